Context: an optimization exercise on an open-source flow, tuned for small area. The choices shown serve that exercise and are no tape-out recipe. Where RTL was checked, it was by simulation tests only, not by an equivalence proof against the original. Order is by start time. A run may have started before the one above it ended, and the first run may already hold edits. Not every run is shown, and edits may drop behaviour that the tests do not exercise. The RTL of runs 3 to 7, 11, 18 and 23 was laid out without a check of its function. The clock port is modelled as an ideal driver; clocking choices that lean on that would not hold on a real chip.

### flow/run.sh
#!/bin/bash
# synth_recipe.tcl (not shown) runs the flow's synth.tcl, then flattens the netlist and writes it again
# the make line also repeats each setting of config.mk as NAME=value (left out here)
make -C /OpenROAD-flow-scripts/flow DESIGN_CONFIG=/design/flow/config.mk WORK_HOME=/design/flow/orfs CLKGATE_MAP_FILE= SYNTH_SCRIPT=/design/flow/synth_recipe.tcl finish
### flow/design.v
module regfile(
		input [4:0] wr_num, input [31:0] wr_data, input wr_en,
		input [4:0] rd0_num, output [31:0] rd0_data,
		input [4:0] rd1_num, output [31:0] rd1_data,
		input clk, reset);
	parameter [31:0] sp_init = 0;
	parameter [31:0] ra_init = 0;
    wire [32*32-1:0] data;
    assign data[31:0] = 32'h00000000;
    genvar i;
    generate
        for (i = 1; i < 32; i = i + 1) begin : g_reg
            reg [31:0] q;
            if (i == 29 || i == 31) begin : g_rst
                always @(posedge clk or posedge reset)
                if(reset)
                    q <= (i == 29) ? sp_init : ra_init;
                else if(wr_en && wr_num == i)
                    q <= wr_data;
            end
            else begin : g_norst
                always @(posedge clk)
                if(wr_en && wr_num == i)
                    q <= wr_data;
            end
            assign data[i*32 +: 32] = q;
        end
    endgenerate
   	assign rd0_data = data[rd0_num*32 +: 32];
   	assign rd1_data = data[rd1_num*32 +: 32];
endmodule
module mips(
	input clk, reset,
    output [31:0] instr_addr,
    input [31:0] instr_in,
    output [31:0] data_addr,
    input [31:0] data_in,
    output logic [31:0] data_out,
    output logic [1:0] data_access_size,
    output data_rd_wr);
	parameter [31:0] pc_init = 0;
	parameter [31:0] sp_init = 0;
	parameter [31:0] ra_init = 0;
	localparam [1:0] sz_byte = 2'd0, sz_word = 2'd1, sz_4word = 2'd2, sz_8word = 2'd3;
	logic [31:0] pc, pc_4, pc_8;
	assign instr_addr = pc;
	logic [31:0] ir;
	logic [5:0] opcode, func;
	logic [4:0] rs, rt, rd, shift_amt;
	logic [15:0] imm;
	logic [25:0] target;
	assign opcode = ir[31:26];
	assign rs = ir[25:21];
	assign rt = ir[20:16];
	assign rd = ir[15:11];
	assign shift_amt = ir[10:6];
	assign func = ir[5:0];
	assign imm = ir[15:0];
	assign target = ir[25:0];
    logic [4:0] reg_rd_num0, reg_rd_num1;
    wire [31:0] reg_rd_data0, reg_rd_data1, rs_data, rt_data;
	assign reg_rd_num0 = ir[25:21];
	assign reg_rd_num1 = ir[20:16];
	assign rs_data = reg_rd_data0;
	assign rt_data = reg_rd_data1;
	logic set;
	logic [31:0] a, b, sign_ext_imm, alu_out, add, sub, shift, upper_imm, ext_data_in, zero;
	logic [63:0] mult;
	logic alu_src_a, alu_src_b;
	logic [1:0] alu_op;
	assign sign_ext_imm = {{16{ir[15]}},ir[15:0]};
	assign upper_imm = imm << 16;
	assign ext_data_in = {24'b0, data_in[7:0]};
	logic st_en;
	assign data_out = rt_data;
	assign data_rd_wr = ~st_en;
	logic mem_wr;
	logic [2:0] mem_to_reg;
 	assign data_addr = alu_out;
	assign st_en = (mem_wr && (state == me)) ? 1 : 0;
    logic [4:0] reg_wr_num;
    logic [31:0] reg_wr_data;
    logic reg_wr_en, reg_wr;
    logic [1:0] reg_dst;
    assign reg_wr = (reg_wr_en && (state==me || state==wb)) ? 1 : 0;
    logic [1:0] pc_src;
    logic [31:0] jump_target, branch_target, next_pc;	
    assign jump_target = {pc_4[31:28], target, 2'b00};
    assign branch_target = pc_4 + {{14{ir[15]}}, imm, 2'b0};
	localparam [2:0] init = 3'd0, fetch = 3'd1, id = 3'd2, ex = 3'd3, me = 3'd4, wb = 3'd5;
	logic [2:0] state;
    regfile #(.sp_init(sp_init), .ra_init(ra_init)) regs(
		.wr_num(reg_wr_num), .wr_data(reg_wr_data), .wr_en(reg_wr),
        .rd0_num(reg_rd_num0), .rd0_data(reg_rd_data0),
		.rd1_num(reg_rd_num1), .rd1_data(reg_rd_data1),
        .clk(clk), .reset(reset));
	assign reg_wr_data = (mem_to_reg==0) ? alu_out : (mem_to_reg==1) ? data_in : (mem_to_reg==2) ? set : (mem_to_reg==3) ? pc_8 : (mem_to_reg==4) ? upper_imm : ext_data_in;
	assign a = (alu_src_a) ? shift_amt : rs_data;
	assign b = (alu_src_b) ? rt_data : sign_ext_imm;
	assign reg_wr_num = (reg_dst==0) ? rt : (reg_dst==1) ? rd : 31;
	assign next_pc = (pc_src==0) ? pc_4 : (pc_src==1) ? jump_target : (pc_src==2) ? rs_data : branch_target;
	assign add = a + b;
	assign sub = a - b;
	assign mult = a * b;
	assign shift = b << a;
	always @(posedge clk or posedge reset) begin
		if(reset) begin
			reg_wr_en <= 0;
			pc <= pc_init;
			state <= init;
			alu_out <= 0;
			data_access_size <= sz_word;
		end
		else
			case(state)
				init: state <= fetch;
				fetch: begin
					reg_wr_en <= 0;
					data_access_size <= sz_word;
					state <= id;
				end
				id: begin
					case(opcode)
						6'b000000: begin  
							case(func)
								6'b000000: reg_wr_en <= 1;  
								6'b100001: reg_wr_en <= 1;  
								6'b100011: reg_wr_en <= 1;  
							endcase
						end
						6'b011100: begin  
							case(func)
								6'b000010: reg_wr_en <= 1;  
							endcase
						end
						6'b001001: reg_wr_en <= 1;  
						6'b001111: reg_wr_en <= 1;  
						6'b101000: data_access_size <= sz_byte;  
						6'b100011: reg_wr_en <= 1;  
						6'b100100: begin  
							reg_wr_en <= 1;
							data_access_size <= sz_byte;
						end
						6'b000011: reg_wr_en <= 1;  
						6'b001010: reg_wr_en <= 1;  
					endcase
					state <= ex;
				end
				ex: begin
					alu_out <= (alu_op==0) ? sub : (alu_op==1) ? add : (alu_op==2) ? mult : shift;
					state <= me;
				end
				me: begin
					pc <= next_pc;
					state <= wb;
				end
				wb: state <= fetch;
				default: begin
					reg_wr_en <= 0;
					state <= fetch;
				end
			endcase
	end
	always @(posedge clk) begin
		if(!reset)
			case(state)
				init: begin
				end
				fetch: begin
					ir <= instr_in;
					pc_4 <= pc + 4;
					pc_8 <= pc + 8;
					pc_src <= 0;
					mem_wr <= 0;
				end
				id: begin
					case(opcode)
						6'b000000: begin  
							case(func)
								6'b000000: begin  
									reg_dst <= 1;  
									mem_to_reg <= 0;  
									alu_src_a <= 1;  
									alu_src_b <= 1;  
									alu_op <= 3;  
								end
								6'b100001: begin  
									alu_op <= 1;
									mem_to_reg <= 0;  
									alu_src_a <= 0;  
									alu_src_b <= 1;  
									reg_dst <= 1;  
								end
								6'b100011: begin  
									alu_op <= 0;
									mem_to_reg <= 0;  
									alu_src_a <= 0;  
									alu_src_b <= 1;  
									reg_dst <= 1;  
								end
								6'b001000: begin  
									pc_src <= 2;  
								end
							endcase
						end
						6'b011100: begin  
							case(func)
								6'b000010: begin  
									alu_src_a <= 0;  
									alu_src_b <= 1;  
									alu_op <= 2;  
									reg_dst <= 1;  
									mem_to_reg <= 0;  
								end
							endcase
						end
						6'b001001: begin  
							alu_op <= 1;
							mem_to_reg <= 0;  
							alu_src_a <= 0;  
							alu_src_b <= 0;  
							reg_dst <= 0;  
						end
						6'b001111: begin  
							mem_to_reg <= 4;  
							reg_dst <= 0;  
						end
						6'b101011: begin  
							alu_src_a <= 0;  
							alu_src_b <= 0;  
							alu_op <= 1;  
							mem_wr <= 1;  
						end
						6'b101000: begin  
							alu_src_a <= 0;  
							alu_src_b <= 0;  
							alu_op <= 1;  
							mem_wr <= 1;  
						end
						6'b100011: begin  
							alu_op <= 1;  
							mem_to_reg <= 1;  
							alu_src_a <= 0;  
							alu_src_b <= 0;  
							mem_wr <= 0;  
							reg_dst <= 0;  
						end
						6'b100100: begin  
							alu_op <= 1;  
							alu_src_a <= 0;  
							alu_src_b <= 0;  
							mem_wr <= 0;  
							reg_dst <= 0;  
							mem_to_reg <= 5;  
						end
						6'b000010: begin  
							pc_src <= 1;  
						end
						6'b000011: begin  
							pc_src <= 1;  
							reg_dst <= 2;  
							mem_to_reg <= 3;  
						end
						6'b001010: begin  
							mem_to_reg <= 2;  
							set <= (rs_data < sign_ext_imm) ? 1 : 0;
							reg_dst <= 0;  
						end
						6'b000100: begin  
							pc_src <= (rs_data == rt_data) ? 3 : 0;  
						end
						6'b000101: begin  
							pc_src <= (rs_data != rt_data) ? 3 : 0;  
						end
					endcase
				end
				ex: begin
				end
				me: begin
				end
				wb: begin
				end
				default: begin
				end
			endcase
	end
endmodule
### flow/constraint.sdc
create_clock -name core_clock -period 15.0 [get_ports {clk}]
set_input_delay 3.0000 -clock core_clock [delete_from_list [all_inputs] [get_ports {clk}]]
set_output_delay 3.0000 -clock core_clock [all_outputs]
set_load 0.01 [all_outputs]
### flow/config.mk
export PLATFORM = sky130hd
export DESIGN_NAME = mips
export DESIGN_NICKNAME = mips
export VERILOG_FILES = /design/flow/design.v
export SDC_FILE = /design/flow/constraint.sdc
export NUM_CORES = 4
export LEC_CHECK = 0
export CAP_MARGIN = 20
export CORE_MARGIN = 2
export CORE_UTILIZATION = 40
export PLACE_DENSITY = 0.6
export SLEW_MARGIN = 20
==> summary.txt, run 1 <==
Detailed routing
  • WL/cell: 35.43 um
  • Initial DRC count: roughly 9,500
  • Vias: roughly 60,000
  • Pre-Repair DR Iteration Count: 8
  • Routed WL: 329.9 mm
  • Vias per cell: between 6 and 7
  • Drt drc: 0
  • Post-DRT Antenna Nets: 0

Logic synthesis
  • Syn Inst Count: 6,467
  • Mean area per synthesized cell: 12.35 sq um
  • Synth Register Bits: 1,168
  • FFs w/ async S/R, synth: between 10% and 20%
  • Post-synthesis sequential area ratio: between 40% and 50%
  • Syn. warnings: 2
  • Top FF cell, synth: edfxtp_1
  • Post-synthesis cell area: between 0.07 and 0.08 sq mm
  • EDFF count, synth: 1,035
  • Netlist cell types: around 120

Clock tree
  • Worst skew pair latency: between 800 and 900 ps
  • # hold bufs at CTS: 0
  • CTS Buffer Depth: 3
  • Root Buffer: clkbuf_16
  • # Post-CTS Setup Buffers: 0
  • TritonCTS clock tree: yes
  • CTS Buf Count: around 120
  • Clk sinks: roughly 1,200
  • Clock transition at path regs: roughly 70 ps
  • H-tree level count: 3
  • Post_cts resized: 0

Worst setup path
  • Crit start category: flop
  • Crit path max fanout: between 80 and 90
  • CP max stage cell: nand2_1
  • R2R Path End: alu_out[30]
  • CP Capture Type: flop
  • Cells on worst reg2reg path: 34
  • Flop2flop setup slack: about 3100 ps
  • CP peak stage delay: slightly above 900 ps
  • Reg2reg start: ir[21]
  • Setup CP Type: flop to flop
  • Critical path data required time: ~16,000 ps
  • Crit path DAT: around 13,000 ps
  • Cell mode on critical path: fa_1

Floorplan
  • Die H: around 450 um
  • Placement Rows: ~160
  • Die area: 0.2033 sq mm
  • Io pins: roughly 170
  • Die width: ~450 um
  • CORE AREA: ~0.2 sq mm
  • Initial Util: between 40% and 50%

Worst hold path
  • Hold Path Stages: 2
  • Worst Min Path Start: data_access_size[0]
  • Worst hold path type: flop to flop
  • Worst Hold End: data_access_size[0]

Global route
  • First-pass GRT wire length: ~460 mm
  • Total track usage: a little under a third
  • Largest net degree at the start of global routing: 130
  • Initial antenna violation count: 22
  • Grt ovf: 0
  • Vias in the first global route: slightly below 60,000

Placement
  • Routability Congestion: between 0.9 and 1
  • DP Wirelength: between 200 and 250 mm
  • Number of port buffers: 163

STA
  • Actual slew at the worst max-slew pin: around 1400 ps
  • F_max: 84.06 MHz
  • Period Utilization, post-route: approximately four fifths
  • Slew Viols, Final: 0
  • Clk_skew: 74.94 ps
  • Rel. slew slack: under 10%
  • Final Critical Period: 11,900 ps
  • Setup_tns: 0 ps
  • Final setup fails: 0
  • RSZ-0062 raised after global routing: false
  • Fin. Hold Viols: 0

Outcome
  • Run status: complete, no violations

Final layout
  • Max reg flops: between 900 and 1,000
  • Layout cells sized above 1: between 15 and 20%
  • Reg with most FFs: regs.g.q
  • Fin nets: between 7,000 and 8,000
  • Layout overhead on the synthesized area: 11.23%

Run
  • Max-cap violations: 0
metal layers:
| metal | global-route usage [%] | vias to the layer above | routed length [um] |
|---|---|---|---|
| met5 | 0 | - | 126 |
| met4 | 17.15 | 18 | 21630 |
| met3 | 9.274 | 909 | 42590 |
| met2 | 47.22 | 4460 | 142600 |
| met1 | 42.39 | 30866 | 123000 |
| li1 | - | 23918 | - |
cells in the final DEF (no fill, tap or decap), types with 66 or more instances in the layout:
cell	n
ha_1	247
nor2_1	536
clkdlybuf4s50_1	163
dfrtp_1	132
a21oi_1	240
fa_1	411
edfxtp_1	1035
mux2_2	159
xnor2_1	144
nor3_1	124
o21ai_0	167
nand3_1	66
mux2i_1	219
mux4_2	367
buf_4	197
a22oi_1	102
inv_1	584
nand2_1	485
clkbuf_16	119
final cells by class:
class / count / area [sq um]
clock buffers: 150 / 3204
inverters: 609 / 2291
multi-input cells: 4283 / 41350
diodes: 2 / 5.005
fillers: 18144 / 110200
clock inverters: 74 / 973.4
repair buffers: 370 / 3302
well taps: 2656 / 3323
flip-flops and latches: 1168 / 34410
kinds of logic (layout without fill, tap and decap cells):
family,after synthesis,count (layout),synth area share [%]
mux,781,781,16.47
other cells,1,3,0.004694
buf+inv,1016,1203,5.895
flops,1168,1168,43.07
fa+ha+maj,658,658,14.17
xor+xnor,212,212,2.445
compound gates,1062,1062,9.111
simple gates,1569,1569,8.832
stage by stage:
stage,hold WS (ps),setup WS [ps],instance area [sq um],std cells,util (%)
floorplan,470.7,5730,79890,6467,-
global placement,473.7,3594,84640,9085,42.52
detailed placement,469.0,3509,84650,9085,42.53
CTS,479.2,3464,88830,9309,44.63
global route,513.9,2845,88850,9310,44.64
finish,482.6,3104,88860,9312,44.64
cell usage after synthesis, types with 53 or more instances:
cell type | instances | area [sq um]
buf_2 | 62 | 310.3
fa_1 | 411 | 8228
xor2_1 | 61 | 534.3
a21oi_1 | 243 | 1216
nor2b_1 | 53 | 331.6
dfrtp_1 | 132 | 3303
mux4_2 | 367 | 8265
ha_1 | 247 | 3090
clkbuf_1 | 198 | 743.2
a22oi_1 | 102 | 765.7
o21ai_0 | 168 | 840.8
mux2i_1 | 220 | 2202
edfxtp_1 | 1035 | 31080
nand3_1 | 66 | 330.3
mux2_2 | 159 | 1790
nand2_1 | 485 | 1821
xnor2_1 | 144 | 1261
nor3_1 | 124 | 620.6
inv_1 | 586 | 2200
nor2_1 | 594 | 2230
worst max path at each step:
stage,from,end
floorplan,ir[23],alu_out[30]
global placement,ir[22],alu_out[31]
detailed placement,ir[22],alu_out[31]
CTS,ir[22],alu_out[31]
global route,ir[21],alu_out[30]
finish,ir[21],alu_out[30]
worst max-delay path, delay by kind of cell (launching register included):
family	cells	cell delay [ps]
multiplexers	1	630
XOR/XNOR	1	230
buffers and inverters	9	2520
adder cells (fa/ha/maj)	10	4530
AND/OR/NAND/NOR	4	1380
flip-flops	1	400
AO/OA/AOI/OAI	9	1920
Power of run 1 is not shown: the default activity estimate is doubtful for this run.
==> run 2: changes to the inputs <==
==> flow/design.v (replaced) <==
module regfile(
		input clk, reset,
		input wr_en, input [4:0] wr_num, input [7:0] wr_data,
		input [4:0] rd0_num, output [7:0] rd0_data,
		input [4:0] rd1_num, output [7:0] rd1_data);
	parameter [31:0] sp_init = 0;
	parameter [31:0] ra_init = 0;
	wire [8*32-1:0] head;
	assign head[7:0] = 8'h00;
	genvar i;
	generate
		for (i = 1; i < 32; i = i + 1) begin : g_reg
			reg [31:0] q;
			wire [7:0] nxt = (wr_en && wr_num == i) ? wr_data : q[7:0];
			if (i == 29 || i == 31) begin : g_rst
				always @(posedge clk or posedge reset)
					if (reset)
						q <= (i == 29) ? sp_init : ra_init;
					else
						q <= {nxt, q[31:8]};
			end
			else begin : g_norst
				always @(posedge clk)
					q <= {nxt, q[31:8]};
			end
			assign head[i*8 +: 8] = q[7:0];
		end
	endgenerate
	assign rd0_data = head[rd0_num*8 +: 8];
	assign rd1_data = head[rd1_num*8 +: 8];
endmodule
module mips(
	input clk, reset,
	output [31:0] instr_addr,
	input [31:0] instr_in,
	output [31:0] data_addr,
	input [31:0] data_in,
	output logic [31:0] data_out,
	output logic [1:0] data_access_size,
	output data_rd_wr);
	parameter [31:0] pc_init = 0;
	parameter [31:0] sp_init = 0;
	parameter [31:0] ra_init = 0;
	logic [1:0] ph, rnd;
	logic [31:0] pc;
	assign instr_addr = pc;
	wire [5:0] op = instr_in[31:26];
	wire [5:0] fn = instr_in[5:0];
	wire [4:0] rs = instr_in[25:21];
	wire [4:0] rt = instr_in[20:16];
	wire [4:0] rd = instr_in[15:11];
	wire [4:0] sh = instr_in[10:6];
	wire [15:0] imm = instr_in[15:0];
	wire special = (op == 6'h00);
	wire i_sll   = special && fn == 6'h00;
	wire i_addu  = special && fn == 6'h21;
	wire i_subu  = special && fn == 6'h23;
	wire i_jr    = special && fn == 6'h08;
	wire i_mul   = (op == 6'h1c) && fn == 6'h02;
	wire i_addiu = (op == 6'h09);
	wire i_lui   = (op == 6'h0f);
	wire i_slti  = (op == 6'h0a);
	wire i_lw    = (op == 6'h23);
	wire i_lbu   = (op == 6'h24);
	wire i_sw    = (op == 6'h2b);
	wire i_sb    = (op == 6'h28);
	wire i_j     = (op == 6'h02);
	wire i_jal   = (op == 6'h03);
	wire i_beq   = (op == 6'h04);
	wire i_bne   = (op == 6'h05);
	wire i_load  = i_lw | i_lbu;
	wire i_store = i_sw | i_sb;
	wire i_mulsh = i_mul | i_sll;
	wire i_jump  = i_j | i_jal;
	wire [1:0] last = (i_load | i_mulsh) ? 2'd2 :
	                  (i_slti | i_store | i_beq | i_bne | i_jr | i_jump) ? 2'd1 : 2'd0;
	wire in_last = (rnd == last);
	logic we;
	logic [4:0] wnum;
	logic [7:0] wdata;
	wire [7:0] ra, rb;
	regfile #(.sp_init(sp_init), .ra_init(ra_init)) regs(
		.clk(clk), .reset(reset),
		.wr_en(we), .wr_num(wnum), .wr_data(wdata),
		.rd0_num(rs), .rd0_data(ra),
		.rd1_num(rt), .rd1_data(rb));
	wire [31:0] pc4 = {pc[31:2] + 30'd1, pc[1:0]};
	wire [31:0] jt = {pc4[31:28], instr_in[25:0], 2'b00};
	wire [31:0] simm = {{16{imm[15]}}, imm};
	wire [31:0] boff = {{14{imm[15]}}, imm, 2'b00};
	wire [31:0] onehot = 32'd1 << sh;
	wire [7:0] pc4_b   = pc4[ph*8 +: 8];
	wire [7:0] jt_b    = jt[ph*8 +: 8];
	wire [7:0] simm_b  = simm[ph*8 +: 8];
	wire [7:0] boff_b  = boff[ph*8 +: 8];
	wire [7:0] oh_b    = onehot[ph*8 +: 8];
	wire [7:0] din_b   = data_in[ph*8 +: 8];
	logic c;
	wire use_pc = i_beq | i_bne | i_jal;
	wire [7:0] a = use_pc ? pc4_b : (i_sll ? 8'h00 : ra);
	wire sub = i_subu | i_slti;
	wire [7:0] b0 = i_addu ? rb :
	                i_subu ? ~rb :
	                (i_addiu | i_load | i_store) ? simm_b :
	                i_slti ? ~simm_b :
	                (i_beq | i_bne) ? boff_b :
	                i_jal ? ((ph == 2'd0) ? 8'd4 : 8'd0) :
	                i_sll ? oh_b : 8'h00;
	wire cin = (ph == 2'd0) ? sub : c;
	wire [8:0] sum = {1'b0, a} + {1'b0, b0} + {8'd0, cin};
	logic [31:0] T, M;
	logic [27:0] P;
	wire [31:0] S = {4'd0, P} + (M[0] ? T : 32'd0) + (M[1] ? {T[30:0], 1'b0} : 32'd0)
	              + (M[2] ? {T[29:0], 2'b0} : 32'd0) + (M[3] ? {T[28:0], 3'b0} : 32'd0);
	wire [7:0] mul_b = (ph == 2'd0) ? M[23:16] :
	                   (ph == 2'd1) ? M[27:20] :
	                   (ph == 2'd2) ? M[31:24] : {S[3:0], M[31:28]};
	logic f;
	wire taken = (i_beq & f) | (i_bne & ~f) | i_jr | i_jump;
	always_comb begin
		we = 1'b0;
		wnum = rt;
		wdata = sum[7:0];
		if (i_addu | i_subu) begin
			we = (rnd == 2'd0);
			wnum = rd;
		end
		if (i_addiu) we = (rnd == 2'd0);
		if (i_lui) begin
			we = (rnd == 2'd0);
			wdata = (ph == 2'd2) ? imm[7:0] : (ph == 2'd3) ? imm[15:8] : 8'h00;
		end
		if (i_jal) begin
			we = (rnd == 2'd0);
			wnum = 5'd31;
		end
		if (i_slti) begin
			we = (rnd == 2'd1);
			wdata = {7'd0, f & (ph == 2'd0)};
		end
		if (i_load) begin
			we = (rnd == 2'd1 && ph != 2'd0) || (rnd == 2'd2 && ph == 2'd0);
			wdata = (i_lbu && ph != 2'd0) ? 8'h00 : din_b;
		end
		if (i_mulsh) begin
			we = (rnd == 2'd2);
			wnum = rd;
			wdata = mul_b;
		end
	end
	assign data_addr = T;
	assign data_out = M;
	assign data_access_size = {1'b0, instr_in[26]};
	assign data_rd_wr = ~(i_store && rnd == 2'd1 && ph == 2'd0);
	always @(posedge clk or posedge reset) begin
		if (reset) begin
			ph <= 2'd0;
			rnd <= 2'd0;
			pc <= pc_init;
		end
		else begin
			ph <= ph + 2'd1;
			if (ph == 2'd3)
				rnd <= in_last ? 2'd0 : rnd + 2'd1;
			if (in_last && ph == 2'd2)
				pc <= taken ? T : pc4;
		end
	end
	always @(posedge clk) begin
		c <= sum[8];
		if (rnd == 2'd0) begin
			T <= {(i_jump ? jt_b : sum[7:0]), T[31:8]};
			M <= {rb, M[31:8]};
			P <= 28'd0;
			f <= i_slti ? ~sum[8] : (((ph == 2'd0) | f) & (ra == rb));
		end
		else if (i_mulsh) begin
			M <= {S[3:0], M[31:4]};
			P <= S[31:4];
		end
	end
endmodule
==> summary.txt, run 2 <==
Final layout
  • Commonest non-fill, non-tap cell in the layout: dfxtp_1
  • Fin nets: roughly 3,500
  • Reg with most FFs: regs.g.q
  • Final instance area: roughly 0.047 sq mm
  • Layout overhead on the synthesized area: 16.82%
  • Layout cells sized above 1: 20.38%
  • # fillers: 8,870
  • Max reg flops: 992
  • N_diodes: 0
  • Most frequent cells in the layout: dfxtp_1, mux2_2, nand2_1
  • Final Util: a little under half

Worst setup path
  • Cells on worst reg2reg path: 15
  • Launch point of the worst path: instr_in[17]
  • Crit path DAT: between 9000 and 10,000 ps
  • Crit path max fanout: 39
  • Setup CP Type: primary input to flop
  • Worst setup path end: regs.g_reg[25].q[28]
  • Crit start category: primary input
  • Reg2reg start: ph[0]
  • Flop2flop setup slack: roughly 9500 ps
  • CP Capture Type: flop
  • Critical path data required time: between 15,000 and 20,000 ps
  • R2R Path End: regs.g_reg[25].q[28]

Clock tree
  • Worst skew pair latency: between 600 and 700 ps
  • TritonCTS clock tree: yes
  • Clk sinks: between 1,000 and 1,500
  • Post_cts resized: 0
  • CTS Buffer Depth: 3
  • Clock transition at path regs: roughly 60 ps
  • CTS Buf Count: 107
  • # hold bufs at CTS: 0
  • # Post-CTS Setup Buffers: 0
  • Root Buffer: clkbuf_16
  • H-tree level count: 3

Detailed routing
  • Drt drc: 0
  • Initial DRC count: approximately 1,900
  • WL/cell: ~24 um
  • Vias: 24,570
  • Post-DRT Antenna Nets: 0
  • Pre-Repair DR Iteration Count: 5
  • Routed WL: approximately 110 mm
  • Vias per cell: between 5 and 6

Floorplan
  • Io pins: 165
  • Die width: 320.9 um
  • Die area: approximately 0.10 sq mm
  • Initial Util: about two fifths
  • CORE AREA: around 0.1 sq mm
  • Die H: 320.9 um
  • Placement Rows: 116

Logic synthesis
  • Mean area per synthesized cell: 12.93 sq um
  • Leading area contributor after synthesis: dfxtp_1
  • Synth Register Bits: ~1,100
  • Syn Inst Count: just over 3,000
  • Netlist cell types: about 90
  • Synth top cells by count: dfxtp_1, mux2_2, nand2_1, a21oi_1, and2_1
  • FFs w/ async S/R, synth: slightly below 9%
  • Syn. warnings: 2
  • Top cells by area, synth: dfxtp_1, mux2_2, dfrtp_1, mux4_2, edfxtp_1
  • Area share of the largest cell type after synthesis: 47.69%
  • Most frequent cell after synthesis: dfxtp_1
  • Post-synthesis cell area: between 0.04 and 0.05 sq mm
  • Post-synthesis sequential area ratio: just under 60%
  • EDFF count, synth: 65
  • Top FF cell, synth: dfxtp_1

STA
  • Slew Viols, Final: 0
  • Actual slew at the worst max-slew pin: between 1000 and 1500 ps
  • Final Critical Period: approximately 8600 ps
  • RSZ-0062 raised after global routing: false
  • Rel. slew slack: between 20% and 30%
  • Final setup fails: 0
  • Fin. Hold Viols: 0
  • Period Utilization, post-route: 57.22%
  • Setup_tns: 0 ps
  • Clk_skew: around 48 ps
  • F_max: 116.5 MHz

Placement
  • Number of port buffers: approximately 160
  • Routability Congestion: around 0.94
  • Placed Area: roughly 0.043 sq mm
  • DP Wirelength: 74.88 mm

Global route
  • Initial antenna violation count: 2
  • First-pass GRT wire length: between 150 and 200 mm
  • Total track usage: between 20% and 30%
  • Vias in the first global route: 24,107
  • Grt ovf: 0
  • Largest net degree at the start of global routing: between 60 and 70

Worst hold path
  • Worst Min Path Start: regs.g_reg[19].q[26]
  • Worst hold path type: flop to flop

Outcome
  • Run status: complete, no violations

Run
  • Max-cap violations: 0
[run 2: cell count changes after synthesis, sizes merged, moves of 142 or more]
| cell | delta |
|---|---|
| ha | -198 |
| nand2 | -317 |
| edfxtp | -970 |
| mux2 | +152 |
| mux4 | -302 |
| dfxtp | +957 |
| fa | -324 |
| buf | -142 |
| nor2 | -460 |
| mux2i | -142 |
| inv | -555 |
[run 2: how the worst min path moves through the flow]
stage	to	slack, ps	cells past startpoint
2_1_floorplan	regs.g_reg[10].q[0]	310	0
6_report	regs.g_reg[19].q[18]	290	0
3_3_place_gp	regs.g_reg[18].q[11]	310	0
4_1_cts	regs.g_reg[19].q[18]	300	0
5_1_grt	regs.g_reg[19].q[18]	290	0
3_5_place_dp	regs.g_reg[28].q[2]	310	0
[run 2: metrics by stage]
step                      hold slack, ps  instances  setup WS [ps]
after floorplan                    309.6       3106           7555
after global placement             309.5       4439           5875
after detailed placement           312.1       4439           5871
after CTS                          295.4       4639           6604
after global routing               294.3       4639           6209
final                              293.2       4639           6417
[run 2: per-layer routing]
metal	track usage (%)	vias to the layer above	part of all wire (%)	routed length (um)
met5	0	-	0.0082	9
met4	6.708	2	3.0	3304
met3	3.614	181	5.6	6161
met2	33.74	785	46	50410
met1	29.27	12304	45	49550
li1	-	11298	-	-
[run 2: critical path, stage by stage]
cell and delay (ps):
buf_4 440, buf_4 610, nor2b_1 680, a22oi_1 190, nor2_1 120, o31ai_1 80, o21ai_0 600, xnor2_1 200
nor2_1 60, a2111oi_0 480, fa_1 320, fa_1 220, nor2b_1 60, o21ai_0 220, a21oi_1 130, nand2b_1 170
a21oi_1 160, a221oi_1 150, a21oi_4 910, mux2_2 320
[run 2: layout make-up]
cell class              instances  area, sq um  area share (%)
flip-flops and latches       1122        23610           50.32
well taps                    1298         1624           3.461
inverters                      41        156.4          0.3333
clock inverters                57        787.0           1.677
clock buffers                 143         3055           6.510
multi-input cells            1778        15800           33.67
repair buffers                200         1892           4.031
[run 2: cell families (layout without fill, tap and decap cells)]
family          Yosys count  after routing  synth area share (%)
other cells               1              1              0.009335
flops                  1122           1122                 58.78
compound gates          466            466                 7.366
fa+ha+maj               136            136                 5.861
buf+inv                 206            441                 2.068
xor+xnor                 76             76                 1.657
simple gates            610            610                 8.023
mux                     489            489                 16.24
Power of run 2 is not shown: the default activity estimate is doubtful for this run.
==> run 3: changes to the inputs <==
--- a/flow/design.v
+++ b/flow/design.v
@@ -28,4 +28,16 @@
 	endgenerate
-	assign rd0_data = head[rd0_num*8 +: 8];
-	assign rd1_data = head[rd1_num*8 +: 8];
+	wire [31:0] sel0 = 32'd1 << rd0_num;
+	wire [31:0] sel1 = 32'd1 << rd1_num;
+	logic [7:0] r0, r1;
+	integer k;
+	always_comb begin
+		r0 = 8'h00;
+		r1 = 8'h00;
+		for (k = 1; k < 32; k = k + 1) begin
+			r0 = r0 | (head[k*8 +: 8] & {8{sel0[k]}});
+			r1 = r1 | (head[k*8 +: 8] & {8{sel1[k]}});
+		end
+	end
+	assign rd0_data = r0;
+	assign rd1_data = r1;
 endmodule
--- a/flow/config.mk
+++ b/flow/config.mk
@@ -9,4 +9,5 @@
 export CORE_MARGIN = 2
-export CORE_UTILIZATION = 40
-export PLACE_DENSITY = 0.6
+export CORE_UTILIZATION = 55
+export CTS_BUF_LIST = sky130_fd_sc_hd__clkbuf_4
+export PLACE_DENSITY = 0.7
 export SLEW_MARGIN = 20
==> summary.txt, run 3 <==
Logic synthesis
  • Post-synthesis sequential area ratio: about three fifths
  • Synth top cells by count: dfxtp_1, nor2_1, mux2_2, nand2_1, a22oi_1
  • Synth Register Bits: between 1,000 and 1,500
  • EDFF count, synth: 65
  • Area share of the largest cell type after synthesis: about half
  • FFs w/ async S/R, synth: between 8 and 9%
  • Syn. warnings: 2
  • Mean area per synthesized cell: ~12 sq um
  • Most frequent cell after synthesis: dfxtp_1
  • Top cells by area, synth: dfxtp_1, dfrtp_1, mux2_2, edfxtp_1, fa_1
  • Leading area contributor after synthesis: dfxtp_1
  • Top FF cell, synth: dfxtp_1
  • Netlist cell types: 90
  • Syn Inst Count: 3,263
  • Post-synthesis cell area: about 0.04 sq mm

Worst setup path
  • R2R Path End: P[27]
  • CP peak stage delay: between 1000 and 1500 ps
  • Setup CP Type: primary input to flop
  • Flop2flop setup slack: approximately 9300 ps
  • CP cell instances: clkdlybuf4s50_1 > nand3b_1 > nor2_1 > a22oi_1 > nand4_1 > or4_1 > xor2_1 > a2111o_1 > ha_1 > nor2b_1 > o21ai_0 > a21boi_0 > o21ai_0 > nand2b_1 > a31oi_1 > xnor2_1 > o2111ai_4 > buf_16 > a31oi_1
  • Buf+Inv Stages, Crit Path: 2
  • CP Capture Type: flop
  • Cells on worst reg2reg path: 17
  • Reg2reg start: M[1]
  • Crit path max fanout: 19
  • Critical path data required time: between 15,000 and 20,000 ps
  • Crit start category: primary input
  • Crit path DAT: roughly 9500 ps
  • Levels on crit path: 19
  • CP max stage cell: clkdlybuf4s50_1
  • Delay-heaviest family, CP: simple AND/OR/NAND/NOR gates

Final layout
  • Fin nets: between 3,000 and 4,000
  • Most frequent cells in the layout: dfxtp_1, clkbuf_4, nor2_1
  • Max reg flops: between 900 and 1,000
  • Commonest non-fill, non-tap cell in the layout: dfxtp_1
  • Layout cells sized above 1: between 20% and 30%
  • # fillers: 5,163
  • Final instance area: approximately 0.046 sq mm
  • Layout overhead on the synthesized area: 16.03%
  • Reg area: roughly 0.024 sq mm
  • Footprint of the multi-input gates: between 0.015 and 0.02 sq mm
  • Reg with most FFs: regs.g.q

STA
  • F_max: about 120 MHz
  • Rel. slew slack: between 10% and 20%
  • Slew Viols, Final: 0
  • Actual slew at the worst max-slew pin: 1277 ps
  • Fin. Hold Viols: 0
  • Clk_skew: ~120 ps
  • Final WS setup: 6437 ps
  • Final Critical Period: approximately 8600 ps
  • Period Utilization, post-route: 57.09%
  • Setup_tns: 0 ps
  • Final setup fails: 0
  • RSZ-0062 raised after global routing: false

Detailed routing
  • Initial DRC count: roughly 3,500
  • Vias: roughly 29,000
  • WL/cell: approximately 31 um
  • Routed WL: about 150 mm
  • Pre-Repair DR Iteration Count: 10
  • Vias per cell: between 6 and 7
  • Post-DRT Antenna Nets: 0
  • Drt drc: 0

Clock tree
  • Root Buffer: clkbuf_4
  • TritonCTS clock tree: yes
  • CTS Buffer Depth: 4
  • Clock transition at path regs: around 70 ps
  • H-tree level count: 5
  • CTS Buf Count: 280
  • Post_cts resized: 0
  • # Post-CTS Setup Buffers: 0
  • Worst skew pair latency: between 1000 and 1500 ps
  • # hold bufs at CTS: 0
  • Clk sinks: approximately 1,100

Worst hold path
  • Worst Hold End: regs.g_reg[12].q[22]
  • Worst hold path type: flop to flop
  • Hold Path Stages: 0
  • Worst Min Path Start: regs.g_reg[12].q[30]

Outcome
  • Run status: complete, no violations

Global route
  • Largest net degree at the start of global routing: 72
  • Grt ovf: 0
  • Initial antenna violation count: 6
  • First-pass GRT wire length: about 210 mm
  • Total track usage: 40.36%
  • Vias in the first global route: 30,524

Placement
  • DP Wirelength: roughly 100 mm
  • Number of port buffers: about 160
  • Routability Congestion: around 1.1
  • Placed Area: ~0.042 sq mm
  • Pre-CTS setup slack: about 5600 ps

Floorplan
  • CORE AREA: 0.07112 sq mm
  • Die area: 0.07363 sq mm
  • Placement Rows: between 90 and 100
  • Die width: 271.4 um
  • Die H: between 200 and 300 um
  • Initial Util: a little under three fifths
  • Io pins: approximately 170

Run
  • Max-cap violations: 0
-- run 3: changes by cell type after synthesis, sizes merged, moves of 25 or more --
cell	delta
nor3	+28
nor2	+130
mux2i	-51
a31oi	+25
mux2	-86
mux4	-83
a22oi	+143
-- run 3: cell families after synthesis --
| logic type | Yosys count | synth area share (%) |
|---|---|---|
| AOI/OAI and AO/OA | 653 | 11.32 |
| muxes | 269 | 8.077 |
| and+or+nand+nor | 824 | 10.98 |
| buffers and inverters | 182 | 1.871 |
| xor gates and xnor gates | 76 | 1.693 |
| adders and majority gates | 136 | 5.990 |
| DFF | 1122 | 60.06 |
| other | 1 | 0.009539 |
-- run 3: layout make-up --
class,instances,share of cell area [%]
flip-flops and latches,1122,51.77
well taps,950,2.606
clock buffers,412,6.781
inverters,46,0.3840
clock inverters,55,0.6419
repair buffers,233,4.773
diodes,6,0.03292
multi-input cells,1959,33.01
-- run 3: per-stage QoR --
step | std cells | util, % | hold slack, ps
after global routing | 4779 | 64.13 | 235.0
final | 4783 | 64.14 | 247.0
after global placement | 4308 | 59.30 | 309.7
after detailed placement | 4309 | 59.32 | 312.1
after CTS | 4776 | 64.08 | 234.9
after floorplan | 3263 | - | 309.6
-- run 3: layer usage --
layer	vias up	track usage [%]	part of all wire [%]
li1	12537	-	-
met1	14567	46.74	36
met2	1741	66.79	48
met3	517	9.483	7.9
met4	4	27.23	7.9
met5	-	0	0.018
-- run 3: how the worst max path moves through the flow --
| stage | start | end | slack (ps) |
|---|---|---|---|
| after detailed placement | instr_in[20] | regs.g_reg[22].q[31] | 5560 |
| after global placement | instr_in[20] | regs.g_reg[29].q[31] | 5520 |
| after CTS | instr_in[20] | regs.g_reg[15].q[31] | 6520 |
| final | instr_in[20] | regs.g_reg[29].q[31] | 6440 |
| after floorplan | instr_in[18] | regs.g_reg[17].q[30] | 7680 |
| after global routing | instr_in[20] | regs.g_reg[10].q[31] | 6340 |
Power of run 3 is not shown: the default activity estimate is doubtful for this run.
==> run 4: changes to the inputs <==
--- a/flow/config.mk
+++ b/flow/config.mk
@@ -10,3 +10,4 @@
 export CORE_UTILIZATION = 55
-export CTS_BUF_LIST = sky130_fd_sc_hd__clkbuf_4
+export CTS_BUF_LIST = sky130_fd_sc_hd__clkbuf_8
+export CTS_CLUSTER_SIZE = 24
 export PLACE_DENSITY = 0.7
==> summary.txt, run 4 <==
Placement
  • DP Wirelength: ~100 mm
  • Number of port buffers: 163
  • Pre-CTS setup slack: about 5600 ps
  • Routability Congestion: roughly 1.1

Worst setup path
  • Setup CP Type: primary input to flop
  • Reg2reg start: M[1]
  • Critical path data required time: around 16,000 ps
  • Crit start category: primary input
  • Crit path DAT: approximately 9400 ps
  • Crit path max fanout: 19
  • Cells on worst reg2reg path: 17
  • Launch point of the worst path: instr_in[20]
  • CP Capture Type: flop

Detailed routing
  • Pre-Repair DR Iteration Count: 9
  • Drt drc: 0
  • Post-DRT Antenna Nets: 0
  • Vias per cell: a little over 6
  • Routed WL: about 150 mm
  • Vias: approximately 29,000
  • WL/cell: between 30 and 40 um
  • Initial DRC count: roughly 3,400

Clock tree
  • # hold bufs at CTS: 0
  • # Post-CTS Setup Buffers: 0
  • H-tree level count: 4
  • CTS Buffer Depth: 3
  • Root Buffer: clkbuf_8
  • Clk sinks: between 1,000 and 1,500
  • Clock transition at path regs: 60 ps
  • Worst skew pair latency: 850 ps
  • TritonCTS clock tree: yes
  • Post_cts resized: 0
  • CTS Buf Count: approximately 160

Logic synthesis
  • FFs w/ async S/R, synth: between 8 and 9%
  • Synth top cells by count: dfxtp_1, nor2_1, mux2_2, nand2_1, a22oi_1
  • Post-synthesis cell area: around 0.039 sq mm
  • Syn Inst Count: 3,263
  • Most frequent cell after synthesis: dfxtp_1
  • Leading area contributor after synthesis: dfxtp_1
  • Area share of the largest cell type after synthesis: just under 50%
  • EDFF count, synth: 65
  • Mean area per synthesized cell: 12.05 sq um
  • Top FF cell, synth: dfxtp_1
  • Syn. warnings: 2
  • Post-synthesis sequential area ratio: roughly three fifths
  • Synth Register Bits: 1,122
  • Netlist cell types: 90
  • Top cells by area, synth: dfxtp_1, dfrtp_1, mux2_2, edfxtp_1, fa_1

Run
  • Max-cap violations: 0

Floorplan
  • Initial Util: between 50% and 60%
  • Die width: approximately 270 um
  • Placement Rows: 98
  • Die area: about 0.074 sq mm
  • Die H: 271.4 um
  • CORE AREA: between 0.07 and 0.08 sq mm
  • Io pins: roughly 170

Global route
  • First-pass GRT wire length: between 200 and 250 mm
  • Grt ovf: 0
  • Total track usage: about two fifths
  • Largest net degree at the start of global routing: just over 70
  • Initial antenna violation count: 4
  • Vias in the first global route: 29,222

Final layout
  • Most frequent cells in the layout: dfxtp_1, nor2_1, mux2_2
  • Fin nets: 3,722
  • Final Util: about 64%
  • Reg with most FFs: regs.g.q
  • Layout overhead on the synthesized area: 16.34%
  • Max reg flops: slightly below 1,000
  • Layout cells sized above 1: 17.08%
  • Commonest non-fill, non-tap cell in the layout: dfxtp_1

STA
  • Final WS setup: slightly above 6000 ps
  • Slew Viols, Final: 0
  • Rel. slew slack: 19.44%
  • Period Utilization, post-route: between 50% and 60%
  • Hold WS: about 290 ps
  • Final setup fails: 0
  • Actual slew at the worst max-slew pin: 1204 ps
  • RSZ-0062 raised after global routing: false
  • F_max: ~110 MHz
  • Clk_skew: between 60 and 70 ps
  • Final Critical Period: 8761 ps
  • Setup_tns: 0 ps
  • Fin. Hold Viols: 0

Worst hold path
  • Hold Path Stages: 0
  • Worst hold path type: flop to flop
  • Worst Min Path Start: regs.g_reg[8].q[14]

Outcome
  • Run status: complete, no violations
-- run 4: per-stage QoR --
stage,cell area (sq um),std cells
5_1_grt,45740,4600
4_1_cts,45700,4597
3_5_place_dp,42190,4309
2_1_floorplan,39310,3263
3_3_place_gp,42170,4308
6_report,45740,4601
-- run 4: final timing paths --
check | end | slack (ps)
worst max-delay path | regs.g_reg[8].q[31] | 6240
worst min-delay path | regs.g_reg[8].q[6] | 290
worst max register to register | P[27] | 9270
worst min register to register | regs.g_reg[8].q[6] | 290
max in group asynchronous | regs.g_reg[29].q[29] | 11080
min in group asynchronous | ph[1] | 2550
-- run 4: layout make-up --
class	count	area, sq um
antenna	3	7.507
clock buffer	207	2849
clock inverter	81	668.1
fill	5114	25380
inverter	46	175.2
multi-input combinational	1959	15060
sequential	1122	23620
tap	950	1189
timing repair buffer	233	2177
-- run 4: logic make-up (layout without fill, tap and decap cells) --
kind of cell | count (synthesis) | after routing | synth area share [%]
other cells | 1 | 4 | 0.009539
buf+inv | 182 | 567 | 1.871
mux | 269 | 269 | 8.077
fa+ha+maj | 136 | 136 | 5.990
simple gates | 824 | 824 | 10.98
compound gates | 653 | 653 | 11.32
xor+xnor | 76 | 76 | 1.693
flops | 1122 | 1122 | 60.06
-- run 4: worst max-delay path, stage by stage --
cell and delay [ps]:
clkdlybuf4s50_1 1090, nand3b_1 450, nor2_1 1010, a22oi_1 240
nand4_1 150, or4_1 400, xor2_1 130, a2111o_1 480
ha_1 300, nor2b_1 120, o21ai_0 220, a21boi_0 160
o21ai_0 170, nand2b_1 100, a31oi_1 220, xnor2_1 160
o2111ai_4 630, buf_16 240, a31oi_1 110
-- run 4: metal layers --
layer  vias to the layer above  GRT usage, %  wire [um]
met5                         -             0         10
met4                         2         27.04      12140
met3                       532         8.846      11700
met2                      1742         65.93      70170
met1                     14162         46.74      54090
li1                      12160             -          -
Power of run 4 is not shown: the default activity estimate is doubtful for this run.
==> run 5: changes to the inputs <==
==> flow/design.v (replaced) <==
module regfile(
		input clk, reset,
		input wr_en, input [4:0] wr_num, input [7:0] wr_data,
		input [4:0] rd_num, output [7:0] rd_data);
	parameter [31:0] sp_init = 0;
	parameter [31:0] ra_init = 0;
	wire [8*32-1:0] head;
	assign head[7:0] = 8'h00;
	genvar i;
	generate
		for (i = 1; i < 32; i = i + 1) begin : g_reg
			reg [31:0] q;
			wire [7:0] nxt = (wr_en && wr_num == i) ? wr_data : q[7:0];
			if (i == 29 || i == 31) begin : g_rst
				always @(posedge clk or posedge reset)
					if (reset)
						q <= (i == 29) ? sp_init : ra_init;
					else
						q <= {nxt, q[31:8]};
			end
			else begin : g_norst
				always @(posedge clk)
					q <= {nxt, q[31:8]};
			end
			assign head[i*8 +: 8] = q[7:0];
		end
	endgenerate
	assign rd_data = head[rd_num*8 +: 8];
endmodule
module mips(
	input clk, reset,
	output [31:0] instr_addr,
	input [31:0] instr_in,
	output [31:0] data_addr,
	input [31:0] data_in,
	output logic [31:0] data_out,
	output logic [1:0] data_access_size,
	output data_rd_wr);
	parameter [31:0] pc_init = 0;
	parameter [31:0] sp_init = 0;
	parameter [31:0] ra_init = 0;
	logic [1:0] ph, rnd;
	logic [11:0] pc;
	assign instr_addr = {20'd0, pc};
	wire [5:0] op = instr_in[31:26];
	wire [5:0] fn = instr_in[5:0];
	wire [4:0] rs = instr_in[25:21];
	wire [4:0] rt = instr_in[20:16];
	wire [4:0] rd = instr_in[15:11];
	wire [4:0] sh = instr_in[10:6];
	wire [15:0] imm = instr_in[15:0];
	wire special = (op == 6'h00);
	wire i_sll   = special && fn == 6'h00;
	wire i_addu  = special && fn == 6'h21;
	wire i_subu  = special && fn == 6'h23;
	wire i_jr    = special && fn == 6'h08;
	wire i_mul   = (op == 6'h1c) && fn == 6'h02;
	wire i_addiu = (op == 6'h09);
	wire i_lui   = (op == 6'h0f);
	wire i_slti  = (op == 6'h0a);
	wire i_lw    = (op == 6'h23);
	wire i_lbu   = (op == 6'h24);
	wire i_sw    = (op == 6'h2b);
	wire i_sb    = (op == 6'h28);
	wire i_j     = (op == 6'h02);
	wire i_jal   = (op == 6'h03);
	wire i_beq   = (op == 6'h04);
	wire i_bne   = (op == 6'h05);
	wire i_load  = i_lw | i_lbu;
	wire i_store = i_sw | i_sb;
	wire i_mulsh = i_mul | i_sll;
	wire i_br    = i_beq | i_bne;
	wire i_jump  = i_j | i_jal;
	wire i_arith = i_addu | i_subu;
	wire [1:0] last = (i_load | i_store | i_mulsh | i_br) ? 2'd2 :
	                  (i_arith | i_slti | i_jr) ? 2'd1 : 2'd0;
	wire in_last = (rnd == last);
	wire r0 = (rnd == 2'd0);
	wire r1 = (rnd == 2'd1);
	wire r2 = (rnd == 2'd2);
	logic we;
	logic [4:0] wnum;
	logic [7:0] wdata;
	wire [7:0] rb;
	regfile #(.sp_init(sp_init), .ra_init(ra_init)) regs(
		.clk(clk), .reset(reset),
		.wr_en(we), .wr_num(wnum), .wr_data(wdata),
		.rd_num(r0 ? rs : rt), .rd_data(rb));
	wire [10:0] pc4h;
	inc #(10) u_pcinc(.a(pc[11:2]), .s(pc4h));
	wire [12:0] pc4 = {pc4h, pc[1:0]};
	wire [31:0] pc4w = {19'd0, pc4};
	wire [31:0] simm = {{16{imm[15]}}, imm};
	wire [31:0] luiw = {imm, 16'd0};
	wire [31:0] onehot = 32'd1 << sh;
	wire [7:0] pc4_b   = pc4w[ph*8 +: 8];
	wire [7:0] simm_b  = simm[ph*8 +: 8];
	wire [7:0] lui_b   = luiw[ph*8 +: 8];
	wire [7:0] oh_b    = onehot[ph*8 +: 8];
	wire [7:0] din_b   = data_in[ph*8 +: 8];
	logic [31:0] T, M;
	logic c;
	wire [7:0] a = r1 ? T[7:0] : (i_jal ? pc4_b : rb);
	wire sub = r1 ? (i_subu | i_br) : i_slti;
	logic [7:0] b0;
	always_comb begin
		b0 = 8'h00;
		if (r1) begin
			if (i_addu) b0 = rb;
			else b0 = ~rb;
		end
		else begin
			if (i_addiu | i_load | i_store) b0 = simm_b;
			if (i_slti) b0 = ~simm_b;
			if (i_lui) b0 = lui_b;
			if (i_sll) b0 = oh_b;
			if (i_jal) b0 = (ph == 2'd0) ? 8'd4 : 8'd0;
		end
	end
	wire cin = (ph == 2'd0) ? sub : c;
	wire [8:0] sum;
	rca #(8) u_alu(.a(a), .b(b0), .cin(cin), .s(sum[7:0]), .cout(sum[8]));
	logic [27:0] P;
	wire [3:0] d = (r1 && ph == 2'd0) ? rb[3:0] : M[3:0];
	logic pb;
	wire pbx = (r1 && ph == 2'd0) ? 1'b0 : pb;
	wire neg0 = d[1] & ~(d[0] & pbx);
	wire one0 = d[0] ^ pbx;
	wire two0 = (d[1] & ~d[0] & ~pbx) | (~d[1] & d[0] & pbx);
	wire neg1 = d[3] & ~(d[2] & d[1]);
	wire one1 = d[2] ^ d[1];
	wire two1 = (d[3] & ~d[2] & ~d[1]) | (~d[3] & d[2] & d[1]);
	wire [31:0] pp0 = (({32{one0}} & T) | ({32{two0}} & {T[30:0], 1'b0})) ^ {32{neg0}};
	wire [29:0] pp1 = (({30{one1}} & T[29:0]) | ({30{two1}} & {T[28:0], 1'b0})) ^ {30{neg1}};
	wire [31:0] csx = {4'd0, P};
	wire [31:0] csz = {pp1, neg1, neg0};
	wire [31:0] css = csx ^ pp0 ^ csz;
	wire [31:0] csc = (csx & pp0) | (csx & csz) | (pp0 & csz);
	wire [31:0] S;
	assign S[0] = css[0];
	rca #(31) u_mcpa(.a(css[31:1]), .b(csc[30:0]), .cin(neg1), .s(S[31:1]), .cout());
	wire [7:0] mul_b = (ph == 2'd0) ? M[23:16] :
	                   (ph == 2'd1) ? M[27:20] :
	                   (ph == 2'd2) ? M[31:24] : {S[3:0], M[31:28]};
	logic [31:0] Mn;
	always_comb begin
		Mn = {(i_store ? d : S[3:0]), M[31:4]};
		if (r1)
			case (ph)
				2'd0: Mn[3:0] = rb[7:4];
				2'd1: Mn[7:0] = rb;
				2'd2: Mn[11:4] = rb;
				2'd3: Mn[15:8] = rb;
			endcase
	end
	logic f;
	wire [9:0] bt_hi;
	rca #(10) u_bt(.a(pc4[11:2]), .b(imm[9:0]), .cin(1'b0), .s(bt_hi), .cout());
	wire [11:0] btarget = {bt_hi, pc4[1:0]};
	always_comb begin
		we = 1'b0;
		wnum = rt;
		wdata = sum[7:0];
		if (i_arith) begin
			we = r1;
			wnum = rd;
		end
		if (i_addiu | i_lui) we = r0;
		if (i_jal) begin
			we = r0;
			wnum = 5'd31;
		end
		if (i_slti) begin
			we = r1;
			wdata = {7'd0, f & (ph == 2'd0)};
		end
		if (i_load) begin
			we = (r1 && ph != 2'd0) || (r2 && ph == 2'd0);
			wdata = (i_lbu && ph != 2'd0) ? 8'h00 : din_b;
		end
		if (i_mulsh) begin
			we = r2;
			wnum = rd;
			wdata = mul_b;
		end
	end
	assign data_addr = T;
	assign data_out = {M[15:0], M[31:16]};
	assign data_access_size = {1'b0, instr_in[26]};
	assign data_rd_wr = ~(i_store && r2 && ph == 2'd0);
	always @(posedge clk or posedge reset) begin
		if (reset) begin
			ph <= 2'd0;
			rnd <= 2'd0;
			pc <= pc_init[11:0];
		end
		else begin
			ph <= ph + 2'd1;
			if (ph == 2'd3)
				rnd <= in_last ? 2'd0 : rnd + 2'd1;
			if (in_last && ph == 2'd2)
				pc <= i_jump ? {instr_in[9:0], 2'b00} :
				      i_jr ? T[11:0] :
				      (i_beq & f) | (i_bne & ~f) ? btarget : pc4[11:0];
		end
	end
	always @(posedge clk) begin
		c <= sum[8];
		if (r0) begin
			T <= {sum[7:0], T[31:8]};
			P <= 28'd0;
			f <= ~sum[8];
		end
		else begin
			if (r1 & (i_arith | i_br))
				T <= {T[7:0], T[31:8]};
			if (r1 & i_br)
				f <= ((ph == 2'd0) | f) & (sum[7:0] == 8'h00);
			if (i_mulsh | i_store) begin
				M <= Mn;
				P <= S[31:4];
				pb <= d[3];
			end
		end
	end
endmodule
module rca #(parameter N = 8) (
	input [N-1:0] a, b, input cin,
	output [N-1:0] s, output cout);
	wire [N:0] c;
	assign c[0] = cin;
	genvar i;
	generate
		for (i = 0; i < N; i = i + 1) begin : g_bit
			assign s[i] = a[i] ^ b[i] ^ c[i];
			assign c[i+1] = (a[i] & b[i]) | (a[i] & c[i]) | (b[i] & c[i]);
		end
	endgenerate
	assign cout = c[N];
endmodule
module inc #(parameter N = 8) (
	input [N-1:0] a, output [N:0] s);
	wire [N:0] c;
	assign c[0] = 1'b1;
	genvar i;
	generate
		for (i = 0; i < N; i = i + 1) begin : g_bit
			assign s[i] = a[i] ^ c[i];
			assign c[i+1] = a[i] & c[i];
		end
	endgenerate
	assign s[N] = c[N];
endmodule
--- a/flow/config.mk
+++ b/flow/config.mk
@@ -10,4 +10,5 @@
 export CORE_UTILIZATION = 55
-export CTS_BUF_LIST = sky130_fd_sc_hd__clkbuf_8
-export CTS_CLUSTER_SIZE = 24
+export CTS_BUF_LIST = sky130_fd_sc_hd__clkbuf_16
+export CTS_CLUSTER_DIAMETER = 100
+export CTS_CLUSTER_SIZE = 25
 export PLACE_DENSITY = 0.7
==> summary.txt, run 5 <==
Outcome
  • Run status: finished with violations
  • SO Viols: setup timing

Clock tree
  • Worst skew pair latency: between 600 and 700 ps
  • Clock transition at path regs: approximately 100 ps
  • H-tree level count: 2
  • CTS Buffer Depth: 3
  • CTS Buf Count: 52
  • Clk sinks: 1,103
  • # hold bufs at CTS: 0
  • Root Buffer: clkbuf_16
  • TritonCTS clock tree: yes

Worst setup path
  • CP Capture Type: flop
  • Cell mode on critical path: fa_2
  • Crit path max fanout: 7
  • Setup CP Type: primary input to flop
  • Worst setup path end: P[27]
  • Crit start category: primary input
  • Launch point of the worst path: instr_in[16]
  • Critical path data required time: about 16,000 ps
  • Crit path DAT: between 15,000 and 20,000 ps
  • R2R Path End: P[27]
  • Cells on worst reg2reg path: 54
  • Flop2flop setup slack: -290 ps
  • Reg2reg start: rnd[0]
  • CP peak stage delay: between 500 and 600 ps
  • CP max stage cell: fa_1

Floorplan
  • Die H: ~260 um
  • Die area: between 0.06 and 0.07 sq mm
  • CORE AREA: about 0.064 sq mm
  • Initial Util: 55.74%
  • Io pins: 165
  • Die width: about 260 um
  • Placement Rows: 93

STA
  • Final WS setup: -1866 ps
  • Final Critical Period: ~17,000 ps
  • Final setup fails: 5
  • Clk_skew: ~30 ps
  • Rel. slew slack: 20.73%
  • Actual slew at the worst max-slew pin: roughly 1200 ps
  • F_max: ~60 MHz
  • RSZ-0062 raised after global routing: true
  • Period Utilization, post-route: 112.4%
  • Fin. Hold Viols: 0
  • Slew Viols, Final: 0
  • Hold WS: between 300 and 400 ps

Logic synthesis
  • Syn. warnings: 2
  • Post-synthesis adder-cell area fraction: under 10%
  • Post-Synth Simple-Gate Area: 7.818%
  • Syn Inst Count: between 2,000 and 3,000
  • Synth Register Bits: ~1,100
  • Top FF cell, synth: dfxtp_1
  • Post-synthesis cell area: between 0.03 and 0.04 sq mm
  • Post-synthesis sequential area ratio: about 64%
  • Post-Synth XOR/XNOR Area: under 10%
  • Most frequent cell after synthesis: dfxtp_1
  • Area share of the largest cell type after synthesis: 53.32%
  • FFs w/ async S/R, synth: under 10%
  • Compound-Gate Fraction of Synth Area: under 10%
  • Mean area per synthesized cell: around 12 sq um
  • Post-synthesis mux area share: 9.552%
  • Largest family of logic cells by synthesized area: multiplexers
  • Synth top cells by count: dfxtp_1, nand2_1, mux2_2, a21oi_1, clkbuf_1
  • Top cells by area, synth: dfxtp_1, mux2_2, dfrtp_1, edfxtp_1, fa_1
  • Leading area contributor after synthesis: dfxtp_1
  • Netlist cell types: 79
  • EDFF count, synth: 66

Final layout
  • Final instance area: roughly 0.04 sq mm
  • Reg area: roughly 0.023 sq mm
  • Layout overhead on the synthesized area: 13.97%
  • Footprint of the multi-input gates: between 0.01 and 0.015 sq mm
  • Largest regs: regs.g.q x992, M x32, T x32
  • Reg with most FFs: regs.g.q
  • Fin nets: 3,225
  • Most frequent cells in the layout: dfxtp_1, nand2_1, mux2_2
  • Layout cells sized above 1: between 20 and 25%
  • Max reg flops: about 990
  • # fillers: approximately 4,900
  • Commonest non-fill, non-tap cell in the layout: dfxtp_1

Global route
  • Total track usage: around 27%
  • Vias in the first global route: about 22,000
  • Largest net degree at the start of global routing: 81
  • First-pass GRT wire length: between 100 and 150 mm
  • Initial antenna violation count: 6
  • Grt ovf: 0

Detailed routing
  • Metal3 WL: between 4 and 5 mm
  • WL met1: 39.63 mm
  • Drt drc: 0
  • Post-DRT Antenna Nets: 0
  • WL/cell: roughly 23 um
  • Initial DRC count: between 1,500 and 2,000
  • Vias: 21,927
  • Vias per cell: 5.568
  • Pre-Repair DR Iteration Count: 6
  • DR WL met2: roughly 44 mm
  • Top sig layer: met5
  • Routed WL: roughly 90 mm

Placement
  • Placed Area: 0.03890 sq mm
  • DP Wirelength: approximately 64 mm
  • Number of port buffers: roughly 140
  • Routability Congestion: around 0.95

Worst hold path
  • Worst hold path type: flop to flop
  • Worst Min Path Start: regs.g_reg[21].q[21]

Run
  • Max-cap violations: 0
-- run 5: cells by family after synthesis --
family | count (synthesis)
compound gates | 440
mux | 297
flops | 1103
xor+xnor | 78
simple gates | 614
other cells | 1
fa+ha+maj | 94
buf+inv | 248
-- run 5: how the worst min path moves through the flow --
stage,to,cells past startpoint
after floorplan,regs.g_reg[10].q[0],0
after global placement,regs.g_reg[10].q[23],0
after detailed placement,regs.g_reg[14].q[16],0
after CTS,regs.g_reg[21].q[13],0
after global routing,regs.g_reg[20].q[5],0
final,regs.g_reg[21].q[13],0
-- run 5: area by class of cell --
| cell class | count | area share (%) |
|---|---|---|
| antenna | 2 | 0.01222 |
| clock buffer | 53 | 3.239 |
| clock inverter | 17 | 0.4339 |
| inverter | 55 | 0.5194 |
| multi-input combinational | 1544 | 29.72 |
| sequential | 1103 | 56.51 |
| tap | 855 | 2.612 |
| timing repair buffer | 309 | 6.948 |
-- run 5: metal layers --
| metal | vias to the layer above | global-route usage (%) |
|---|---|---|
| met4 | 6 | 9.610 |
| met2 | 690 | 45.84 |
| met1 | 10923 | 36.50 |
| met5 | - | 0 |
| met3 | 161 | 2.758 |
| li1 | 10147 | - |
-- run 5: timing repair --
action,CTS,global route
gates cloned,1,0
setup endpoints to repair,6,7
gates resized for setup,23,80
pin swaps,1,16
buffers inserted,7,9
-- run 5: through the flow --
stage                     cells  utilization (%)  worst slack, ps  setup TNS [ps]
after floorplan            2895                -            -2103           -5381
after global placement     3849            60.34            -2835           -9920
after detailed placement   3849            60.34            -2997          -10880
after CTS                  3927            62.94            -2100           -4993
after global routing       3936            63.51            -2186           -5134
final                      3938            63.52            -1866           -3772
-- run 5: critical path: cells and delay by family --
family / cells / cell delay (ps)
muxes: 4 / 1130
xor gates and xnor gates: 2 / 350
buffers and inverters: 8 / 710
AOI/OAI and AO/OA: 4 / 820
adders and majority gates: 31 / 10380
and+or+nand+nor: 6 / 960
Power of run 5 is not shown: the default activity estimate is doubtful for this run.
==> run 6: changes to the inputs <==
--- a/flow/design.v
+++ b/flow/design.v
@@ -2,3 +2,3 @@
 		input clk, reset,
-		input wr_en, input [4:0] wr_num, input [7:0] wr_data,
+		input wr_en, input [4:0] wr_num, input [7:0] wr_data, input wr_last,
 		input [4:0] rd_num, output [7:0] rd_data);
@@ -12,15 +12,18 @@
 			reg [31:0] q;
-			wire [7:0] nxt = (wr_en && wr_num == i) ? wr_data : q[7:0];
+			wire wsel = wr_en && wr_num == i;
+			wire [7:0] nxt = wsel ? wr_data : q[7:0];
+			always @(posedge clk)
+				q <= {nxt, q[31:8]};
 			if (i == 29 || i == 31) begin : g_rst
+				reg valid;
 				always @(posedge clk or posedge reset)
 					if (reset)
-						q <= (i == 29) ? sp_init : ra_init;
-					else
-						q <= {nxt, q[31:8]};
+						valid <= 1'b0;
+					else if (wsel && wr_last)
+						valid <= 1'b1;
+				assign head[i*8 +: 8] = q[7:0] & {8{valid}};
 			end
 			else begin : g_norst
-				always @(posedge clk)
-					q <= {nxt, q[31:8]};
+				assign head[i*8 +: 8] = q[7:0];
 			end
-			assign head[i*8 +: 8] = q[7:0];
 		end
@@ -86,3 +89,3 @@
 		.clk(clk), .reset(reset),
-		.wr_en(we), .wr_num(wnum), .wr_data(wdata),
+		.wr_en(we), .wr_num(wnum), .wr_data(wdata), .wr_last(ph == 2'd3),
 		.rd_num(r0 ? rs : rt), .rd_data(rb));
@@ -140,3 +143,8 @@
 	assign S[0] = css[0];
-	rca #(31) u_mcpa(.a(css[31:1]), .b(csc[30:0]), .cin(neg1), .s(S[31:1]), .cout());
+	wire k22;
+	wire [9:0] sh0, sh1;
+	rca #(21) u_mlo(.a(css[21:1]), .b(csc[20:0]), .cin(neg1), .s(S[21:1]), .cout(k22));
+	rca #(10) u_mh0(.a(css[31:22]), .b(csc[30:21]), .cin(1'b0), .s(sh0), .cout());
+	rca #(10) u_mh1(.a(css[31:22]), .b(csc[30:21]), .cin(1'b1), .s(sh1), .cout());
+	assign S[31:22] = k22 ? sh1 : sh0;
 	wire [7:0] mul_b = (ph == 2'd0) ? M[23:16] :
@@ -208,5 +216,7 @@
 		c <= sum[8];
+		M <= Mn;
+		P <= r0 ? 28'd0 : S[31:4];
+		pb <= d[3];
 		if (r0) begin
 			T <= {sum[7:0], T[31:8]};
-			P <= 28'd0;
 			f <= ~sum[8];
@@ -218,7 +228,2 @@
 				f <= ((ph == 2'd0) | f) & (sum[7:0] == 8'h00);
-			if (i_mulsh | i_store) begin
-				M <= Mn;
-				P <= S[31:4];
-				pb <= d[3];
-			end
 		end
==> summary.txt, run 6 <==
Outcome
  • Run status: complete, no violations

Final layout
  • Reg with most FFs: regs.g.q
  • Most frequent cells in the layout: dfxtp_1, mux2_2, buf_4
  • Final Util: between 60% and 70%
  • Footprint of the multi-input gates: roughly 0.012 sq mm
  • Max reg flops: just under 1,000
  • Final instance area: between 0.03 and 0.04 sq mm
  • Fin nets: about 3,100
  • Largest regs: regs.g.q x992, M x32, T x32
  • Layout cells sized above 1: a little under a fifth
  • Reg area: between 0.02 and 0.025 sq mm
  • # fillers: a little under 5,000
  • Layout overhead on the synthesized area: 13.24%
  • Commonest non-fill, non-tap cell in the layout: dfxtp_1

Worst hold path
  • Worst Min Path Start: regs.g_reg[10].q[23]
  • Worst hold path type: flop to flop
  • Hold Path Stages: 0
  • Worst Hold End: regs.g_reg[10].q[15]

Global route
  • Initial antenna violation count: 4
  • First-pass GRT wire length: roughly 140 mm
  • Grt ovf: 0
  • Total track usage: roughly 27%
  • Vias in the first global route: between 20,000 and 25,000
  • Largest net degree at the start of global routing: about 50

Detailed routing
  • Vias per cell: around 5.6
  • Vias: ~21,000
  • WL met1: between 40 and 50 mm
  • Post-DRT Antenna Nets: 0
  • Routed WL: between 90 and 100 mm
  • Pre-Repair DR Iteration Count: 5
  • Top sig layer: met5
  • Initial DRC count: 1,586
  • Metal3 WL: between 5 and 6 mm
  • WL/cell: between 20 and 25 um
  • Drt drc: 0
  • DR WL met2: between 40 and 50 mm

Floorplan
  • Die width: 256.9 um
  • Die H: ~260 um
  • Placement Rows: 92
  • Die area: about 0.066 sq mm
  • CORE AREA: between 0.06 and 0.07 sq mm
  • Io pins: between 150 and 200
  • Initial Util: between 50% and 60%

Placement
  • DP Wirelength: about 66 mm
  • Pre-CTS setup slack: -769.8 ps
  • Placed Area: 0.03811 sq mm
  • Routability Congestion: between 0.9 and 1
  • Number of port buffers: around 140

Clock tree
  • Root Buffer: clkbuf_16
  • H-tree level count: 2
  • TritonCTS clock tree: yes
  • CTS Buf Count: 51
  • # hold bufs at CTS: 0
  • CTS Buffer Depth: 3
  • Clock transition at path regs: around 90 ps
  • Worst skew pair latency: approximately 660 ps
  • Clk sinks: between 1,000 and 1,500

Worst setup path
  • Cell mode on critical path: fa_2
  • CP max stage cell: clkdlybuf4s50_1
  • Buf+Inv Stages, Crit Path: 5
  • Levels on crit path: 45
  • Setup CP Type: primary input to flop
  • Crit start category: primary input
  • Critical path data required time: around 16,000 ps
  • Flop2flop setup slack: between 1000 and 1500 ps
  • Cells on worst reg2reg path: between 40 and 50
  • R2R Path End: P[27]
  • Delay-heaviest family, CP: adder cells
  • Crit path DAT: 15,360 ps
  • CP peak stage delay: ~430 ps
  • Reg2reg start: rnd[0]
  • CP Capture Type: flop
  • Crit path max fanout: 7

Logic synthesis
  • Area share of the largest cell type after synthesis: roughly 60%
  • Post-synthesis cell area: 0.03518 sq mm
  • Most frequent cell after synthesis: dfxtp_1
  • Leading area contributor after synthesis: dfxtp_1
  • Synth top cells by count: dfxtp_1, mux2_2, nand2_1, nor2_1, a21oi_1
  • Mean area per synthesized cell: 12.70 sq um
  • FFs w/ async S/R, synth: 1.629%
  • Synth Register Bits: ~1,100
  • Netlist cell types: between 80 and 90
  • Post-synthesis sequential area ratio: 64.07%
  • Syn. warnings: 2
  • Top cells by area, synth: dfxtp_1, mux2_2, fa_1, edfxtp_1, mux4_2
  • Top FF cell, synth: dfxtp_1
  • Syn Inst Count: around 2,800
  • EDFF count, synth: 33

Run
  • Max-cap violations: 0

STA
  • RSZ-0062 raised after global routing: true
  • Rel. slew slack: a little over a quarter
  • Actual slew at the worst max-slew pin: between 1000 and 1500 ps
  • Slew Viols, Final: 0
  • Fin. Hold Viols: 0
  • Clk_skew: ~34 ps
  • Setup_tns: 0 ps
  • Final WS setup: about 170 ps
  • Period Utilization, post-route: 98.85%
  • Final setup fails: 0
  • Final Critical Period: 14,830 ps
  • F_max: about 67 MHz
run 6: worst max-delay path by stage:
| stage | slack, ps | startpoint | end |
|---|---|---|---|
| floorplan | 8 | instr_in[16] | P[27] |
| finish | 170 | instr_in[23] | P[27] |
| CTS | 10 | instr_in[17] | P[27] |
| global placement | -550 | instr_in[16] | P[27] |
| global route | -180 | instr_in[23] | P[27] |
| detailed placement | -770 | instr_in[16] | P[27] |
run 6: logic make-up (layout without fill, tap and decap cells):
group,count (synthesis),count (layout),share of synthesized area [%]
other,1,24,0.01066
buffers and inverters,263,432,3.339
XOR/XNOR,86,86,2.201
adder cells (fa/ha/maj),95,95,4.723
multiplexers,284,284,10.13
AND/OR/NAND/NOR,469,469,6.558
AO/OA/AOI/OAI,468,468,8.969
flip-flops,1105,1105,64.07
run 6: through the flow:
stage	hold WS, ps	cells
after floorplan	309.6	2791
after global placement	309.5	3725
after detailed placement	312.1	3725
after CTS	321.0	3793
after global routing	329.8	3806
final	321.5	3809
run 6: timing repair:
action | CTS | global route
endpoints found under the setup margin | 1 | 2
gates resized for setup | 4 | 23
pin swaps | 1 | 11
buffers inserted | 5 | 10
run 6: worst reg2reg max path: cells and delay by family (launching register included):
family,cells,cell delay [ps]
adders and majority gates,22,8030
AOI/OAI and AO/OA,12,2360
muxes,3,870
buffers and inverters,6,780
and+or+nand+nor,3,710
DFF,1,390
xor gates and xnor gates,2,360
run 6: metal layers:
layer	up-vias	global-route usage, %
li1	9819	-
met1	10490	37.70
met2	799	44.54
met5	-	0
met3	169	3.733
met4	2	10.13
run 6: layout make-up:
class / count / share of cell area [%]
well taps: 846 / 2.657
inverters: 80 / 0.7537
clock inverters: 9 / 0.2575
flip-flops and latches: 1105 / 56.58
diodes: 3 / 0.01884
clock buffers: 54 / 3.392
repair buffers: 289 / 6.403
multi-input cells: 1423 / 29.94
Power of run 6 is not shown: the default activity estimate is doubtful for this run.
==> run 7: changes to the inputs <==
==> flow/flow/run.sh (new file) <==
#!/bin/bash
# The standard layout (standard.sh), with two ORFS settings passed in the
# environment:
#  - ports are buffered with buf_1 cells instead of clkdlybuf4s50_1
#  - clock tree: sink clusters of up to 25 flip-flops, each driven by a
#    clkbuf_16, and no dummy loads
# standard.sh's full output goes to standard.log in this folder; ORFS's own
# per-step logs stay under orfs/logs.
set -o pipefail
cp standard.sh standard.sh.txt
export BUFFER_PORTS_ARGS="-buffer_cell sky130_fd_sc_hd__buf_1"
export CTS_ARGS="-sink_clustering_enable -repair_clock_nets -dont_use_dummy_load -sink_clustering_size 25 -sink_clustering_max_diameter 100 -buf_list sky130_fd_sc_hd__clkbuf_16"
bash standard.sh > standard.log 2>&1
==> flow/standard.sh (new file) <==
#!/bin/bash
# synth_recipe.tcl (not shown) runs the flow's synth.tcl, then flattens the netlist and writes it again
# the make line also repeats each setting of config.mk as NAME=value (left out here)
make -C /OpenROAD-flow-scripts/flow DESIGN_CONFIG=/design/flow/config.mk WORK_HOME=/design/flow/orfs CLKGATE_MAP_FILE= SYNTH_SCRIPT=/design/flow/synth_recipe.tcl "${@:-finish}"
removed: flow/run.sh
==> summary.txt, run 7 <==
Worst setup path
  • R2R Path End: P[27]
  • Cell mode on critical path: fa_2
  • Launch point of the worst path: instr_in[17]
  • Worst setup path end: P[27]
  • Reg2reg start: rnd[1]
  • Crit path max fanout: 6
  • Critical path data required time: between 15,000 and 20,000 ps
  • Crit path DAT: 15,150 ps
  • CP max stage cell: fa_1
  • CP Capture Type: flop
  • Setup CP Type: primary input to flop
  • Cells on worst reg2reg path: 49
  • Flop2flop setup slack: approximately 1400 ps
  • Crit start category: primary input
  • CP peak stage delay: 530 ps

Placement
  • DP Wirelength: approximately 65 mm
  • Pre-CTS setup slack: -414.4 ps
  • Number of port buffers: 143
  • Routability Congestion: between 0.9 and 1
  • Placed Instances: 3,710

STA
  • Actual slew at the worst max-slew pin: approximately 1100 ps
  • Period Utilization, post-route: between 90% and 100%
  • Final Critical Period: around 15,000 ps
  • Clk_skew: 78.14 ps
  • Final WS setup: roughly 330 ps
  • Slew Viols, Final: 0
  • F_max: just under 70 MHz
  • Final setup fails: 0
  • Hold WS: between 200 and 300 ps
  • Fin. Hold Viols: 0
  • Rel. slew slack: approximately 28%

Detailed routing
  • Vias: 21,127
  • Drt drc: 0
  • WL/cell: approximately 24 um
  • Post-DRT Antenna Nets: 0
  • Routed WL: a little over 90 mm
  • Vias per cell: about 5.6
  • Pre-Repair DR Iteration Count: 5
  • Initial DRC count: about 1,600

Logic synthesis
  • Most frequent cell after synthesis: dfxtp_1
  • Post-synthesis cell area: ~0.035 sq mm
  • Post-synthesis sequential area ratio: ~64%
  • Syn. warnings: 2
  • Top FF cell, synth: dfxtp_1
  • Netlist cell types: 89
  • Area share of the largest cell type after synthesis: roughly 60%
  • Mean area per synthesized cell: approximately 13 sq um
  • Leading area contributor after synthesis: dfxtp_1
  • Synth Register Bits: about 1,100
  • FFs w/ async S/R, synth: about 1.6%
  • EDFF count, synth: 33
  • Syn Inst Count: 2,771
  • Synth top cells by count: dfxtp_1, mux2_2, nand2_1, nor2_1, a21oi_1
  • Top cells by area, synth: dfxtp_1, mux2_2, fa_1, edfxtp_1, mux4_2

Run
  • Max-cap violations: 0

Final layout
  • Most frequent cells in the layout: dfxtp_1, mux2_2, buf_1
  • Final Util: approximately three fifths
  • Layout overhead on the synthesized area: 9.616%
  • Max reg flops: between 900 and 1,000
  • Reg with most FFs: regs.g.q
  • Layout cells sized above 1: between 15 and 20%
  • Largest regs: regs.g.q x992, M x32, T x32
  • Fin nets: approximately 3,100
  • # fillers: between 5,000 and 6,000
  • Final cell count without fillers: ~3,800
  • Commonest non-fill, non-tap cell in the layout: dfxtp_1

Clock tree
  • CTS Buf Count: a little over 50
  • # hold bufs at CTS: 0
  • TritonCTS clock tree: yes
  • CTS Buffer Depth: 3
  • Worst skew pair latency: 640 ps
  • Clk sinks: 1,105
  • H-tree level count: 2
  • Clock transition at path regs: 90 ps
  • Root Buffer: clkbuf_16

Global route
  • First-pass GRT wire length: 135.6 mm
  • Total track usage: approximately 27%
  • Vias in the first global route: 21,117
  • Grt ovf: 0
  • Initial antenna violation count: 7
  • Largest net degree at the start of global routing: 47

Outcome
  • Run status: complete, no violations

Floorplan
  • Die width: approximately 260 um
  • Die H: 256.9 um
  • Io pins: 165
  • CORE AREA: 0.06320 sq mm
  • Initial Util: 55.67%
  • Placement Rows: slightly above 90
  • Die area: 0.06601 sq mm

Worst hold path
  • Worst hold path type: flop to flop
[run 7: final cells by class]
| cell class | count | area (sq um) | area share, % |
|---|---|---|---|
| multi-input cells | 1423 | 11930 | 30.94 |
| flip-flops and latches | 1105 | 22540 | 58.45 |
| repair buffers | 261 | 1443 | 3.741 |
| clock buffers | 51 | 1276 | 3.309 |
| diodes | 5 | 12.51 | 0.03244 |
| inverters | 80 | 300.3 | 0.7786 |
| well taps | 846 | 1059 | 2.745 |
[run 7: timing repair]
action	in CTS	in global routing
setup buffers	0	5
resized for setup	0	26
endpoints found under the setup margin	0	2
[run 7: metal layers]
layer / share of wire, % / vias to the layer above / global-route usage [%]
met4: 3.9 / 6 / 9.916
met5: 0.034 / - / 0.1462
li1: - / 9760 / -
met2: 46 / 739 / 44.52
met1: 44 / 10473 / 37.67
met3: 5.6 / 149 / 3.763
[run 7: through the flow]
step	cell area [sq um]	setup TNS (ps)
2_1_floorplan	35480	0
3_3_place_gp	37110	-269.7
3_5_place_dp	37110	-498.8
4_1_cts	38380	0
5_1_grt	38550	-14.59
6_report	38570	0
[run 7: how the worst min path moves through the flow]
stage,start,cells after the start,endpoint
6_report,regs.g_reg[14].q[21],0,regs.g_reg[14].q[13]
3_3_place_gp,regs.g_reg[7].q[27],0,regs.g_reg[7].q[19]
3_5_place_dp,regs.g_reg[16].q[18],0,regs.g_reg[16].q[10]
5_1_grt,regs.g_reg[14].q[14],0,regs.g_reg[14].q[6]
4_1_cts,regs.g_reg[14].q[21],0,regs.g_reg[14].q[13]
2_1_floorplan,regs.g_reg[10].q[8],0,regs.g_reg[10].q[0]
[run 7: cell families (layout without fill, tap and decap cells)]
family,Yosys count,in the layout,synth area share [%]
buffers and inverters,263,392,3.339
flip-flops,1105,1105,64.07
other,1,26,0.01066
AND/OR/NAND/NOR,469,469,6.558
adder cells (fa/ha/maj),95,95,4.723
multiplexers,284,284,10.13
AO/OA/AOI/OAI,468,468,8.969
XOR/XNOR,86,86,2.201
[run 7: critical path, delay by kind of cell]
kind | cells | cell delay [ps]
mux | 2 | 580
fa+ha+maj | 22 | 7580
compound gates | 11 | 2160
buf+inv | 5 | 500
simple gates | 6 | 930
xor+xnor | 2 | 350
Power of run 7 is not shown: the default activity estimate is doubtful for this run.
==> run 8: changes to the inputs <==
--- a/flow/design.v
+++ b/flow/design.v
@@ -143,7 +143,11 @@
 	assign S[0] = css[0];
-	wire k22;
-	wire [9:0] sh0, sh1;
-	rca #(21) u_mlo(.a(css[21:1]), .b(csc[20:0]), .cin(neg1), .s(S[21:1]), .cout(k22));
+	wire k12, k22_0, k22_1;
+	wire [9:0] sm0, sm1, sh0, sh1;
+	rca #(11) u_mlo(.a(css[11:1]), .b(csc[10:0]), .cin(neg1), .s(S[11:1]), .cout(k12));
+	rca #(10) u_mm0(.a(css[21:12]), .b(csc[20:11]), .cin(1'b0), .s(sm0), .cout(k22_0));
+	rca #(10) u_mm1(.a(css[21:12]), .b(csc[20:11]), .cin(1'b1), .s(sm1), .cout(k22_1));
 	rca #(10) u_mh0(.a(css[31:22]), .b(csc[30:21]), .cin(1'b0), .s(sh0), .cout());
 	rca #(10) u_mh1(.a(css[31:22]), .b(csc[30:21]), .cin(1'b1), .s(sh1), .cout());
+	wire k22 = k12 ? k22_1 : k22_0;
+	assign S[21:12] = k12 ? sm1 : sm0;
 	assign S[31:22] = k22 ? sh1 : sh0;
--- a/flow/flow/run.sh
+++ b/flow/flow/run.sh
@@ -9,3 +9,2 @@
 set -o pipefail
-cp standard.sh standard.sh.txt
 export BUFFER_PORTS_ARGS="-buffer_cell sky130_fd_sc_hd__buf_1"
==> summary.txt, run 8 <==
Outcome
  • Run status: complete, no violations

Logic synthesis
  • Top FF cell, synth: dfxtp_1
  • Post-synthesis cell area: roughly 0.035 sq mm
  • Leading area contributor after synthesis: dfxtp_1
  • Synth Register Bits: ~1,100
  • Synth top cells by count: dfxtp_1, nand2_1, mux2_2, nor2_1, o21ai_0
  • Syn Inst Count: between 2,000 and 3,000
  • Top cells by area, synth: dfxtp_1, mux2_2, fa_1, edfxtp_1, nand2_1
  • Area share of the largest cell type after synthesis: between 60 and 70%
  • Syn. warnings: 2
  • FFs w/ async S/R, synth: about 1.6%
  • Mean area per synthesized cell: about 12 sq um
  • Most frequent cell after synthesis: dfxtp_1
  • EDFF count, synth: 33
  • Post-synthesis sequential area ratio: around 64%
  • Netlist cell types: ~90

STA
  • RSZ-0062 raised after global routing: false
  • F_max: a little over 70 MHz
  • Final Critical Period: 13,920 ps
  • Setup_tns: 0 ps
  • Period Utilization, post-route: between 90 and 100%
  • Actual slew at the worst max-slew pin: between 1000 and 1500 ps
  • Final setup fails: 0
  • Slew Viols, Final: 0
  • Rel. slew slack: between 20% and 30%
  • Fin. Hold Viols: 0
  • Clk_skew: 76.14 ps

Final layout
  • Final instance area: 0.03752 sq mm
  • Largest regs: regs.g.q x992, M x32, T x32
  • Final cell count without fillers: about 3,700
  • # fillers: approximately 5,000
  • Fin nets: 3,067
  • N_diodes: 0
  • Reg with most FFs: regs.g.q
  • Most frequent cells in the layout: dfxtp_1, nand2_1, mux2_2
  • Layout cells sized above 1: 12.64%
  • Max reg flops: ~1,000
  • Layout overhead on the synthesized area: 7.256%
  • Commonest non-fill, non-tap cell in the layout: dfxtp_1

Placement
  • Routability Congestion: approximately 0.92
  • Number of port buffers: 143
  • Placed Area: 0.03625 sq mm
  • DP Wirelength: ~60 mm
  • Placed Instances: 3,698

Clock tree
  • # hold bufs at CTS: 0
  • Post_cts resized: 0
  • CTS Buf Count: 51
  • CTS Buffer Depth: 3
  • Clk sinks: ~1,100
  • TritonCTS clock tree: yes
  • Worst skew pair latency: 650 ps
  • # Post-CTS Setup Buffers: 0
  • H-tree level count: 2
  • Root Buffer: clkbuf_16
  • Clock transition at path regs: around 100 ps

Floorplan
  • Placement Rows: 92
  • Die H: between 200 and 300 um
  • Die area: ~0.066 sq mm
  • Io pins: 165
  • CORE AREA: roughly 0.063 sq mm
  • Die width: 256.2 um
  • Initial Util: 55.56%

Worst setup path
  • Cell mode on critical path: fa_1
  • Crit path DAT: 14,390 ps
  • CP Capture Type: flop
  • Crit start category: primary input
  • Crit path max fanout: 32
  • CP max stage cell: or4_4
  • Launch point of the worst path: instr_in[16]
  • Critical path data required time: roughly 15,000 ps
  • Setup CP Type: primary input to flop
  • Reg2reg start: rnd[1]
  • CP peak stage delay: roughly 580 ps

Detailed routing
  • Routed WL: 84.54 mm
  • Initial DRC count: about 1,900
  • Drt drc: 0
  • Vias per cell: about 5.6
  • Vias: 20,900
  • Pre-Repair DR Iteration Count: 5
  • WL/cell: 22.55 um
  • Post-DRT Antenna Nets: 0

Run
  • Max-cap violations: 0

Global route
  • Grt ovf: 0
  • Vias in the first global route: just over 20,000
  • Largest net degree at the start of global routing: 54
  • First-pass GRT wire length: approximately 130 mm
  • Initial antenna violation count: 0
  • Total track usage: between 20 and 30%

Worst hold path
  • Worst Min Path Start: regs.g_reg[26].q[25]
  • Worst hold path type: flop to flop
run 8: changes by cell type in the layout (fill, tap and decap cells not counted), sizes merged, moves of 18 or more:
cell | before | now
xnor2 | 16 | 73
o21ai | 94 | 132
xor2 | 69 | 25
nand2 | 141 | 235
buf | 258 | 181
inv | 80 | 62
run 8: worst max-delay path: cells and delay by family:
| family | cells | cell delay, ps |
|---|---|---|
| buffers and inverters | 5 | 1270 |
| adder cells (fa/ha/maj) | 11 | 4600 |
| AND/OR/NAND/NOR | 8 | 2070 |
| XOR/XNOR | 1 | 240 |
| AO/OA/AOI/OAI | 10 | 2670 |
| multiplexers | 1 | 520 |
run 8: path summary, 6_finish.rpt:
path                                   endpoint  slack, ps  cells past startpoint
min in group asynchronous                pc[11]       2550                      2
max in group asynchronous                 pc[2]      11860                      2
min                        regs.g_reg[26].q[17]        300                      0
min reg2reg                regs.g_reg[26].q[17]        300                      0
max reg2reg                               P[27]       2400                     38
max                                       P[27]       1080                     36
run 8: layer usage:
layer  vias up  wire (um)  share of wire (%)  GRT usage [%]
met5         -          0                  0              0
met4         0       3280                3.9          10.09
met3       177       4512                5.3          2.798
met2       681      38730                 46          40.89
met1     10280      38020                 45          35.44
li1       9762          -                  -              -
run 8: cell families after synthesis:
family | after synthesis | synth area share [%]
flip-flops | 1105 | 64.43
adder cells (fa/ha/maj) | 96 | 4.571
multiplexers | 276 | 9.803
other | 1 | 0.01072
XOR/XNOR | 98 | 2.453
AND/OR/NAND/NOR | 540 | 6.874
buffers and inverters | 231 | 3.068
AO/OA/AOI/OAI | 470 | 8.791
run 8: area by class of cell:
class	count	area (sq um)	share of cell area, %
tap	846	1059	2.821
clock buffer	51	1276	3.401
inverter	65	244.0	0.6502
timing repair buffer	181	852.1	2.271
sequential	1105	22540	60.07
multi-input combinational	1501	11550	30.79
run 8: per-stage QoR:
stage	util [%]	hold WS, ps	setup WS (ps)
floorplan	-	309.6	1441
global placement	57.51	309.7	719.8
detailed placement	57.57	312.1	503.2
CTS	59.59	294.6	1139
global route	59.60	303.9	452.4
finish	59.60	295.2	1079
Power of run 8 is not shown: the default activity estimate is doubtful for this run.
==> run 9: changes to the inputs <==
==> flow/flow/run.sh (replaced) <==
#!/bin/bash
# The standard layout (standard.sh), with two ORFS settings passed in the
# environment:
#  - ports are buffered with buf_1 cells instead of clkdlybuf4s50_1
#  - clock tree: sink clusters of up to 32 flip-flops, each driven by a
#    clkbuf_16, and no dummy loads
# standard.sh's full output goes to standard.log in this folder; ORFS's own
# per-step logs stay under orfs/logs.
set -o pipefail
export BUFFER_PORTS_ARGS="-buffer_cell sky130_fd_sc_hd__buf_1"
export CTS_ARGS="-sink_clustering_enable -repair_clock_nets -dont_use_dummy_load -sink_clustering_size 32 -sink_clustering_max_diameter 90 -buf_list sky130_fd_sc_hd__clkbuf_16"
bash standard.sh > standard.log 2>&1
==> summary.txt, run 9 <==
Clock tree
  • Clock transition at path regs: between 100 and 150 ps
  • TritonCTS clock tree: yes
  • # hold bufs at CTS: 0
  • Worst skew pair latency: between 600 and 700 ps
  • Post_cts resized: 0
  • CTS Buf Count: 44
  • Root Buffer: clkbuf_16
  • # Post-CTS Setup Buffers: 0
  • H-tree level count: 2
  • Clk sinks: about 1,100
  • CTS Buffer Depth: 3

Logic synthesis
  • Mean area per synthesized cell: 12.42 sq um
  • Syn Inst Count: between 2,000 and 3,000
  • Most frequent cell after synthesis: dfxtp_1
  • Netlist cell types: just under 90
  • FFs w/ async S/R, synth: under 10%
  • Leading area contributor after synthesis: dfxtp_1
  • Synth Register Bits: ~1,100
  • Post-synthesis sequential area ratio: approximately 64%
  • EDFF count, synth: 33
  • Syn. warnings: 2
  • Area share of the largest cell type after synthesis: between 60% and 70%
  • Top FF cell, synth: dfxtp_1
  • Top cells by area, synth: dfxtp_1, mux2_2, fa_1, edfxtp_1, nand2_1
  • Synth top cells by count: dfxtp_1, nand2_1, mux2_2, nor2_1, o21ai_0
  • Post-synthesis cell area: about 0.035 sq mm

Detailed routing
  • Drt drc: 0
  • Routed WL: about 84 mm
  • Initial DRC count: 1,919
  • Pre-Repair DR Iteration Count: 6
  • WL/cell: 22.41 um
  • Post-DRT Antenna Nets: 0
  • Vias: roughly 21,000
  • Vias per cell: roughly 5.6

STA
  • Setup_tns: 0 ps
  • Period Utilization, post-route: between 90% and 100%
  • Final WS setup: between 1000 and 1500 ps
  • Clk_skew: approximately 89 ps
  • Hold WS: roughly 270 ps
  • Final setup fails: 0
  • Fin. Hold Viols: 0
  • Rel. slew slack: roughly 20%
  • Actual slew at the worst max-slew pin: ~1200 ps
  • Final Critical Period: 13,990 ps
  • Slew Viols, Final: 0
  • F_max: around 70 MHz
  • RSZ-0062 raised after global routing: false

Placement
  • Number of port buffers: 143
  • Routability Congestion: ~0.9
  • DP Wirelength: 59.20 mm
  • Pre-CTS setup slack: ~500 ps

Worst setup path
  • Setup CP Type: primary input to flop
  • Crit path DAT: around 14,000 ps
  • Cell mode on critical path: fa_1
  • Flop2flop setup slack: 2320 ps
  • Buf+Inv Stages, Crit Path: 5
  • Levels on crit path: 36
  • Reg2reg start: rnd[1]
  • Delay-heaviest family, CP: adder cells
  • Cells on worst reg2reg path: 38
  • CP Capture Type: flop
  • Launch point of the worst path: instr_in[16]
  • CP max stage cell: or4_4
  • R2R Path End: P[27]
  • Crit start category: primary input
  • Crit path max fanout: 32
  • CP peak stage delay: 580 ps
  • Worst setup path end: P[27]
  • Critical path data required time: ~15,000 ps

Final layout
  • Fin nets: a little over 3,000
  • Layout overhead on the synthesized area: 6.756%
  • Layout cells sized above 1: between 10% and 20%
  • Final Util: roughly three fifths
  • Reg with most FFs: regs.g.q
  • Most frequent cells in the layout: dfxtp_1, nand2_1, mux2_2
  • # fillers: 5,058
  • Max reg flops: 992
  • Commonest non-fill, non-tap cell in the layout: dfxtp_1
  • Largest regs: regs.g.q x992, M x32, T x32
  • N_diodes: 0

Floorplan
  • CORE AREA: 0.06297 sq mm
  • Die area: roughly 0.066 sq mm
  • Placement Rows: 92
  • Die H: roughly 260 um
  • Die width: between 200 and 300 um
  • Io pins: about 170
  • Initial Util: 55.56%

Run
  • Max-cap violations: 0

Global route
  • First-pass GRT wire length: approximately 130 mm
  • Initial antenna violation count: 1
  • Total track usage: between 20% and 30%
  • Largest net degree at the start of global routing: 54
  • Grt ovf: 0
  • Vias in the first global route: roughly 21,000

Worst hold path
  • Worst hold path type: flop to flop

Outcome
  • Run status: complete, no violations
## run 9: area by class of cell
cell class              count  area [sq um]  share of cell area, %
clock buffers              44          1101                  2.948
repair buffers            181         852.1                  2.281
flip-flops and latches   1105         22540                  60.35
multi-input cells        1501         11550                  30.93
inverters                  65         244.0                 0.6532
well taps                 846          1059                  2.834
## run 9: worst min path at each step
stage | endpoint | start | cells after the start | slack, ps
3_5_place_dp | regs.g_reg[1].q[14] | regs.g_reg[1].q[22] | 0 | 310
5_1_grt | regs.g_reg[8].q[14] | regs.g_reg[8].q[22] | 0 | 270
2_1_floorplan | regs.g_reg[10].q[0] | regs.g_reg[10].q[8] | 0 | 310
3_3_place_gp | regs.g_reg[7].q[8] | regs.g_reg[7].q[16] | 0 | 310
6_report | regs.g_reg[8].q[14] | regs.g_reg[8].q[22] | 0 | 270
4_1_cts | regs.g_reg[8].q[14] | regs.g_reg[8].q[22] | 0 | 270
## run 9: cell families after synthesis
group,Yosys count,share of synthesized area (%)
mux,276,9.803
xor+xnor,98,2.453
fa+ha+maj,96,4.571
flops,1105,64.43
compound gates,470,8.791
simple gates,540,6.874
other cells,1,0.01072
buf+inv,231,3.068
## run 9: stage by stage
stage          instances  cell area [sq um]
2_1_floorplan       2837              35060
6_report            3742              37350
3_5_place_dp        3698              36250
5_1_grt             3742              37350
3_3_place_gp        3696              36210
4_1_cts             3742              37350
## run 9: layer usage
layer / track usage [%] / vias up / wire length (um)
li1: - / 9735 / -
met1: 35.19 / 10184 / 37480
met2: 40.75 / 729 / 38460
met3: 2.877 / 155 / 4808
met4: 9.535 / 0 / 3111
met5: 0 / - / 0
## run 9: worst register-to-register path: cells and delay by family (launching register included)
kind	cells	cell delay, ps
AOI/OAI and AO/OA	9	2430
xor gates and xnor gates	1	240
adders and majority gates	12	5110
buffers and inverters	7	1910
DFF	1	430
muxes	1	550
and+or+nand+nor	8	1820
Power of run 9 is not shown: the default activity estimate is doubtful for this run.
==> run 10: changes to the inputs <==
--- a/flow/flow/run.sh
+++ b/flow/flow/run.sh
@@ -1,4 +1,8 @@
 #!/bin/bash
-# The standard layout (standard.sh), with two ORFS settings passed in the
-# environment:
+# The standard layout (standard.sh), with these ORFS settings changed
+# through the environment:
+#  - synthesis maps logic with an area-oriented ABC script (flow/abc_area.script,
+#    used in place of ORFS's abc_speed.script in a copy of ORFS's scripts
+#    folder); everything else in synthesis is unchanged, so the registers are
+#    the standard synthesis's
 #  - ports are buffered with buf_1 cells instead of clkdlybuf4s50_1
@@ -9,2 +13,6 @@
 set -o pipefail
+rm -rf scripts_abc
+cp -r "$FLOW_HOME/scripts" scripts_abc
+cp flow/abc_area.script scripts_abc/abc_speed.script
+export SCRIPTS_DIR="$PWD/scripts_abc"
 export BUFFER_PORTS_ARGS="-buffer_cell sky130_fd_sc_hd__buf_1"
==> flow/flow/abc_area.script (new file) <==
&get -n
&st
&dch
&nf -R 1000 -p -F 16 -C 32
&put
topo
dnsize -c
==> summary.txt, run 10 <==
Outcome
  • Run status: complete, no violations

Final layout
  • Largest regs: regs.g.q x992, M x32, T x32
  • Reg with most FFs: regs.g.q
  • Most frequent cells in the layout: dfxtp_1, nor2_1, o21ai_0
  • Final instance area: 0.03638 sq mm
  • N_diodes: 0
  • Layout overhead on the synthesized area: 9.230%
  • Max reg flops: between 900 and 1,000
  • Commonest non-fill, non-tap cell in the layout: dfxtp_1
  • Layout cells sized above 1: 6.223%
  • Fin nets: 3,121

Logic synthesis
  • Post-synthesis cell area: about 0.033 sq mm
  • Top cells by area, synth: dfxtp_1, mux4_2, o21ai_0, a21oi_1, fa_1
  • Syn Inst Count: 2,733
  • Leading area contributor after synthesis: dfxtp_1
  • FFs w/ async S/R, synth: under 10%
  • Mean area per synthesized cell: roughly 12 sq um
  • Syn. warnings: 2
  • Synth Register Bits: 1,105
  • Most frequent cell after synthesis: dfxtp_1
  • Top FF cell, synth: dfxtp_1
  • Synth top cells by count: dfxtp_1, nor2_1, o21ai_0, a21oi_1, nand2_1
  • Area share of the largest cell type after synthesis: between 60% and 70%
  • Post-synthesis sequential area ratio: about two thirds
  • EDFF count, synth: 33
  • Netlist cell types: 48

Clock tree
  • Worst skew pair latency: around 640 ps
  • Post_cts resized: 0
  • H-tree level count: 2
  • Clock transition at path regs: 110 ps
  • CTS Buf Count: 43
  • Clk sinks: ~1,100
  • TritonCTS clock tree: yes
  • Root Buffer: clkbuf_16
  • CTS Buffer Depth: 3
  • # hold bufs at CTS: 0
  • # Post-CTS Setup Buffers: 0

Detailed routing
  • Vias: ~21,000
  • Routed WL: about 81 mm
  • Drt drc: 0
  • Post-DRT Antenna Nets: 0
  • Vias per cell: 5.580
  • Initial DRC count: 1,707
  • Pre-Repair DR Iteration Count: 6
  • WL/cell: around 22 um

STA
  • Fin. Hold Viols: 0
  • Clk_skew: between 90 and 100 ps
  • Actual slew at the worst max-slew pin: ~1100 ps
  • F_max: roughly 70 MHz
  • Setup_tns: 0 ps
  • Final Critical Period: around 14,000 ps
  • Final setup fails: 0
  • RSZ-0062 raised after global routing: false
  • Final WS setup: roughly 770 ps
  • Period Utilization, post-route: 94.87%
  • Slew Viols, Final: 0
  • Rel. slew slack: 22.72%

Floorplan
  • Die H: ~250 um
  • Die area: 0.06255 sq mm
  • Die width: approximately 250 um
  • Placement Rows: 90
  • CORE AREA: between 0.06 and 0.07 sq mm
  • Initial Util: 55.39%
  • Io pins: 165

Global route
  • Vias in the first global route: roughly 21,000
  • Total track usage: ~26%
  • First-pass GRT wire length: around 120 mm
  • Largest net degree at the start of global routing: 46
  • Initial antenna violation count: 0
  • Grt ovf: 0

Worst setup path
  • Crit path max fanout: 15
  • Delay-heaviest family, CP: adder cells
  • CP Capture Type: flop
  • CP peak stage delay: around 800 ps
  • Crit path DAT: approximately 15,000 ps
  • Buf+Inv Stages, Crit Path: 4
  • CP max stage cell: mux2i_4
  • Crit start category: primary input
  • Setup CP Type: primary input to flop
  • Critical path data required time: about 16,000 ps
  • Cell mode on critical path: nor2_1

Placement
  • Pre-CTS setup slack: about 200 ps
  • Number of port buffers: approximately 140
  • Placed Area: approximately 0.035 sq mm
  • Routability Congestion: approximately 0.96
  • DP Wirelength: approximately 58 mm

Run
  • Max-cap violations: 0

Worst hold path
  • Worst hold path type: flop to flop
==> run 10: cell types whose count changed in the layout (fill, tap and decap cells not counted), moves of 25 or more <==
cell	before	now
a21oi_1	96	226
mux4_2	31	56
clkinv_1	3	56
mux2_2	199	0
o21ai_0	107	235
nor2_1	133	271
inv_1	62	0
==> run 10: final timing paths <==
kind / start / end / slack (ps) / cells after the start
worst max-delay path: instr_in[16] / P[27] / 770 / 49
worst min-delay path: regs.g_reg[30].q[12] / regs.g_reg[30].q[4] / 290 / 0
worst max register to register: rnd[0] / P[27] / 2310 / 50
worst min register to register: regs.g_reg[30].q[12] / regs.g_reg[30].q[4] / 290 / 0
max in group asynchronous: reset / pc[10] / 12100 / 2
min in group asynchronous: reset / regs.g_reg[29].g_rst.valid / 2440 / 2
==> run 10: cell type report <==
class	count	area (sq um)
multi-input cells	1558	10610
fillers	4785	23750
repair buffers	195	967.2
flip-flops and latches	1105	22540
well taps	782	978.4
inverters	56	210.2
clock buffers	43	1076
==> run 10: metal layers <==
layer | wire (um) | global-route usage (%)
met4 | 3844 | 10.93
met3 | 5724 | 3.377
met5 | 0 | 0
met2 | 35180 | 39.90
met1 | 36470 | 36.97
==> run 10: worst reg2reg max path: cells and delay by family (launching register included) <==
kind / cells / cell delay (ps)
flip-flops: 1 / 410
adder cells (fa/ha/maj): 11 / 4600
multiplexers: 3 / 1670
XOR/XNOR: 1 / 130
buffers and inverters: 4 / 910
AND/OR/NAND/NOR: 19 / 2380
AO/OA/AOI/OAI: 12 / 2540
==> run 10: per-stage QoR <==
step	hold WS, ps	utilization, %	cells
after global placement	309.6	58.61	3694
after global routing	283.1	60.50	3739
after detailed placement	312.1	58.62	3694
after CTS	285.8	60.41	3737
after floorplan	309.6	-	2753
final	286.6	60.50	3739
==> run 10: logic make-up after synthesis <==
family          after synthesis  share of synthesized area (%)
buf+inv                      90                          1.397
mux                          96                          5.011
fa+ha+maj                    96                          4.801
compound gates              642                          10.98
flops                      1105                          67.68
xor+xnor                     98                          2.577
other cells                   1                        0.01126
simple gates                605                          7.543
Power of run 10 is not shown: the default activity estimate is doubtful for this run.
==> run 11: changes to the inputs <==
--- a/flow/design.v
+++ b/flow/design.v
@@ -30,3 +30,11 @@
 	endgenerate
-	assign rd_data = head[rd_num*8 +: 8];
+	wire [31:0] sel = 32'd1 << rd_num;
+	logic [7:0] r;
+	integer k;
+	always_comb begin
+		r = 8'h00;
+		for (k = 1; k < 32; k = k + 1)
+			r = r | (head[k*8 +: 8] & {8{sel[k]}});
+	end
+	assign rd_data = r;
 endmodule
==> summary.txt, run 11 <==
Logic synthesis
  • Top cells by area, synth: dfxtp_1, o21ai_0, fa_1, nand2_1, edfxtp_1
  • FFs w/ async S/R, synth: under 10%
  • Leading area contributor after synthesis: dfxtp_1
  • Synth top cells by count: dfxtp_1, nand2_1, nor2_1, o21ai_0, a21oi_1
  • Netlist cell types: 52
  • Syn Inst Count: approximately 2,800
  • EDFF count, synth: 33
  • Synth Register Bits: about 1,100
  • Mean area per synthesized cell: ~12 sq um
  • Area share of the largest cell type after synthesis: around 64%
  • Post-synthesis sequential area ratio: 68.59%
  • Syn. warnings: 2
  • Top FF cell, synth: dfxtp_1
  • Most frequent cell after synthesis: dfxtp_1
  • Post-synthesis cell area: roughly 0.033 sq mm

Clock tree
  • # Post-CTS Setup Buffers: 0
  • Clock transition at path regs: 110 ps
  • H-tree level count: 2
  • Root Buffer: clkbuf_16
  • Clk sinks: around 1,100
  • Post_cts resized: 0
  • TritonCTS clock tree: yes
  • CTS Buffer Depth: 3
  • # hold bufs at CTS: 0
  • CTS Buf Count: 44
  • Worst skew pair latency: 650 ps

STA
  • Clk_skew: about 110 ps
  • RSZ-0062 raised after global routing: false
  • Period Utilization, post-route: approximately 94%
  • Slew Viols, Final: 0
  • Final setup fails: 0
  • Final WS setup: 891.6 ps
  • Final Critical Period: between 10,000 and 15,000 ps
  • Rel. slew slack: a little over a fifth
  • F_max: between 70 and 80 MHz
  • Actual slew at the worst max-slew pin: ~1200 ps
  • Fin. Hold Viols: 0
  • Setup_tns: 0 ps
  • Hold WS: between 200 and 300 ps

Placement
  • Number of port buffers: 143
  • DP Wirelength: about 65 mm
  • Placed Instances: 3,701
  • Pre-CTS setup slack: between 150 and 200 ps
  • Routability Congestion: 1.017

Worst hold path
  • Worst Hold End: regs.g_reg[26].q[6]
  • Hold Path Stages: 0
  • Worst Min Path Start: regs.g_reg[26].q[14]
  • Worst hold path type: flop to flop

Worst setup path
  • Flop2flop setup slack: between 2000 and 2500 ps
  • Reg2reg start: rnd[0]
  • Crit path DAT: ~15,000 ps
  • CP max stage cell: a222oi_1
  • Cell mode on critical path: nor2_1
  • Crit path max fanout: 29
  • Cells on worst reg2reg path: 52
  • Critical path data required time: ~16,000 ps
  • R2R Path End: P[27]
  • Crit start category: primary input
  • CP peak stage delay: roughly 560 ps
  • CP Capture Type: flop
  • Setup CP Type: primary input to flop

Floorplan
  • Die area: 0.06172 sq mm
  • Placement Rows: approximately 90
  • Die H: 248.4 um
  • Initial Util: between 50% and 60%
  • Io pins: around 170
  • Die width: between 200 and 250 um
  • CORE AREA: around 0.059 sq mm

Detailed routing
  • Vias: 21,344
  • Drt drc: 0
  • Post-DRT Antenna Nets: 0
  • Vias per cell: around 5.7
  • WL/cell: ~24 um
  • Initial DRC count: between 2,000 and 2,500
  • Routed WL: 89.90 mm
  • Pre-Repair DR Iteration Count: 9

Final layout
  • Max reg flops: a little under 1,000
  • Largest regs: regs.g.q x992, M x32, T x32
  • Fin nets: 3,136
  • Reg with most FFs: regs.g.q
  • Commonest non-fill, non-tap cell in the layout: dfxtp_1
  • Final cell count without fillers: 3,747
  • Layout cells sized above 1: ~3.8%
  • Most frequent cells in the layout: dfxtp_1, nand2_1, nor2_1
  • Layout overhead on the synthesized area: 8.772%

Global route
  • Vias in the first global route: ~21,000
  • Grt ovf: 0
  • Largest net degree at the start of global routing: 45
  • First-pass GRT wire length: between 100 and 150 mm
  • Total track usage: 28.80%
  • Initial antenna violation count: 1

Run
  • Max-cap violations: 0

Outcome
  • Run status: complete, no violations
## run 11: cell types whose count changed after synthesis, sizes merged, moves of 14 or more
cell    change
a222oi     +34
nor3       +15
nand4      +21
a22oi      +40
nor2       -23
a211oi     -14
xor2       +20
a21oi      -68
mux4       -48
xnor2      -20
nand2      +52
## run 11: area by class of cell
| cell class | instances | area [sq um] |
|---|---|---|
| repair buffers | 187 | 874.6 |
| multi-input cells | 1572 | 10020 |
| inverters | 64 | 240.2 |
| diodes | 2 | 5.005 |
| flip-flops and latches | 1105 | 22540 |
| fillers | 4816 | 23270 |
| well taps | 773 | 967.2 |
| clock buffers | 44 | 1101 |
## run 11: logic make-up (layout without fill, tap and decap cells)
logic type,after synthesis,in the layout,synth area share (%)
muxes,45,45,1.710
adders and majority gates,96,96,4.866
xor gates and xnor gates,98,98,2.612
and+or+nand+nor,672,672,8.669
DFF,1105,1105,68.59
AOI/OAI and AO/OA,640,640,12.03
buffers and inverters,98,295,1.508
other,1,23,0.01141
## run 11: worst max-delay path: cells and delay by family
kind	cells	cell delay [ps]
adder cells (fa/ha/maj)	11	4700
AND/OR/NAND/NOR	22	2970
AO/OA/AOI/OAI	9	1970
buffers and inverters	7	1380
multiplexers	1	390
XOR/XNOR	1	210
## run 11: worst max-delay path by stage
stage,startpoint,endpoint,slack [ps]
final,instr_in[19],P[27],890
after detailed placement,instr_in[25],P[27],200
after global placement,instr_in[25],P[27],460
after floorplan,instr_in[24],P[27],130
after global routing,instr_in[25],P[27],30
after CTS,instr_in[25],P[27],790
## run 11: per-stage QoR
stage / util (%) / instance area [sq um]
after global placement: 58.65 / 34620
after CTS: 60.52 / 35720
after floorplan: - / 32940
after detailed placement: 58.66 / 34620
final: 60.57 / 35750
after global routing: 60.56 / 35740
## run 11: layer usage
layer	wire (um)	track usage, %	vias to the layer above	part of all wire [%]
met4	4642	12.95	0	5.2
met3	7029	4.470	224	7.8
met1	38390	39.47	10191	43
met5	0	0	-	0
li1	-	-	9928	-
met2	39840	45.33	1001	44
Power of run 11 is not shown: the default activity estimate is doubtful for this run.
==> run 12: changes to the inputs <==
--- a/flow/design.v
+++ b/flow/design.v
@@ -62,19 +62,20 @@
 	wire [15:0] imm = instr_in[15:0];
-	wire special = (op == 6'h00);
-	wire i_sll   = special && fn == 6'h00;
-	wire i_addu  = special && fn == 6'h21;
-	wire i_subu  = special && fn == 6'h23;
-	wire i_jr    = special && fn == 6'h08;
-	wire i_mul   = (op == 6'h1c) && fn == 6'h02;
-	wire i_addiu = (op == 6'h09);
-	wire i_lui   = (op == 6'h0f);
-	wire i_slti  = (op == 6'h0a);
-	wire i_lw    = (op == 6'h23);
-	wire i_lbu   = (op == 6'h24);
-	wire i_sw    = (op == 6'h2b);
-	wire i_sb    = (op == 6'h28);
-	wire i_j     = (op == 6'h02);
-	wire i_jal   = (op == 6'h03);
-	wire i_beq   = (op == 6'h04);
-	wire i_bne   = (op == 6'h05);
+	wire lo = ~op[5] & ~op[4];                     
+	wire special = lo & ~op[3] & ~op[2] & ~op[1];
+	wire i_sll   = special & ~fn[5] & ~fn[3];
+	wire i_addu  = special & fn[5] & ~fn[1];
+	wire i_subu  = special & fn[5] & fn[1];
+	wire i_jr    = special & ~fn[5] & fn[3];
+	wire i_mul   = ~op[5] & op[4];
+	wire i_addiu = lo & op[3] & ~op[1];
+	wire i_lui   = lo & op[3] & op[1] & op[0];
+	wire i_slti  = lo & op[3] & op[1] & ~op[0];
+	wire i_lw    = op[5] & ~op[3] & ~op[2];
+	wire i_lbu   = op[5] & ~op[3] & op[2];
+	wire i_sw    = op[5] & op[3] & op[0];
+	wire i_sb    = op[5] & op[3] & ~op[0];
+	wire i_j     = lo & ~op[3] & ~op[2] & op[1] & ~op[0];
+	wire i_jal   = lo & ~op[3] & ~op[2] & op[1] & op[0];
+	wire i_beq   = lo & ~op[3] & op[2] & ~op[0];
+	wire i_bne   = lo & ~op[3] & op[2] & op[0];
 	wire i_load  = i_lw | i_lbu;
@@ -108,9 +109,10 @@
 	wire [7:0] simm_b  = simm[ph*8 +: 8];
+	wire [31:0] boff = {{14{imm[15]}}, imm, 2'b00};
+	wire [7:0] boff_b  = boff[ph*8 +: 8];
 	wire [7:0] lui_b   = luiw[ph*8 +: 8];
 	wire [7:0] oh_b    = onehot[ph*8 +: 8];
-	wire [7:0] din_b   = data_in[ph*8 +: 8];
 	logic [31:0] T, M;
 	logic c;
-	wire [7:0] a = r1 ? T[7:0] : (i_jal ? pc4_b : rb);
-	wire sub = r1 ? (i_subu | i_br) : i_slti;
+	wire [7:0] a = (i_jal | (i_br & r1)) ? pc4_b : (r1 ? T[7:0] : rb);
+	wire sub = r1 ? i_subu : i_slti;
 	logic [7:0] b0;
@@ -120,3 +122,4 @@
 			if (i_addu) b0 = rb;
-			else b0 = ~rb;
+			if (i_subu) b0 = ~rb;
+			if (i_br) b0 = boff_b;
 		end
@@ -176,5 +179,2 @@
 	logic f;
-	wire [9:0] bt_hi;
-	rca #(10) u_bt(.a(pc4[11:2]), .b(imm[9:0]), .cin(1'b0), .s(bt_hi), .cout());
-	wire [11:0] btarget = {bt_hi, pc4[1:0]};
 	always_comb begin
@@ -198,3 +198,3 @@
 			we = (r1 && ph != 2'd0) || (r2 && ph == 2'd0);
-			wdata = (i_lbu && ph != 2'd0) ? 8'h00 : din_b;
+			wdata = (i_lbu && ph != 2'd0) ? 8'h00 : data_in[7:0];
 		end
@@ -206,5 +206,5 @@
 	end
-	assign data_addr = T;
+	assign data_addr = {T[31:2], i_lw ? {~ph[1] ^ ph[0], ph[0]} : T[1:0]};
 	assign data_out = {M[15:0], M[31:16]};
-	assign data_access_size = {1'b0, instr_in[26]};
+	assign data_access_size = {1'b0, i_sw};
 	assign data_rd_wr = ~(i_store && r2 && ph == 2'd0);
@@ -222,4 +222,3 @@
 				pc <= i_jump ? {instr_in[9:0], 2'b00} :
-				      i_jr ? T[11:0] :
-				      (i_beq & f) | (i_bne & ~f) ? btarget : pc4[11:0];
+				      (i_jr | (i_beq & f) | (i_bne & ~f)) ? T[11:0] : pc4[11:0];
 		end
@@ -237,5 +236,5 @@
 			if (r1 & (i_arith | i_br))
-				T <= {T[7:0], T[31:8]};
+				T <= {sum[7:0], T[31:8]};
 			if (r1 & i_br)
-				f <= ((ph == 2'd0) | f) & (sum[7:0] == 8'h00);
+				f <= ((ph == 2'd0) | f) & (T[7:0] == rb);
 		end
==> summary.txt, run 12 <==
Floorplan
  • Die area: approximately 0.06 sq mm
  • Die H: 247.3 um
  • Placement Rows: 89
  • CORE AREA: slightly below 0.06 sq mm
  • Die width: between 200 and 250 um
  • Initial Util: 55.37%
  • Io pins: ~170

Worst setup path
  • CP max stage cell: fa_1
  • CP peak stage delay: between 500 and 600 ps
  • Reg2reg start: rnd[0]
  • Critical path data required time: between 15,000 and 20,000 ps
  • Buf+Inv Stages, Crit Path: 5
  • Crit path max fanout: 10
  • CP Capture Type: flop
  • Flop2flop setup slack: around 1700 ps
  • Cells on worst reg2reg path: 55
  • Cell mode on critical path: nor2_1
  • Crit path DAT: between 10,000 and 15,000 ps
  • Delay-heaviest family, CP: adder cells
  • Setup CP Type: primary input to flop
  • Crit start category: primary input
  • R2R Path End: P[27]

Final layout
  • Layout cells sized above 1: between 4 and 5%
  • Layout overhead on the synthesized area: 8.686%
  • Footprint of the multi-input gates: between 0.009 and 0.01 sq mm
  • Max reg flops: ~1,000
  • # fillers: around 4,700
  • Reg area: between 0.02 and 0.025 sq mm
  • Commonest non-fill, non-tap cell in the layout: dfxtp_1
  • Reg with most FFs: regs.g.q
  • Most frequent cells in the layout: dfxtp_1, nor2_1, a21oi_1
  • Fin nets: roughly 3,100
  • Largest regs: regs.g.q x992, M x32, T x32

Worst hold path
  • Worst Min Path Start: regs.g_reg[15].q[11]
  • Worst hold path type: flop to flop
  • Hold Path Stages: 0
  • Worst Hold End: regs.g_reg[15].q[3]

STA
  • Final Critical Period: between 10,000 and 15,000 ps
  • Setup_tns: 0 ps
  • Fin. Hold Viols: 0
  • Slew Viols, Final: 0
  • Period Utilization, post-route: between 90 and 100%
  • Clk_skew: 83.86 ps
  • Actual slew at the worst max-slew pin: about 1100 ps
  • RSZ-0062 raised after global routing: false
  • Final setup fails: 0
  • F_max: 70.27 MHz
  • Rel. slew slack: between 20% and 30%

Clock tree
  • # hold bufs at CTS: 0
  • TritonCTS clock tree: yes
  • CTS Buffer Depth: 3
  • Root Buffer: clkbuf_16
  • # Post-CTS Setup Buffers: 0
  • CTS Buf Count: 45
  • Clock transition at path regs: 110 ps
  • H-tree level count: 2
  • Clk sinks: 1,105
  • Post_cts resized: 0
  • Worst skew pair latency: between 600 and 700 ps

Logic synthesis
  • Area share of the largest cell type after synthesis: between 60 and 70%
  • Top cells by area, synth: dfxtp_1, nor2_1, a21oi_1, edfxtp_1, fa_1
  • Synth top cells by count: dfxtp_1, nor2_1, a21oi_1, nand2_1, o21ai_0
  • Most frequent cell after synthesis: dfxtp_1
  • Post-synthesis cell area: around 0.033 sq mm
  • EDFF count, synth: 33
  • Post-synthesis adder-cell area fraction: between 4 and 5%
  • Top FF cell, synth: dfxtp_1
  • Post-synthesis mux area share: 1.403%
  • Netlist cell types: between 50 and 60
  • Largest family of logic cells by synthesized area: compound AO/OA/AOI/OAI gates
  • Post-Synth XOR/XNOR Area: under 10%
  • Post-synthesis sequential area ratio: about 70%
  • FFs w/ async S/R, synth: between 1.5 and 2%
  • Syn Inst Count: ~2,700
  • Post-Synth Simple-Gate Area: under 10%
  • Syn. warnings: 2
  • Leading area contributor after synthesis: dfxtp_1
  • Mean area per synthesized cell: 11.99 sq um
  • Compound-Gate Fraction of Synth Area: ~12%
  • Synth Register Bits: about 1,100

Detailed routing
  • Pre-Repair DR Iteration Count: 6
  • WL/cell: about 21 um
  • Drt drc: 0
  • Post-DRT Antenna Nets: 0
  • Vias: about 20,000
  • Vias per cell: about 5.5
  • Routed WL: 78.07 mm
  • Initial DRC count: roughly 1,600

Global route
  • Met1 Resource Use GR: between 30% and 40%
  • Met3 GRT Util: slightly above 3%
  • Initial antenna violation count: 2
  • Met2 demand-to-capacity share in global routing: 40.62%
  • Total track usage: between 20% and 30%
  • Busiest grt layer: met2
  • Grt ovf: 0
  • Largest net degree at the start of global routing: between 40 and 50
  • Vias in the first global route: roughly 20,000
  • First-pass GRT wire length: 117.9 mm

Placement
  • DP Wirelength: around 55 mm
  • Number of port buffers: 119
  • Routability Congestion: ~0.95

Outcome
  • Run status: complete, no violations

Run
  • Max-cap violations: 0
## run 12: cell count changes after synthesis, moves of 8 or more
cell	delta
a21oi_1	+76
and3_1	-12
a22oi_1	-11
fa_1	-8
o22ai_1	+9
nor2_1	+102
nand4_1	-14
mux4_2	-8
o21ai_0	-113
clkinv_1	-16
mux2_1	+12
nand2_1	-92
buf_4	+30
## run 12: kinds of logic after synthesis
kind of cell               count (synthesis)
xor gates and xnor gates                  94
DFF                                     1105
muxes                                     43
adders and majority gates                 87
AOI/OAI and AO/OA                        622
buffers and inverters                    112
and+or+nand+nor                          652
other                                      1
## run 12: layer usage
layer,wire length [um],up-vias
li1,-,9713
met1,36790,9969
met2,35270,630
met3,4221,122
met4,1777,2
met5,14,-
## run 12: layout make-up
cell class / count / area share, %
diodes: 1 / 0.007072
multi-input cells: 1519 / 26.98
flip-flops and latches: 1105 / 63.71
clock buffers: 45 / 3.183
well taps: 773 / 2.733
repair buffers: 194 / 2.875
inverters: 48 / 0.5092
## run 12: worst max-delay path by stage
stage	from	endpoint	slack, ps	depth (start not counted)
3_5_place_dp	instr_in[18]	P[27]	250	54
5_1_grt	instr_in[18]	P[27]	30	54
4_1_cts	instr_in[18]	P[27]	860	54
3_3_place_gp	instr_in[18]	P[27]	340	54
2_1_floorplan	instr_in[24]	P[27]	7	50
6_report	instr_in[18]	P[27]	770	54
## run 12: through the flow
stage | area [sq um] | hold slack [ps] | utilization [%] | setup slack (ps) | cells
2_1_floorplan | 32640 | 309.6 | - | 7.450 | 2736
3_3_place_gp | 34220 | 309.5 | 58.20 | 338.4 | 3638
3_5_place_dp | 34220 | 312.1 | 58.21 | 251.7 | 3638
4_1_cts | 35350 | 285.9 | 60.12 | 855.7 | 3683
5_1_grt | 35380 | 281.4 | 60.18 | 34.39 | 3685
6_report | 35380 | 278.7 | 60.18 | 769.7 | 3685
Power of run 12 is not shown: the default activity estimate is doubtful for this run.
==> run 13: changes to the inputs <==
--- a/flow/config.mk
+++ b/flow/config.mk
@@ -13,2 +13,3 @@
 export CTS_CLUSTER_SIZE = 25
+export GPL_TIMING_DRIVEN = 0
 export PLACE_DENSITY = 0.7
==> summary.txt, run 13 <==
Clock tree
  • CTS Buffer Depth: 3
  • Clock transition at path regs: between 100 and 150 ps
  • Worst skew pair latency: approximately 640 ps
  • Clk sinks: 1,105
  • H-tree level count: 2
  • TritonCTS clock tree: yes
  • Root Buffer: clkbuf_16
  • CTS Buf Count: 44

Final layout
  • Commonest non-fill, non-tap cell in the layout: dfxtp_1
  • Footprint of the multi-input gates: 0.009896 sq mm
  • # fillers: about 4,700
  • Most frequent cells in the layout: dfxtp_1, nor2_1, a21oi_1
  • Layout cells sized above 1: under 10%
  • Reg with most FFs: regs.g.q
  • Fin nets: between 3,000 and 4,000
  • Reg area: ~0.023 sq mm
  • Layout overhead on the synthesized area: 10.85%
  • Largest regs: regs.g.q x992, M x32, T x32
  • Max reg flops: roughly 1,000

Placement
  • DP Wirelength: 53.50 mm
  • Number of port buffers: between 100 and 150
  • Routability Congestion: 0.9553

Detailed routing
  • Post-DRT Antenna Nets: 0
  • Initial DRC count: approximately 1,800
  • Drt drc: 0
  • Routed WL: 77.71 mm
  • Pre-Repair DR Iteration Count: 6
  • Vias per cell: ~5.6
  • WL/cell: around 21 um
  • Vias: ~21,000

STA
  • Fin. Hold Viols: 0
  • Final Critical Period: approximately 14,000 ps
  • Final setup fails: 0
  • F_max: about 70 MHz
  • Slew Viols, Final: 0
  • Clk_skew: 74.49 ps
  • Rel. slew slack: 19.57%
  • Actual slew at the worst max-slew pin: approximately 1200 ps
  • Period Utilization, post-route: 95.25%
  • Setup_tns: 0 ps

Logic synthesis
  • Synth top cells by count: dfxtp_1, nor2_1, a21oi_1, nand2_1, o21ai_0
  • Mean area per synthesized cell: approximately 12 sq um
  • Most frequent cell after synthesis: dfxtp_1
  • Leading area contributor after synthesis: dfxtp_1
  • Top cells by area, synth: dfxtp_1, nor2_1, a21oi_1, edfxtp_1, fa_1
  • Synth Register Bits: between 1,000 and 1,500
  • FFs w/ async S/R, synth: under 10%
  • Area share of the largest cell type after synthesis: roughly 65%
  • Netlist cell types: 55
  • Syn. warnings: 2
  • Top FF cell, synth: dfxtp_1
  • Syn Inst Count: roughly 2,700
  • Post-synthesis sequential area ratio: between 60 and 70%
  • Post-synthesis cell area: approximately 0.033 sq mm
  • EDFF count, synth: 33

Global route
  • Initial antenna violation count: 2
  • Total track usage: around a quarter
  • Vias in the first global route: approximately 20,000
  • Largest net degree at the start of global routing: 40
  • Grt ovf: 0
  • First-pass GRT wire length: approximately 120 mm

Floorplan
  • Placement Rows: slightly below 90
  • Die area: between 0.06 and 0.07 sq mm
  • Io pins: roughly 170
  • Initial Util: 55.37%
  • Die width: ~250 um
  • Die H: 247.3 um
  • CORE AREA: 0.05880 sq mm

Worst hold path
  • Worst hold path type: flop to flop

Outcome
  • Run status: complete, no violations

Worst setup path
  • Crit path DAT: ~15,000 ps
  • Crit start category: primary input
  • CP peak stage delay: about 580 ps
  • Critical path data required time: about 16,000 ps
  • CP max stage cell: mux2i_2
  • CP Capture Type: flop
  • Crit path max fanout: 8
  • Cell mode on critical path: nor2_1
  • Setup CP Type: primary input to flop

Run
  • Max-cap violations: 0
run 13: cell counts after synthesis:
No cell type changed its count.
run 13: worst paths after layout:
kind / start / to / slack, ps / cells past startpoint
worst max-delay path: instr_in[20] / P[27] / 710 / 51
worst min-delay path: regs.g_reg[24].q[24] / regs.g_reg[24].q[16] / 290 / 0
worst max register to register: rnd[0] / P[27] / 2170 / 54
worst min register to register: regs.g_reg[24].q[24] / regs.g_reg[24].q[16] / 290 / 0
max in group asynchronous: reset / pc[8] / 12140 / 2
min in group asynchronous: reset / pc[4] / 2430 / 2
run 13: cell type report:
class / count / share of cell area, %
Antenna cell: 1 / 0.006934
Buffer: 64 / 1.331
Clock buffer: 44 / 3.051
Inverter: 48 / 0.4993
Multi-Input combinational cell: 1522 / 27.42
Sequential cell: 1105 / 62.46
Tap cell: 773 / 2.680
Timing Repair Buffer: 155 / 2.548
run 13: logic make-up after synthesis:
group,count (synthesis),synth area share (%)
xor gates and xnor gates,94,2.529
other,1,0.01152
AOI/OAI and AO/OA,622,12.08
DFF,1105,69.24
adders and majority gates,87,4.381
muxes,43,1.403
and+or+nand+nor,652,8.325
buffers and inverters,112,2.029
run 13: per-layer routing:
layer | track usage, % | part of all wire (%)
met5 | 0 | 0.017
met4 | 7.432 | 2.6
met2 | 40.00 | 45
met3 | 2.952 | 6.3
met1 | 36.35 | 46
run 13: stage by stage:
stage / utilization (%) / hold WS (ps) / worst slack [ps] / cells / area (sq um)
2_1_floorplan: - / 309.6 / 7.450 / 2736 / 32640
3_3_place_gp: 57.92 / 309.8 / -3227 / 3628 / 34060
3_5_place_dp: 58.81 / 312.1 / -2368 / 3643 / 34580
4_1_cts: 60.88 / 295.6 / 10.50 / 3694 / 35790
5_1_grt: 61.37 / 295.3 / -2.544 / 3711 / 36090
6_report: 61.38 / 291.7 / 712.5 / 3712 / 36090
run 13: timing repair:
item,CTS,global route
gates cloned,2,1
setup endpoints to repair,11,10
hold buffers,0,0
gates resized for setup,15,36
pin swaps,2,8
setup buffers,5,16
run 13: worst max-delay path: cells and delay by family:
family | cells | cell delay [ps]
AOI/OAI and AO/OA | 8 | 1410
muxes | 2 | 970
adders and majority gates | 12 | 5020
xor gates and xnor gates | 1 | 180
buffers and inverters | 5 | 570
and+or+nand+nor | 23 | 3600
Power of run 13 is not shown: the default activity estimate is doubtful for this run.
==> run 14: changes to the inputs <==
--- a/flow/config.mk
+++ b/flow/config.mk
@@ -9,3 +9,3 @@
 export CORE_MARGIN = 2
-export CORE_UTILIZATION = 55
+export CORE_UTILIZATION = 45
 export CTS_BUF_LIST = sky130_fd_sc_hd__clkbuf_16
@@ -13,4 +13,3 @@
 export CTS_CLUSTER_SIZE = 25
-export GPL_TIMING_DRIVEN = 0
-export PLACE_DENSITY = 0.7
+export PLACE_DENSITY = 0.6
 export SLEW_MARGIN = 20
==> summary.txt, run 14 <==
Outcome
  • Run status: complete, no violations

Worst setup path
  • Crit start category: primary input
  • Flop2flop setup slack: ~2400 ps
  • R2R Path End: P[27]
  • CP Capture Type: flop
  • Levels on crit path: 52
  • Setup CP Type: primary input to flop
  • Crit path max fanout: 16
  • Delay-heaviest family, CP: adder cells
  • Reg2reg start: rnd[0]
  • Worst setup path end: P[27]
  • Cell mode on critical path: nor2_1
  • Cells on worst reg2reg path: 54
  • Launch point of the worst path: instr_in[19]
  • Critical path data required time: 15,520 ps
  • CP peak stage delay: roughly 700 ps
  • Crit path DAT: ~15,000 ps
  • CP max stage cell: nor4_1
  • Buf+Inv Stages, Crit Path: 7

Worst hold path
  • Hold Path Stages: 0
  • Worst hold path type: flop to flop

Floorplan
  • CORE AREA: 0.07161 sq mm
  • Io pins: about 170
  • Die H: approximately 270 um
  • Die area: roughly 0.075 sq mm
  • Initial Util: a little under half
  • Die width: between 200 and 300 um
  • Placement Rows: 98

Global route
  • Initial antenna violation count: 3
  • Grt ovf: 0
  • Total track usage: between 20 and 25%
  • Vias in the first global route: roughly 20,000
  • First-pass GRT wire length: between 100 and 150 mm
  • Largest net degree at the start of global routing: 40

Final layout
  • Fin nets: around 3,100
  • Most frequent cells in the layout: dfxtp_1, nor2_1, a21oi_1
  • N_diodes: 0
  • Layout cells sized above 1: roughly 5.2%
  • Largest regs: regs.g.q x992, M x32, T x32
  • Max reg flops: slightly below 1,000
  • Commonest non-fill, non-tap cell in the layout: dfxtp_1
  • Final cell count without fillers: ~3,900
  • Reg with most FFs: regs.g.q
  • Layout overhead on the synthesized area: 9.655%

Detailed routing
  • WL/cell: 21.26 um
  • Post-DRT Antenna Nets: 0
  • Vias: between 20,000 and 25,000
  • Routed WL: a little over 80 mm
  • Vias per cell: 5.244
  • Pre-Repair DR Iteration Count: 5
  • Initial DRC count: around 1,600
  • Drt drc: 0

STA
  • F_max: 70.74 MHz
  • Final setup fails: 0
  • RSZ-0062 raised after global routing: false
  • Fin. Hold Viols: 0
  • Period Utilization, post-route: between 90% and 100%
  • Final Critical Period: roughly 14,000 ps
  • Clk_skew: a little under 100 ps
  • Rel. slew slack: around 28%
  • Slew Viols, Final: 0
  • Setup_tns: 0 ps
  • Actual slew at the worst max-slew pin: roughly 1100 ps

Logic synthesis
  • Leading area contributor after synthesis: dfxtp_1
  • Post-synthesis cell area: 0.03255 sq mm
  • EDFF count, synth: 33
  • Most frequent cell after synthesis: dfxtp_1
  • Mean area per synthesized cell: approximately 12 sq um
  • Area share of the largest cell type after synthesis: between 60 and 70%
  • Top cells by area, synth: dfxtp_1, nor2_1, a21oi_1, edfxtp_1, fa_1
  • Syn Inst Count: roughly 2,700
  • Top FF cell, synth: dfxtp_1
  • Post-synthesis sequential area ratio: around 70%
  • Synth Register Bits: between 1,000 and 1,500
  • Netlist cell types: 55
  • FFs w/ async S/R, synth: between 1.5 and 2%
  • Syn. warnings: 2
  • Synth top cells by count: dfxtp_1, nor2_1, a21oi_1, nand2_1, o21ai_0

Run
  • Max-cap violations: 0

Clock tree
  • # hold bufs at CTS: 0
  • Worst skew pair latency: between 600 and 700 ps
  • H-tree level count: 2
  • CTS Buffer Depth: 3
  • Clock transition at path regs: roughly 120 ps
  • Clk sinks: about 1,100
  • Root Buffer: clkbuf_16
  • CTS Buf Count: 44
  • TritonCTS clock tree: yes

Placement
  • Placed Instances: between 3,000 and 4,000
  • Number of port buffers: 119
  • DP Wirelength: a little under 60 mm
  • Routability Congestion: roughly 0.91
==> run 14: cell counts after synthesis <==
Identical to the previous run, type by type.
==> run 14: area by class of cell <==
class                      count  area, sq um
fill                        6405        35910
sequential                  1105        22540
timing repair buffer         209         1142
clock buffer                  44         1101
multi-input combinational   1519         9544
tap                          950         1189
inverter                      48        180.2
==> run 14: logic make-up after synthesis <==
group	Yosys count	synth area share [%]
adders and majority gates	87	4.381
AOI/OAI and AO/OA	622	12.08
buffers and inverters	112	2.029
muxes	43	1.403
xor gates and xnor gates	94	2.529
and+or+nand+nor	652	8.325
DFF	1105	69.24
other	1	0.01152
==> run 14: how the worst min path moves through the flow <==
stage                               startpoint                   end  slack (ps)
final                      regs.g_reg[10].q[9]   regs.g_reg[10].q[1]         290
after global routing      regs.g_reg[14].q[17]   regs.g_reg[14].q[9]         300
after CTS                  regs.g_reg[10].q[9]   regs.g_reg[10].q[1]         290
after detailed placement  regs.g_reg[26].q[14]   regs.g_reg[26].q[6]         310
after global placement    regs.g_reg[16].q[19]  regs.g_reg[16].q[11]         310
after floorplan            regs.g_reg[10].q[8]   regs.g_reg[10].q[0]         310
==> run 14: metrics by stage <==
step	hold WS [ps]	worst slack, ps	instance area, sq um	utilization (%)
after global placement	309.7	228.9	34550	48.24
final	291.9	863.4	35700	49.85
after detailed placement	312.1	107.5	34560	48.27
after CTS	292.2	721.2	35660	49.80
after floorplan	309.6	7.450	32640	-
after global routing	300.9	39.86	35700	49.85
==> run 14: routing by layer <==
| metal | share of wire, % | up-vias | GRT usage [%] |
|---|---|---|---|
| met5 | 0 | - | 0 |
| met2 | 45 | 601 | 34.74 |
| met4 | 4.0 | 0 | 8.657 |
| met3 | 5.3 | 132 | 2.689 |
| li1 | - | 9741 | - |
| met1 | 46 | 9848 | 30.46 |
==> run 14: what timing repair did <==
action | CTS | global route
buffers inserted | 0 | 0
resized for setup | 0 | 1
setup endpoints to repair | 0 | 1
==> run 14: worst reg2reg max path, delay by kind of cell (launching register included) <==
kind | cells | cell delay [ps]
flip-flops | 1 | 440
XOR/XNOR | 1 | 180
buffers and inverters | 5 | 510
AND/OR/NAND/NOR | 25 | 3510
multiplexers | 2 | 820
adder cells (fa/ha/maj) | 13 | 5510
AO/OA/AOI/OAI | 8 | 1530
Power of run 14 is not shown: the default activity estimate is doubtful for this run.
==> run 15: changes to the inputs <==
--- a/flow/config.mk
+++ b/flow/config.mk
@@ -7,5 +7,5 @@
 export LEC_CHECK = 0
-export CAP_MARGIN = 20
+export CAP_MARGIN = 5
 export CORE_MARGIN = 2
-export CORE_UTILIZATION = 45
+export CORE_UTILIZATION = 55
 export CTS_BUF_LIST = sky130_fd_sc_hd__clkbuf_16
@@ -13,3 +13,3 @@
 export CTS_CLUSTER_SIZE = 25
-export PLACE_DENSITY = 0.6
-export SLEW_MARGIN = 20
+export PLACE_DENSITY = 0.7
+export SLEW_MARGIN = 5
==> summary.txt, run 15 <==
Final layout
  • # fillers: about 4,800
  • Reg with most FFs: regs.g.q
  • Reg area: around 0.023 sq mm
  • Commonest non-fill, non-tap cell in the layout: dfxtp_1
  • N_diodes: 0
  • Layout overhead on the synthesized area: 8.590%
  • Most frequent cells in the layout: dfxtp_1, nor2_1, a21oi_1
  • Largest regs: regs.g.q x992, M x32, T x32
  • Footprint of the multi-input gates: about 0.0095 sq mm
  • Layout cells sized above 1: under 10%
  • Fin nets: about 3,100
  • Max reg flops: between 900 and 1,000

Logic synthesis
  • Syn. warnings: 2
  • FFs w/ async S/R, synth: under 10%
  • Netlist cell types: 55
  • Synth top cells by count: dfxtp_1, nor2_1, a21oi_1, nand2_1, o21ai_0
  • Syn Inst Count: 2,716
  • Most frequent cell after synthesis: dfxtp_1
  • Top cells by area, synth: dfxtp_1, nor2_1, a21oi_1, edfxtp_1, fa_1
  • EDFF count, synth: 33
  • Synth Register Bits: between 1,000 and 1,500
  • Area share of the largest cell type after synthesis: between 60% and 70%
  • Post-synthesis sequential area ratio: roughly 69%
  • Leading area contributor after synthesis: dfxtp_1
  • Mean area per synthesized cell: around 12 sq um
  • Post-synthesis cell area: approximately 0.033 sq mm
  • Top FF cell, synth: dfxtp_1

Floorplan
  • Placement Rows: 89
  • CORE AREA: between 0.05 and 0.06 sq mm
  • Initial Util: between 50% and 60%
  • Die H: about 250 um
  • Die area: about 0.06 sq mm
  • Io pins: ~170
  • Die width: 247.3 um

Run
  • Max-cap violations: 0

STA
  • Fin. Hold Viols: 0
  • Final Critical Period: roughly 14,000 ps
  • Final setup fails: 0
  • Setup_tns: 0 ps
  • Slew Viols, Final: 0
  • F_max: just over 70 MHz
  • Actual slew at the worst max-slew pin: 1229 ps
  • Rel. slew slack: about 18%
  • Period Utilization, post-route: 94.05%
  • Clk_skew: a little under 80 ps
  • RSZ-0062 raised after global routing: false

Placement
  • Routability Congestion: roughly 0.95
  • DP Wirelength: 54.67 mm
  • Number of port buffers: approximately 120

Worst setup path
  • Flop2flop setup slack: between 1500 and 2000 ps
  • CP peak stage delay: roughly 520 ps
  • Buf+Inv Stages, Crit Path: 5
  • CP max stage cell: fa_1
  • Crit start category: primary input
  • Cells on worst reg2reg path: 55
  • Crit path max fanout: 10
  • Levels on crit path: 54
  • Critical path data required time: about 15,000 ps
  • Setup CP Type: primary input to flop
  • Delay-heaviest family, CP: adder cells
  • Crit path DAT: 14,520 ps
  • Cell mode on critical path: nor2_1
  • Reg2reg start: rnd[0]
  • CP Capture Type: flop
  • R2R Path End: P[27]

Clock tree
  • CTS Buffer Depth: 3
  • Root Buffer: clkbuf_16
  • Worst skew pair latency: approximately 620 ps
  • Clock transition at path regs: between 100 and 150 ps
  • CTS Buf Count: 45
  • H-tree level count: 2
  • Clk sinks: between 1,000 and 1,500
  • TritonCTS clock tree: yes

Detailed routing
  • Routed WL: between 70 and 80 mm
  • Vias per cell: between 5 and 6
  • Vias: about 20,000
  • Initial DRC count: 1,599
  • Post-DRT Antenna Nets: 0
  • Pre-Repair DR Iteration Count: 7
  • Drt drc: 0
  • WL/cell: 21.28 um

Outcome
  • Run status: complete, no violations

Worst hold path
  • Hold Path Stages: 0
  • Worst hold path type: flop to flop
  • Worst Hold End: regs.g_reg[29].q[13]
  • Worst Min Path Start: regs.g_reg[29].q[21]

Global route
  • Vias in the first global route: ~20,000
  • Initial antenna violation count: 2
  • Total track usage: 25.43%
  • Grt ovf: 0
  • Largest net degree at the start of global routing: 42
  • First-pass GRT wire length: between 100 and 150 mm
run 15: per-stage QoR:
step	hold slack, ps	setup slack [ps]	cells	cell area (sq um)	util [%]
4_1_cts	278.5	826.8	3683	35350	60.12
2_1_floorplan	309.6	7.450	2736	32640	-
3_3_place_gp	309.5	338.4	3638	34220	58.20
3_5_place_dp	312.1	203.9	3638	34220	58.20
5_1_grt	265.4	13.43	3683	35350	60.13
6_report	264.6	892.6	3683	35350	60.13
run 15: kinds of logic after synthesis:
group | Yosys count | synth area share, %
AND/OR/NAND/NOR | 652 | 8.325
XOR/XNOR | 94 | 2.529
buffers and inverters | 112 | 2.029
AO/OA/AOI/OAI | 622 | 12.08
other | 1 | 0.01152
adder cells (fa/ha/maj) | 87 | 4.381
multiplexers | 43 | 1.403
flip-flops | 1105 | 69.24
run 15: layout make-up:
cell class,instances,area share (%)
well taps,773,2.736
flip-flops and latches,1105,63.76
inverters,48,0.5097
clock buffers,45,3.185
repair buffers,193,2.835
multi-input cells,1519,26.97
run 15: timing repair:
item	in CTS	in global routing
buffers inserted	0	0
hold buffers	0	0
hold endpoints to repair	0	0
resized for setup	0	1
setup endpoints to repair	0	1
run 15: worst max path at each step:
stage | endpoint | startpoint
after floorplan | P[27] | instr_in[24]
after detailed placement | P[27] | instr_in[18]
after global placement | P[27] | instr_in[18]
after CTS | P[27] | instr_in[18]
after global routing | P[27] | instr_in[19]
final | P[27] | instr_in[18]
run 15: routing by layer:
| layer | vias to the layer above | global-route usage [%] | share of wire, % |
|---|---|---|---|
| met5 | - | 0 | 0.020 |
| met1 | 9959 | 37.10 | 47 |
| met4 | 2 | 6.199 | 2.1 |
| met3 | 105 | 2.898 | 5.7 |
| met2 | 667 | 40.65 | 45 |
| li1 | 9703 | - | - |
Power of run 15 is not shown: the default activity estimate is doubtful for this run.
==> run 16: changes to the inputs <==
--- a/flow/config.mk
+++ b/flow/config.mk
@@ -7,5 +7,5 @@
 export LEC_CHECK = 0
-export CAP_MARGIN = 5
+export CAP_MARGIN = 20
 export CORE_MARGIN = 2
-export CORE_UTILIZATION = 55
+export CORE_UTILIZATION = 72
 export CTS_BUF_LIST = sky130_fd_sc_hd__clkbuf_16
@@ -13,3 +13,3 @@
 export CTS_CLUSTER_SIZE = 25
-export PLACE_DENSITY = 0.7
-export SLEW_MARGIN = 5
+export PLACE_DENSITY = 0.88
+export SLEW_MARGIN = 20
==> summary.txt, run 16 <==
Outcome
  • Run status: complete, no violations

STA
  • Period Utilization, post-route: ~95%
  • Rel. slew slack: a little over a fifth
  • Slew Viols, Final: 0
  • Setup_tns: 0 ps
  • Clk_skew: ~68 ps
  • F_max: roughly 70 MHz
  • Final Critical Period: approximately 14,000 ps
  • Fin. Hold Viols: 0
  • Final setup fails: 0
  • Actual slew at the worst max-slew pin: approximately 1200 ps
  • RSZ-0062 raised after global routing: false

Global route
  • Initial antenna violation count: 3
  • Largest net degree at the start of global routing: 39
  • Total track usage: ~36%
  • First-pass GRT wire length: approximately 130 mm
  • Vias in the first global route: about 22,000
  • Grt ovf: 0

Floorplan
  • Die width: around 220 um
  • Initial Util: approximately 73%
  • Placement Rows: 77
  • CORE AREA: 0.04441 sq mm
  • Io pins: roughly 170
  • Die H: ~220 um
  • Die area: 0.04693 sq mm

Placement
  • Placed Instances: between 3,000 and 4,000
  • Routability Congestion: 1.011
  • Number of port buffers: around 120
  • DP Wirelength: 57.24 mm

Detailed routing
  • Initial DRC count: ~2,700
  • WL/cell: about 24 um
  • Pre-Repair DR Iteration Count: 9
  • Vias per cell: between 6 and 7
  • Routed WL: ~85 mm
  • Vias: roughly 22,000
  • Drt drc: 0
  • Post-DRT Antenna Nets: 0

Worst setup path
  • Buf+Inv Stages, Crit Path: 4
  • Flop2flop setup slack: approximately 2200 ps
  • Critical path data required time: roughly 16,000 ps
  • Cells on worst reg2reg path: 53
  • R2R Path End: P[27]
  • Crit path max fanout: 6
  • Setup CP Type: primary input to flop
  • Reg2reg start: rnd[0]
  • Delay-heaviest family, CP: adder cells
  • Crit start category: primary input
  • Crit path DAT: about 15,000 ps
  • CP max stage cell: fa_1
  • Cell mode on critical path: nor2_1
  • CP peak stage delay: 520 ps
  • CP Capture Type: flop

Logic synthesis
  • EDFF count, synth: 33
  • Synth Register Bits: between 1,000 and 1,500
  • Syn. warnings: 2
  • FFs w/ async S/R, synth: 1.629%
  • Synth top cells by count: dfxtp_1, nor2_1, a21oi_1, nand2_1, o21ai_0
  • Post-synthesis sequential area ratio: just under 70%
  • Syn Inst Count: ~2,700
  • Top cells by area, synth: dfxtp_1, nor2_1, a21oi_1, edfxtp_1, fa_1
  • Netlist cell types: 55
  • Leading area contributor after synthesis: dfxtp_1
  • Area share of the largest cell type after synthesis: between 60% and 70%
  • Post-synthesis cell area: 0.03255 sq mm
  • Top FF cell, synth: dfxtp_1
  • Mean area per synthesized cell: 11.99 sq um
  • Most frequent cell after synthesis: dfxtp_1

Final layout
  • Final Util: between 70% and 80%
  • Layout cells sized above 1: under 10%
  • Reg with most FFs: regs.g.q
  • Fin nets: approximately 3,100
  • Max reg flops: roughly 990
  • Largest regs: regs.g.q x992, M x32, T x32
  • Commonest non-fill, non-tap cell in the layout: dfxtp_1
  • Final cell count without fillers: between 3,000 and 4,000
  • Layout overhead on the synthesized area: 7.633%
  • Most frequent cells in the layout: dfxtp_1, nor2_1, a21oi_1

Clock tree
  • Worst skew pair latency: 620 ps
  • H-tree level count: 2
  • Clk sinks: about 1,100
  • Clock transition at path regs: around 110 ps
  • CTS Buffer Depth: 3
  • CTS Buf Count: 42
  • # Post-CTS Setup Buffers: 0
  • Root Buffer: clkbuf_16
  • TritonCTS clock tree: yes

Worst hold path
  • Worst Hold End: regs.g_reg[14].q[18]
  • Hold Path Stages: 0
  • Worst hold path type: flop to flop
  • Worst Min Path Start: regs.g_reg[14].q[26]

Run
  • Max-cap violations: 0
==> run 16: how the worst max path moves through the flow <==
stage | start | endpoint | slack (ps) | cells after the start
after floorplan | instr_in[24] | P[27] | 7 | 50
after global placement | instr_in[19] | P[27] | 400 | 50
after detailed placement | instr_in[23] | P[27] | 90 | 52
after CTS | instr_in[23] | P[27] | 560 | 52
after global routing | instr_in[17] | P[27] | 8 | 53
final | instr_in[23] | P[27] | 740 | 52
==> run 16: metal layers <==
metal,up-vias,part of all wire [%],global-route usage (%)
met5,-,0.013,0
met4,2,4.9,16.74
met3,276,8.8,6.386
met2,1245,46,57.81
met1,10562,40,47.19
li1,9695,-,-
==> run 16: cells by family (layout without fill, tap and decap cells) <==
kind of cell             count (synthesis)  count (layout)  synth area share, %
adder cells (fa/ha/maj)                 87              87                4.381
flip-flops                            1105            1105                69.24
AO/OA/AOI/OAI                          622             622                12.08
buffers and inverters                  112             275                2.029
other                                    1              24              0.01152
multiplexers                            43              43                1.403
AND/OR/NAND/NOR                        652             652                8.325
XOR/XNOR                                94              94                2.529
==> run 16: per-stage QoR <==
stage / worst slack (ps) / area (sq um) / hold WS, ps
global route: 7.759 / 35030 / 309.9
floorplan: 7.450 / 32640 / 309.6
global placement: 396.3 / 33900 / 309.7
CTS: 561.4 / 34960 / 303.6
finish: 744.3 / 35040 / 297.3
detailed placement: 90.84 / 33910 / 312.1
==> run 16: what timing repair did <==
item,CTS,global route
setup endpoints to repair,0,1
gates resized for setup,0,4
hold buffers,0,0
==> run 16: cell type report <==
cell class | count | area [sq um]
antenna | 3 | 7.507
clock buffer | 42 | 1051
inverter | 48 | 180.2
multi-input combinational | 1519 | 9557
timing repair buffer | 185 | 962.2
tap | 592 | 740.7
fill | 2548 | 9374
sequential | 1105 | 22540
Power of run 16 is not shown: the default activity estimate is doubtful for this run.
==> run 17: changes to the inputs <==
--- a/flow/config.mk
+++ b/flow/config.mk
@@ -9,3 +9,3 @@
 export CORE_MARGIN = 2
-export CORE_UTILIZATION = 72
+export CORE_UTILIZATION = 65
 export CTS_BUF_LIST = sky130_fd_sc_hd__clkbuf_16
@@ -13,3 +13,3 @@
 export CTS_CLUSTER_SIZE = 25
-export PLACE_DENSITY = 0.88
+export PLACE_DENSITY = 0.8
 export SLEW_MARGIN = 20
==> summary.txt, run 17 <==
STA
  • Final setup fails: 0
  • Actual slew at the worst max-slew pin: about 1200 ps
  • Slew Viols, Final: 0
  • Fin. Hold Viols: 0
  • Final Critical Period: ~14,000 ps
  • RSZ-0062 raised after global routing: false
  • Setup_tns: 0 ps
  • Rel. slew slack: between 20% and 30%
  • Clk_skew: between 70 and 80 ps
  • Period Utilization, post-route: a little over nine tenths
  • F_max: ~70 MHz

Final layout
  • Final instance area: around 0.035 sq mm
  • Most frequent cells in the layout: dfxtp_1, nor2_1, a21oi_1
  • Layout overhead on the synthesized area: 7.725%
  • Commonest non-fill, non-tap cell in the layout: dfxtp_1
  • Fin nets: slightly above 3,000
  • Largest regs: regs.g.q x992, M x32, T x32
  • Layout cells sized above 1: between 4 and 5%
  • Reg with most FFs: regs.g.q
  • Max reg flops: 992

Worst setup path
  • Cells on worst reg2reg path: 52
  • CP peak stage delay: approximately 480 ps
  • Setup CP Type: primary input to flop
  • Crit start category: primary input
  • Launch point of the worst path: instr_in[23]
  • Reg2reg start: rnd[0]
  • Cell mode on critical path: nor2_1
  • Critical path data required time: between 15,000 and 20,000 ps
  • Flop2flop setup slack: 1720 ps
  • Buf+Inv Stages, Crit Path: 3
  • Crit path max fanout: 6
  • CP max stage cell: fa_1
  • R2R Path End: P[27]
  • Crit path DAT: between 10,000 and 15,000 ps
  • Delay-heaviest family, CP: adder cells
  • CP Capture Type: flop

Outcome
  • Run status: complete, no violations

Clock tree
  • H-tree level count: 2
  • TritonCTS clock tree: yes
  • Worst skew pair latency: 620 ps
  • Post_cts resized: 0
  • CTS Buffer Depth: 3
  • Root Buffer: clkbuf_16
  • Clock transition at path regs: 120 ps
  • Clk sinks: 1,105
  • CTS Buf Count: 41
  • # hold bufs at CTS: 0
  • # Post-CTS Setup Buffers: 0

Detailed routing
  • Vias: ~21,000
  • Post-DRT Antenna Nets: 0
  • Routed WL: 79.39 mm
  • Drt drc: 0
  • Pre-Repair DR Iteration Count: 12
  • WL/cell: about 22 um
  • Initial DRC count: 2,232
  • Vias per cell: about 5.9

Worst hold path
  • Worst hold path type: flop to flop
  • Worst Min Path Start: regs.g_reg[31].q[26]
  • Hold Path Stages: 0
  • Worst Hold End: regs.g_reg[31].q[18]

Floorplan
  • Placement Rows: 82
  • Die H: approximately 230 um
  • Die width: approximately 230 um
  • CORE AREA: 0.04976 sq mm
  • Die area: 0.05189 sq mm
  • Io pins: between 150 and 200
  • Initial Util: between 60% and 70%

Global route
  • Largest net degree at the start of global routing: 42
  • Grt ovf: 0
  • Initial antenna violation count: 4
  • Total track usage: 30.17%
  • Vias in the first global route: between 20,000 and 25,000
  • First-pass GRT wire length: 121.0 mm

Logic synthesis
  • Synth Register Bits: approximately 1,100
  • Mean area per synthesized cell: approximately 12 sq um
  • Synth top cells by count: dfxtp_1, nor2_1, a21oi_1, nand2_1, o21ai_0
  • Top cells by area, synth: dfxtp_1, nor2_1, a21oi_1, edfxtp_1, fa_1
  • FFs w/ async S/R, synth: under 10%
  • Syn. warnings: 2
  • Most frequent cell after synthesis: dfxtp_1
  • Post-synthesis sequential area ratio: between 60 and 70%
  • Leading area contributor after synthesis: dfxtp_1
  • Area share of the largest cell type after synthesis: 64.81%
  • Post-synthesis cell area: between 0.03 and 0.04 sq mm
  • EDFF count, synth: 33
  • Syn Inst Count: ~2,700
  • Netlist cell types: between 50 and 60
  • Top FF cell, synth: dfxtp_1

Placement
  • Number of port buffers: ~120
  • DP Wirelength: between 50 and 60 mm
  • Placed Area: between 0.03 and 0.04 sq mm
  • Routability Congestion: 0.9482

Run
  • Max-cap violations: 0
-- run 17: cell count changes in the layout (fill, tap and decap cells not counted), sizes merged --
cell    previous run  this run
buf              185       179
clkbuf            42        41
diode              3         4
-- run 17: per-layer routing --
layer  routed length [um]  track usage [%]  up-vias
li1                     -                -     9672
met1                32610            39.53    10187
met2                36860            49.09     1016
met3                 5556            4.325      220
met4                 4348            15.81        2
met5                   16                0        -
-- run 17: kinds of logic after synthesis --
family,share of synthesized area [%]
other cells,0.01152
compound gates,12.08
buf+inv,2.029
xor+xnor,2.529
flops,69.24
fa+ha+maj,4.381
simple gates,8.325
mux,1.403
-- run 17: worst max path at each step --
stage | end | cells past startpoint
detailed placement | P[27] | 52
global placement | P[27] | 52
finish | P[27] | 54
global route | P[27] | 53
CTS | P[27] | 52
floorplan | P[27] | 50
-- run 17: layout make-up --
type,instances,area (sq um)
Sequential cell,1105,22540
Fill cell,3478,14690
Multi-Input combinational cell,1519,9554
Clock buffer,41,1026
Timing Repair Buffer,179,917.1
Tap cell,672,840.8
Inverter,48,180.2
Antenna cell,4,10.01
-- run 17: metrics by stage --
stage	setup WS [ps]	instances	util, %	hold slack (ps)
global placement	489.1	3520	68.21	309.7
floorplan	7.450	2736	-	309.6
CTS	819.8	3562	70.31	304.3
detailed placement	311.2	3521	68.25	312.1
finish	760.5	3568	70.48	301.5
global route	26.84	3566	70.47	315.9
Power of run 17 is not shown: the default activity estimate is doubtful for this run.
==> run 18: changes to the inputs <==
--- a/flow/design.v
+++ b/flow/design.v
@@ -137,5 +137,6 @@
 	logic [27:0] P;
-	wire [3:0] d = (r1 && ph == 2'd0) ? rb[3:0] : M[3:0];
+	wire [3:0] d = M[3:0];
 	logic pb;
-	wire pbx = (r1 && ph == 2'd0) ? 1'b0 : pb;
+	wire first = r1 && ph == 2'd1;
+	wire pbx = first ? 1'b0 : pb;
 	wire neg0 = d[1] & ~(d[0] & pbx);
@@ -154,15 +155,14 @@
 	assign S[0] = css[0];
-	wire k12, k22_0, k22_1;
-	wire [9:0] sm0, sm1, sh0, sh1;
-	rca #(11) u_mlo(.a(css[11:1]), .b(csc[10:0]), .cin(neg1), .s(S[11:1]), .cout(k12));
-	rca #(10) u_mm0(.a(css[21:12]), .b(csc[20:11]), .cin(1'b0), .s(sm0), .cout(k22_0));
-	rca #(10) u_mm1(.a(css[21:12]), .b(csc[20:11]), .cin(1'b1), .s(sm1), .cout(k22_1));
-	rca #(10) u_mh0(.a(css[31:22]), .b(csc[30:21]), .cin(1'b0), .s(sh0), .cout());
-	rca #(10) u_mh1(.a(css[31:22]), .b(csc[30:21]), .cin(1'b1), .s(sh1), .cout());
-	wire k22 = k12 ? k22_1 : k22_0;
-	assign S[21:12] = k12 ? sm1 : sm0;
-	assign S[31:22] = k22 ? sh1 : sh0;
-	wire [7:0] mul_b = (ph == 2'd0) ? M[23:16] :
-	                   (ph == 2'd1) ? M[27:20] :
-	                   (ph == 2'd2) ? M[31:24] : {S[3:0], M[31:28]};
+	wire k19;
+	wire [12:0] sh0, sh1;
+	rca #(18) u_mlo(.a(css[18:1]), .b(csc[17:0]), .cin(neg1), .s(S[18:1]), .cout(k19));
+	rca #(13) u_mh0(.a(css[31:19]), .b(csc[30:18]), .cin(1'b0), .s(sh0), .cout());
+	rca #(13) u_mh1(.a(css[31:19]), .b(csc[30:18]), .cin(1'b1), .s(sh1), .cout());
+	assign S[31:19] = k19 ? sh1 : sh0;
+	wire [3:0] n7 = M[7:4];
+	wire [3:0] p7 = S[7:4] + ({4{n7[0] ^ d[3]}} & T[3:0]) + ({4{n7[0] & d[3]}} & {T[2:0], 1'b0})
+	              + ({4{n7[1]}} & {T[2:0], 1'b0}) + ({4{n7[2]}} & {T[1:0], 2'b0}) + ({4{n7[3]}} & {T[0], 3'b0});
+	wire [7:0] mul_b = (ph == 2'd0) ? M[27:20] :
+	                   (ph == 2'd1) ? M[31:24] :
+	                   (ph == 2'd2) ? {S[3:0], M[31:28]} : {p7, S[3:0]};
 	logic [31:0] Mn;
@@ -172,6 +172,6 @@
 			case (ph)
-				2'd0: Mn[3:0] = rb[7:4];
-				2'd1: Mn[7:0] = rb;
-				2'd2: Mn[11:4] = rb;
-				2'd3: Mn[15:8] = rb;
+				2'd0: Mn[7:0] = rb;
+				2'd1: Mn[11:4] = rb;
+				2'd2: Mn[15:8] = rb;
+				2'd3: Mn[19:12] = rb;
 			endcase
@@ -207,3 +207,3 @@
 	assign data_addr = {T[31:2], i_lw ? {~ph[1] ^ ph[0], ph[0]} : T[1:0]};
-	assign data_out = {M[15:0], M[31:16]};
+	assign data_out = {M[19:0], M[31:20]};
 	assign data_access_size = {1'b0, i_sw};
@@ -228,3 +228,3 @@
 		M <= Mn;
-		P <= r0 ? 28'd0 : S[31:4];
+		P <= (r0 | (r1 & ph == 2'd0)) ? 28'd0 : S[31:4];
 		pb <= d[3];
==> summary.txt, run 18 <==
Outcome
  • Run status: complete, no violations

Placement
  • Number of port buffers: about 120
  • DP Wirelength: approximately 52 mm
  • Routability Congestion: around 0.96
  • Pre-CTS setup slack: 2050 ps

Logic synthesis
  • FFs w/ async S/R, synth: ~1.6%
  • Mean area per synthesized cell: 11.93 sq um
  • Most frequent cell after synthesis: dfxtp_1
  • Leading area contributor after synthesis: dfxtp_1
  • Top FF cell, synth: dfxtp_1
  • Syn. warnings: 2
  • Synth Register Bits: around 1,100
  • EDFF count, synth: 33
  • Post-synthesis cell area: roughly 0.033 sq mm
  • Synth top cells by count: dfxtp_1, nor2_1, a21oi_1, nand2_1, o21ai_0
  • Top cells by area, synth: dfxtp_1, a21oi_1, nor2_1, fa_1, edfxtp_1
  • Netlist cell types: 47
  • Post-synthesis sequential area ratio: approximately 69%
  • Syn Inst Count: around 2,800
  • Area share of the largest cell type after synthesis: between 60% and 70%

Worst setup path
  • R2R Path End: P[27]
  • Crit path DAT: around 13,000 ps
  • Setup CP Type: flop to flop
  • Flop2flop setup slack: around 2200 ps
  • Launch point of the worst path: ph[1]
  • Worst setup path end: P[27]
  • Cell mode on critical path: fa_1
  • Reg2reg start: ph[1]
  • Critical path data required time: 15,460 ps
  • CP peak stage delay: roughly 900 ps
  • Crit start category: flop
  • CP Capture Type: flop
  • CP max stage cell: dfrtp_1
  • Cells on worst reg2reg path: 33
  • Crit path max fanout: 32

STA
  • Clk_skew: 76.15 ps
  • Actual slew at the worst max-slew pin: 1136 ps
  • F_max: about 78 MHz
  • Final WS setup: 2236 ps
  • Final Critical Period: around 13,000 ps
  • Setup_tns: 0 ps
  • RSZ-0062 raised after global routing: false
  • Rel. slew slack: about a quarter
  • Period Utilization, post-route: 85.09%
  • Final setup fails: 0
  • Fin. Hold Viols: 0
  • Slew Viols, Final: 0

Clock tree
  • H-tree level count: 2
  • TritonCTS clock tree: yes
  • CTS Buf Count: 43
  • # Post-CTS Setup Buffers: 0
  • Clk sinks: 1,105
  • Clock transition at path regs: between 100 and 150 ps
  • Post_cts resized: 0
  • CTS Buffer Depth: 3
  • Worst skew pair latency: 640 ps
  • Root Buffer: clkbuf_16
  • # hold bufs at CTS: 0

Detailed routing
  • Post-DRT Antenna Nets: 0
  • Initial DRC count: approximately 2,300
  • Pre-Repair DR Iteration Count: 6
  • Vias per cell: about 5.9
  • WL/cell: roughly 22 um
  • Vias: around 21,000
  • Drt drc: 0
  • Routed WL: just under 80 mm

Floorplan
  • Io pins: around 170
  • Initial Util: approximately 66%
  • Die width: ~230 um
  • Die H: ~230 um
  • Die area: between 0.05 and 0.06 sq mm
  • CORE AREA: 0.04997 sq mm
  • Placement Rows: just over 80

Final layout
  • Layout overhead on the synthesized area: 7.618%
  • Layout cells sized above 1: 4.144%
  • Most frequent cells in the layout: dfxtp_1, nor2_1, a21oi_1
  • Fin nets: between 3,000 and 4,000
  • Max reg flops: about 990
  • Reg with most FFs: regs.g.q
  • Largest regs: regs.g.q x992, M x32, T x32
  • Commonest non-fill, non-tap cell in the layout: dfxtp_1

Run
  • Max-cap violations: 0

Global route
  • Grt ovf: 0
  • Largest net degree at the start of global routing: 62
  • First-pass GRT wire length: ~120 mm
  • Total track usage: roughly 30%
  • Initial antenna violation count: 5
  • Vias in the first global route: between 20,000 and 25,000

Worst hold path
  • Worst hold path type: flop to flop
## run 18: changes by cell type after synthesis, moves of 10 or more
cell	change
nor2_1	-37
xor2_1	-36
xnor2_1	+33
nand2_1	+26
o21ai_0	+17
and2_0	+15
fa_1	+11
nand3_1	+11
a22oi_1	+10
## run 18: metal layers
layer / wire length, um / GRT usage (%) / vias to the layer above
met5: 29 / 0 / -
met4: 3269 / 12.70 / 4
met3: 5633 / 4.491 / 211
met2: 36700 / 48.84 / 926
met1: 32680 / 39.33 / 10341
li1: - / - / 9778
## run 18: cell families (layout without fill, tap and decap cells)
family / after synthesis / in the layout / synth area share, %
xor+xnor: 91 / 91 / 2.428
compound gates: 634 / 634 / 11.95
buf+inv: 113 / 262 / 1.978
simple gates: 668 / 668 / 8.617
flops: 1105 / 1105 / 68.66
fa+ha+maj: 97 / 97 / 4.977
mux: 42 / 42 / 1.380
other cells: 1 / 22 / 0.01142
## run 18: worst min-delay path by stage
stage                         startpoint                   end  slack (ps)  cells after the start
floorplan            regs.g_reg[10].q[8]   regs.g_reg[10].q[0]         310                      0
global placement    regs.g_reg[23].q[28]  regs.g_reg[23].q[20]         310                      0
detailed placement  regs.g_reg[11].q[22]  regs.g_reg[11].q[14]         310                      0
CTS                 regs.g_reg[30].q[21]  regs.g_reg[30].q[13]         310                      0
global route        regs.g_reg[27].q[20]  regs.g_reg[27].q[12]         310                      0
finish              regs.g_reg[30].q[21]  regs.g_reg[30].q[13]         310                      0
## run 18: cell type report
type | instances | area [sq um]
Inverter | 53 | 198.9
Clock buffer | 43 | 1076
Tap cell | 672 | 840.8
Timing Repair Buffer | 166 | 812.0
Multi-Input combinational cell | 1553 | 9861
Sequential cell | 1105 | 22540
Antenna cell | 1 | 2.502
Fill cell | 3483 | 14630
## run 18: worst max-delay path, delay by kind of cell, from the launching register on
family / cells / cell delay, ps
AO/OA/AOI/OAI: 5 / 1280
XOR/XNOR: 2 / 430
adder cells (fa/ha/maj): 20 / 9020
buffers and inverters: 3 / 690
flip-flops: 1 / 920
AND/OR/NAND/NOR: 3 / 270
## run 18: metrics by stage
stage | instances | utilization, % | hold slack (ps) | area, sq um
6_report | 3593 | 70.71 | 307.2 | 35330
3_5_place_dp | 3548 | 68.45 | 312.1 | 34200
5_1_grt | 3593 | 70.71 | 311.3 | 35330
2_1_floorplan | 2771 | - | 309.6 | 32910
4_1_cts | 3591 | 70.60 | 305.8 | 35280
3_3_place_gp | 3546 | 68.39 | 309.6 | 34170
Power of run 18 is not shown: the default activity estimate is doubtful for this run.
==> run 19: changes to the inputs <==
--- a/flow/design.v
+++ b/flow/design.v
@@ -137,6 +137,5 @@
 	logic [27:0] P;
-	wire [3:0] d = M[3:0];
+	wire [3:0] d = (r1 && ph == 2'd0) ? rb[3:0] : M[3:0];
 	logic pb;
-	wire first = r1 && ph == 2'd1;
-	wire pbx = first ? 1'b0 : pb;
+	wire pbx = (r1 && ph == 2'd0) ? 1'b0 : pb;
 	wire neg0 = d[1] & ~(d[0] & pbx);
@@ -155,14 +154,15 @@
 	assign S[0] = css[0];
-	wire k19;
-	wire [12:0] sh0, sh1;
-	rca #(18) u_mlo(.a(css[18:1]), .b(csc[17:0]), .cin(neg1), .s(S[18:1]), .cout(k19));
-	rca #(13) u_mh0(.a(css[31:19]), .b(csc[30:18]), .cin(1'b0), .s(sh0), .cout());
-	rca #(13) u_mh1(.a(css[31:19]), .b(csc[30:18]), .cin(1'b1), .s(sh1), .cout());
-	assign S[31:19] = k19 ? sh1 : sh0;
-	wire [3:0] n7 = M[7:4];
-	wire [3:0] p7 = S[7:4] + ({4{n7[0] ^ d[3]}} & T[3:0]) + ({4{n7[0] & d[3]}} & {T[2:0], 1'b0})
-	              + ({4{n7[1]}} & {T[2:0], 1'b0}) + ({4{n7[2]}} & {T[1:0], 2'b0}) + ({4{n7[3]}} & {T[0], 3'b0});
-	wire [7:0] mul_b = (ph == 2'd0) ? M[27:20] :
-	                   (ph == 2'd1) ? M[31:24] :
-	                   (ph == 2'd2) ? {S[3:0], M[31:28]} : {p7, S[3:0]};
+	wire k12, k22_0, k22_1;
+	wire [9:0] sm0, sm1, sh0, sh1;
+	rca #(11) u_mlo(.a(css[11:1]), .b(csc[10:0]), .cin(neg1), .s(S[11:1]), .cout(k12));
+	rca #(10) u_mm0(.a(css[21:12]), .b(csc[20:11]), .cin(1'b0), .s(sm0), .cout(k22_0));
+	rca #(10) u_mm1(.a(css[21:12]), .b(csc[20:11]), .cin(1'b1), .s(sm1), .cout(k22_1));
+	rca #(10) u_mh0(.a(css[31:22]), .b(csc[30:21]), .cin(1'b0), .s(sh0), .cout());
+	rca #(10) u_mh1(.a(css[31:22]), .b(csc[30:21]), .cin(1'b1), .s(sh1), .cout());
+	wire k22 = k12 ? k22_1 : k22_0;
+	assign S[21:12] = k12 ? sm1 : sm0;
+	assign S[31:22] = k22 ? sh1 : sh0;
+	wire [7:0] mul_b = (ph == 2'd0) ? M[23:16] :
+	                   (ph == 2'd1) ? M[27:20] :
+	                   (ph == 2'd2) ? M[31:24] : {S[3:0], M[31:28]};
 	logic [31:0] Mn;
@@ -172,6 +172,6 @@
 			case (ph)
-				2'd0: Mn[7:0] = rb;
-				2'd1: Mn[11:4] = rb;
-				2'd2: Mn[15:8] = rb;
-				2'd3: Mn[19:12] = rb;
+				2'd0: Mn[3:0] = rb[7:4];
+				2'd1: Mn[7:0] = rb;
+				2'd2: Mn[11:4] = rb;
+				2'd3: Mn[15:8] = rb;
 			endcase
@@ -207,3 +207,3 @@
 	assign data_addr = {T[31:2], i_lw ? {~ph[1] ^ ph[0], ph[0]} : T[1:0]};
-	assign data_out = {M[19:0], M[31:20]};
+	assign data_out = {M[15:0], M[31:16]};
 	assign data_access_size = {1'b0, i_sw};
@@ -228,3 +228,3 @@
 		M <= Mn;
-		P <= (r0 | (r1 & ph == 2'd0)) ? 28'd0 : S[31:4];
+		P <= r0 ? 28'd0 : S[31:4];
 		pb <= d[3];
--- a/flow/flow/run.sh
+++ b/flow/flow/run.sh
@@ -8,3 +8,3 @@
 #  - ports are buffered with buf_1 cells instead of clkdlybuf4s50_1
-#  - clock tree: sink clusters of up to 32 flip-flops, each driven by a
+#  - clock tree: sink clusters of up to 40 flip-flops, each driven by a
 #    clkbuf_16, and no dummy loads
@@ -18,3 +18,3 @@
 export BUFFER_PORTS_ARGS="-buffer_cell sky130_fd_sc_hd__buf_1"
-export CTS_ARGS="-sink_clustering_enable -repair_clock_nets -dont_use_dummy_load -sink_clustering_size 32 -sink_clustering_max_diameter 90 -buf_list sky130_fd_sc_hd__clkbuf_16"
+export CTS_ARGS="-sink_clustering_enable -repair_clock_nets -dont_use_dummy_load -sink_clustering_size 40 -sink_clustering_max_diameter 40 -buf_list sky130_fd_sc_hd__clkbuf_16"
 bash standard.sh > standard.log 2>&1
==> summary.txt, run 19 <==
Detailed routing
  • Drt drc: 0
  • Pre-Repair DR Iteration Count: 7
  • Vias: 21,638
  • Post-DRT Antenna Nets: 0
  • WL/cell: between 20 and 25 um
  • Routed WL: approximately 84 mm
  • Initial DRC count: ~2,100
  • Vias per cell: about 6

Clock tree
  • Clock transition at path regs: 70 ps
  • Root Buffer: clkbuf_16
  • Worst skew pair latency: a little under 700 ps
  • H-tree level count: 3
  • CTS Buffer Depth: 3
  • # hold bufs at CTS: 0
  • CTS Buf Count: ~100
  • Clk sinks: ~1,100
  • TritonCTS clock tree: yes

Worst setup path
  • Critical path data required time: roughly 16,000 ps
  • Cell mode on critical path: nor2_1
  • CP peak stage delay: 640 ps
  • Crit path DAT: 14,820 ps
  • Crit start category: primary input
  • Crit path max fanout: 8
  • CP max stage cell: a222oi_1
  • Setup CP Type: primary input to flop
  • CP Capture Type: flop

Worst hold path
  • Worst hold path type: flop to flop

Global route
  • Met2 demand-to-capacity share in global routing: 52.06%
  • Met1 Resource Use GR: between 40% and 50%
  • Vias in the first global route: between 20,000 and 25,000
  • Largest net degree at the start of global routing: 42
  • Busiest grt layer: met2
  • First-pass GRT wire length: ~130 mm
  • Met3 GRT Util: 5.538%
  • Grt ovf: 0
  • Total track usage: between 30% and 40%
  • Initial antenna violation count: 7

STA
  • Slew Viols, Final: 0
  • RSZ-0062 raised after global routing: false
  • Fin. Hold Viols: 0
  • Clk_skew: around 90 ps
  • Hold WS: 286.0 ps
  • Actual slew at the worst max-slew pin: 1114 ps
  • Final setup fails: 0
  • Period Utilization, post-route: a little over nine tenths
  • Final Critical Period: ~14,000 ps
  • Setup_tns: 0 ps
  • Rel. slew slack: ~26%
  • F_max: 69.95 MHz

Run
  • Max-cap violations: 0

Logic synthesis
  • EDFF count, synth: 33
  • Compound-Gate Fraction of Synth Area: around 12%
  • Top cells by area, synth: dfxtp_1, nor2_1, a21oi_1, edfxtp_1, fa_1
  • Synth Register Bits: 1,105
  • Top FF cell, synth: dfxtp_1
  • Post-synthesis mux area share: between 1 and 1.5%
  • Post-Synth Simple-Gate Area: 8.325%
  • Leading area contributor after synthesis: dfxtp_1
  • Area share of the largest cell type after synthesis: ~65%
  • Post-synthesis sequential area ratio: approximately 69%
  • Syn Inst Count: approximately 2,700
  • Post-Synth XOR/XNOR Area: around 2.5%
  • Synth top cells by count: dfxtp_1, nor2_1, a21oi_1, nand2_1, o21ai_0
  • Largest family of logic cells by synthesized area: compound AO/OA/AOI/OAI gates
  • FFs w/ async S/R, synth: 1.629%
  • Most frequent cell after synthesis: dfxtp_1
  • Netlist cell types: 55
  • Mean area per synthesized cell: approximately 12 sq um
  • Syn. warnings: 2
  • Post-synthesis adder-cell area fraction: 4.381%
  • Post-synthesis cell area: 0.03255 sq mm

Floorplan
  • Die width: roughly 230 um
  • Initial Util: ~65%
  • Placement Rows: 82
  • CORE AREA: 0.04976 sq mm
  • Die H: between 200 and 250 um
  • Io pins: approximately 170
  • Die area: between 0.05 and 0.06 sq mm

Outcome
  • Run status: complete, no violations

Final layout
  • Reg with most FFs: regs.g.q
  • Final cell count without fillers: between 3,000 and 4,000
  • Layout overhead on the synthesized area: 12.58%
  • # fillers: between 3,000 and 4,000
  • Footprint of the multi-input gates: between 0.009 and 0.01 sq mm
  • Commonest non-fill, non-tap cell in the layout: dfxtp_1
  • Fin nets: just over 3,000
  • Layout cells sized above 1: under 10%
  • Max reg flops: roughly 990
  • Largest regs: regs.g.q x992, M x32, T x32
  • Most frequent cells in the layout: dfxtp_1, nor2_1, a21oi_1
  • Reg area: 0.02254 sq mm

Placement
  • Number of port buffers: about 120
  • Routability Congestion: 0.9482
  • DP Wirelength: about 54 mm
  • Placed Instances: around 3,500
run 19: cell types whose count changed in the layout (fill, tap and decap cells not counted), sizes merged, moves of 10 or more:
| cell | change |
|---|---|
| a22oi | -10 |
| fa | -11 |
| buf | +13 |
| and2 | -15 |
| o21ai | -17 |
| clkbuf | +61 |
| nor2 | +37 |
| nand3 | -11 |
| nand2 | -26 |
| xor2 | +36 |
| xnor2 | -33 |
run 19: critical path: cells and delay by family:
kind / cells / cell delay (ps)
mux: 2 / 710
compound gates: 7 / 1580
xor+xnor: 1 / 180
buf+inv: 5 / 650
fa+ha+maj: 12 / 5150
simple gates: 24 / 3510
run 19: timing repair:
| action | CTS | global route |
|---|---|---|
| buffers inserted | 0 | 0 |
| gates resized for setup | 0 | 2 |
| setup endpoints to repair | 0 | 1 |
run 19: worst paths after layout:
check / startpoint / endpoint / slack [ps] / cells after the start
max in group asynchronous: reset / pc[8] / 12060 / 2
setup reg to reg: rnd[0] / P[27] / 1660 / 52
hold reg to reg: regs.g_reg[11].q[19] / regs.g_reg[11].q[11] / 290 / 0
hold / removal: regs.g_reg[11].q[19] / regs.g_reg[11].q[11] / 290 / 0
setup / recovery: instr_in[25] / P[27] / 700 / 51
min in group asynchronous: reset / regs.g_reg[31].g_rst.valid / 2460 / 2
run 19: routing by layer:
metal  up-vias  wire length [um]
li1       9803                 -
met1     10483             33540
met2      1082             39500
met3       264              6045
met4         6              4814
met5         -                33
run 19: layout make-up:
| type | instances | area share, % |
|---|---|---|
| clock buffer | 104 | 7.101 |
| antenna | 3 | 0.02048 |
| timing repair buffer | 179 | 2.489 |
| sequential | 1105 | 61.50 |
| multi-input combinational | 1519 | 26.10 |
| tap | 672 | 2.294 |
| inverter | 48 | 0.4916 |
run 19: kinds of logic (layout without fill, tap and decap cells):
family,count (synthesis),in the layout
xor gates and xnor gates,94,94
adders and majority gates,87,87
other,1,24
DFF,1105,1105
buffers and inverters,112,331
muxes,43,43
and+or+nand+nor,652,652
AOI/OAI and AO/OA,622,622
run 19: through the flow:
stage                     instance area [sq um]  worst slack [ps]  util, %
final                                     36650             703.8    73.65
after global routing                      36650             23.15    73.65
after CTS                                 36570             869.3    73.48
after detailed placement                  33960             311.2    68.25
after global placement                    33940             489.1    68.21
after floorplan                           32640             7.450        -
Power of run 19 is not shown: the default activity estimate is doubtful for this run.
==> run 20: changes to the inputs <==
--- a/flow/flow/run.sh
+++ b/flow/flow/run.sh
@@ -8,3 +8,3 @@
 #  - ports are buffered with buf_1 cells instead of clkdlybuf4s50_1
-#  - clock tree: sink clusters of up to 40 flip-flops, each driven by a
+#  - clock tree: sink clusters of up to 36 flip-flops, each driven by a
 #    clkbuf_16, and no dummy loads
@@ -18,3 +18,3 @@
 export BUFFER_PORTS_ARGS="-buffer_cell sky130_fd_sc_hd__buf_1"
-export CTS_ARGS="-sink_clustering_enable -repair_clock_nets -dont_use_dummy_load -sink_clustering_size 40 -sink_clustering_max_diameter 40 -buf_list sky130_fd_sc_hd__clkbuf_16"
+export CTS_ARGS="-sink_clustering_enable -repair_clock_nets -dont_use_dummy_load -sink_clustering_size 36 -sink_clustering_max_diameter 55 -buf_list sky130_fd_sc_hd__clkbuf_16"
 bash standard.sh > standard.log 2>&1
==> summary.txt, run 20 <==
Outcome
  • Run status: complete, no violations

Run
  • Max-cap violations: 0

Final layout
  • Fin nets: 3,057
  • Reg with most FFs: regs.g.q
  • Max reg flops: between 900 and 1,000
  • Layout cells sized above 1: 4.755%
  • Layout overhead on the synthesized area: 8.486%
  • Commonest non-fill, non-tap cell in the layout: dfxtp_1
  • Largest regs: regs.g.q x992, M x32, T x32
  • Final instance area: ~0.035 sq mm
  • Most frequent cells in the layout: dfxtp_1, nor2_1, a21oi_1

Clock tree
  • H-tree level count: 2
  • CTS Buffer Depth: 3
  • Worst skew pair latency: between 600 and 700 ps
  • Clk sinks: around 1,100
  • Post_cts resized: 0
  • Root Buffer: clkbuf_16
  • # Post-CTS Setup Buffers: 0
  • # hold bufs at CTS: 0
  • CTS Buf Count: 51
  • Clock transition at path regs: 120 ps
  • TritonCTS clock tree: yes

Detailed routing
  • Post-DRT Antenna Nets: 0
  • Pre-Repair DR Iteration Count: 6
  • Drt drc: 0
  • Vias: approximately 21,000
  • Routed WL: approximately 80 mm
  • WL/cell: 22.38 um
  • Initial DRC count: between 2,000 and 2,500
  • Vias per cell: approximately 5.9

Logic synthesis
  • Post-synthesis cell area: around 0.033 sq mm
  • Post-Synth XOR/XNOR Area: about 2.5%
  • Top FF cell, synth: dfxtp_1
  • Area share of the largest cell type after synthesis: 64.81%
  • Top cells by area, synth: dfxtp_1, nor2_1, a21oi_1, edfxtp_1, fa_1
  • Largest family of logic cells by synthesized area: compound AO/OA/AOI/OAI gates
  • Netlist cell types: 55
  • Compound-Gate Fraction of Synth Area: between 10% and 20%
  • Syn Inst Count: approximately 2,700
  • Post-Synth Simple-Gate Area: 8.325%
  • FFs w/ async S/R, synth: under 10%
  • Post-synthesis adder-cell area fraction: 4.381%
  • EDFF count, synth: 33
  • Synth Register Bits: approximately 1,100
  • Most frequent cell after synthesis: dfxtp_1
  • Synth top cells by count: dfxtp_1, nor2_1, a21oi_1, nand2_1, o21ai_0
  • Leading area contributor after synthesis: dfxtp_1
  • Syn. warnings: 2
  • Post-synthesis sequential area ratio: 69.24%
  • Mean area per synthesized cell: between 10 and 15 sq um
  • Post-synthesis mux area share: 1.403%

Floorplan
  • Die width: around 230 um
  • Placement Rows: 82
  • Io pins: between 150 and 200
  • Die H: roughly 230 um
  • Initial Util: about 65%
  • Die area: between 0.05 and 0.06 sq mm
  • CORE AREA: approximately 0.050 sq mm

STA
  • Setup_tns: 0 ps
  • Actual slew at the worst max-slew pin: 1183 ps
  • Period Utilization, post-route: between 90 and 100%
  • Rel. slew slack: a little over a fifth
  • Final setup fails: 0
  • Hold WS: ~250 ps
  • Clk_skew: 99.95 ps
  • RSZ-0062 raised after global routing: false
  • Final WS setup: 770.0 ps
  • Fin. Hold Viols: 0
  • Final Critical Period: roughly 14,000 ps
  • F_max: between 70 and 80 MHz
  • Slew Viols, Final: 0

Worst setup path
  • CP peak stage delay: about 480 ps
  • Crit path DAT: 14,770 ps
  • CP Capture Type: flop
  • Launch point of the worst path: instr_in[23]
  • Reg2reg start: rnd[0]
  • CP max stage cell: fa_1
  • Crit path max fanout: 6
  • Cell mode on critical path: nor2_1
  • Critical path data required time: between 15,000 and 20,000 ps
  • Crit start category: primary input
  • Setup CP Type: primary input to flop

Placement
  • Number of port buffers: roughly 120
  • Routability Congestion: roughly 0.95
  • Pre-CTS setup slack: 311.2 ps
  • Placed Area: between 0.03 and 0.04 sq mm
  • DP Wirelength: roughly 54 mm

Global route
  • Grt ovf: 0
  • Total track usage: 30.35%
  • First-pass GRT wire length: 121.3 mm
  • Vias in the first global route: 20,925
  • Initial antenna violation count: 4
  • Largest net degree at the start of global routing: 42

Worst hold path
  • Worst Min Path Start: regs.g_reg[8].q[11]
  • Worst hold path type: flop to flop
run 20: cell count changes in the layout (fill, tap and decap cells not counted), sizes merged:
cell	previous run	this run
clkbuf	104	51
run 20: path summary, 6_finish.rpt:
check	slack (ps)	depth (start not counted)	to
max	770	54	P[27]
min	250	0	regs.g_reg[8].q[3]
max reg2reg	1790	55	P[27]
min reg2reg	250	0	regs.g_reg[8].q[3]
max in group asynchronous	12050	2	ph[0]
min in group asynchronous	2440	2	regs.g_reg[29].g_rst.valid
run 20: layout make-up:
class	count	area, sq um
diodes	3	7.507
clock buffers	51	1276
fillers	3439	14440
inverters	48	180.2
multi-input cells	1519	9554
flip-flops and latches	1105	22540
well taps	672	840.8
repair buffers	179	917.1
run 20: routing by layer:
metal	global-route usage (%)	share of wire [%]	up-vias
met2	49.26	47	902
met1	39.52	41	10274
li1	-	-	9693
met5	0	0.016	-
met3	4.438	6.8	241
met4	16.57	5.6	2
run 20: cell families after synthesis:
kind of cell | count (synthesis)
flip-flops | 1105
AND/OR/NAND/NOR | 652
AO/OA/AOI/OAI | 622
buffers and inverters | 112
XOR/XNOR | 94
adder cells (fa/ha/maj) | 87
multiplexers | 43
other | 1
run 20: worst max-delay path, delay by kind of cell:
family	cells	cell delay (ps)
AO/OA/AOI/OAI	11	2020
adder cells (fa/ha/maj)	11	4650
XOR/XNOR	1	240
multiplexers	2	800
buffers and inverters	3	290
AND/OR/NAND/NOR	26	3760
run 20: per-stage QoR:
stage               utilization [%]  cells
global route                  70.97   3575
global placement              68.21   3520
detailed placement            68.25   3521
finish                        70.98   3577
CTS                           70.82   3572
floorplan                         -   2736
Power of run 20 is not shown: the default activity estimate is doubtful for this run.
==> run 21: changes to the inputs <==
--- a/flow/flow/run.sh
+++ b/flow/flow/run.sh
@@ -8,3 +8,6 @@
 #  - ports are buffered with buf_1 cells instead of clkdlybuf4s50_1
-#  - clock tree: sink clusters of up to 36 flip-flops, each driven by a
+#  - timing-driven global placement keeps none of the resizer's trial
+#    buffers (they are only used to estimate timing); repair after placement
+#    and clock-tree synthesis still fixes what needs fixing
+#  - clock tree: sink clusters of up to 32 flip-flops, each driven by a
 #    clkbuf_16, and no dummy loads
@@ -17,4 +20,5 @@
 export SCRIPTS_DIR="$PWD/scripts_abc"
+export GPL_KEEP_OVERFLOW=0
 export BUFFER_PORTS_ARGS="-buffer_cell sky130_fd_sc_hd__buf_1"
-export CTS_ARGS="-sink_clustering_enable -repair_clock_nets -dont_use_dummy_load -sink_clustering_size 36 -sink_clustering_max_diameter 55 -buf_list sky130_fd_sc_hd__clkbuf_16"
+export CTS_ARGS="-sink_clustering_enable -repair_clock_nets -dont_use_dummy_load -sink_clustering_size 32 -sink_clustering_max_diameter 90 -buf_list sky130_fd_sc_hd__clkbuf_16"
 bash standard.sh > standard.log 2>&1
==> summary.txt, run 21 <==
Clock tree
  • CTS Buffer Depth: 3
  • CTS Buf Count: 41
  • H-tree level count: 2
  • Clock transition at path regs: about 110 ps
  • Clk sinks: roughly 1,100
  • Root Buffer: clkbuf_16
  • TritonCTS clock tree: yes
  • Worst skew pair latency: 630 ps

Logic synthesis
  • Post-synthesis cell area: about 0.033 sq mm
  • Most frequent cell after synthesis: dfxtp_1
  • Synth top cells by count: dfxtp_1, nor2_1, a21oi_1, nand2_1, o21ai_0
  • Syn Inst Count: between 2,000 and 3,000
  • Syn. warnings: 2
  • Top cells by area, synth: dfxtp_1, nor2_1, a21oi_1, edfxtp_1, fa_1
  • Synth Register Bits: 1,105
  • FFs w/ async S/R, synth: under 10%
  • Mean area per synthesized cell: approximately 12 sq um
  • Top FF cell, synth: dfxtp_1
  • Leading area contributor after synthesis: dfxtp_1
  • Area share of the largest cell type after synthesis: between 60% and 70%
  • Netlist cell types: 55
  • EDFF count, synth: 33
  • Post-synthesis sequential area ratio: between 60 and 70%

Placement
  • Number of port buffers: approximately 120
  • Routability Congestion: around 0.97
  • DP Wirelength: approximately 53 mm

Floorplan
  • Io pins: 165
  • Die area: around 0.052 sq mm
  • Die H: around 230 um
  • Initial Util: between 60% and 70%
  • Die width: 227.8 um
  • Placement Rows: 82
  • CORE AREA: 0.04976 sq mm

Global route
  • Met3 GRT Util: under 10%
  • Grt ovf: 0
  • Met1 Resource Use GR: roughly 40%
  • Total track usage: 28.79%
  • First-pass GRT wire length: 116.3 mm
  • Largest net degree at the start of global routing: 40
  • Met2 demand-to-capacity share in global routing: 45.42%
  • Vias in the first global route: between 20,000 and 25,000
  • Busiest grt layer: met2
  • Initial antenna violation count: 2

Detailed routing
  • WL/cell: 21.72 um
  • Vias: about 21,000
  • Routed WL: slightly below 80 mm
  • Pre-Repair DR Iteration Count: 7
  • Vias per cell: slightly below 6
  • Post-DRT Antenna Nets: 0
  • Drt drc: 0
  • Initial DRC count: ~2,200

Final layout
  • Reg with most FFs: regs.g.q
  • Largest regs: regs.g.q x992, M x32, T x32
  • Layout overhead on the synthesized area: 8.851%
  • # fillers: roughly 3,400
  • Max reg flops: ~990
  • Most frequent cells in the layout: dfxtp_1, nor2_1, a21oi_1
  • Fin nets: just over 3,000
  • Layout cells sized above 1: just under 6%
  • Commonest non-fill, non-tap cell in the layout: dfxtp_1

Worst setup path
  • Flop2flop setup slack: a little over 2000 ps
  • CP max stage cell: fa_1
  • Crit path max fanout: 17
  • Crit path DAT: 14,890 ps
  • Critical path data required time: about 16,000 ps
  • Reg2reg start: rnd[0]
  • R2R Path End: P[27]
  • Cell mode on critical path: nor2_1
  • Setup CP Type: primary input to flop
  • CP peak stage delay: about 490 ps
  • Crit start category: primary input
  • CP Capture Type: flop
  • Cells on worst reg2reg path: 54

STA
  • Period Utilization, post-route: ~96%
  • Fin. Hold Viols: 0
  • Slew Viols, Final: 0
  • Setup_tns: 0 ps
  • Final setup fails: 0
  • Final Critical Period: 14,370 ps
  • Hold WS: about 310 ps
  • Actual slew at the worst max-slew pin: 1116 ps
  • Clk_skew: 73.82 ps
  • Rel. slew slack: around 26%
  • F_max: between 60 and 70 MHz

Worst hold path
  • Worst Min Path Start: regs.g_reg[27].q[17]
  • Hold Path Stages: 0
  • Worst hold path type: flop to flop
  • Worst Hold End: regs.g_reg[27].q[9]

Outcome
  • Run status: complete, no violations

Run
  • Max-cap violations: 0
[run 21: cells by family after synthesis]
| kind of cell | synth area share, % |
|---|---|
| adder cells (fa/ha/maj) | 4.381 |
| AND/OR/NAND/NOR | 8.325 |
| AO/OA/AOI/OAI | 12.08 |
| multiplexers | 1.403 |
| buffers and inverters | 2.029 |
| flip-flops | 69.24 |
| XOR/XNOR | 2.529 |
| other | 0.01152 |
[run 21: final cells by class]
type                    instances  area (sq um)  area share [%]
repair buffers                160         972.2           2.743
multi-input cells            1521          9873           27.86
well taps                     672         840.8           2.373
clock buffers                  41          1026           2.895
flip-flops and latches       1105         22540           63.61
diodes                          1         2.502        0.007062
inverters                      48         180.2          0.5084
[run 21: metrics by stage]
stage               cell area [sq um]  setup WS (ps)  util, %  std cells
detailed placement              33950          -1962    68.23       3478
finish                          35440          630.9    71.21       3548
global placement                33450          -2503    67.22       3463
global route                    35440         -108.8    71.21       3548
floorplan                       32640          7.450        -       2736
CTS                             35040          51.84    70.43       3522
[run 21: timing repair]
action | 4_1_cts | 5_1_grt
hold buffers | 0 | 0
endpoints found under the setup margin | 10 | 10
cloned | 2 | 0
gates resized for setup | 11 | 38
pin swaps | 1 | 7
hold endpoints to repair | 0 | 0
buffers inserted | 1 | 24
[run 21: routing by layer]
layer	share of wire (%)	vias up
met5	0.025	-
met3	7.1	217
met4	4.6	2
met2	45	971
met1	43	10123
li1	-	9625
[run 21: worst max path at each step]
stage	startpoint	to	slack (ps)	depth (start not counted)
after floorplan	instr_in[24]	P[27]	7	50
after global placement	instr_in[24]	P[27]	-2500	50
after detailed placement	instr_in[19]	P[27]	-1960	48
after CTS	instr_in[25]	P[27]	50	53
after global routing	instr_in[23]	P[27]	-110	53
final	instr_in[23]	P[27]	630	53
[run 21: worst max-delay path: cells and delay by family]
kind | cells | cell delay [ps]
compound gates | 9 | 1680
xor+xnor | 1 | 240
mux | 2 | 780
fa+ha+maj | 11 | 4620
buf+inv | 4 | 510
simple gates | 26 | 4010
Power of run 21 is not shown: the default activity estimate is doubtful for this run.
==> run 22: changes to the inputs <==
--- a/flow/flow/run.sh
+++ b/flow/flow/run.sh
@@ -8,5 +8,4 @@
 #  - ports are buffered with buf_1 cells instead of clkdlybuf4s50_1
-#  - timing-driven global placement keeps none of the resizer's trial
-#    buffers (they are only used to estimate timing); repair after placement
-#    and clock-tree synthesis still fixes what needs fixing
+#  - after global routing, cells on paths with positive slack are sized down
+#    (ORFS's RECOVER_POWER, all such paths)
 #  - clock tree: sink clusters of up to 32 flip-flops, each driven by a
@@ -20,3 +19,3 @@
 export SCRIPTS_DIR="$PWD/scripts_abc"
-export GPL_KEEP_OVERFLOW=0
+export RECOVER_POWER=100
 export BUFFER_PORTS_ARGS="-buffer_cell sky130_fd_sc_hd__buf_1"
==> summary.txt, run 22 <==
Final layout
  • Final Util: a little over two thirds
  • Layout cells sized above 1: between 3 and 4%
  • Most frequent cells in the layout: dfxtp_1, nor2_1, a21oi_1
  • Commonest non-fill, non-tap cell in the layout: dfxtp_1
  • # fillers: 3,514
  • Reg with most FFs: regs.g.q
  • Largest regs: regs.g.q x992, M x32, T x32
  • Max reg flops: roughly 1,000
  • Fin nets: roughly 3,000
  • Final cell count without fillers: roughly 3,600
  • Layout overhead on the synthesized area: 7.218%

Logic synthesis
  • Syn. warnings: 2
  • Top FF cell, synth: dfxtp_1
  • Syn Inst Count: approximately 2,700
  • Post-synthesis sequential area ratio: between 60% and 70%
  • Post-synthesis cell area: around 0.033 sq mm
  • Leading area contributor after synthesis: dfxtp_1
  • Mean area per synthesized cell: roughly 12 sq um
  • Most frequent cell after synthesis: dfxtp_1
  • Synth top cells by count: dfxtp_1, nor2_1, a21oi_1, nand2_1, o21ai_0
  • FFs w/ async S/R, synth: under 10%
  • EDFF count, synth: 33
  • Area share of the largest cell type after synthesis: 64.81%
  • Netlist cell types: between 50 and 60
  • Top cells by area, synth: dfxtp_1, nor2_1, a21oi_1, edfxtp_1, fa_1
  • Synth Register Bits: 1,105

Global route
  • Largest net degree at the start of global routing: 42
  • Vias in the first global route: 21,006
  • Grt ovf: 0
  • Total track usage: a little over 30%
  • Initial antenna violation count: 4
  • First-pass GRT wire length: 121.0 mm

Clock tree
  • Clk sinks: about 1,100
  • Root Buffer: clkbuf_16
  • # Post-CTS Setup Buffers: 0
  • CTS Buffer Depth: 3
  • CTS Buf Count: 41
  • Clock transition at path regs: between 100 and 150 ps
  • Worst skew pair latency: approximately 620 ps
  • H-tree level count: 2
  • TritonCTS clock tree: yes

Worst setup path
  • Crit path max fanout: 9
  • Flop2flop setup slack: around 1700 ps
  • Setup CP Type: primary input to flop
  • Crit start category: primary input
  • Cells on worst reg2reg path: 55
  • CP peak stage delay: about 580 ps
  • Cell mode on critical path: nor2_1
  • Reg2reg start: rnd[0]
  • Crit path DAT: approximately 15,000 ps
  • Critical path data required time: ~15,000 ps
  • R2R Path End: P[24]
  • CP max stage cell: a222oi_1
  • CP Capture Type: flop

Floorplan
  • Placement Rows: between 80 and 90
  • Initial Util: around two thirds
  • Die H: around 230 um
  • Die width: between 200 and 250 um
  • Die area: 0.05189 sq mm
  • CORE AREA: between 0.04 and 0.05 sq mm
  • Io pins: around 170

Outcome
  • SO Viols: capacitance limit, slew limit
  • Run status: finished with violations

STA
  • Clk_skew: 79.25 ps
  • Actual slew at the worst max-slew pin: 3351 ps
  • Rel. slew slack: -123.4%
  • Setup_tns: 0 ps
  • Period Utilization, post-route: 95.17%
  • Final setup fails: 0
  • Slew Viols, Final: roughly 230
  • Final Critical Period: about 14,000 ps
  • Final WS setup: between 700 and 800 ps
  • F_max: 70.05 MHz
  • RSZ-0062 raised after global routing: false
  • Fin. Hold Viols: 0

Detailed routing
  • Top sig layer: met5
  • Post-DRT Antenna Nets: 0
  • WL met1: between 30 and 40 mm
  • Routed WL: between 70 and 80 mm
  • Drt drc: 0
  • Vias: 21,095
  • Metal3 WL: about 5.3 mm
  • Vias per cell: 5.916
  • Pre-Repair DR Iteration Count: 6
  • DR WL met2: 36.92 mm
  • Initial DRC count: 2,111
  • WL/cell: between 20 and 25 um

Placement
  • Routability Congestion: ~0.95
  • Placed Instances: around 3,500
  • Number of port buffers: 119
  • Pre-CTS setup slack: roughly 310 ps
  • DP Wirelength: between 50 and 60 mm

Run
  • Max-cap violations: 8

Worst hold path
  • Hold Path Stages: 0
  • Worst hold path type: flop to flop
  • Worst Hold End: regs.g_reg[31].q[9]
  • Worst Min Path Start: regs.g_reg[31].q[17]
-- run 22: changes by cell type in the layout (fill, tap and decap cells not counted), moves of 5 or more --
cell      before  now
nand2_1      168  175
nor2_1       323  354
nand2_2        5    0
a21oi_1      238  243
nor2_2        29    1
clkbuf_1       0   19
buf_4         26   42
nor3_1         9   24
buf_16         9    0
nor3_2        13    0
-- run 22: worst max-delay path by stage --
stage	startpoint	end	cells after the start
floorplan	instr_in[24]	P[27]	50
global placement	instr_in[23]	P[27]	52
detailed placement	instr_in[23]	P[27]	52
CTS	instr_in[23]	P[27]	52
global route	instr_in[25]	P[24]	53
finish	instr_in[25]	P[24]	51
-- run 22: worst max-delay path: cells and delay by family --
| kind | cells | cell delay [ps] |
|---|---|---|
| adders and majority gates | 12 | 5150 |
| and+or+nand+nor | 24 | 3220 |
| buffers and inverters | 6 | 1160 |
| AOI/OAI and AO/OA | 5 | 1140 |
| muxes | 2 | 710 |
| xor gates and xnor gates | 2 | 320 |
-- run 22: kinds of logic (layout without fill, tap and decap cells) --
logic type | after synthesis | in the layout | share of synthesized area (%)
and+or+nand+nor | 652 | 652 | 8.325
adders and majority gates | 87 | 87 | 4.381
buffers and inverters | 112 | 268 | 2.029
other | 1 | 23 | 0.01152
DFF | 1105 | 1105 | 69.24
xor gates and xnor gates | 94 | 94 | 2.529
AOI/OAI and AO/OA | 622 | 622 | 12.08
muxes | 43 | 43 | 1.403
-- run 22: final cells by class --
class	instances	area [sq um]	share of cell area, %
diodes	2	5.005	0.01434
clock buffers	41	1026	2.939
inverters	48	180.2	0.5162
multi-input cells	1519	9482	27.16
flip-flops and latches	1105	22540	64.58
well taps	672	840.8	2.409
repair buffers	179	829.5	2.377
-- run 22: through the flow --
| step | cell area (sq um) | hold WS [ps] |
|---|---|---|
| floorplan | 32640 | 309.6 |
| global placement | 33940 | 309.7 |
| detailed placement | 33960 | 312.1 |
| CTS | 34990 | 304.3 |
| global route | 34900 | 315.9 |
| finish | 34900 | 304.1 |
-- run 22: layer usage --
metal	up-vias	track usage [%]
met5	-	0
met4	4	15.81
met3	229	4.325
met2	979	49.09
met1	10212	39.53
li1	9671	-
-- run 22: repair_timing --
item | 4_1_cts | 5_1_grt
gates resized for setup | 0 | 1
hold buffers | 0 | 0
hold endpoints to repair | 0 | 0
setup endpoints to repair | 0 | 1
Power of run 22 is not shown: the default activity estimate is doubtful for this run.
==> run 23: changes to the inputs <==
--- a/flow/design.v
+++ b/flow/design.v
@@ -154,12 +154,17 @@
 	assign S[0] = css[0];
-	wire k12, k22_0, k22_1;
-	wire [9:0] sm0, sm1, sh0, sh1;
-	rca #(11) u_mlo(.a(css[11:1]), .b(csc[10:0]), .cin(neg1), .s(S[11:1]), .cout(k12));
-	rca #(10) u_mm0(.a(css[21:12]), .b(csc[20:11]), .cin(1'b0), .s(sm0), .cout(k22_0));
-	rca #(10) u_mm1(.a(css[21:12]), .b(csc[20:11]), .cin(1'b1), .s(sm1), .cout(k22_1));
-	rca #(10) u_mh0(.a(css[31:22]), .b(csc[30:21]), .cin(1'b0), .s(sh0), .cout());
-	rca #(10) u_mh1(.a(css[31:22]), .b(csc[30:21]), .cin(1'b1), .s(sh1), .cout());
-	wire k22 = k12 ? k22_1 : k22_0;
-	assign S[21:12] = k12 ? sm1 : sm0;
-	assign S[31:22] = k22 ? sh1 : sh0;
+	wire k9, k17_0, k17_1, k25_0, k25_1;
+	wire [7:0] sa0, sa1, sb0, sb1;
+	wire [6:0] sc0, sc1;
+	rca #(8) u_m1(.a(css[8:1]), .b(csc[7:0]), .cin(neg1), .s(S[8:1]), .cout(k9));
+	rca #(8) u_m2a(.a(css[16:9]), .b(csc[15:8]), .cin(1'b0), .s(sa0), .cout(k17_0));
+	rca #(8) u_m2b(.a(css[16:9]), .b(csc[15:8]), .cin(1'b1), .s(sa1), .cout(k17_1));
+	rca #(8) u_m3a(.a(css[24:17]), .b(csc[23:16]), .cin(1'b0), .s(sb0), .cout(k25_0));
+	rca #(8) u_m3b(.a(css[24:17]), .b(csc[23:16]), .cin(1'b1), .s(sb1), .cout(k25_1));
+	rca #(7) u_m4a(.a(css[31:25]), .b(csc[30:24]), .cin(1'b0), .s(sc0), .cout());
+	rca #(7) u_m4b(.a(css[31:25]), .b(csc[30:24]), .cin(1'b1), .s(sc1), .cout());
+	wire k17 = k9 ? k17_1 : k17_0;
+	wire k25 = k17 ? k25_1 : k25_0;
+	assign S[16:9] = k9 ? sa1 : sa0;
+	assign S[24:17] = k17 ? sb1 : sb0;
+	assign S[31:25] = k25 ? sc1 : sc0;
 	wire [7:0] mul_b = (ph == 2'd0) ? M[23:16] :
--- a/flow/flow/run.sh
+++ b/flow/flow/run.sh
@@ -8,4 +8,2 @@
 #  - ports are buffered with buf_1 cells instead of clkdlybuf4s50_1
-#  - after global routing, cells on paths with positive slack are sized down
-#    (ORFS's RECOVER_POWER, all such paths)
 #  - clock tree: sink clusters of up to 32 flip-flops, each driven by a
@@ -19,3 +17,2 @@
 export SCRIPTS_DIR="$PWD/scripts_abc"
-export RECOVER_POWER=100
 export BUFFER_PORTS_ARGS="-buffer_cell sky130_fd_sc_hd__buf_1"
==> summary.txt, run 23 <==
Worst setup path
  • Critical path data required time: between 15,000 and 20,000 ps
  • CP Capture Type: flop
  • Crit start category: primary input
  • Setup CP Type: primary input to flop
  • Reg2reg start: rnd[0]
  • CP max stage cell: nor3_1
  • Delay-heaviest family, CP: adder cells
  • Levels on crit path: 44
  • Buf+Inv Stages, Crit Path: 2
  • R2R Path End: P[27]
  • Crit path DAT: about 14,000 ps
  • CP peak stage delay: slightly below 600 ps
  • Flop2flop setup slack: 2800 ps
  • Crit path max fanout: 11
  • Cells on worst reg2reg path: 45
  • Cell mode on critical path: nor2_1

STA
  • Final setup fails: 0
  • Fin. Hold Viols: 0
  • Slew Viols, Final: 0
  • Period Utilization, post-route: approximately 90%
  • Final Critical Period: between 10,000 and 15,000 ps
  • Clk_skew: 91.54 ps
  • Setup_tns: 0 ps
  • F_max: roughly 74 MHz
  • Actual slew at the worst max-slew pin: between 1000 and 1500 ps
  • Rel. slew slack: 21.67%
  • RSZ-0062 raised after global routing: false

Floorplan
  • Die area: 0.05219 sq mm
  • Die width: approximately 230 um
  • Die H: 228.5 um
  • Placement Rows: just over 80
  • Io pins: about 170
  • CORE AREA: roughly 0.05 sq mm
  • Initial Util: roughly 66%

Logic synthesis
  • Netlist cell types: approximately 50
  • FFs w/ async S/R, synth: approximately 1.6%
  • Synth Register Bits: 1,105
  • Most frequent cell after synthesis: dfxtp_1
  • EDFF count, synth: 33
  • Area share of the largest cell type after synthesis: between 60 and 70%
  • Top cells by area, synth: dfxtp_1, nor2_1, a21oi_1, edfxtp_1, a22oi_1
  • Syn Inst Count: approximately 2,700
  • Post-synthesis sequential area ratio: between 60% and 70%
  • Top FF cell, synth: dfxtp_1
  • Mean area per synthesized cell: 11.98 sq um
  • Post-synthesis cell area: approximately 0.033 sq mm
  • Syn. warnings: 2
  • Leading area contributor after synthesis: dfxtp_1
  • Synth top cells by count: dfxtp_1, nor2_1, a21oi_1, nand2_1, a22oi_1

Clock tree
  • # Post-CTS Setup Buffers: 0
  • Clock transition at path regs: approximately 120 ps
  • Post_cts resized: 0
  • H-tree level count: 2
  • Root Buffer: clkbuf_16
  • CTS Buffer Depth: 3
  • Worst skew pair latency: ~630 ps
  • TritonCTS clock tree: yes
  • # hold bufs at CTS: 0
  • Clk sinks: between 1,000 and 1,500
  • CTS Buf Count: 43

Final layout
  • Layout overhead on the synthesized area: 7.920%
  • Largest regs: regs.g.q x992, M x32, T x32
  • Commonest non-fill, non-tap cell in the layout: dfxtp_1
  • Layout cells sized above 1: between 4 and 5%
  • Fin nets: roughly 3,100
  • Max reg flops: a little under 1,000
  • Most frequent cells in the layout: dfxtp_1, nor2_1, a21oi_1
  • Reg with most FFs: regs.g.q

Detailed routing
  • Vias: roughly 21,000
  • Vias per cell: between 5 and 6
  • Pre-Repair DR Iteration Count: 9
  • Initial DRC count: roughly 2,200
  • Post-DRT Antenna Nets: 0
  • WL/cell: approximately 22 um
  • Drt drc: 0
  • Routed WL: 80.44 mm

Global route
  • Largest net degree at the start of global routing: 55
  • Met2 demand-to-capacity share in global routing: between 40 and 50%
  • Total track usage: 30.61%
  • Initial antenna violation count: 5
  • Grt ovf: 0
  • Met3 GRT Util: between 4 and 5%
  • Vias in the first global route: 20,896
  • Busiest grt layer: met2
  • First-pass GRT wire length: ~120 mm
  • Met1 Resource Use GR: between 40% and 50%

Placement
  • DP Wirelength: approximately 54 mm
  • Number of port buffers: 119
  • Routability Congestion: approximately 0.9

Worst hold path
  • Worst hold path type: flop to flop
  • Worst Min Path Start: regs.g_reg[25].q[17]
  • Hold Path Stages: 0
  • Worst Hold End: regs.g_reg[25].q[9]

Outcome
  • Run status: complete, no violations

Run
  • Max-cap violations: 0
==> run 23: worst max-delay path by stage <==
stage                             from  endpoint  slack (ps)
after floorplan           instr_in[24]     P[27]         300
after global placement    instr_in[20]     P[27]        1250
after detailed placement  instr_in[20]     P[27]        1050
after CTS                 instr_in[20]     P[27]        1670
after global routing      instr_in[20]     P[27]         960
final                     instr_in[20]     P[27]        1510
==> run 23: final cells by class <==
cell class	count	area, sq um
flip-flops and latches	1105	22540
fillers	3513	14620
multi-input cells	1519	9698
clock buffers	43	1076
repair buffers	184	934.6
well taps	672	840.8
inverters	66	247.7
diodes	1	2.502
==> run 23: layer usage <==
layer / share of wire (%) / wire length (um)
met5: 0.062 / 50
met3: 6.8 / 5501
met1: 43 / 34230
met4: 4.3 / 3487
met2: 46 / 37160
==> run 23: cell families (layout without fill, tap and decap cells) <==
group                      count (synthesis)  after routing  synth area share, %
AOI/OAI and AO/OA                        606            606                11.68
xor gates and xnor gates                 102            102                2.728
adders and majority gates                 88             88                4.325
buffers and inverters                    130            293                2.224
DFF                                     1105           1105                68.83
muxes                                     58             58                1.876
other                                      1             22              0.01145
and+or+nand+nor                          644            644                8.322
==> run 23: stage by stage <==
step                      hold slack [ps]  utilization (%)  area, sq um  setup WS (ps)  cells
after floorplan                     309.6                -        32820          298.9   2754
after global placement              309.5            68.52        34240           1253   3546
after detailed placement            312.1            68.53        34240           1046   3546
after CTS                           297.6            70.69        35320           1673   3589
after global routing                294.9            70.73        35340          957.7   3589
final                               296.0            70.73        35340           1513   3590
==> run 23: worst reg2reg max path: cells and delay by family, from the launching register on <==
kind            cells  cell delay (ps)
xor+xnor            2              360
fa+ha+maj          10             4620
compound gates      9             1710
mux                 4             1640
buf+inv             2              200
simple gates       18             3100
flops               1              450
Power of run 23 is not shown: the default activity estimate is doubtful for this run.

==> separate check: timing with driven ports <==
How much do the figures lean on ideal ports? The routed layouts below were timed once more, with nothing changed but the port constraints.
Step 1 assumes that a clkbuf_16 drives the clock port and a buf_2 every other input.
Step 2, shift: input delay + t, output delay - t, t = (earliest + latest rising clock arrival at the registers) / 2. This alone moves slack from input paths to output paths.
Slacks: ideal ports / drivers / drivers and shift; pairs: ideal ports / drivers.
run | shift t [ns] | setup slack, ns | worst setup path after step 2 | pins driven straight from the clock port
run 1 | 0.875 | 3.104 / 3.104 / 3.104 | register to register | 1
run 2 | 0.737 | 6.417 / 6.456 / 5.719 | input to register | 1
run 3 | 1.102 | 6.437 / 6.435 / 5.333 | input to register | 1
run 4 | 0.881 | 6.239 / 6.242 / 5.361 | input to register | 1
run 5 | 0.708 | -1.866 / -1.837 / -2.545 | input to register | 1
run 6 | 0.705 | 0.173 / 0.169 / -0.536 | input to register | 1
run 7 | 0.660 | 0.326 / 0.286 / -0.374 | input to register | 1
run 8 | 0.668 | 1.079 / 1.103 / 0.434 | input to register | 1
run 9 | 0.657 | 1.008 / 1.035 / 0.378 | input to register | 1
run 10 | 0.648 | 0.769 / 0.806 / 0.158 | input to register | 1
run 11 | 0.649 | 0.892 / 0.931 / 0.282 | input to register | 1
run 12 | 0.643 | 0.770 / 0.773 / 0.131 | input to register | 1
run 13 | 0.660 | 0.713 / 0.749 / 0.089 | input to register | 1
run 14 | 0.659 | 0.863 / 0.895 / 0.236 | input to register | 1
run 15 | 0.644 | 0.893 / 0.896 / 0.252 | input to register | 1
run 16 | 0.653 | 0.744 / 0.777 / 0.125 | input to register | 1
run 17 | 0.637 | 0.761 / 0.798 / 0.161 | input to register | 1
run 18 | 0.659 | 2.236 / 2.236 / 2.236 | register to register | 1
run 19 | 0.701 | 0.704 / 0.742 / 0.041 | input to register | 1
run 20 | 0.667 | 0.770 / 0.810 / 0.143 | input to register | 1
run 21 | 0.648 | 0.631 / 0.668 / 0.020 | input to register | 1
run 22 | 0.637 | 0.725 / 0.757 / 0.120 | input to register | 1
run 23 | 0.642 | 1.513 / 1.496 / 0.853 | input to register | 1
With both steps, setup timing fails in run 6 and run 7, where it was met with ideal ports. The setup slack of run 3, which loses most, moves by -0.002 ns with the drivers and by -1.104 ns with both steps.
